Context: an optimization exercise on an open-source flow, tuned for small area and a short achievable clock period. The choices shown serve that exercise and are no tape-out recipe.
At most, simulation tests tie the RTL to the original design; equivalence was not proved.
The runs stand in the order in which they began. Some may have run side by side, so a run need not build on the results above it, and the first need not be the original design.
Some runs may be left out. An edit can pass the tests and still lose a function that they never use.
Function not checked in runs 4 to 12 and 18: the RTL went through the layout flow alone.
Power and IR drop assume default switching activity.

==> flow/design.v <==
`timescale 1ns / 1ps
module ColorDetect(
    input reset_n,
    input clk,
    input enable,
    input [23:0] DATA_IN,
    input DATA_IN_VALID,
    input [10:0] X_VALUE,
    input [9:0] Y_VALUE,
    input [1:0] COLOR,
	input [31:0] FRAME_WAIT,
    output [31:0] COORDINATE,
    output READY
    );
    reg ready;
    reg frame_count;
    wire EN;
    integer x_sum, y_sum, counter;
    wire sof = (X_VALUE == 11'b0) && (Y_VALUE == 10'b0);
    wire [31:0] x_base = sof ? 32'd0 : x_sum;
    wire [31:0] y_base = sof ? 32'd0 : y_sum;
    wire [31:0] c_base = sof ? 32'd0 : counter;
    Internal_EN dut (
        .CLK(clk),
        .RESET(reset_n),
        .EN_IN(enable),
        .NEW_FRAME(DATA_IN_VALID && (X_VALUE == 11'b0) && (Y_VALUE == 10'b0)),
        .FRAME_WAIT(FRAME_WAIT),
        .EN_OUT(EN)
    );
    always @(posedge clk)
    begin
        if (!reset_n || !EN)
        begin
            x_sum <= 0;
            y_sum <= 0;
            counter <= 0;
            ready <= 1'b0;
        end        
        else if (EN && DATA_IN_VALID)
        begin
            if (sof)
            begin
                x_sum <= 0;
                y_sum <= 0;
                counter <= 0;
            end
            case (COLOR)
            2'b00 :      
                if ( DATA_IN[23:16] >= 180      
                    && DATA_IN[15:8] <= 80       
                    && DATA_IN[7:0] <= 80 )     
                begin     
                    x_sum <= x_base + X_VALUE;
                    y_sum <= y_base + Y_VALUE;
                    counter <= c_base + 1;
                end
            2'b01 :      
                if ( DATA_IN[23:16] < 80       
                    && DATA_IN[15:8] > 180      
                    && DATA_IN[7:0] < 80 )     
                begin     
                    x_sum <= x_base + X_VALUE;
                    y_sum <= y_base + Y_VALUE;
                    counter <= c_base + 1;
                end
            2'b10 :      
                if ( DATA_IN[23:16] < 80       
                    && DATA_IN[15:8] < 80       
                    && DATA_IN[7:0] > 180 )    
                begin     
                    x_sum <= x_base + X_VALUE;
                    y_sum <= y_base + Y_VALUE;
                    counter <= c_base + 1;
                end
            2'b11 :      
                if ( DATA_IN[23:16] > 200      
                    && DATA_IN[15:8] > 200      
                    && DATA_IN[7:0] < 80 )     
                begin     
                    x_sum <= x_base + X_VALUE;
                    y_sum <= y_base + Y_VALUE;
                    counter <= c_base + 1;
                end                 
            endcase
        end
        if( X_VALUE == 1279 && Y_VALUE == 719 ) begin   
            ready <= 1'b1;            
        end 
		if (ready) begin	
			ready <= 1'b0;
		end
    end  
    assign COORDINATE[31:16] = x_sum / counter;  
    assign COORDINATE[15:0] = y_sum / counter;  
    assign READY = ready;
endmodule
module Internal_EN(
    input CLK,
    input RESET,
    input EN_IN,
    input NEW_FRAME,
    input [31:0] FRAME_WAIT,
    output EN_OUT
    );
    reg en_out;
    integer frames;   
    always @ (posedge CLK) begin
        if (!EN_IN || !RESET) begin
            en_out <= 1'b0;
            frames <= 0;
        end
        else if (EN_IN) begin
            if (frames == FRAME_WAIT) begin
                frames <= 0;
                en_out <= 1'b1;
            end
            else if (NEW_FRAME) begin
                frames <= frames + 1;
                en_out <= 1'b0;
            end
            else begin
                en_out <= 1'b0;
            end
        end
        else begin
            en_out <= 1'b0;
        end
    end
    assign EN_OUT = en_out;    
endmodule
==> flow/run.sh <==
#!/bin/bash
# synth_recipe.tcl (not shown) runs the flow's synth.tcl, then flattens the netlist and writes it again
# the make line also repeats each setting of config.mk as NAME=value (left out here)
make -C /OpenROAD-flow-scripts/flow DESIGN_CONFIG=/design/flow/config.mk WORK_HOME=/design/flow/orfs CLKGATE_MAP_FILE= SYNTH_SCRIPT=/design/flow/synth_recipe.tcl finish
==> flow/config.mk <==
export PLATFORM = sky130hd
export DESIGN_NAME = ColorDetect
export DESIGN_NICKNAME = ColorDetect
export VERILOG_FILES = /design/flow/design.v
export SDC_FILE = /design/flow/constraint.sdc
export NUM_CORES = 4
export LEC_CHECK = 0
export CAP_MARGIN = 20
export CORE_MARGIN = 2
export CORE_UTILIZATION = 40
export SLEW_MARGIN = 20
==> flow/constraint.sdc <==
create_clock -name core_clock -period 100.0 [get_ports {clk}]
set_input_delay 20.0000 -clock core_clock [delete_from_list [all_inputs] [get_ports {clk}]]
set_output_delay 20.0000 -clock core_clock [all_outputs]
set_load 0.01 [all_outputs]
==> flow_summary.json, run 1 <==
{
  "tightest_slew_ns": 1.21,
  "slew_violations": 0,
  "hold_path_class": "flop to flop",
  "rrSetupSlack_ns": 94.96,
  "routabilityCongestion": 1.06,
  "first_pass_iters": 8,
  "grtUsageTotal_pct": 34.8,
  "fin_crit_ns": 96.89,
  "setup_viol": 0,
  "synth_edf_count": 0,
  "finalHoldViolCount": 0,
  "ys_seq_elements": 130,
  "fin_skew_ns": 0.0191,
  "drive_gt1_share_pct": 16.7,
  "cts_buffers": 17,
  "clock_latency_ns": 0.45,
  "die_x_um": 413,
  "synthCells": 9831,
  "fin_cells": 12900,
  "totalWireLength_mm": 313,
  "initial_core_util_pct": 40.1,
  "syn_avg_cell_area_um2": 6.80,
  "nFillCells": 17100,
  "async_flop_share_pct": 0,
  "regArea_mm2": 0.00261,
  "root_buffer": "clkbuf_16",
  "outcome": "timing/DRC/antenna clean",
  "antenna_found_initial": 12,
  "ios": 116,
  "cts_tree": "yes",
  "first_iter_violations": 8007,
  "dp_hpwl_mm": 248,
  "postLayoutCoreUtil_pct": 48.3,
  "syn_area_mm2": 0.0668,
  "port_buffers": 115,
  "finalCritPeriodShare_pct": 96.9,
  "htree_levels": 4,
  "postCtsHoldBufs": 0,
  "vias_per_cell": 6.27,
  "yosys_warnings": 2,
  "path_max_fanout": 29,
  "multi_input_comb_area_mm2": 0.0639,
  "antenna_left": 0,
  "grt_pass1_wl_mm": 461,
  "clock_path_buffers": 2,
  "slew_headroom_pct": 19.1,
  "worstPathArrival_ns": 76.89,
  "crit_top_cell": "buf_4",
  "grt_overflow": 0,
  "cp-start-kind": "flop",
  "cts_sinks": 130,
  "coreArea_mm2": 0.167,
  "crit_path_max_incr_delay_ns": 0.61,
  "vias": 80800,
  "dpl.cell_count": 12800,
  "die_h_um": 413,
  "path_clk_slew_ns": 0.06,
  "worstSetupPathType": "flop to primary output",
  "cap_violations": 0,
  "num_rows": 150,
  "synth_seq_area_share_pct": 3.89,
  "wl_per_cell_um": 24.3,
  "synth_top_area_cell": "ha_1",
  "cp_slowest_cell": "or4_4",
  "grt_pass1_vias": 75000,
  "end_kind": "primary output",
  "synth_area_leaders": "ha_1 20%, xnor2_1 7.1%, a21oi_1 6.3%",
  "syn2layout_area_growth_pct": 20.5,
  "drc": 0,
  "finalNetCount": 11800,
  "synth.distinct_cells": 93,
  "ys.flop_type": "dfxtp_1",
  "fmax_ghz": 0.0103,
  "synth_top_area_share_pct": 20.3,
  "die_area_mm2": 0.170,
  "synthTopCellsByCount": "1110 x nor2_1, 1087 x ha_1, 966 x nand2_1",
  "crit_required_ns": 80.00,
  "yosysMostFrequentCell": "nor2_1",
  "grt_max_degree": 91
}
-- state kept, by name (all words and copies together), names as in the netlist --
signal and flops:
counter 32, x_sum 32, y_sum 32, dut.frames 32
dut.en_out 1, ready 1
-- per-layer routing --
layer	vias to the layer above	wire, um	GRT usage (%)	part of all wire [%]
met5	-	75	0	0.024
met4	10	13900	12.7	4.4
met3	657	27800	5.03	8.9
met2	3720	134000	54.9	43
met1	38300	137000	47.7	44
li1	38100	-	-	-
-- critical path, delay by kind of cell, from the launching register on --
family	cells	cell delay, ns
adder cells (fa/ha/maj)	31	9.41
buffers and inverters	48	8.61
AND/OR/NAND/NOR	98	18.91
multiplexers	8	2.14
flip-flops	1	0.46
XOR/XNOR	1	0.39
AO/OA/AOI/OAI	171	36.30
-- cells in the final DEF (no fill, tap or decap), types with 103 or more instances in the layout --
cell type,netlist,routed
a21o_1,346,342
a21oi_1,839,781
a31oi_1,158,136
and3_1,113,111
buf_4,0,1017
clkdlybuf4s50_1,0,113
dfxtp_1,130,123
ha_1,1087,1080
inv_1,338,332
mux2_2,142,142
nand2_1,966,958
nand2b_1,104,103
nand3_1,287,282
nand4_1,144,144
nor2_1,1110,1078
nor2b_1,123,120
nor3_1,334,320
o21a_1,250,246
o21ai_0,573,509
or3_1,110,110
xnor2_1,541,530
xor2_1,334,323
-- cells by family after synthesis --
group | count (synthesis) | synth area share (%)
xor gates and xnor gates | 875 | 11.5
buffers and inverters | 704 | 4.01
and+or+nand+nor | 3712 | 26.3
adders and majority gates | 1090 | 20.4
AOI/OAI and AO/OA | 3110 | 30.5
DFF | 130 | 3.89
muxes | 210 | 3.43
-- layout make-up --
cell class / count / area share (%)
Multi-Input combinational cell: 9001 / 79.4
Timing Repair Buffer: 1168 / 11.6
Tap cell: 2204 / 3.42
Sequential cell: 130 / 3.24
Inverter: 339 / 1.59
Clock buffer: 19 / 0.562
Clock inverter: 13 / 0.199
Antenna cell: 5 / 0.0155
-- worst paths after layout --
check / start / endpoint / cells past startpoint
min: ready$_SDFF_PP0_ / ready$_SDFF_PP0_ / 1
max: counter[5]$_SDFFE_PP0P_ / COORDINATE[29] / 357
max reg2reg: y_sum[0]$_SDFFE_PP0P_ / y_sum[30]$_SDFFE_PP0P_ / 20
min reg2reg: ready$_SDFF_PP0_ / ready$_SDFF_PP0_ / 1
-- metrics by stage --
stage | cell area (um2) | hold slack (ns) | setup slack [ns] | setup TNS [ns]
after floorplan | 66800 | 0.467 | 0.616 | 0
after global placement | 77400 | 0.425 | -2.68 | -56.53
after detailed placement | 77400 | 0.415 | -3.06 | -78.10
after CTS | 78500 | 0.433 | 0.0236 | 0
after global routing | 80500 | 0.451 | -0.349 | -3.82
final | 80500 | 0.439 | 3.11 | 0
-- timing repair --
item,CTS,global route
resized for setup,94,387
setup buffers,6,54
pin swaps,7,67
cloned,2,2
setup endpoints to repair,32,32
Power of run 1 is not shown: default switching activity piles up to over one toggle a cycle in this logic, so the estimate is an artifact.
==> inputs of run 2 (changes only) <==
==> flow/design.v (replaced) <==
`timescale 1ns / 1ps
module ColorDetect(
    input reset_n,
    input clk,
    input enable,
    input [23:0] DATA_IN,
    input DATA_IN_VALID,
    input [10:0] X_VALUE,
    input [9:0] Y_VALUE,
    input [1:0] COLOR,
    input [31:0] FRAME_WAIT,
    output [31:0] COORDINATE,
    output READY
    );
    localparam KX = 4;   
    localparam KY = 4;   
    reg ready;
    reg en;
    reg [15:0] frames;
    reg [19:0] count;            
    reg [10:0] x_q0;             
    reg x_neg;                   
    reg [19:0] x_part;           
    reg [10:KX] x_qhi;           
    reg [9:0] y_q0;
    reg y_neg;
    reg [19:0] y_part;
    reg [9:KY] y_qhi;
    wire sof = (X_VALUE == 11'd0) && (Y_VALUE == 10'd0);
    wire run = enable && reset_n;
    wire hit = (frames == FRAME_WAIT[15:0]);
    always @(posedge clk) begin
        en <= run && hit;
        if (!run || hit)
            frames <= 16'd0;
        else if (DATA_IN_VALID && sof)
            frames <= frames + 16'd1;
    end
    always @(posedge clk)
        ready <= (X_VALUE == 11'd1279) && (Y_VALUE == 10'd719) && !ready;
    wire [7:0] r = DATA_IN[23:16];
    wire [7:0] g = DATA_IN[15:8];
    wire [7:0] b = DATA_IN[7:0];
    reg match;
    always @(*) begin
        case (COLOR)
            2'b00: match = (r >= 8'd180) && (g <= 8'd80) && (b <= 8'd80);
            2'b01: match = (r < 8'd80) && (g > 8'd180) && (b < 8'd80);
            2'b10: match = (r < 8'd80) && (g < 8'd80) && (b > 8'd180);
            default: match = (r > 8'd200) && (g > 8'd200) && (b < 8'd80);
        endcase
    end
    wire [10:0] qx;
    wire [19:0] rx;
    wire [9:0] qy;
    wire [19:0] ry;
    CentroidFinish #(.W(11), .K0(KX)) fx (.q0(x_q0), .neg(x_neg), .part(x_part), .qhi(x_qhi), .d(count), .q(qx), .r(rx));
    CentroidFinish #(.W(10), .K0(KY)) fy (.q0(y_q0), .neg(y_neg), .part(y_part), .qhi(y_qhi), .d(count), .q(qy), .r(ry));
    wire [19:0] dn = count + 20'd1;
    wire nx_neg, ny_neg;
    wire [19:0] nx_part, ny_part;
    wire [10:KX] nx_qhi;
    wire [9:KY] ny_qhi;
    CentroidStart #(.W(11), .K0(KX)) sx (.q(qx), .r(rx), .v(X_VALUE), .d(dn), .neg(nx_neg), .part(nx_part), .qhi(nx_qhi));
    CentroidStart #(.W(10), .K0(KY)) sy (.q(qy), .r(ry), .v(Y_VALUE), .d(dn), .neg(ny_neg), .part(ny_part), .qhi(ny_qhi));
    wire clr = !reset_n || !en;
    always @(posedge clk) begin
        if (clr || (DATA_IN_VALID && sof)) begin
            count <= {19'd0, !clr && match};
            x_q0 <= 11'd0;
            x_neg <= 1'b0;
            x_part <= 20'd0;
            x_qhi <= 0;
            y_q0 <= 10'd0;
            y_neg <= 1'b0;
            y_part <= 20'd0;
            y_qhi <= 0;
        end else if (DATA_IN_VALID && match) begin
            count <= dn;
            x_q0 <= qx;
            x_neg <= nx_neg;
            x_part <= nx_part;
            x_qhi <= nx_qhi;
            y_q0 <= qy;
            y_neg <= ny_neg;
            y_part <= ny_part;
            y_qhi <= ny_qhi;
        end
    end
    assign COORDINATE = {5'd0, qx, 6'd0, qy};
    assign READY = ready;
endmodule
module RippleAdd #(parameter N = 8) (
    input [N-1:0] a,
    input [N-1:0] b,
    input ci,
    output [N-1:0] s,
    output co
    );
    wire [N:0] c;
    assign c[0] = ci;
    genvar j;
    generate
        for (j = 0; j < N; j = j + 1) begin : bit_
            assign s[j] = a[j] ^ b[j] ^ c[j];
            assign c[j+1] = (a[j] & b[j]) | (c[j] & (a[j] ^ b[j]));
        end
    endgenerate
    assign co = c[N];
endmodule
module DivStage #(parameter W = 11, parameter I = 1) (
    input [W:0] a,
    input [19:0] d,
    output [W:0] an,
    output qb
    );
    localparam K = W + 1 - I;
    wire [K-1:0] t;
    wire ge;
    RippleAdd #(.N(K)) sub (.a(a[W:I]), .b(~d[K-1:0]), .ci(1'b1), .s(t), .co(ge));
    assign qb = ge & ~|d[19:K];
    generate
        if (I > 0) begin : low
            assign an = qb ? {t, a[I-1:0]} : a;
        end
    endgenerate
endmodule
module CentroidStart #(parameter W = 11, parameter K0 = 4) (
    input [W-1:0] q,
    input [19:0] r,
    input [W-1:0] v,
    input [19:0] d,
    output neg,
    output [19:0] part,
    output [W-1:K0] qhi
    );
    wire [20:0] o1 = {1'b0, r};
    wire [20:0] o2 = {{(21-W){1'b0}}, v};
    wire [20:0] o3 = {{(21-W){1'b1}}, ~q};
    wire [20:0] cs = o1 ^ o2 ^ o3;
    wire [20:0] cc = (o1 & o2) | (o1 & o3) | (o2 & o3);
    wire [20:0] n;
    wire co;
    RippleAdd #(.N(21)) add (.a(cs), .b({cc[19:0], 1'b0}), .ci(1'b1), .s(n), .co(co));
    assign neg = n[20];
    wire [19:0] m = n[19:0] ^ {20{neg}};
    wire [W:0] a [K0:W];
    assign a[W] = m[W:0];
    genvar i;
    generate
        for (i = W - 1; i >= K0; i = i - 1) begin : stage
            DivStage #(.W(W), .I(i)) st (.a(a[i+1]), .d(d), .an(a[i]), .qb(qhi[i]));
        end
    endgenerate
    assign part = {m[19:W+1], a[K0]};
endmodule
module CentroidFinish #(parameter W = 11, parameter K0 = 4) (
    input [W-1:0] q0,
    input neg,
    input [19:0] part,
    input [W-1:K0] qhi,
    input [19:0] d,
    output [W-1:0] q,
    output [19:0] r
    );
    wire [W:0] a [0:K0];
    wire [K0-1:0] qlo;
    assign a[K0] = part[W:0];
    genvar i;
    generate
        for (i = K0 - 1; i >= 1; i = i - 1) begin : stage
            DivStage #(.W(W), .I(i)) st (.a(a[i+1]), .d(d), .an(a[i]), .qb(qlo[i]));
        end
    endgenerate
    wire [19:0] p = {part[19:W+1], a[1]};
    wire [19:0] t0;
    wire [19:0] u;
    wire ge0, cu;
    RippleAdd #(.N(20)) sub0 (.a(p), .b(~d), .ci(1'b1), .s(t0), .co(ge0));
    RippleAdd #(.N(20)) add2 (.a({d[18:0], 1'b0}), .b(~p), .ci(1'b0), .s(u), .co(cu));
    assign qlo[0] = ge0;
    assign r = neg ? (ge0 ? u : ~t0) : (ge0 ? t0 : p);
    wire [W-1:0] quo = {qhi, qlo};
    wire cq;
    RippleAdd #(.N(W)) addq (.a(q0), .b(quo ^ {W{neg}}), .ci(1'b0), .s(q), .co(cq));
endmodule
--- a/flow/config.mk
+++ b/flow/config.mk
@@ -6,4 +6,5 @@
 export NUM_CORES = 4
 export LEC_CHECK = 0
+export ABC_AREA = 1
 export CAP_MARGIN = 20
 export CORE_MARGIN = 2
==> run 2 against run 1 <==
Compared with the run above:
- global-route usage decreased by 14 points
- clock skew shrank 0.0088 ns
- first-iteration DRC count fell by 91%
- utilization decreased by 2.0 points
- register-to-register slack got worse by 39 ns
- flip-flop and latch count down 16
- worst hold slack better by 0.025 ns
- sequential share of layout area is 11 points higher
- count of clock-buffer cells in the layout unchanged
- fmax is 110% higher
- routed wire length decreased by 88%
- setup slack better by 50 ns
- critical path type unchanged
- critical endpoint is now COORDINATE[26]
==> flow_summary.json, run 2 <==
{
  "outcome": "timing/DRC/antenna clean",
  "nFillCells": 3565,
  "path_clk_slew_ns": 0.06,
  "ys_seq_elements": 114,
  "end_kind": "primary output",
  "dp_slack_ns": 54.06,
  "synth_top_area_cell": "fa_1",
  "synthCells": 1766,
  "worstPathArrival_ns": 26.41,
  "wl_per_cell_um": 16.5,
  "drc": 0,
  "ys.flop_type": "dfxtp_1",
  "synth_seq_area_share_pct": 15.7,
  "path_max_fanout": 21,
  "async_flop_share_pct": 0,
  "hold_path_class": "flop to flop",
  "cts_post_setup_buffers_inserted": 0,
  "syn_area_mm2": 0.0146,
  "regArea_mm2": 0.00229,
  "power_density_mw_per_mm2": 11.6,
  "synth_edf_count": 1,
  "ios": 116,
  "final_common_cell": "inv_1",
  "coreArea_mm2": 0.0357,
  "htree_levels": 4,
  "fin_crit_ns": 46.41,
  "clock_path_buffers": 2,
  "die_x_um": 195,
  "slew_headroom_pct": 20.0,
  "cp_slowest_cell": "fa_1",
  "totalWireLength_mm": 38.2,
  "grt_pass1_vias": 11900,
  "postCtsHoldBufs": 0,
  "crit_top_cell": "fa_1",
  "multi_input_comb_area_mm2": 0.0107,
  "syn_avg_cell_area_um2": 8.25,
  "fmax_ghz": 0.0215,
  "cap_violations": 0,
  "grt_max_degree": 64,
  "synth.distinct_cells": 60,
  "fin_skew_ns": 0.0103,
  "drive_gt1_share_pct": 8.08,
  "setup_viol": 0,
  "antenna_left": 0,
  "final_cell_mix": "337 x inv_1, 297 x nand2_1, 250 x fa_1, 113 x dfxtp_1, 108 x o21ai_0",
  "crit_required_ns": 80.00,
  "finalPower_mw": 0.192,
  "grt_overflow": 0,
  "vias_per_cell": 5.05,
  "cts_sinks": 114,
  "die_h_um": 195,
  "first_pass_iters": 5,
  "num_rows": 69,
  "dp_hpwl_mm": 30.2,
  "slew_violations": 0,
  "synthTopCellsByCount": "337 x inv_1, 298 x nand2_1, 250 x fa_1",
  "finalCritPeriodShare_pct": 46.4,
  "clock_latency_ns": 0.44,
  "vias": 11700,
  "finalHoldViolCount": 0,
  "peakVddDrop_mv": 0.0122,
  "synth_area_leaders": "fa_1 34%, dfxtp_1 16%, inv_1 8.7%",
  "cts_resized": 0,
  "p_leak_nw": 6.86,
  "cts_buffers": 17,
  "grt_pass1_wl_mm": 63.1,
  "grtUsageTotal_pct": 21.1,
  "routabilityCongestion": 0.874,
  "crit_path_max_incr_delay_ns": 0.68,
  "initial_core_util_pct": 40.8,
  "num_antenna_cells": 0,
  "yosysMostFrequentCell": "inv_1",
  "cp-start-kind": "flop",
  "yosys_warnings": 5,
  "cts_tree": "yes",
  "antenna_found_initial": 0,
  "root_buffer": "clkbuf_16",
  "worst_slack_ns": 53.59,
  "port_buffers": 88,
  "die_area_mm2": 0.0380,
  "worstSetupPathType": "flop to primary output",
  "first_iter_violations": 686,
  "syn2layout_area_growth_pct": 13.5,
  "finalNetCount": 2203,
  "grt_setup_unrepaired": "false",
  "synth_top_area_share_pct": 34.3,
  "tightest_slew_ns": 1.19,
  "finalSetupTns_ns": 0,
  "largest_registers": "count: 20 flops, x_part: 20 flops, y_part: 20 flops"
}
[run 2: cell count changes after synthesis, sizes merged, moves of 466 or more]
| cell | previous run | this run |
|---|---|---|
| o21ai | 583 | 117 |
| xnor2 | 541 | 58 |
| nor2 | 1110 | 83 |
| ha | 1087 | 27 |
| a21oi | 840 | 30 |
| nand2 | 966 | 308 |
[run 2: critical path: cells and delay by family (launching register included)]
kind                     cells  cell delay [ns]
flip-flops                   1             0.31
adder cells (fa/ha/maj)     56            20.61
XOR/XNOR                     2             0.45
buffers and inverters       14             2.14
AO/OA/AOI/OAI                2             0.44
AND/OR/NAND/NOR              8             2.00
[run 2: layout make-up]
class | count | share of cell area, %
Sequential cell | 114 | 13.9
Clock buffer | 19 | 2.81
Multi-Input combinational cell | 1250 | 64.8
Inverter | 351 | 7.96
Clock inverter | 13 | 0.824
Timing Repair Buffer | 109 | 6.28
Tap cell | 461 | 3.49
[run 2: kinds of logic (layout without fill, tap and decap cells)]
logic type / count (synthesis) / in the layout / synth area share (%)
AND/OR/NAND/NOR: 587 / 587 / 19.1
buffers and inverters: 412 / 492 / 11.0
adder cells (fa/ha/maj): 277 / 277 / 36.7
AO/OA/AOI/OAI: 274 / 274 / 11.2
flip-flops: 114 / 114 / 15.7
XOR/XNOR: 80 / 80 / 4.86
multiplexers: 21 / 21 / 1.51
other: 1 / 11 / 0.0257
[run 2: report_power, final]
| group | internal [mW] | switching [mW] | leakage, nW | total (mW) |
|---|---|---|---|---|
| registers | 0.0455 | 0.0000000101 | 0.922 | 0.0455 |
| clock network | 0.0373 | 0.0270 | 0.299 | 0.0642 |
| logic | 0.0362 | 0.0458 | 5.64 | 0.0819 |
[run 2: routing by layer]
metal / part of all wire [%] / up-vias / track usage [%]
met4: 2.6 / 0 / 7.21
met1: 45 / 5713 / 27.7
met2: 49 / 240 / 35.7
met5: 0 / - / 0
li1: - / 5708 / -
met3: 4.3 / 36 / 3.21
[run 2: path summary, 6_finish.rpt]
path	from	end	slack, ns	cells after the start
worst max-delay path	count[1]$_SDFFE_PP0P_	COORDINATE[26]	53.59	82
worst min-delay path	x_qhi[4]$_SDFFE_PP0P_	x_qhi[4]$_SDFFE_PP0P_	0.46	2
worst min register to register	x_qhi[4]$_SDFFE_PP0P_	x_qhi[4]$_SDFFE_PP0P_	0.46	2
worst max register to register	count[1]$_SDFFE_PP0P_	x_part[8]$_SDFFE_PP0P_	55.58	158
[run 2: stage by stage]
step	cells	instance area, um2	hold slack [ns]	utilization [%]
after CTS	2317	16500	0.466	46.3
after floorplan	1776	14600	0.439	-
after global placement	2285	15900	0.453	44.6
after detailed placement	2285	15900	0.457	44.6
after global routing	2317	16500	0.483	46.3
final	2317	16500	0.465	46.3
==> inputs of run 3 (changes only) <==
--- a/flow/design.v
+++ b/flow/design.v
@@ -13,6 +13,6 @@
     output READY
     );
-    localparam KX = 4;   
-    localparam KY = 4;   
+    localparam KX = 5;   
+    localparam KY = 5;   
     reg ready;
     reg en;
@@ -57,11 +57,12 @@
     CentroidFinish #(.W(11), .K0(KX)) fx (.q0(x_q0), .neg(x_neg), .part(x_part), .qhi(x_qhi), .d(count), .q(qx), .r(rx));
     CentroidFinish #(.W(10), .K0(KY)) fy (.q0(y_q0), .neg(y_neg), .part(y_part), .qhi(y_qhi), .d(count), .q(qy), .r(ry));
-    wire [19:0] dn = count + 20'd1;
+    wire take = DATA_IN_VALID && match;
+    wire [19:0] dn = count + {19'd0, take};
     wire nx_neg, ny_neg;
     wire [19:0] nx_part, ny_part;
     wire [10:KX] nx_qhi;
     wire [9:KY] ny_qhi;
-    CentroidStart #(.W(11), .K0(KX)) sx (.q(qx), .r(rx), .v(X_VALUE), .d(dn), .neg(nx_neg), .part(nx_part), .qhi(nx_qhi));
-    CentroidStart #(.W(10), .K0(KY)) sy (.q(qy), .r(ry), .v(Y_VALUE), .d(dn), .neg(ny_neg), .part(ny_part), .qhi(ny_qhi));
+    CentroidStart #(.W(11), .K0(KX)) sx (.q(qx), .r(rx), .v(X_VALUE), .take(take), .d(dn), .neg(nx_neg), .part(nx_part), .qhi(nx_qhi));
+    CentroidStart #(.W(10), .K0(KY)) sy (.q(qy), .r(ry), .v(Y_VALUE), .take(take), .d(dn), .neg(ny_neg), .part(ny_part), .qhi(ny_qhi));
     wire clr = !reset_n || !en;
     always @(posedge clk) begin
@@ -76,5 +77,5 @@
             y_part <= 20'd0;
             y_qhi <= 0;
-        end else if (DATA_IN_VALID && match) begin
+        end else begin
             count <= dn;
             x_q0 <= qx;
@@ -109,4 +110,26 @@
     assign co = c[N];
 endmodule
+module SelectAdd #(parameter N = 8, parameter B = 4) (
+    input [N-1:0] a,
+    input [N-1:0] b,
+    input ci,
+    output [N-1:0] s,
+    output co
+    );
+    generate
+        if (N <= B) begin : one
+            RippleAdd #(.N(N)) r (.a(a), .b(b), .ci(ci), .s(s), .co(co));
+        end else begin : split
+            wire c;
+            RippleAdd #(.N(B)) lo (.a(a[B-1:0]), .b(b[B-1:0]), .ci(ci), .s(s[B-1:0]), .co(c));
+            wire [N-B-1:0] s0, s1;
+            wire c0, c1;
+            RippleAdd #(.N(N-B)) h0 (.a(a[N-1:B]), .b(b[N-1:B]), .ci(1'b0), .s(s0), .co(c0));
+            RippleAdd #(.N(N-B)) h1 (.a(a[N-1:B]), .b(b[N-1:B]), .ci(1'b1), .s(s1), .co(c1));
+            assign s[N-1:B] = c ? s1 : s0;
+            assign co = c0 | (c & c1);
+        end
+    endgenerate
+endmodule
 module DivStage #(parameter W = 11, parameter I = 1) (
     input [W:0] a,
@@ -118,5 +141,5 @@
     wire [K-1:0] t;
     wire ge;
-    RippleAdd #(.N(K)) sub (.a(a[W:I]), .b(~d[K-1:0]), .ci(1'b1), .s(t), .co(ge));
+    SelectAdd #(.N(K), .B((K+1)/2)) sub (.a(a[W:I]), .b(~d[K-1:0]), .ci(1'b1), .s(t), .co(ge));
     assign qb = ge & ~|d[19:K];
     generate
@@ -130,4 +153,5 @@
     input [19:0] r,
     input [W-1:0] v,
+    input take,
     input [19:0] d,
     output neg,
@@ -136,11 +160,11 @@
     );
     wire [20:0] o1 = {1'b0, r};
-    wire [20:0] o2 = {{(21-W){1'b0}}, v};
-    wire [20:0] o3 = {{(21-W){1'b1}}, ~q};
+    wire [20:0] o2 = {{(21-W){1'b0}}, v & {W{take}}};
+    wire [20:0] o3 = {{(21-W){1'b1}}, ~(q & {W{take}})};
     wire [20:0] cs = o1 ^ o2 ^ o3;
     wire [20:0] cc = (o1 & o2) | (o1 & o3) | (o2 & o3);
     wire [20:0] n;
     wire co;
-    RippleAdd #(.N(21)) add (.a(cs), .b({cc[19:0], 1'b0}), .ci(1'b1), .s(n), .co(co));
+    SelectAdd #(.N(21), .B(11)) add (.a(cs), .b({cc[19:0], 1'b0}), .ci(1'b1), .s(n), .co(co));
     assign neg = n[20];
     wire [19:0] m = n[19:0] ^ {20{neg}};
@@ -177,6 +201,6 @@
     wire [19:0] u;
     wire ge0, cu;
-    RippleAdd #(.N(20)) sub0 (.a(p), .b(~d), .ci(1'b1), .s(t0), .co(ge0));
-    RippleAdd #(.N(20)) add2 (.a({d[18:0], 1'b0}), .b(~p), .ci(1'b0), .s(u), .co(cu));
+    SelectAdd #(.N(20), .B(10)) sub0 (.a(p), .b(~d), .ci(1'b1), .s(t0), .co(ge0));
+    SelectAdd #(.N(20), .B(10)) add2 (.a({d[18:0], 1'b0}), .b(~p), .ci(1'b0), .s(u), .co(cu));
     assign qlo[0] = ge0;
     assign r = neg ? (ge0 ? u : ~t0) : (ge0 ? t0 : p);
==> run 3 against run 2 <==
Compared with the run above:
- still clean
- clock skew grew 0.0036 ns
- routed wire length increased by 8.8%
- fmax grew 10%
- critical path depth grew 3
- clock power down 34%
- global-route usage about the same
- area after synthesis increased by 8.2%
- utilization is 1.2 points lower
==> flow_summary.json, run 3 <==
{
  "outcome": "timing/DRC/antenna clean",
  "synthAdderAreaFrac_pct": 32.1,
  "fmax_ghz": 0.0237,
  "synthTopCellsByCount": "418 x inv_1, 376 x nand2_1, 197 x nor2_1",
  "end_kind": "primary output",
  "path_clk_slew_ns": 0.09,
  "synth-simple-area-share_pct": 20.6,
  "routabilityCongestion": 0.872,
  "synthCells": 2176,
  "synth_top_area_cell": "fa_1",
  "slew_headroom_pct": 38.4,
  "tightest_slew_ns": 0.923,
  "ys.flop_type": "dfxtp_1",
  "num_antenna_cells": 0,
  "power.share.sequential_pct": 21.7,
  "synthXorXnorAreaFrac_pct": 7.66,
  "cts_buffers": 9,
  "coreArea_mm2": 0.0388,
  "first_pass_iters": 5,
  "syn_area_mm2": 0.0158,
  "fin_skew_ns": 0.0139,
  "dp_hpwl_mm": 33.7,
  "htree_levels": 3,
  "grt_setup_unrepaired": "false",
  "grt_pass1_vias": 13800,
  "synth.distinct_cells": 54,
  "synth_top_family_by_area": "adder cells",
  "synth_compound_area_share_pct": 13.0,
  "drc": 0,
  "grt_pass1_wl_mm": 68.7,
  "synthMuxAreaShare_pct": 0.603,
  "finalCritPeriodShare_pct": 42.1,
  "largest_registers": "count: 20 flops, x_part: 20 flops, y_part: 20 flops",
  "die_h_um": 203,
  "ios": 116,
  "fin_crit_ns": 42.12,
  "final_common_cell": "inv_1",
  "synth_top_area_share_pct": 22.2,
  "syn_avg_cell_area_um2": 7.25,
  "yosys_warnings": 5,
  "setup_viol": 0,
  "crit_path_max_incr_delay_ns": 0.60,
  "power_density_mw_per_mm2": 11.7,
  "power.share.combinational_pct": 57.5,
  "cts_tree": "yes",
  "peakVddDrop_mv": 0.0145,
  "async_flop_share_pct": 0,
  "grtUsageTotal_pct": 21.1,
  "path_max_fanout": 16,
  "intPower_mw": 0.113,
  "cts_sinks": 112,
  "drive_gt1_share_pct": 3.53,
  "die_area_mm2": 0.0410,
  "final_area_mm2": 0.0175,
  "antenna_found_initial": 1,
  "initial_core_util_pct": 40.6,
  "yosysMostFrequentCell": "inv_1",
  "synth_area_leaders": "fa_1 22%, dfxtp_1 14%, inv_1 9.9%",
  "vias_per_cell": 4.98,
  "num_rows": 72,
  "slew_violations": 0,
  "synth_edf_count": 0,
  "postCtsHoldBufs": 0,
  "ys_seq_elements": 112,
  "finalNetCount": 2618,
  "root_buffer": "clkbuf_16",
  "clock_path_buffers": 2,
  "crit_top_cell": "fa_1",
  "antenna_left": 0,
  "worstPathArrival_ns": 22.12,
  "grt_overflow": 0,
  "p_leak_nw": 8.07,
  "top_layer": "met5",
  "die_x_um": 203,
  "synth_seq_area_share_pct": 14.2,
  "finalPower_mw": 0.205,
  "cap_violations": 0,
  "vias": 13700,
  "final_cell_mix": "418 x inv_1, 376 x nand2_1, 195 x nor2_1, 175 x fa_1, 174 x o21ai_0",
  "sw_frac_of_total_pct": 45.1,
  "met3_length_mm": 1.93,
  "wl_per_cell_um": 15.1,
  "crit_required_ns": 80.00,
  "finalSetupTns_ns": 0,
  "cp-start-kind": "flop",
  "p_sw_mw": 0.0925,
  "hold_path_class": "flop to flop",
  "port_buffers": 88,
  "drt-met1-wl_mm": 19.1,
  "clock_latency_ns": 0.40,
  "placed_area_mm2": 0.0172,
  "wl_met2_mm": 19.4,
  "cp_slowest_cell": "clkdlybuf4s50_1",
  "p_clk_share_pct": 20.8,
  "syn2layout_area_growth_pct": 11.1,
  "first_iter_violations": 844,
  "finalHoldViolCount": 0,
  "grt_max_degree": 46,
  "totalWireLength_mm": 41.5,
  "cts_post_setup_buffers_inserted": 0,
  "cts_resized": 0,
  "worstSetupPathType": "flop to primary output"
}
run 3: critical path: cells and delay by family (launching register included):
kind            cells  cell delay (ns)
buf+inv            16             2.93
xor+xnor            3             0.70
fa+ha+maj          36            13.78
compound gates     10             1.40
simple gates       20             2.57
flops               1             0.32
run 3: cell type report:
type	instances	area (um2)
clock buffer	9	225
clock inverter	7	110
fill	3925	21300
inverter	421	1580
multi-input combinational	1587	11700
sequential	112	2240
tap	518	648
timing repair buffer	105	1010
run 3: through the flow:
step                      worst slack [ns]  hold WS [ns]  cells  util, %
after floorplan                      61.61         0.459   2186        -
after CTS                            57.95         0.510   2759     45.1
after detailed placement             58.65         0.494   2743     44.3
after global routing                 56.46         0.522   2759     45.1
final                                57.88         0.502   2759     45.1
after global placement               58.67         0.481   2743     44.3
run 3: power groups by stage:
stage | Sequential, mW | Combinational (mW) | Clock (mW)
after global placement | 0.0456 | 0.113 | 0
after floorplan | 0.0456 | 0.0898 | 0
final | 0.0446 | 0.118 | 0.0426
after CTS | 0.0446 | 0.119 | 0.0436
after detailed placement | 0.0456 | 0.118 | 0
after global routing | 0.0446 | 0.136 | 0.0449
run 3: final timing paths:
check | start | end | slack (ns) | cells after the start
min reg2reg | frames[11]$_SDFFE_PP0P_ | frames[11]$_SDFFE_PP0P_ | 0.50 | 2
max reg2reg | count[0]$_DFF_P_ | x_part[6]$_SDFF_PN0_ | 63.92 | 150
min | frames[11]$_SDFFE_PP0P_ | frames[11]$_SDFFE_PP0P_ | 0.50 | 2
max | count[0]$_DFF_P_ | COORDINATE[26] | 57.88 | 85
run 3: kinds of logic (layout without fill, tap and decap cells):
kind of cell,after synthesis,after routing
simple gates,762,762
mux,9,9
xor+xnor,138,138
compound gates,368,368
other cells,1,11
buf+inv,487,542
fa+ha+maj,299,299
flops,112,112
run 3: layer usage:
metal | track usage (%) | up-vias
met5 | 0 | -
met3 | 3.23 | 54
met2 | 36.0 | 274
met4 | 7.19 | 4
li1 | - | 6932
met1 | 27.3 | 6473
==> inputs of run 4 (changes only) <==
--- a/flow/design.v
+++ b/flow/design.v
@@ -205,6 +205,9 @@
     assign qlo[0] = ge0;
     assign r = neg ? (ge0 ? u : ~t0) : (ge0 ? t0 : p);
-    wire [W-1:0] quo = {qhi, qlo};
-    wire cq;
-    RippleAdd #(.N(W)) addq (.a(q0), .b(quo ^ {W{neg}}), .ci(1'b0), .s(q), .co(cq));
-endmodule
+    wire [W-1:0] e = {qhi, qlo[K0-1:1], 1'b0} ^ {{(W-1){neg}}, 1'b0};
+    wire [W-1:0] q_0, q_1;
+    wire cq0, cq1;
+    RippleAdd #(.N(W)) addq0 (.a(q0), .b(e), .ci(1'b0), .s(q_0), .co(cq0));
+    RippleAdd #(.N(W)) addq1 (.a(q0), .b(e | 1'b1), .ci(1'b0), .s(q_1), .co(cq1));
+    assign q = (ge0 ^ neg) ? q_1 : q_0;
+endmodule
==> flow/flow/run.sh (new file) <==
#!/bin/bash
# Standard layout, with the port buffers made from buf_2 cells instead of
# the resizer's default choice.
set -euo pipefail
export BUFFER_PORTS_ARGS="-buffer_cell sky130_fd_sc_hd__buf_2"
bash standard.sh "BUFFER_PORTS_ARGS=-buffer_cell sky130_fd_sc_hd__buf_2" finish > standard.log 2>&1
==> flow/standard.sh (new file) <==
#!/bin/bash
# synth_recipe.tcl (not shown) runs the flow's synth.tcl, then flattens the netlist and writes it again
# the make line also repeats each setting of config.mk as NAME=value (left out here)
make -C /OpenROAD-flow-scripts/flow DESIGN_CONFIG=/design/flow/config.mk WORK_HOME=/design/flow/orfs CLKGATE_MAP_FILE= SYNTH_SCRIPT=/design/flow/synth_recipe.tcl "${@:-finish}"
removed: flow/run.sh
==> run 4 against run 3 <==
Compared with the run above:
- via count decreased by 0.41%
- fmax about the same
- worst hold slack improved by 0.030 ns
- utilization decreased by 1.0 points
- cell count about the same
- synthesized cell count decreased by 0.23%
- first-iteration DRC count increased by 1.1%
- routed wire length decreased by 1.4%
- still clean on timing, DRC and antenna
- sequential power about the same
- total power decreased by 2.7%
- largest cell class unchanged
==> flow_summary.json, run 4 <==
{
  "p_leak_nw": 8.07,
  "grt_setup_unrepaired": "false",
  "grt_overflow": 0,
  "synthCells": 2171,
  "vias_per_cell": 4.96,
  "coreArea_mm2": 0.0388,
  "grt_pass1_vias": 13300,
  "first_pass_iters": 7,
  "setup_viol": 0,
  "antenna_left": 0,
  "synth_top_area_cell": "fa_1",
  "finalCritPeriodShare_pct": 42.2,
  "synth_edf_count": 0,
  "crit_required_ns": 80.00,
  "fin_crit_ns": 42.16,
  "synth_top_area_share_pct": 22.1,
  "nFillCells": 3975,
  "ys.flop_type": "dfxtp_1",
  "fmax_ghz": 0.0237,
  "final_cell_mix": "416 x inv_1, 382 x nand2_1, 184 x nor2_1, 175 x fa_1, 171 x o21ai_0",
  "grt_max_degree": 47,
  "worstHoldEndpoint": "frames[15]$_SDFFE_PP0P_",
  "largest_registers": "count: 20 flops, x_part: 20 flops, y_part: 20 flops",
  "yosysMostFrequentCell": "inv_1",
  "die_x_um": 203,
  "hold_path_class": "flop to flop",
  "cts_tree": "yes",
  "wl_per_cell_um": 14.8,
  "tightest_slew_ns": 1.17,
  "async_flop_share_pct": 0,
  "hp-start": "frames[15]$_SDFFE_PP0P_",
  "synth_area_leaders": "fa_1 22%, dfxtp_1 14%, inv_1 9.9%",
  "regArea_mm2": 0.00224,
  "vias": 13700,
  "r2r-start": "count[1]$_SDFF_PN0_",
  "cts_post_setup_buffers_inserted": 0,
  "synthTopCellsByCount": "416 x inv_1, 383 x nand2_1, 185 x nor2_1",
  "finalSetupTns_ns": 0,
  "die_area_mm2": 0.0412,
  "end_kind": "primary output",
  "slew_violations": 0,
  "die_h_um": 203,
  "port_buffers": 88,
  "timing.reg2reg.worst_path_depth": 153,
  "first_iter_violations": 853,
  "fin_cells": 2758,
  "synth_seq_area_share_pct": 14.2,
  "grtUsageTotal_pct": 20.5,
  "yosys_warnings": 5,
  "routabilityCongestion": 0.873,
  "r2r_end": "x_part[7]$_SDFF_PN0_",
  "ys_seq_elements": 112,
  "syn_avg_cell_area_um2": 7.29,
  "dpl.cell_count": 2741,
  "clock_path_buffers": 2,
  "ios": 116,
  "path_max_fanout": 43,
  "postCtsHoldBufs": 0,
  "drc": 0,
  "drive_gt1_share_pct": 7.95,
  "totalWireLength_mm": 40.9,
  "cp_slowest_cell": "fa_1",
  "grt_pass1_wl_mm": 67.0,
  "hold_depth": 2,
  "finalNetCount": 2616,
  "dp_hpwl_mm": 33.3,
  "fin_skew_ns": 0.0139,
  "cp-start-kind": "flop",
  "power_density_mw_per_mm2": 11.7,
  "outcome": "timing/DRC/antenna clean",
  "synth.distinct_cells": 58,
  "cts_buffers": 9,
  "htree_levels": 3,
  "initial_core_util_pct": 40.8,
  "syn_area_mm2": 0.0158,
  "rrSetupSlack_ns": 63.75,
  "multi_input_comb_area_mm2": 0.0118,
  "finalHoldViolCount": 0,
  "crit_top_cell": "fa_1",
  "final_common_cell": "inv_1",
  "startpoint": "count[1]$_SDFF_PN0_",
  "cap_violations": 0,
  "slew_headroom_pct": 21.0,
  "num_rows": 72,
  "cts_sinks": 112,
  "root_buffer": "clkbuf_16",
  "worstSetupPathType": "flop to primary output",
  "peakVddDrop_mv": 0.0157,
  "path_clk_slew_ns": 0.07,
  "cts_resized": 0,
  "syn2layout_area_growth_pct": 8.14,
  "crit_path_max_incr_delay_ns": 0.57,
  "worstPathArrival_ns": 22.16,
  "antenna_found_initial": 1,
  "clock_latency_ns": 0.39
}
-- run 4: routing by layer --
metal	global-route usage (%)	vias up	share of wire [%]
li1	-	6883	-
met1	27.8	6448	48
met2	34.2	312	45
met3	2.97	38	5.3
met4	5.16	0	1.9
met5	0	-	0
-- run 4: logic make-up (layout without fill, tap and decap cells) --
| group | Yosys count | in the layout | share of synthesized area, % |
|---|---|---|---|
| AO/OA/AOI/OAI | 363 | 363 | 12.7 |
| XOR/XNOR | 148 | 148 | 8.19 |
| adder cells (fa/ha/maj) | 299 | 299 | 31.9 |
| buffers and inverters | 483 | 541 | 11.8 |
| flip-flops | 112 | 112 | 14.2 |
| multiplexers | 9 | 9 | 0.593 |
| other | 1 | 12 | 0.0237 |
| AND/OR/NAND/NOR | 756 | 756 | 20.6 |
-- run 4: metrics by stage --
| step | hold WS (ns) | instance area (um2) | power [mW] | util (%) | worst slack (ns) |
|---|---|---|---|---|---|
| after global routing | 0.550 | 17100 | 0.221 | 44.1 | 56.30 |
| after floorplan | 0.478 | 15900 | 0.137 | - | 62.09 |
| final | 0.533 | 17100 | 0.200 | 44.1 | 57.84 |
| after global placement | 0.514 | 16800 | 0.157 | 43.3 | 58.69 |
| after CTS | 0.531 | 17100 | 0.201 | 44.1 | 57.86 |
| after detailed placement | 0.517 | 16800 | 0.160 | 43.3 | 58.44 |
-- run 4: worst max path at each step --
stage / to / cells past startpoint
2_1_floorplan: COORDINATE[26] / 82
3_5_place_dp: COORDINATE[26] / 82
5_1_grt: COORDINATE[26] / 82
4_1_cts: COORDINATE[26] / 82
6_report: COORDINATE[26] / 82
3_3_place_gp: COORDINATE[26] / 82
-- run 4: power by group --
group,internal [mW],switching [mW],total [mW]
registers,0.0445,0.0000000801,0.0445
clock network,0.0203,0.0195,0.0398
logic,0.0463,0.0690,0.115
-- run 4: layout make-up --
cell class / instances / area share [%]
Clock buffer: 10 / 1.40
Inverter: 420 / 9.21
Timing Repair Buffer: 105 / 3.32
Antenna cell: 1 / 0.0146
Multi-Input combinational cell: 1586 / 68.8
Clock inverter: 6 / 0.380
Sequential cell: 112 / 13.1
Tap cell: 518 / 3.79
-- run 4: critical path, delay by kind of cell (launching register included) --
kind,cells,cell delay [ns]
buffers and inverters,15,2.75
multiplexers,1,0.14
AO/OA/AOI/OAI,10,1.37
adder cells (fa/ha/maj),33,13.23
flip-flops,1,0.31
XOR/XNOR,2,0.47
AND/OR/NAND/NOR,21,3.48
==> inputs of run 5 (changes only) <==
==> flow/flow/run.sh (replaced) <==
#!/bin/bash
# Standard layout, with the port buffers made from buf_2 cells instead of
# the resizer's default choice, and timing repair aiming at a shorter period
# than the clock's (a larger setup slack margin).
set -euo pipefail
export BUFFER_PORTS_ARGS="-buffer_cell sky130_fd_sc_hd__buf_2"
bash standard.sh "BUFFER_PORTS_ARGS=-buffer_cell sky130_fd_sc_hd__buf_2" "SETUP_SLACK_MARGIN=62" finish > standard.log 2>&1
==> run 5 against run 4 <==
Compared with the run above:
- still clean
- critical path depth increased by 1
- utilization increased by 2.1 points
- global-route usage increased by 0.61 points
- first-iteration DRC count decreased by 10%
- worst hold slack got worse by 0.0043 ns
- non-clock buffer count increased by 45
- flip-flop and latch count unchanged
- sequential power about the same
- critical path type unchanged
- largest cell class unchanged
- largest power group unchanged
- highest routed layer is now met5
==> flow_summary.json, run 5 <==
{
  "outcome": "timing/DRC/antenna clean",
  "worst_slack_ns": 62.73,
  "routabilityCongestion": 0.873,
  "nFillCells": 3945,
  "hold_path_class": "flop to flop",
  "clock_latency_ns": 0.39,
  "end_kind": "primary output",
  "fin_skew_ns": 0.0153,
  "synthXorXnorAreaFrac_pct": 8.19,
  "cts_sinks": 112,
  "crit_path_max_incr_delay_ns": 0.43,
  "cp_slowest_cell": "fa_2",
  "power_density_mw_per_mm2": 11.8,
  "die_h_um": 203,
  "synth-simple-area-share_pct": 20.6,
  "dp_slack_ns": 58.44,
  "cap_violations": 0,
  "syn_avg_cell_area_um2": 7.29,
  "grt_max_degree": 47,
  "synth.distinct_cells": 58,
  "vias_per_cell": 4.98,
  "num_rows": 72,
  "synth_seq_area_share_pct": 14.2,
  "peakVddDrop_mv": 0.0195,
  "final_cell_mix": "409 x inv_1, 368 x nand2_1, 180 x nor2_1, 158 x o21ai_0, 136 x fa_1",
  "cts_tree": "yes",
  "clock_path_buffers": 2,
  "synthCells": 2171,
  "worstPathArrival_ns": 17.27,
  "grt_pass1_wl_mm": 68.8,
  "wl_per_cell_um": 15.3,
  "synthTopCellsByCount": "416 x inv_1, 383 x nand2_1, 185 x nor2_1",
  "totalWireLength_mm": 42.9,
  "slew_headroom_pct": 22.1,
  "root_buffer": "clkbuf_16",
  "crit_required_ns": 80.00,
  "postLayoutCoreUtil_pct": 46.2,
  "crit_top_cell": "fa_2",
  "ys_seq_elements": 112,
  "async_flop_share_pct": 0,
  "fmax_ghz": 0.0268,
  "finalNetCount": 2663,
  "yosys_warnings": 5,
  "dp_hpwl_mm": 33.3,
  "antenna_found_initial": 1,
  "first_pass_iters": 5,
  "synth_compound_area_share_pct": 12.7,
  "die_x_um": 203,
  "port_buffers": 88,
  "yosysMostFrequentCell": "inv_1",
  "finalCritPeriodShare_pct": 37.3,
  "grtUsageTotal_pct": 21.1,
  "antenna_left": 0,
  "htree_levels": 3,
  "ys.flop_type": "dfxtp_1",
  "final_common_cell": "inv_1",
  "first_iter_violations": 765,
  "ios": 116,
  "critical-path-top-delay-family": "adder cells",
  "cp-start-kind": "flop",
  "drc": 0,
  "largest_registers": "count: 20 flops, x_part: 20 flops, y_part: 20 flops",
  "drive_gt1_share_pct": 13.6,
  "synth_top_family_by_area": "adder cells",
  "fin_crit_ns": 37.27,
  "postCtsHoldBufs": 0,
  "synth_edf_count": 0,
  "synthMuxAreaShare_pct": 0.593,
  "synthAdderAreaFrac_pct": 31.9,
  "path_buf_inv": 16,
  "grt_setup_unrepaired": "false",
  "slew_violations": 0,
  "p_leak_nw": 8.32,
  "initial_core_util_pct": 40.8,
  "worstSetupPathType": "flop to primary output",
  "grt_pass1_vias": 13600,
  "synth_area_leaders": "fa_1 22%, dfxtp_1 14%, inv_1 9.9%",
  "grt_overflow": 0,
  "path_max_fanout": 11,
  "synth_top_area_share_pct": 22.1,
  "finalHoldViolCount": 0,
  "syn_area_mm2": 0.0158,
  "syn2layout_area_growth_pct": 13.2,
  "setup_viol": 0,
  "synth_top_area_cell": "fa_1",
  "coreArea_mm2": 0.0388,
  "tightest_slew_ns": 1.16,
  "path_clk_slew_ns": 0.08,
  "cts_buffers": 9,
  "vias": 14000,
  "die_area_mm2": 0.0412,
  "finalSetupTns_ns": 0
}
-- run 5: cell count changes in the layout (fill, tap and decap cells not counted), moves of 4 or more --
cell        before  now
fa_2             0   39
nor2_1         184  180
clkinvlp_4       1    6
nand2_1        382  368
inv_1          416  409
nand2_4          2   13
fa_1           175  136
o21ai_0        171  158
o21ai_1          8   14
nand3_1         83   78
o21ai_2          1    6
buf_4           17   57
-- run 5: where the power goes --
part	switching, mW	internal, mW	leakage [nW]
Combinational	0.0741	0.0527	7.27
Clock	0.0196	0.0203	0.149
Sequential	0.0000000825	0.0445	0.903
Total	0.0937	0.118	8.32
-- run 5: cells by family (layout without fill, tap and decap cells) --
logic type | Yosys count | count (layout)
AO/OA/AOI/OAI | 363 | 363
XOR/XNOR | 148 | 148
adder cells (fa/ha/maj) | 299 | 299
buffers and inverters | 483 | 586
flip-flops | 112 | 112
multiplexers | 9 | 9
other | 1 | 12
AND/OR/NAND/NOR | 756 | 758
-- run 5: final timing paths --
path                                from                endpoint  slack, ns  depth (start not counted)
setup / recovery     count[1]$_SDFF_PN0_          COORDINATE[26]      62.73                         83
hold / removal    frames[1]$_SDFFE_PP0P_  frames[1]$_SDFFE_PP0P_       0.53                          2
setup reg to reg     count[1]$_SDFF_PN0_    x_part[7]$_SDFF_PN0_      70.19                        150
hold reg to reg   frames[1]$_SDFFE_PP0P_  frames[1]$_SDFFE_PP0P_       0.53                          2
-- run 5: metal layers --
metal  part of all wire [%]  global-route usage, %  vias up
li1                       -                      -     6981
met4                    2.2                   5.66        2
met1                     46                   28.2     6612
met5                   0.14                      0        -
met3                    6.0                   3.58       54
met2                     45                   35.1      313
-- run 5: per-stage QoR --
step | area, um2 | power, mW | hold slack [ns] | instances
detailed placement | 16800 | 0.160 | 0.517 | 2741
finish | 17900 | 0.211 | 0.528 | 2805
global route | 17900 | 0.233 | 0.550 | 2804
CTS | 17500 | 0.204 | 0.531 | 2780
floorplan | 15900 | 0.137 | 0.478 | 2181
global placement | 16800 | 0.157 | 0.514 | 2741
-- run 5: final cells by class --
type,instances,area [um2],area share [%]
Multi-Input combinational cell,1588,12200,67.8
Sequential cell,112,2250,12.5
Inverter,420,1600,8.94
Timing Repair Buffer,150,965,5.38
Tap cell,518,648,3.62
Clock buffer,10,239,1.33
Clock inverter,6,65.1,0.363
Antenna cell,1,2.50,0.0140
-- run 5: worst reg2reg max path: cells and delay by family, from the launching register on --
kind                     cells  cell delay [ns]
AO/OA/AOI/OAI               20             2.08
adder cells (fa/ha/maj)     56            20.28
buffers and inverters       26             2.16
flip-flops                   1             0.34
multiplexers                 2             0.22
AND/OR/NAND/NOR             46             4.62
-- run 5: what timing repair did --
| action | in CTS | in global routing |
|---|---|---|
| cloned | 2 | 1 |
| pin swaps | 9 | 22 |
| setup endpoints to repair | 20 | 16 |
| setup buffers | 21 | 23 |
| gates resized for setup | 61 | 73 |
==> inputs of run 6 (changes only) <==
==> flow/flow/run.sh (replaced) <==
#!/bin/bash
# Standard layout, with the port buffers made from buf_2 cells instead of
# the resizer's default choice.
set -euo pipefail
export BUFFER_PORTS_ARGS="-buffer_cell sky130_fd_sc_hd__buf_2"
bash standard.sh "BUFFER_PORTS_ARGS=-buffer_cell sky130_fd_sc_hd__buf_2" finish > standard.log 2>&1
--- a/flow/config.mk
+++ b/flow/config.mk
@@ -9,4 +9,4 @@
 export CAP_MARGIN = 20
 export CORE_MARGIN = 2
-export CORE_UTILIZATION = 40
+export CORE_UTILIZATION = 65
 export SLEW_MARGIN = 20
==> run 6 against run 5 <==
Compared with the run above:
- still clean
- register-to-register slack lost 6.1 ns
- area after synthesis is the same
- flip-flop and latch count is the same
- utilization grew 24 points
- clock skew shrank 0.0015 ns
- sequential power is essentially flat
- count of clock-buffer cells in the layout shrank 1
==> flow_summary.json, run 6 <==
{
  "nFillCells": 2126,
  "multi_input_comb_area_mm2": 0.0118,
  "yosys_warnings": 5,
  "cp-start-kind": "flop",
  "synth.distinct_cells": 58,
  "cts_post_setup_buffers_inserted": 0,
  "final_common_cell": "inv_1",
  "syn_area_mm2": 0.0158,
  "yosysMostFrequentCell": "inv_1",
  "path_max_fanout": 43,
  "cp_slowest_cell": "fa_1",
  "first_iter_violations": 787,
  "crit_required_ns": 80.00,
  "cts_tree": "yes",
  "met3_length_mm": 2.52,
  "hold_depth": 2,
  "tightest_slew_ns": 0.959,
  "finalHoldWorstSlack_ns": 0.527,
  "startpoint": "count[1]$_SDFF_PN0_",
  "grt_max_degree": 44,
  "synth_top_area_share_pct": 22.1,
  "regArea_mm2": 0.00224,
  "postCtsHoldBufs": 0,
  "critical-path-top-delay-family": "adder cells",
  "async_flop_share_pct": 0,
  "fmax_ghz": 0.0238,
  "fin_crit_ns": 41.94,
  "postLayoutCoreUtil_pct": 70.1,
  "crit_top_cell": "fa_1",
  "die_area_mm2": 0.0256,
  "syn2layout_area_growth_pct": 6.74,
  "timing.reg2reg.worst_path_depth": 150,
  "grt_overflow": 0,
  "r2r_end": "x_part[7]$_SDFF_PN0_",
  "wl_per_cell_um": 15.5,
  "outcome": "timing/DRC/antenna clean",
  "grt_pass1_vias": 13800,
  "drive_gt1_share_pct": 7.99,
  "grt_pass1_wl_mm": 66.7,
  "synth_area_leaders": "fa_1 22%, dfxtp_1 14%, inv_1 9.9%",
  "crit_path_max_incr_delay_ns": 0.56,
  "path_clk_slew_ns": 0.09,
  "antenna_left": 0,
  "num_antenna_cells": 0,
  "first_pass_iters": 5,
  "finalNetCount": 2618,
  "clock_path_buffers": 2,
  "largest_registers": "count: 20 flops, x_part: 20 flops, y_part: 20 flops",
  "worstSetupPathType": "flop to primary output",
  "path_buf_inv": 15,
  "antenna_found_initial": 0,
  "finalSetupTns_ns": 0,
  "hold_path_class": "flop to flop",
  "port_buffers": 88,
  "synth_top_area_cell": "fa_1",
  "vias": 13900,
  "p_leak_nw": 8.09,
  "drc": 0,
  "vias_per_cell": 5.43,
  "power_density_mw_per_mm2": 11.7,
  "grtUsageTotal_pct": 32.5,
  "root_buffer": "clkbuf_16",
  "cp.depth": 82,
  "initial_core_util_pct": 65.7,
  "num_rows": 57,
  "final_cell_mix": "416 x inv_1, 382 x nand2_1, 185 x nor2_1, 175 x fa_1, 171 x o21ai_0",
  "synthCells": 2171,
  "fin_skew_ns": 0.0138,
  "cts_sinks": 112,
  "top_layer": "met4",
  "cts_buffers": 9,
  "peakVddDrop_mv": 0.0140,
  "ys_seq_elements": 112,
  "synthTopCellsByCount": "416 x inv_1, 383 x nand2_1, 185 x nor2_1",
  "coreArea_mm2": 0.0241,
  "finalPower_mw": 0.198,
  "wl_met2_mm": 18.7,
  "finalCritPeriodShare_pct": 41.9,
  "setup_viol": 0,
  "cts_resized": 0,
  "synth_edf_count": 0,
  "dp_slack_ns": 58.74,
  "worst_slack_ns": 58.06,
  "slew_headroom_pct": 35.8,
  "end_kind": "primary output",
  "finalHoldViolCount": 0,
  "r2r-start": "count[1]$_SDFF_PN0_",
  "slew_violations": 0,
  "ios": 116,
  "clock_latency_ns": 0.38,
  "syn_avg_cell_area_um2": 7.29,
  "die_x_um": 160,
  "routabilityCongestion": 0.942,
  "grt_setup_unrepaired": "false",
  "cap_violations": 0,
  "worstPathArrival_ns": 21.94,
  "totalWireLength_mm": 39.8,
  "die_h_um": 160,
  "rrSetupSlack_ns": 64.06,
  "crit_path_end": "COORDINATE[26]",
  "ys.flop_type": "dfxtp_1",
  "drt-met1-wl_mm": 17.2,
  "htree_levels": 3,
  "synth_seq_area_share_pct": 14.2,
  "dp_hpwl_mm": 32.0
}
## run 6: logic make-up after synthesis
family                   count (synthesis)  share of synthesized area, %
AO/OA/AOI/OAI                          363                          12.7
XOR/XNOR                               148                          8.19
adder cells (fa/ha/maj)                299                          31.9
buffers and inverters                  483                          11.8
flip-flops                             112                          14.2
multiplexers                             9                         0.593
other                                    1                        0.0237
AND/OR/NAND/NOR                        756                          20.6
## run 6: metrics by stage
step	instance area [um2]	instances
3_3_place_gp	16600	2549
6_report	16900	2565
3_5_place_dp	16600	2549
4_1_cts	16900	2565
2_1_floorplan	15900	2181
5_1_grt	16900	2565
## run 6: worst min-delay path by stage
| stage | slack (ns) | startpoint | to |
|---|---|---|---|
| after CTS | 0.53 | frames[1]$_SDFFE_PP0P_ | frames[1]$_SDFFE_PP0P_ |
| after detailed placement | 0.52 | frames[1]$_SDFFE_PP0P_ | frames[1]$_SDFFE_PP0P_ |
| after global placement | 0.51 | frames[1]$_SDFFE_PP0P_ | frames[1]$_SDFFE_PP0P_ |
| final | 0.53 | frames[1]$_SDFFE_PP0P_ | frames[1]$_SDFFE_PP0P_ |
| after global routing | 0.56 | frames[1]$_SDFFE_PP0P_ | frames[1]$_SDFFE_PP0P_ |
| after floorplan | 0.48 | frames[1]$_SDFFE_PP0P_ | frames[1]$_SDFFE_PP0P_ |
## run 6: worst min-delay path: cells and delay by family, from the launching register on
family                 cells  cell delay, ns
DFF                        1            0.37
buffers and inverters      1            0.07
AOI/OAI and AO/OA          1            0.05
## run 6: layout make-up
type                    count  share of cell area (%)
clock buffers               9                    1.33
clock inverters             7                   0.526
inverters                 420                    9.33
multi-input cells        1586                    69.7
flip-flops and latches    112                    13.3
well taps                 324                    2.40
repair buffers            107                    3.45
## run 6: where the power goes
group / switching, mW / internal, mW
combinational: 0.0673 / 0.0463
clock: 0.0214 / 0.0183
sequential: 0.0000000871 / 0.0446
total: 0.0886 / 0.109
## run 6: metal layers
metal | vias to the layer above | GRT usage [%]
li1 | 6885 | -
met3 | 73 | 3.92
met2 | 390 | 55.3
met4 | 0 | 11.5
met1 | 6580 | 42.9
met5 | - | 0
==> inputs of run 7 (changes only) <==
--- a/flow/design.v
+++ b/flow/design.v
@@ -141,5 +141,5 @@
     wire [K-1:0] t;
     wire ge;
-    SelectAdd #(.N(K), .B((K+1)/2)) sub (.a(a[W:I]), .b(~d[K-1:0]), .ci(1'b1), .s(t), .co(ge));
+    RippleAdd #(.N(K)) sub (.a(a[W:I]), .b(~d[K-1:0]), .ci(1'b1), .s(t), .co(ge));
     assign qb = ge & ~|d[19:K];
     generate
@@ -166,5 +166,5 @@
     wire [20:0] n;
     wire co;
-    SelectAdd #(.N(21), .B(11)) add (.a(cs), .b({cc[19:0], 1'b0}), .ci(1'b1), .s(n), .co(co));
+    RippleAdd #(.N(21)) add (.a(cs), .b({cc[19:0], 1'b0}), .ci(1'b1), .s(n), .co(co));
     assign neg = n[20];
     wire [19:0] m = n[19:0] ^ {20{neg}};
@@ -201,13 +201,10 @@
     wire [19:0] u;
     wire ge0, cu;
-    SelectAdd #(.N(20), .B(10)) sub0 (.a(p), .b(~d), .ci(1'b1), .s(t0), .co(ge0));
-    SelectAdd #(.N(20), .B(10)) add2 (.a({d[18:0], 1'b0}), .b(~p), .ci(1'b0), .s(u), .co(cu));
+    RippleAdd #(.N(20)) sub0 (.a(p), .b(~d), .ci(1'b1), .s(t0), .co(ge0));
+    RippleAdd #(.N(20)) add2 (.a({d[18:0], 1'b0}), .b(~p), .ci(1'b0), .s(u), .co(cu));
     assign qlo[0] = ge0;
     assign r = neg ? (ge0 ? u : ~t0) : (ge0 ? t0 : p);
-    wire [W-1:0] e = {qhi, qlo[K0-1:1], 1'b0} ^ {{(W-1){neg}}, 1'b0};
-    wire [W-1:0] q_0, q_1;
-    wire cq0, cq1;
-    RippleAdd #(.N(W)) addq0 (.a(q0), .b(e), .ci(1'b0), .s(q_0), .co(cq0));
-    RippleAdd #(.N(W)) addq1 (.a(q0), .b(e | 1'b1), .ci(1'b0), .s(q_1), .co(cq1));
-    assign q = (ge0 ^ neg) ? q_1 : q_0;
-endmodule
+    wire [W-1:0] quo = {qhi, qlo};
+    wire cq;
+    RippleAdd #(.N(W)) addq (.a(q0), .b(quo ^ {W{neg}}), .ci(1'b0), .s(q), .co(cq));
+endmodule
==> flow/flow/run.sh (replaced) <==
#!/bin/bash
# Standard layout, except: synthesis leaves adders to ABC (no full-adder
# cells), ABC's buffers are removed at floorplan, and the port buffers are
# buf_2 cells.
set -euo pipefail
export BUFFER_PORTS_ARGS="-buffer_cell sky130_fd_sc_hd__buf_2"
bash standard.sh "ADDER_MAP_FILE=" "REMOVE_ABC_BUFFERS=1" "BUFFER_PORTS_ARGS=-buffer_cell sky130_fd_sc_hd__buf_2" finish > standard.log 2>&1
--- a/flow/config.mk
+++ b/flow/config.mk
@@ -9,4 +9,4 @@
 export CAP_MARGIN = 20
 export CORE_MARGIN = 2
-export CORE_UTILIZATION = 65
+export CORE_UTILIZATION = 40
 export SLEW_MARGIN = 20
==> run 7 against run 6 <==
Compared with the run above:
- first-iteration DRC count grew 54%
- count of clock-buffer cells in the layout is the same
- final area grew 13%
- synthesized cell count grew 48%
- sequential share of layout area shrank 1.5 points
- via count grew 36%
- area after synthesis grew 17%
- worst hold slack gained 0.0027 ns
- routed wire length grew 36%
- utilization shrank 28 points
- critical endpoint is now COORDINATE[9]
==> flow_summary.json, run 7 <==
{
  "outcome": "timing/DRC/antenna clean",
  "synth_top_area_share_pct": 20.6,
  "first_pass_iters": 5,
  "rrSetupSlack_ns": 78.35,
  "antenna_found_initial": 3,
  "setup_viol": 0,
  "syn_area_mm2": 0.0185,
  "clock_path_buffers": 2,
  "final_cell_mix": "1015 x nand2_1, 418 x inv_1, 318 x nand3_1, 241 x nand2_2, 178 x nor2_1",
  "crit_top_cell": "nand2_2",
  "path_max_fanout": 43,
  "crit_path_end": "COORDINATE[9]",
  "largest_registers": "count: 20 flops, x_part: 20 flops, y_part: 20 flops",
  "async_flop_share_pct": 0,
  "finalHoldViolCount": 0,
  "routabilityCongestion": 0.858,
  "cp_slowest_cell": "a21oi_2",
  "antenna_left": 0,
  "num_rows": 78,
  "crit_path_max_incr_delay_ns": 0.58,
  "fin_crit_ns": 34.76,
  "slew_headroom_pct": 36.7,
  "grt_setup_unrepaired": "false",
  "timing.reg2reg.worst_path_depth": 198,
  "synth_seq_area_share_pct": 12.2,
  "crit_required_ns": 80.00,
  "finalCritPeriodShare_pct": 34.8,
  "clock_latency_ns": 0.40,
  "synth.distinct_cells": 72,
  "cts_tree": "yes",
  "postCtsHoldBufs": 0,
  "htree_levels": 3,
  "grt_pass1_wl_mm": 86.3,
  "worstSetupPathType": "flop to primary output",
  "finalSetupTns_ns": 0,
  "syn2layout_area_growth_pct": 3.24,
  "final_common_cell": "nand2_1",
  "wl_per_cell_um": 14.1,
  "end_kind": "primary output",
  "cp-start-kind": "flop",
  "totalWireLength_mm": 54.3,
  "dp_hpwl_mm": 43.1,
  "ys_seq_elements": 112,
  "grt_pass1_vias": 16500,
  "die_area_mm2": 0.0479,
  "synth_top_area_cell": "nand2_1",
  "synth_area_leaders": "nand2_1 21%, dfxtp_1 12%, nand3_1 8.6%",
  "cap_violations": 0,
  "cts_post_setup_buffers_inserted": 0,
  "vias": 18900,
  "fmax_ghz": 0.0288,
  "syn_avg_cell_area_um2": 5.74,
  "worstPathArrival_ns": 14.76,
  "startpoint": "count[1]$_SDFF_PN0_",
  "hold_path_class": "flop to flop",
  "drc": 0,
  "grt_max_degree": 47,
  "die_h_um": 219,
  "ys.flop_type": "dfxtp_1",
  "port_buffers": 88,
  "grtUsageTotal_pct": 22.7,
  "r2r-start": "count[1]$_SDFF_PN0_",
  "coreArea_mm2": 0.0455,
  "cts_buffers": 9,
  "tightest_slew_ns": 0.948,
  "synth_edf_count": 0,
  "drive_gt1_share_pct": 18.8,
  "ios": 116,
  "cts_resized": 0,
  "fin_skew_ns": 0.0140,
  "initial_core_util_pct": 40.6,
  "yosysMostFrequentCell": "nand2_1",
  "grt_overflow": 0,
  "root_buffer": "clkbuf_16",
  "slew_violations": 0,
  "first_iter_violations": 1212,
  "r2r_end": "y_part[5]$_SDFF_PN0_",
  "finalNetCount": 3320,
  "path_clk_slew_ns": 0.09,
  "vias_per_cell": 4.93,
  "die_x_um": 219,
  "synthTopCellsByCount": "1015 x nand2_1, 419 x inv_1, 318 x nand3_1",
  "synthCells": 3213,
  "cts_sinks": 112,
  "yosys_warnings": 5
}
-- run 7: cell count changes after synthesis, moves of 30 or more --
| cell | change |
|---|---|
| a21oi_1 | -32 |
| clkbuf_8 | +45 |
| fa_1 | -175 |
| ha_1 | -124 |
| inv_2 | +38 |
| nand2_1 | +632 |
| nand2_2 | +236 |
| nand2_4 | +30 |
| nand3_1 | +235 |
| nand3_2 | +56 |
| nand4_1 | +44 |
| o21ai_0 | -48 |
| xnor2_1 | +35 |
-- run 7: layout make-up --
class	count	area [um2]
Tap cell	600	751
Timing Repair Buffer	106	576
Antenna cell	1	2.50
Inverter	476	1820
Sequential cell	112	2240
Fill cell	5194	26400
Clock buffer	9	225
Clock inverter	7	96.3
Multi-Input combinational cell	2532	13300
-- run 7: kinds of logic (layout without fill, tap and decap cells) --
| kind of cell | after synthesis | after routing | share of synthesized area, % |
|---|---|---|---|
| fa+ha+maj | 1 | 1 | 0.0543 |
| simple gates | 2061 | 2061 | 54.9 |
| compound gates | 296 | 296 | 9.30 |
| flops | 112 | 112 | 12.2 |
| xor+xnor | 163 | 163 | 7.78 |
| buf+inv | 579 | 598 | 15.8 |
| other cells | 1 | 12 | 0.0203 |
-- run 7: critical path: cells and delay by family (launching register included) --
kind            cells  cell delay, ns
flops               1            0.31
simple gates      112            9.47
buf+inv             8            1.30
compound gates     16            3.23
-- run 7: metrics by stage --
step / worst slack, ns / instance area, um2 / std cells / utilization [%] / hold slack [ns]
finish: 65.24 / 19000 / 3843 / 41.9 / 0.530
detailed placement: 65.71 / 18700 / 3826 / 41.2 / 0.509
CTS: 65.21 / 19000 / 3842 / 41.9 / 0.524
global route: 63.42 / 19000 / 3842 / 41.9 / 0.542
global placement: 65.83 / 18700 / 3826 / 41.2 / 0.505
floorplan: 68.63 / 17400 / 3120 / - / 0.470
-- run 7: per-layer routing --
metal | wire, um | global-route usage (%) | up-vias | part of all wire, %
met3 | 2240 | 2.36 | 64 | 4.1
met4 | 1370 | 6.76 | 0 | 2.5
met2 | 24100 | 37.6 | 371 | 44
met1 | 26600 | 31.1 | 8344 | 49
met5 | 0 | 0 | - | 0
li1 | - | - | 10200 | -
-- run 7: worst min path at each step --
stage | startpoint | endpoint | slack, ns | depth (start not counted)
2_1_floorplan | en$_DFF_P_ | count[0]$_DFF_P_ | 0.47 | 2
3_3_place_gp | frames[10]$_SDFFE_PP0P_ | frames[10]$_SDFFE_PP0P_ | 0.51 | 2
3_5_place_dp | frames[10]$_SDFFE_PP0P_ | frames[10]$_SDFFE_PP0P_ | 0.51 | 2
4_1_cts | frames[10]$_SDFFE_PP0P_ | frames[10]$_SDFFE_PP0P_ | 0.52 | 2
5_1_grt | frames[10]$_SDFFE_PP0P_ | frames[10]$_SDFFE_PP0P_ | 0.54 | 2
6_report | frames[7]$_SDFFE_PP0P_ | frames[7]$_SDFFE_PP0P_ | 0.53 | 2
Power of run 7 is left out: the tool's default activity adds up to more than one toggle a clock period on the data nets, which glitch-free logic cannot reach.
==> inputs of run 8 (changes only) <==
==> flow/flow/run.sh (replaced) <==
#!/bin/bash
# Standard layout, except: synthesis leaves adders to ABC (no full-adder
# cells), and the port buffers are buf_2 cells.
set -euo pipefail
export BUFFER_PORTS_ARGS="-buffer_cell sky130_fd_sc_hd__buf_2"
bash standard.sh "ADDER_MAP_FILE=" "BUFFER_PORTS_ARGS=-buffer_cell sky130_fd_sc_hd__buf_2" finish > standard.log 2>&1
==> run 8 against run 7 <==
Compared with the run above:
- clock skew up 0.0067 ns
- worst hold slack about the same
- sequential share of layout area about the same
- global-route usage down 0.68 points
- utilization about the same
- synthesized cell count unchanged
- flip-flop and latch count unchanged
- via count about the same
==> flow_summary.json, run 8 <==
{
  "r2r_end": "y_part[7]$_SDFF_PN0_",
  "die_area_mm2": 0.0479,
  "setup_viol": 0,
  "port_buffers": 88,
  "r2r-start": "count[1]$_SDFF_PN0_",
  "startpoint": "count[1]$_SDFF_PN0_",
  "synthXorXnorAreaFrac_pct": 7.78,
  "synthAdderAreaFrac_pct": 0.0542,
  "postLayoutCoreUtil_pct": 41.8,
  "hold_depth": 2,
  "tightest_slew_ns": 1.26,
  "wl_per_cell_um": 13.6,
  "async_flop_share_pct": 0,
  "crit_top_cell": "nand2_2",
  "die_x_um": 219,
  "timing.reg2reg.worst_path_depth": 200,
  "grt_pass1_wl_mm": 84.3,
  "synth.distinct_cells": 72,
  "finalCritPeriodShare_pct": 34.4,
  "path_buf_inv": 8,
  "slew_violations": 0,
  "final_common_cell": "nand2_1",
  "finalHoldViolCount": 0,
  "largest_registers": "count: 20 flops, x_part: 20 flops, y_part: 20 flops",
  "yosysMostFrequentCell": "nand2_1",
  "num_antenna_cells": 0,
  "ys_seq_elements": 112,
  "drc": 0,
  "finalSetupTns_ns": 0,
  "vias": 18900,
  "slew_headroom_pct": 15.2,
  "grt_setup_unrepaired": "false",
  "crit_required_ns": 80.00,
  "postCtsHoldBufs": 0,
  "crit_path_end": "COORDINATE[9]",
  "synth_top_area_cell": "nand2_1",
  "die_h_um": 219,
  "antenna_left": 0,
  "grt_overflow": 0,
  "initial_core_util_pct": 40.6,
  "cp_slowest_cell": "a21oi_2",
  "first_iter_violations": 1159,
  "grt_pass1_vias": 16800,
  "clock_path_buffers": 2,
  "synth_top_family_by_area": "simple AND/OR/NAND/NOR gates",
  "synthTopCellsByCount": "1015 x nand2_1, 419 x inv_1, 318 x nand3_1",
  "rrSetupSlack_ns": 78.96,
  "synth-simple-area-share_pct": 54.9,
  "routabilityCongestion": 0.873,
  "fin_skew_ns": 0.0207,
  "syn_area_mm2": 0.0185,
  "yosys_warnings": 5,
  "outcome": "timing/DRC/antenna clean",
  "path_clk_slew_ns": 0.09,
  "worstPathArrival_ns": 14.38,
  "cp.depth": 136,
  "synthMuxAreaShare_pct": 0,
  "hold_path_class": "flop to flop",
  "first_pass_iters": 5,
  "synth_edf_count": 0,
  "cts_tree": "yes",
  "antenna_found_initial": 0,
  "num_rows": 78,
  "synth_area_leaders": "nand2_1 21%, dfxtp_1 12%, nand3_1 8.6%",
  "cap_violations": 0,
  "coreArea_mm2": 0.0455,
  "ios": 116,
  "fin_crit_ns": 34.38,
  "syn_avg_cell_area_um2": 5.74,
  "dp_hpwl_mm": 41.3,
  "clock_latency_ns": 0.42,
  "final_cell_mix": "1015 x nand2_1, 418 x inv_1, 318 x nand3_1, 241 x nand2_2, 178 x nor2_1",
  "synth_top_area_share_pct": 20.6,
  "synth_compound_area_share_pct": 9.30,
  "path_max_fanout": 43,
  "drive_gt1_share_pct": 18.7,
  "grtUsageTotal_pct": 22.0,
  "cp-start-kind": "flop",
  "synth_seq_area_share_pct": 12.2,
  "ys.flop_type": "dfxtp_1",
  "fmax_ghz": 0.0291,
  "cts_sinks": 112,
  "cts_post_setup_buffers_inserted": 0,
  "cts_resized": 0,
  "critical-path-top-delay-family": "simple AND/OR/NAND/NOR gates",
  "grt_max_degree": 64,
  "totalWireLength_mm": 52.4,
  "crit_path_max_incr_delay_ns": 0.53,
  "root_buffer": "clkbuf_16",
  "cts_buffers": 9,
  "finalNetCount": 3318,
  "end_kind": "primary output",
  "syn2layout_area_growth_pct": 3.13,
  "worstSetupPathType": "flop to primary output",
  "synthCells": 3213,
  "vias_per_cell": 4.93,
  "htree_levels": 3
}
## run 8: cell counts after synthesis
No cell type changed its count.
## run 8: cell families after synthesis
| family | after synthesis |
|---|---|
| fa+ha+maj | 1 |
| xor+xnor | 163 |
| other cells | 1 |
| flops | 112 |
| compound gates | 296 |
| buf+inv | 579 |
| simple gates | 2061 |
## run 8: worst reg2reg max path: cells and delay by family (launching register included)
kind,cells,cell delay (ns)
compound gates,19,3.75
buf+inv,11,1.90
flops,1,0.31
simple gates,170,15.01
## run 8: how the worst min path moves through the flow
stage / endpoint / slack [ns] / startpoint
global route: frames[13]$_SDFFE_PP0P_ / 0.55 / frames[13]$_SDFFE_PP0P_
floorplan: count[0]$_DFF_P_ / 0.47 / en$_DFF_P_
global placement: frames[10]$_SDFFE_PP0P_ / 0.51 / frames[10]$_SDFFE_PP0P_
finish: frames[10]$_SDFFE_PP0P_ / 0.53 / frames[10]$_SDFFE_PP0P_
detailed placement: frames[10]$_SDFFE_PP0P_ / 0.51 / frames[10]$_SDFFE_PP0P_
CTS: frames[10]$_SDFFE_PP0P_ / 0.52 / frames[10]$_SDFFE_PP0P_
## run 8: per-stage QoR
step / cells / area [um2] / setup slack [ns] / hold slack (ns)
after floorplan: 3223 / 18500 / 69.39 / 0.470
after global placement: 3824 / 18700 / 66.28 / 0.506
after detailed placement: 3824 / 18700 / 66.11 / 0.505
after CTS: 3840 / 19000 / 65.62 / 0.524
after global routing: 3840 / 19000 / 63.80 / 0.550
final: 3840 / 19000 / 65.62 / 0.530
## run 8: layout make-up
class | count | area (um2)
Clock buffer | 9 | 225
Tap cell | 600 | 751
Multi-Input combinational cell | 2532 | 13300
Timing Repair Buffer | 104 | 561
Sequential cell | 112 | 2240
Inverter | 476 | 1820
Clock inverter | 7 | 93.8
Fill cell | 5109 | 26400
## run 8: metal layers
metal	share of wire, %	track usage (%)	vias up	wire [um]
li1	-	-	10200	-
met2	46	38.1	375	24300
met3	5.1	3.31	47	2680
met4	1.9	5.56	0	1010
met5	0	0	-	0
met1	47	28.6	8346	24400
Power of run 8 is left out for the same reason.
==> inputs of run 9 (changes only) <==
==> flow/flow/run.sh (replaced) <==
#!/bin/bash
# Standard layout, except: synthesis leaves adders to ABC (no full-adder
# cells), timing repair aims at a shorter period than the clock's (a larger
# setup slack margin), and the port buffers are buf_2 cells.
set -euo pipefail
export BUFFER_PORTS_ARGS="-buffer_cell sky130_fd_sc_hd__buf_2"
bash standard.sh "ADDER_MAP_FILE=" "SETUP_SLACK_MARGIN=68" "BUFFER_PORTS_ARGS=-buffer_cell sky130_fd_sc_hd__buf_2" finish > standard.log 2>&1
==> run 9 against run 8 <==
Compared with the run above:
- routed wire length increased by 8.0%
- non-clock buffer count increased by 168
- synthesized cell count is the same
- count of clock-buffer cells in the layout did not move
- die area did not move
- worst hold slack better by 0.0015 ns
- fmax up 7.8%
- sequential share of layout area is 1.1 points lower
- largest cell class unchanged
==> flow_summary.json, run 9 <==
{
  "antenna_found_initial": 0,
  "vias": 20100,
  "finalHoldWorstSlack_ns": 0.531,
  "grt_pass1_vias": 17300,
  "synth-simple-area-share_pct": 54.9,
  "port_buffers": 88,
  "worstPathArrival_ns": 11.90,
  "tightest_slew_ns": 1.31,
  "ys.flop_type": "dfxtp_1",
  "htree_levels": 3,
  "ys_seq_elements": 112,
  "grtUsageTotal_pct": 22.8,
  "cts_buffers": 9,
  "syn_area_mm2": 0.0185,
  "initial_core_util_pct": 40.6,
  "finalNetCount": 3491,
  "die_x_um": 219,
  "end_kind": "primary output",
  "path_clk_slew_ns": 0.10,
  "first_pass_iters": 5,
  "grt_pass1_wl_mm": 87.2,
  "synth_compound_area_share_pct": 9.30,
  "dp_slack_ns": 66.11,
  "coreArea_mm2": 0.0455,
  "vias_per_cell": 5.00,
  "die_h_um": 219,
  "routabilityCongestion": 0.873,
  "synthAdderAreaFrac_pct": 0.0542,
  "grt_setup_unrepaired": "true",
  "totalWireLength_mm": 56.5,
  "synth_top_area_cell": "nand2_1",
  "cap_violations": 0,
  "synthTopCellsByCount": "1015 x nand2_1, 419 x inv_1, 318 x nand3_1",
  "final_cell_mix": "937 x nand2_1, 415 x inv_1, 300 x nand3_1, 290 x nand2_2, 174 x nor2_1",
  "grt_max_degree": 64,
  "postCtsHoldBufs": 0,
  "path_max_fanout": 10,
  "synthCells": 3213,
  "finalSetupTns_ns": 0,
  "cp.depth": 139,
  "synthXorXnorAreaFrac_pct": 7.78,
  "first_iter_violations": 1190,
  "synth_seq_area_share_pct": 12.2,
  "crit_path_max_incr_delay_ns": 0.35,
  "final_common_cell": "nand2_1",
  "yosys_warnings": 5,
  "ios": 116,
  "path_buf_inv": 8,
  "cts_tree": "yes",
  "cp_slowest_cell": "dfxtp_2",
  "setup_viol": 0,
  "grt_overflow": 0,
  "wl_per_cell_um": 14.1,
  "async_flop_share_pct": 0,
  "synth.distinct_cells": 72,
  "antenna_left": 0,
  "hold_depth": 2,
  "fin_crit_ns": 31.90,
  "cts_sinks": 112,
  "slew_violations": 0,
  "die_area_mm2": 0.0479,
  "fin_skew_ns": 0.0187,
  "root_buffer": "clkbuf_16",
  "num_antenna_cells": 0,
  "worstSetupPathType": "flop to primary output",
  "drc": 0,
  "fmax_ghz": 0.0313,
  "hold_path_class": "flop to flop",
  "largest_registers": "count: 20 flops, x_part: 20 flops, y_part: 20 flops",
  "cp-start-kind": "flop",
  "outcome": "timing/DRC/antenna clean",
  "worst_slack_ns": 68.10,
  "yosysMostFrequentCell": "nand2_1",
  "dp_hpwl_mm": 41.3,
  "synth_top_family_by_area": "simple AND/OR/NAND/NOR gates",
  "num_rows": 78,
  "critical-path-top-delay-family": "simple AND/OR/NAND/NOR gates",
  "timing.reg2reg.worst_path_depth": 204,
  "finalCritPeriodShare_pct": 31.9,
  "crit_top_cell": "nand2_2",
  "drive_gt1_share_pct": 26.7,
  "synth_area_leaders": "nand2_1 21%, dfxtp_1 12%, nand3_1 8.6%",
  "syn_avg_cell_area_um2": 5.74,
  "clock_path_buffers": 2,
  "synth_top_area_share_pct": 20.6,
  "crit_required_ns": 80.00,
  "finalHoldViolCount": 0,
  "synth_edf_count": 0,
  "slew_headroom_pct": 11.9,
  "syn2layout_area_growth_pct": 15.6,
  "clock_latency_ns": 0.42,
  "synthMuxAreaShare_pct": 0
}
==> run 9: changes by cell type in the layout (fill, tap and decap cells not counted), moves of 12 or more <==
cell,previous run,this run
dfxtp_1,112,100
nand3_1,318,300
nand2_2,241,290
buf_4,16,172
nand2_4,32,59
nand3_4,5,22
nand2_1,1015,937
==> run 9: layout make-up <==
class                      count  area (um2)
fill                        4863       24200
multi-input combinational   2537       14100
sequential                   112        2270
timing repair buffer         272        1950
inverter                     476        1890
tap                          600         751
clock buffer                   9         225
clock inverter                 7        93.8
==> run 9: what timing repair did <==
action,CTS,global route
hold endpoints to repair,0,0
cloned,6,0
gates resized for setup,90,161
endpoints found under the setup margin,18,34
pin swaps,38,141
buffers inserted,50,117
==> run 9: tightest hold or removal path, cell delays in order (launching register included) <==
cell and delay [ns]:
dfxtp_1 0.34, nor2_1 0.11, nor3_1 0.05
==> run 9: path summary, 6_finish.rpt <==
check | startpoint | slack (ns) | end
worst min-delay path | frames[7]$_SDFFE_PP0P_ | 0.53 | frames[7]$_SDFFE_PP0P_
worst max register to register | count[1]$_SDFF_PN0_ | 80.74 | y_part[6]$_SDFF_PN0_
worst max-delay path | count[1]$_SDFF_PN0_ | 68.10 | COORDINATE[9]
worst min register to register | frames[7]$_SDFFE_PP0P_ | 0.53 | frames[7]$_SDFFE_PP0P_
==> run 9: routing by layer <==
| layer | GRT usage [%] | vias to the layer above | wire, um |
|---|---|---|---|
| li1 | - | 10500 | - |
| met1 | 29.5 | 8990 | 25800 |
| met2 | 39.1 | 464 | 26500 |
| met3 | 3.42 | 76 | 2850 |
| met4 | 6.69 | 0 | 1470 |
| met5 | 0 | - | 0 |
==> run 9: cells by family (layout without fill, tap and decap cells) <==
family,count (synthesis),after routing
buffers and inverters,579,764
DFF,112,112
xor gates and xnor gates,163,163
adders and majority gates,1,1
other,1,11
AOI/OAI and AO/OA,296,297
and+or+nand+nor,2061,2065
==> run 9: stage by stage <==
step                cells  cell area [um2]  util [%]
global route         4013            21300      46.9
global placement     3824            18700      41.1
detailed placement   3824            18700      41.1
floorplan            3223            18500         -
finish               4013            21300      46.9
CTS                  3896            19800      43.6
Power of run 9 is left out for the same reason.
==> inputs of run 10 (changes only) <==
--- a/flow/design.v
+++ b/flow/design.v
@@ -13,6 +13,6 @@
     output READY
     );
-    localparam KX = 5;   
-    localparam KY = 5;   
+    localparam KX = 4;   
+    localparam KY = 4;   
     reg ready;
     reg en;
==> run 10 against run 9 <==
Compared with the run above:
- setup slack better by 0.72 ns
- register-to-register slack better by 0.39 ns
- sequential share of layout area is 0.47 points higher
- flip-flop and latch count is 2 higher
- cell count is 2.3% lower
- first-iteration DRC count is 7.1% higher
- worst hold slack worse by 0.053 ns
- clock skew is 0.0041 ns lower
- die area is 0.87% lower
- fmax is 2.3% higher
- critical endpoint is now x_part[4]$_SDFF_PN0_
- largest cell class unchanged
- critical path depth is 25 lower
- final area is 3.2% lower
==> flow_summary.json, run 10 <==
{
  "outcome": "timing/DRC/antenna clean",
  "coreArea_mm2": 0.0453,
  "regArea_mm2": 0.00229,
  "final_common_cell": "nand2_1",
  "syn_avg_cell_area_um2": 5.72,
  "postCtsHoldBufs": 0,
  "finalSetupTns_ns": 0,
  "tightest_slew_ns": 1.09,
  "die_area_mm2": 0.0474,
  "initial_core_util_pct": 40.4,
  "synth_edf_count": 0,
  "fmax_ghz": 0.0321,
  "path_clk_slew_ns": 0.06,
  "synth_top_area_share_pct": 20.3,
  "syn2layout_area_growth_pct": 12.8,
  "num_rows": 78,
  "root_buffer": "clkbuf_16",
  "first_pass_iters": 5,
  "grt_setup_unrepaired": "true",
  "yosysMostFrequentCell": "nand2_1",
  "synth_seq_area_share_pct": 12.5,
  "synthCells": 3199,
  "cp-start-kind": "primary input",
  "dp_hpwl_mm": 42.1,
  "ys.flop_type": "dfxtp_1",
  "crit_path_max_incr_delay_ns": 0.31,
  "first_iter_violations": 1274,
  "port_buffers": 88,
  "slew_headroom_pct": 26.8,
  "ys_seq_elements": 114,
  "antenna_found_initial": 1,
  "multi_input_comb_area_mm2": 0.0139,
  "worstPathArrival_ns": 31.57,
  "synth.distinct_cells": 66,
  "clock_latency_ns": 0.46,
  "fin_crit_ns": 31.18,
  "grt_pass1_wl_mm": 86.0,
  "synth_top_area_cell": "nand2_1",
  "path_max_fanout": 24,
  "end_kind": "flop",
  "grt_pass1_vias": 16800,
  "hold_path_class": "flop to flop",
  "finalCritPeriodShare_pct": 31.2,
  "async_flop_share_pct": 0,
  "clock_path_buffers": 2,
  "crit_required_ns": 100.39,
  "largest_registers": "count: 20 flops, x_part: 20 flops, y_part: 20 flops",
  "vias": 19500,
  "routabilityCongestion": 0.905,
  "slew_violations": 0,
  "nFillCells": 4913,
  "vias_per_cell": 4.98,
  "crit_top_cell": "nand2_2",
  "worstSetupPathType": "primary input to flop",
  "drc": 0,
  "final_cell_mix": "967 x nand2_1, 405 x inv_1, 304 x nand3_1, 276 x nand2_2, 179 x nor2_1",
  "cts_buffers": 17,
  "htree_levels": 4,
  "fin_skew_ns": 0.0146,
  "cap_violations": 0,
  "ios": 116,
  "die_x_um": 218,
  "grt_overflow": 0,
  "totalWireLength_mm": 55.6,
  "antenna_left": 0,
  "syn_area_mm2": 0.0183,
  "die_h_um": 218,
  "finalNetCount": 3390,
  "yosys_warnings": 5,
  "finalHoldViolCount": 0,
  "grt_max_degree": 62,
  "cp_slowest_cell": "a22o_4",
  "cts_sinks": 114,
  "wl_per_cell_um": 14.2,
  "drive_gt1_share_pct": 24.0,
  "cts_tree": "yes",
  "synthTopCellsByCount": "991 x nand2_1, 414 x inv_1, 331 x nand3_1",
  "grtUsageTotal_pct": 22.8,
  "synth_area_leaders": "nand2_1 20%, dfxtp_1 12%, nand3_1 9.1%",
  "setup_viol": 0
}
## run 10: cell type report
type / instances / share of cell area, %
repair buffers: 171 / 5.85
clock buffers: 21 / 2.28
multi-input cells: 2529 / 67.3
repair inverters: 1 / 0.0424
clock inverters: 11 / 0.849
inverters: 473 / 8.86
well taps: 600 / 3.64
diodes: 1 / 0.0121
flip-flops and latches: 114 / 11.1
## run 10: worst max-delay path: cells and delay by family
kind | cells | cell delay [ns]
buf+inv | 21 | 1.96
compound gates | 5 | 1.03
simple gates | 88 | 8.43
## run 10: final timing paths
check / startpoint / to / slack [ns] / cells past startpoint
worst max-delay path: DATA_IN[21] / x_part[4]$_SDFF_PN0_ / 68.82 / 114
worst min register to register: frames[12]$_SDFFE_PP0P_ / frames[12]$_SDFFE_PP0P_ / 0.48 / 2
worst max register to register: count[11]$_SDFF_PN0_ / y_part[8]$_SDFF_PN0_ / 81.13 / 185
worst min-delay path: frames[12]$_SDFFE_PP0P_ / frames[12]$_SDFFE_PP0P_ / 0.48 / 2
## run 10: cells by family (layout without fill, tap and decap cells)
kind of cell,count (synthesis),after routing,share of synthesized area [%]
simple gates,2053,2058,54.6
buf+inv,571,677,15.3
compound gates,289,289,9.32
xor+xnor,168,168,8.05
flops,114,114,12.5
fa+ha+maj,3,3,0.171
other cells,1,12,0.0205
## run 10: per-layer routing
metal	routed length, um	global-route usage (%)
met1	25900	30.3
met3	2810	2.71
met2	25900	38.9
met5	12	0
met4	903	6.12
## run 10: through the flow
stage	util (%)	std cells	setup slack (ns)	area [um2]	hold slack, ns
after floorplan	-	3209	68.55	18300	0.452
after global placement	41.2	3817	64.98	18600	0.472
after detailed placement	41.2	3817	65.03	18600	0.468
after CTS	43.2	3861	68.04	19600	0.478
after global routing	45.6	3920	67.91	20600	0.510
final	45.6	3921	68.82	20600	0.478
## run 10: what timing repair did
action | in CTS | in global routing
cloned | 2 | 7
resized for setup | 27 | 146
setup endpoints to repair | 22 | 31
buffers inserted | 10 | 52
pin swaps | 9 | 41
Power of run 10 is left out for the same reason.
==> inputs of run 11 (changes only) <==
--- a/flow/design.v
+++ b/flow/design.v
@@ -30,10 +30,12 @@
     wire run = enable && reset_n;
     wire hit = (frames == FRAME_WAIT[15:0]);
+    wire [15:0] frames_inc;
+    Increment #(.N(16)) fi (.a(frames), .ci(DATA_IN_VALID && sof), .s(frames_inc));
     always @(posedge clk) begin
         en <= run && hit;
         if (!run || hit)
             frames <= 16'd0;
-        else if (DATA_IN_VALID && sof)
-            frames <= frames + 16'd1;
+        else
+            frames <= frames_inc;
     end
     always @(posedge clk)
@@ -58,5 +60,6 @@
     CentroidFinish #(.W(10), .K0(KY)) fy (.q0(y_q0), .neg(y_neg), .part(y_part), .qhi(y_qhi), .d(count), .q(qy), .r(ry));
     wire take = DATA_IN_VALID && match;
-    wire [19:0] dn = count + {19'd0, take};
+    wire [19:0] dn;
+    Increment #(.N(20)) ci (.a(count), .ci(take), .s(dn));
     wire nx_neg, ny_neg;
     wire [19:0] nx_part, ny_part;
@@ -92,4 +95,19 @@
     assign READY = ready;
 endmodule
+module Increment #(parameter N = 8) (
+    input [N-1:0] a,
+    input ci,
+    output [N-1:0] s
+    );
+    wire [N:0] c;
+    assign c[0] = ci;
+    genvar j;
+    generate
+        for (j = 0; j < N; j = j + 1) begin : bit_
+            assign s[j] = a[j] ^ c[j];
+            assign c[j+1] = a[j] & c[j];
+        end
+    endgenerate
+endmodule
 module RippleAdd #(parameter N = 8) (
     input [N-1:0] a,
@@ -105,30 +123,25 @@
         for (j = 0; j < N; j = j + 1) begin : bit_
             assign s[j] = a[j] ^ b[j] ^ c[j];
-            assign c[j+1] = (a[j] & b[j]) | (c[j] & (a[j] ^ b[j]));
+            assign c[j+1] = (a[j] & b[j]) | (a[j] & c[j]) | (b[j] & c[j]);
         end
     endgenerate
     assign co = c[N];
 endmodule
-module SelectAdd #(parameter N = 8, parameter B = 4) (
+module RippleSub #(parameter N = 8) (
     input [N-1:0] a,
     input [N-1:0] b,
-    input ci,
-    output [N-1:0] s,
-    output co
-    );
-    generate
-        if (N <= B) begin : one
-            RippleAdd #(.N(N)) r (.a(a), .b(b), .ci(ci), .s(s), .co(co));
-        end else begin : split
-            wire c;
-            RippleAdd #(.N(B)) lo (.a(a[B-1:0]), .b(b[B-1:0]), .ci(ci), .s(s[B-1:0]), .co(c));
-            wire [N-B-1:0] s0, s1;
-            wire c0, c1;
-            RippleAdd #(.N(N-B)) h0 (.a(a[N-1:B]), .b(b[N-1:B]), .ci(1'b0), .s(s0), .co(c0));
-            RippleAdd #(.N(N-B)) h1 (.a(a[N-1:B]), .b(b[N-1:B]), .ci(1'b1), .s(s1), .co(c1));
-            assign s[N-1:B] = c ? s1 : s0;
-            assign co = c0 | (c & c1);
-        end
-    endgenerate
+    output [N-1:0] f,
+    output ge
+    );
+    wire [N:0] bw;
+    assign bw[0] = 1'b0;
+    genvar j;
+    generate
+        for (j = 0; j < N; j = j + 1) begin : bit_
+            assign bw[j+1] = (~a[j] & (b[j] | bw[j])) | (b[j] & bw[j]);
+        end
+    endgenerate
+    assign f = b ^ bw[N-1:0];
+    assign ge = ~bw[N];
 endmodule
 module DivStage #(parameter W = 11, parameter I = 1) (
@@ -139,13 +152,9 @@
     );
     localparam K = W + 1 - I;
-    wire [K-1:0] t;
+    wire [K-1:0] f;
     wire ge;
-    RippleAdd #(.N(K)) sub (.a(a[W:I]), .b(~d[K-1:0]), .ci(1'b1), .s(t), .co(ge));
+    RippleSub #(.N(K)) sub (.a(a[W:I]), .b(d[K-1:0]), .f(f), .ge(ge));
     assign qb = ge & ~|d[19:K];
-    generate
-        if (I > 0) begin : low
-            assign an = qb ? {t, a[I-1:0]} : a;
-        end
-    endgenerate
+    assign an = {a[W:I] ^ (f & {K{qb}}), a[I-1:0]};
 endmodule
 module CentroidStart #(parameter W = 11, parameter K0 = 4) (
@@ -198,11 +207,13 @@
     endgenerate
     wire [19:0] p = {part[19:W+1], a[1]};
-    wire [19:0] t0;
+    wire [19:0] f0;
+    wire ge0;
+    RippleSub #(.N(20)) sub0 (.a(p), .b(d), .f(f0), .ge(ge0));
+    wire [19:0] t0 = p ^ f0;
     wire [19:0] u;
-    wire ge0, cu;
-    RippleAdd #(.N(20)) sub0 (.a(p), .b(~d), .ci(1'b1), .s(t0), .co(ge0));
+    wire cu;
     RippleAdd #(.N(20)) add2 (.a({d[18:0], 1'b0}), .b(~p), .ci(1'b0), .s(u), .co(cu));
     assign qlo[0] = ge0;
-    assign r = neg ? (ge0 ? u : ~t0) : (ge0 ? t0 : p);
+    assign r = neg ? (ge0 ? u : ~t0) : (p ^ (f0 & {20{ge0}}));
     wire [W-1:0] quo = {qhi, qlo};
     wire cq;
--- a/flow/flow/run.sh
+++ b/flow/flow/run.sh
@@ -5,3 +5,3 @@
 set -euo pipefail
 export BUFFER_PORTS_ARGS="-buffer_cell sky130_fd_sc_hd__buf_2"
-bash standard.sh "ADDER_MAP_FILE=" "SETUP_SLACK_MARGIN=68" "BUFFER_PORTS_ARGS=-buffer_cell sky130_fd_sc_hd__buf_2" finish > standard.log 2>&1
+bash standard.sh "ADDER_MAP_FILE=" "SETUP_SLACK_MARGIN=66" "BUFFER_PORTS_ARGS=-buffer_cell sky130_fd_sc_hd__buf_2" finish > standard.log 2>&1
==> run 11 against run 10 <==
Compared with the run above:
- worst hold slack gained 0.020 ns
- count of clock-buffer cells in the layout shrank 4
- setup slack lost 2.1 ns
- first-iteration DRC count shrank 24%
- die area shrank 8.3%
- critical path depth is the same
- area after synthesis shrank 8.4%
- via count shrank 7.5%
- fmax shrank 6.2%
- global-route usage shrank 0.20 points
==> flow_summary.json, run 11 <==
{
  "outcome": "timing/DRC/antenna clean",
  "finalSetupTns_ns": 0,
  "ys.flop_type": "dfxtp_1",
  "routabilityCongestion": 0.938,
  "ios": 116,
  "placed_area_mm2": 0.0172,
  "tightest_slew_ns": 0.869,
  "power_density_mw_per_mm2": 8.56,
  "first_pass_iters": 6,
  "peakVddDrop_mv": 0.0120,
  "grtUsageTotal_pct": 22.6,
  "grt_max_degree": 57,
  "largest_registers": "count: 20 flops, x_part: 20 flops, y_part: 20 flops",
  "initial_core_util_pct": 40.7,
  "hold_depth": 2,
  "fin_crit_ns": 33.25,
  "syn_avg_cell_area_um2": 5.78,
  "synth_top_area_share_pct": 20.8,
  "finalNetCount": 3104,
  "path_max_fanout": 7,
  "cts_sinks": 114,
  "slew_violations": 0,
  "path_buf_inv": 12,
  "syn2layout_area_growth_pct": 14.7,
  "synthTopCellsByCount": "930 x nand2_1, 377 x inv_1, 271 x nand3_1",
  "p_leak_nw": 10.3,
  "final_area_mm2": 0.0192,
  "coreArea_mm2": 0.0411,
  "root_buffer": "clkbuf_16",
  "timing.reg2reg.worst_path_depth": 198,
  "die_area_mm2": 0.0435,
  "final_cell_mix": "866 x nand2_1, 369 x inv_1, 243 x nand3_1, 218 x nor2_1, 180 x nand2_2",
  "rrSetupSlack_ns": 78.82,
  "grt_pass1_vias": 16100,
  "drc": 0,
  "die_x_um": 209,
  "finalHoldWorstSlack_ns": 0.498,
  "grt_pass1_wl_mm": 79.3,
  "clock_path_buffers": 2,
  "critical-path-top-delay-family": "simple AND/OR/NAND/NOR gates",
  "vias_per_cell": 5.06,
  "worstHoldEndpoint": "frames[9]$_SDFF_PP0_",
  "synth_edf_count": 0,
  "wl_per_cell_um": 14.5,
  "htree_levels": 4,
  "fin_skew_ns": 0.0139,
  "port_buffers": 88,
  "synth_top_area_cell": "nand2_1",
  "fmax_ghz": 0.0301,
  "hold_path_class": "flop to flop",
  "final_common_cell": "nand2_1",
  "num_antenna_cells": 0,
  "cap_violations": 0,
  "yosysMostFrequentCell": "nand2_1",
  "cts_buffers": 17,
  "cp-start-kind": "flop",
  "first_iter_violations": 963,
  "cp_slowest_cell": "dfxtp_1",
  "synth_seq_area_share_pct": 13.6,
  "finalHoldViolCount": 0,
  "setup_viol": 0,
  "crit_path_max_incr_delay_ns": 0.39,
  "worstPathArrival_ns": 13.25,
  "fin_cells": 3566,
  "die_h_um": 209,
  "crit_required_ns": 80.00,
  "antenna_left": 0,
  "dp_hpwl_mm": 38.7,
  "yosys_warnings": 5,
  "grt_setup_unrepaired": "true",
  "vias": 18100,
  "num_rows": 74,
  "startpoint": "count[19]$_SDFF_PN0_",
  "synthCells": 2898,
  "path_clk_slew_ns": 0.06,
  "slew_headroom_pct": 42.0,
  "syn_area_mm2": 0.0167,
  "drive_gt1_share_pct": 21.7,
  "grt_overflow": 0,
  "finalCritPeriodShare_pct": 33.2,
  "worstSetupPathType": "flop to primary output",
  "async_flop_share_pct": 0,
  "postLayoutCoreUtil_pct": 46.7,
  "antenna_found_initial": 0,
  "synth_area_leaders": "nand2_1 21%, dfxtp_1 14%, inv_1 8.4%",
  "hp-start": "frames[9]$_SDFF_PP0_",
  "ys_seq_elements": 114,
  "synth.distinct_cells": 70,
  "r2r-start": "count[1]$_SDFF_PN0_",
  "cts_tree": "yes",
  "r2r_end": "x_part[10]$_SDFF_PN0_",
  "end_kind": "primary output",
  "clock_latency_ns": 0.47,
  "crit_top_cell": "nand2_2",
  "dpl.cell_count": 3462,
  "totalWireLength_mm": 51.6,
  "nFillCells": 4300
}
[run 11: cell count changes after synthesis, moves of 21 or more]
cell / before / now
xor2_1: 92 / 159
nand3_1: 331 / 271
o21ai_0: 116 / 70
clkbuf_8: 42 / 21
nor2_1: 196 / 233
nand2_2: 261 / 132
inv_1: 414 / 377
nand2_1: 991 / 930
[run 11: worst max-delay path by stage]
stage,to,cells past startpoint
after floorplan,x_part[10]$_SDFF_PN0_,115
after global placement,x_part[4]$_SDFF_PN0_,118
after detailed placement,x_part[4]$_SDFF_PN0_,119
after CTS,COORDINATE[9],129
after global routing,COORDINATE[9],127
final,COORDINATE[9],114
[run 11: cell families after synthesis]
family,synth area share (%)
and+or+nand+nor,50.0
buffers and inverters,14.0
xor gates and xnor gates,13.2
AOI/OAI and AO/OA,9.06
DFF,13.6
other,0.0224
[run 11: metrics by stage]
stage | power, mW | worst slack, ns
final | 0.164 | 66.75
after global routing | 0.174 | 65.59
after CTS | 0.165 | 66.04
after detailed placement | 0.0948 | 65.57
after global placement | 0.0940 | 65.99
after floorplan | 0.0865 | 68.73
[run 11: cell type report]
| type | instances | area (um2) | share of cell area (%) |
|---|---|---|---|
| clock buffers | 17 | 425 | 2.21 |
| clock inverters | 15 | 205 | 1.07 |
| inverters | 414 | 1590 | 8.27 |
| multi-input cells | 2296 | 12800 | 66.6 |
| flip-flops and latches | 114 | 2290 | 11.9 |
| well taps | 532 | 666 | 3.47 |
| repair buffers | 178 | 1240 | 6.48 |
[run 11: worst min-delay path, delay by kind of cell (launching register included)]
| family | cells | cell delay [ns] |
|---|---|---|
| flip-flops | 1 | 0.33 |
| buffers and inverters | 1 | 0.07 |
| AO/OA/AOI/OAI | 1 | 0.06 |
[run 11: routing by layer]
layer	global-route usage (%)	wire (um)	vias to the layer above
met4	7.96	1410	0
li1	-	-	9359
met3	5.15	3140	71
met1	28.8	23400	8201
met5	0	0	-
met2	37.5	23700	429
[run 11: report_power, final]
| group | total (mW) | leakage, nW | switching, mW | internal, mW |
|---|---|---|---|---|
| logic | 0.0497 | 9.11 | 0.0324 | 0.0173 |
| registers | 0.0454 | 0.920 | 0.0000000697 | 0.0454 |
| clock network | 0.0693 | 0.301 | 0.0274 | 0.0419 |
| total | 0.164 | 10.3 | 0.0598 | 0.105 |
[run 11: timing repair]
action                                  4_1_cts  5_1_grt
gates cloned                                  0        3
hold buffers                                  0        0
hold endpoints to repair                      0        0
buffers inserted                              0       69
resized for setup                             5      191
endpoints found under the setup margin        2       30
pin swaps                                     0      114
==> inputs of run 12 (changes only) <==
--- a/flow/design.v
+++ b/flow/design.v
@@ -13,6 +13,6 @@
     output READY
     );
-    localparam KX = 4;   
-    localparam KY = 4;   
+    localparam KX = 5;   
+    localparam KY = 5;   
     reg ready;
     reg en;
==> flow/flow/run.sh (replaced) <==
#!/bin/bash
# Standard layout, except: synthesis leaves adders to ABC (no full-adder
# cells), and the port buffers are buf_2 cells.
set -euo pipefail
export BUFFER_PORTS_ARGS="-buffer_cell sky130_fd_sc_hd__buf_2"
bash standard.sh "ADDER_MAP_FILE=" "BUFFER_PORTS_ARGS=-buffer_cell sky130_fd_sc_hd__buf_2" finish > standard.log 2>&1
==> run 12 against run 11 <==
Compared with the run above:
- total power fell by 23%
- still clean
- critical path depth rose by 27
- synthesized cell count fell by 1.5%
- worst hold slack barely moved
- non-clock buffer count fell by 81
- final area fell by 11%
- area after synthesis fell by 2.0%
- clock skew rose by 0.0062 ns
- global-route usage fell by 0.43 points
==> flow_summary.json, run 12 <==
{
  "synthCells": 2854,
  "final_cell_mix": "988 x nand2_1, 340 x inv_1, 301 x nand3_1, 187 x nor2_1, 149 x xor2_1",
  "p_leak_nw": 9.33,
  "crit_path_max_incr_delay_ns": 0.94,
  "path_max_fanout": 52,
  "hold_depth": 2,
  "ys_seq_elements": 112,
  "cp_slowest_cell": "dfxtp_1",
  "wl_per_cell_um": 13.6,
  "grt_overflow": 0,
  "syn_avg_cell_area_um2": 5.75,
  "clock_path_buffers": 2,
  "critical-path-top-delay-family": "simple AND/OR/NAND/NOR gates",
  "htree_levels": 3,
  "ys.flop_type": "dfxtp_1",
  "routabilityCongestion": 0.927,
  "final_common_cell": "nand2_1",
  "die_x_um": 207,
  "totalWireLength_mm": 46.6,
  "clock_latency_ns": 0.40,
  "power.share.sequential_pct": 35.3,
  "root_buffer": "clkbuf_16",
  "nFillCells": 4367,
  "antenna_left": 0,
  "die_area_mm2": 0.0427,
  "slew_violations": 0,
  "cts_tree": "yes",
  "crit_top_cell": "nand2_1",
  "num_antenna_cells": 0,
  "hold_path_class": "flop to flop",
  "port_buffers": 88,
  "grt_use_met3_pct": 2.23,
  "cp-start-kind": "flop",
  "worstSetupPathType": "flop to primary output",
  "cts_post_setup_buffers_inserted": 0,
  "syn2layout_area_growth_pct": 4.33,
  "finalCritPeriodShare_pct": 37.3,
  "cts_buffers": 9,
  "path_buf_inv": 5,
  "outcome": "timing/DRC/antenna clean",
  "grt_setup_unrepaired": "false",
  "finalSetupTns_ns": 0,
  "finalPower_mw": 0.126,
  "tightest_slew_ns": 1.02,
  "met1_usage_pct": 28.5,
  "path_clk_slew_ns": 0.09,
  "dp_hpwl_mm": 36.8,
  "yosys_warnings": 5,
  "synth_top_area_cell": "nand2_1",
  "worstPathArrival_ns": 17.35,
  "num_rows": 74,
  "synth.distinct_cells": 66,
  "synth_edf_count": 0,
  "ios": 116,
  "slew_headroom_pct": 31.6,
  "coreArea_mm2": 0.0406,
  "die_h_um": 207,
  "largest_registers": "count: 20 flops, x_part: 20 flops, y_part: 20 flops",
  "fmax_ghz": 0.0268,
  "synth_top_area_share_pct": 22.6,
  "postLayoutCoreUtil_pct": 42.1,
  "synth_seq_area_share_pct": 13.7,
  "drc": 0,
  "rrSetupSlack_ns": 77.20,
  "synthTopCellsByCount": "988 x nand2_1, 340 x inv_1, 302 x nand3_1",
  "vias": 17400,
  "vias_per_cell": 5.07,
  "first_pass_iters": 5,
  "finalHoldViolCount": 0,
  "antenna_found_initial": 0,
  "grt_max_degree": 61,
  "synth_area_leaders": "nand2_1 23%, dfxtp_1 14%, nand3_1 9.2%",
  "syn_area_mm2": 0.0164,
  "p_clk_share_pct": 31.2,
  "grt_pass1_wl_mm": 76.4,
  "first_iter_violations": 1264,
  "peakVddDrop_mv": 0.00817,
  "sw_frac_of_total_pct": 39.4,
  "postCtsHoldBufs": 0,
  "setup_viol": 0,
  "end_kind": "primary output",
  "cts_resized": 0,
  "initial_core_util_pct": 40.4,
  "cp.depth": 141,
  "grtUsageTotal_pct": 22.2,
  "multi_input_comb_area_mm2": 0.0119,
  "fin_skew_ns": 0.0201,
  "busiest_layer": "met2",
  "async_flop_share_pct": 0,
  "drive_gt1_share_pct": 13.4,
  "cts_sinks": 112,
  "crit_required_ns": 80.00,
  "yosysMostFrequentCell": "nand2_1",
  "regArea_mm2": 0.00224,
  "power.share.combinational_pct": 33.5,
  "power_density_mw_per_mm2": 7.38,
  "met2_usage_pct": 38.8,
  "fin_crit_ns": 37.35,
  "grt_pass1_vias": 15700,
  "cap_violations": 0,
  "finalNetCount": 2972,
  "timing.reg2reg.worst_path_depth": 192,
  "intPower_mw": 0.0765,
  "p_sw_mw": 0.0498
}
## run 12: worst paths after layout
path | startpoint | endpoint
worst min register to register | frames[11]$_SDFF_PP0_ | frames[11]$_SDFF_PP0_
worst max register to register | count[1]$_SDFF_PN0_ | y_part[5]$_SDFF_PN0_
worst max-delay path | count[1]$_SDFF_PN0_ | COORDINATE[9]
worst min-delay path | frames[11]$_SDFF_PP0_ | frames[11]$_SDFF_PP0_
## run 12: power by group through the flow
stage / Combinational, mW / Clock, mW / Sequential (mW)
2_1_floorplan: 0.0332 / 0 / 0.0456
3_3_place_gp: 0.0414 / 0 / 0.0456
3_5_place_dp: 0.0420 / 0 / 0.0456
4_1_cts: 0.0423 / 0.0407 / 0.0446
5_1_grt: 0.0481 / 0.0422 / 0.0446
6_report: 0.0424 / 0.0394 / 0.0446
## run 12: through the flow
step	worst slack [ns]	hold WS, ns	std cells	cell area (um2)
after CTS	62.78	0.501	3426	17100
after global routing	60.56	0.517	3426	17100
final	62.65	0.498	3426	17100
after floorplan	67.68	0.468	2864	16400
after detailed placement	63.24	0.484	3410	16800
after global placement	63.63	0.478	3410	16800
## run 12: kinds of logic after synthesis
| group | Yosys count | share of synthesized area, % |
|---|---|---|
| buf+inv | 466 | 14.3 |
| other cells | 1 | 0.0228 |
| compound gates | 228 | 8.84 |
| flops | 112 | 13.7 |
| simple gates | 1816 | 50.5 |
| xor+xnor | 231 | 12.7 |
## run 12: tightest hold or removal path: stages (launching register included)
cell and delay [ns]:
dfxtp_1 0.32, nor2_1 0.10, nor3_1 0.04
## run 12: layout make-up
class / count / share of cell area, %
Clock buffer: 9 / 1.32
Clock inverter: 7 / 0.453
Inverter: 383 / 8.93
Multi-Input combinational cell: 2286 / 69.4
Sequential cell: 112 / 13.1
Tap cell: 532 / 3.89
Timing Repair Buffer: 97 / 2.97
## run 12: routing by layer
metal / share of wire (%) / up-vias
li1: - / 9075
met1: 46 / 7896
met2: 47 / 337
met3: 4.0 / 65
met4: 2.8 / 0
met5: 0 / -
==> inputs of run 13 (changes only) <==
--- a/flow/design.v
+++ b/flow/design.v
@@ -13,6 +13,6 @@
     output READY
     );
-    localparam KX = 5;   
-    localparam KY = 5;   
+    localparam KX = 4;   
+    localparam KY = 4;   
     reg ready;
     reg en;
@@ -177,5 +177,5 @@
     RippleAdd #(.N(21)) add (.a(cs), .b({cc[19:0], 1'b0}), .ci(1'b1), .s(n), .co(co));
     assign neg = n[20];
-    wire [19:0] m = n[19:0] ^ {20{neg}};
+    wire [19:0] m = {n[19:W] & {(20-W){~neg}}, n[W-1:0] ^ {W{neg}}};
     wire [W:0] a [K0:W];
     assign a[W] = m[W:0];
@@ -211,9 +211,9 @@
     RippleSub #(.N(20)) sub0 (.a(p), .b(d), .f(f0), .ge(ge0));
     wire [19:0] t0 = p ^ f0;
-    wire [19:0] u;
+    wire [W:0] u;
     wire cu;
-    RippleAdd #(.N(20)) add2 (.a({d[18:0], 1'b0}), .b(~p), .ci(1'b0), .s(u), .co(cu));
+    RippleAdd #(.N(W+1)) add2 (.a({d[W-1:0], 1'b0}), .b(~p[W:0]), .ci(1'b0), .s(u), .co(cu));
     assign qlo[0] = ge0;
-    assign r = neg ? (ge0 ? u : ~t0) : (p ^ (f0 & {20{ge0}}));
+    assign r = neg ? (ge0 ? {{(19-W){1'b0}}, u} : ~t0) : (p ^ (f0 & {20{ge0}}));
     wire [W-1:0] quo = {qhi, qlo};
     wire cq;
==> flow/flow/run.sh (replaced) <==
#!/bin/bash
# Standard layout, except: synthesis leaves adders to ABC (no full-adder
# cells), timing repair aims at a shorter period than the clock's (a larger
# setup slack margin), and the port buffers are buf_2 cells.
set -euo pipefail
export BUFFER_PORTS_ARGS="-buffer_cell sky130_fd_sc_hd__buf_2"
bash standard.sh "ADDER_MAP_FILE=" "SETUP_SLACK_MARGIN=66" "BUFFER_PORTS_ARGS=-buffer_cell sky130_fd_sc_hd__buf_2" finish > standard.log 2>&1
==> run 13 against run 12 <==
Compared with the run above:
- still clean on timing, DRC and antenna
- final area is 5.1% higher
- clock skew decreased by 0.0058 ns
- setup slack better by 3.9 ns
- cell count is 2.7% lower
- sequential share of layout area down 0.37 points
==> flow_summary.json, run 13 <==
{
  "vias": 16600,
  "startpoint": "count[1]$_SDFF_PN0_",
  "synth_top_area_cell": "nand2_1",
  "synth_area_leaders": "nand2_1 20%, dfxtp_1 15%, nand3_1 9.1%",
  "drc": 0,
  "yosys_warnings": 5,
  "clock_latency_ns": 0.46,
  "cts_tree": "yes",
  "die_area_mm2": 0.0406,
  "totalWireLength_mm": 45.9,
  "drive_gt1_share_pct": 21.5,
  "postCtsHoldBufs": 0,
  "synthTopCellsByCount": "828 x nand2_1, 346 x inv_1, 285 x nand3_1",
  "finalCritPeriodShare_pct": 33.5,
  "postLayoutCoreUtil_pct": 46.7,
  "outcome": "timing/DRC/antenna clean",
  "wl_per_cell_um": 13.8,
  "grt_overflow": 0,
  "cts_buffers": 17,
  "finalNetCount": 2885,
  "synth_top_area_share_pct": 19.9,
  "grt_setup_unrepaired": "true",
  "r2r-start": "count[2]$_SDFF_PN0_",
  "syn_avg_cell_area_um2": 5.83,
  "crit_required_ns": 80.00,
  "finalSetupTns_ns": 0,
  "num_rows": 72,
  "power_density_mw_per_mm2": 9.21,
  "finalPower_mw": 0.166,
  "synth_seq_area_share_pct": 14.6,
  "crit_top_cell": "nand2_2",
  "crit_path_end": "COORDINATE[9]",
  "hold_path_class": "flop to flop",
  "antenna_found_initial": 0,
  "fin_crit_ns": 33.46,
  "first_pass_iters": 6,
  "tightest_slew_ns": 1.13,
  "coreArea_mm2": 0.0386,
  "fmax_ghz": 0.0299,
  "worstPathArrival_ns": 13.46,
  "first_iter_violations": 951,
  "syn_area_mm2": 0.0156,
  "setup_viol": 0,
  "antenna_left": 0,
  "final_cell_mix": "767 x nand2_1, 342 x inv_1, 270 x nand3_1, 205 x nor2_1, 172 x nand2_2",
  "p_leak_nw": 9.28,
  "dp_slack_ns": 65.22,
  "timing.reg2reg.worst_path_depth": 202,
  "grt_max_degree": 58,
  "slew_headroom_pct": 24.2,
  "grtUsageTotal_pct": 21.8,
  "worst_slack_ns": 66.54,
  "final_common_cell": "nand2_1",
  "grt_pass1_wl_mm": 71.7,
  "slew_violations": 0,
  "cts_sinks": 114,
  "htree_levels": 4,
  "worstSetupPathType": "flop to primary output",
  "ys_seq_elements": 114,
  "die_x_um": 202,
  "ios": 116,
  "r2r_end": "x_part[10]$_SDFF_PN0_",
  "largest_registers": "count: 20 flops, x_part: 20 flops, y_part: 20 flops",
  "ys.flop_type": "dfxtp_1",
  "path_max_fanout": 8,
  "grt_pass1_vias": 14900,
  "synthCells": 2679,
  "crit_path_max_incr_delay_ns": 0.35,
  "async_flop_share_pct": 0,
  "yosysMostFrequentCell": "nand2_1",
  "fin_skew_ns": 0.0143,
  "routabilityCongestion": 0.926,
  "cap_violations": 0,
  "root_buffer": "clkbuf_16",
  "dp_hpwl_mm": 34.3,
  "vias_per_cell": 4.97,
  "cp_slowest_cell": "dfxtp_4",
  "cp-start-kind": "flop",
  "path_clk_slew_ns": 0.06,
  "end_kind": "primary output",
  "rrSetupSlack_ns": 78.96,
  "port_buffers": 88,
  "syn2layout_area_growth_pct": 15.2,
  "clock_path_buffers": 2,
  "synth.distinct_cells": 67,
  "finalHoldViolCount": 0,
  "initial_core_util_pct": 40.5,
  "peakVddDrop_mv": 0.0122,
  "synth_edf_count": 0,
  "num_antenna_cells": 0,
  "die_h_um": 202
}
-- run 13: cell types whose count changed after synthesis, sizes merged, moves of 12 or more --
| cell | delta |
|---|---|
| xnor2 | +24 |
| o21a | +12 |
| nand2 | -132 |
| xor2 | -36 |
| clkbuf | -14 |
| a21oi | -18 |
-- run 13: stage by stage --
| step | instance area (um2) | hold WS [ns] | std cells |
|---|---|---|---|
| 3_5_place_dp | 16200 | 0.475 | 3236 |
| 5_1_grt | 18000 | 0.523 | 3333 |
| 4_1_cts | 16900 | 0.484 | 3273 |
| 2_1_floorplan | 15700 | 0.451 | 2689 |
| 3_3_place_gp | 16200 | 0.468 | 3236 |
| 6_report | 18000 | 0.480 | 3333 |
-- run 13: routing by layer --
metal / wire length (um) / GRT usage (%) / up-vias / share of wire [%]
li1: - / - / 8693 / -
met1: 20500 / 27.2 / 7428 / 45
met2: 21700 / 38.2 / 381 / 47
met3: 2050 / 2.82 / 77 / 4.5
met4: 1700 / 8.48 / 0 / 3.7
met5: 0 / 0 / - / 0
-- run 13: timing repair --
item                                    CTS  global route
endpoints found under the setup margin   12            32
setup buffers                             4            54
pin swaps                                 1            79
cloned                                    1             6
gates resized for setup                   8           166
-- run 13: area by class of cell --
cell class | count | area [um2]
repair inverters | 1 | 6.26
fillers | 4124 | 20600
inverters | 386 | 1520
well taps | 518 | 648
multi-input cells | 2119 | 11800
flip-flops and latches | 114 | 2290
clock buffers | 17 | 425
repair buffers | 163 | 1120
clock inverters | 15 | 199
-- run 13: critical path: cells and delay by family (launching register included) --
kind	cells	cell delay, ns
compound gates	20	3.03
flops	1	0.35
buf+inv	13	1.18
xor+xnor	3	0.56
simple gates	91	7.91
-- run 13: kinds of logic after synthesis --
| family | synth area share [%] |
|---|---|
| and+or+nand+nor | 49.7 |
| AOI/OAI and AO/OA | 8.80 |
| buffers and inverters | 13.8 |
| DFF | 14.6 |
| xor gates and xnor gates | 13.0 |
| other | 0.0240 |
-- run 13: where the power goes --
part / internal (mW) / switching (mW) / total, mW
combinational: 0.0188 / 0.0343 / 0.0531
clock: 0.0400 / 0.0273 / 0.0672
sequential: 0.0454 / 0.0000000442 / 0.0454
total: 0.104 / 0.0616 / 0.166
-- run 13: how the worst min path moves through the flow --
stage,from,end,cells after the start
CTS,frames[15]$_SDFF_PP0_,frames[15]$_SDFF_PP0_,2
detailed placement,frames[15]$_SDFF_PP0_,frames[15]$_SDFF_PP0_,2
global placement,frames[15]$_SDFF_PP0_,frames[15]$_SDFF_PP0_,2
global route,frames[14]$_SDFF_PP0_,frames[14]$_SDFF_PP0_,1
finish,frames[15]$_SDFF_PP0_,frames[15]$_SDFF_PP0_,2
floorplan,frames[15]$_SDFF_PP0_,frames[15]$_SDFF_PP0_,2
==> inputs of run 14 (changes only) <==
--- a/flow/design.v
+++ b/flow/design.v
@@ -13,6 +13,6 @@
     output READY
     );
-    localparam KX = 4;   
-    localparam KY = 4;   
+    localparam KX = 5;   
+    localparam KY = 5;   
     reg ready;
     reg en;
==> flow/flow/run.sh (replaced) <==
#!/bin/bash
# Standard layout, except: synthesis leaves adders to ABC (no full-adder
# cells), and the port buffers are buf_2 cells.
set -euo pipefail
export BUFFER_PORTS_ARGS="-buffer_cell sky130_fd_sc_hd__buf_2"
bash standard.sh "ADDER_MAP_FILE=" "BUFFER_PORTS_ARGS=-buffer_cell sky130_fd_sc_hd__buf_2" finish > standard.log 2>&1
==> run 14 against run 13 <==
Compared with the run above:
- still clean on timing, DRC and antenna
- cell count is 2.7% lower
- first-iteration DRC count is 9.4% higher
- sequential share of layout area is 1.2 points higher
- sequential power is 2% lower
- flip-flop and latch count is 2 lower
- critical path depth is 18 higher
- total power is 22% lower
- final area is 10% lower
- largest cell class unchanged
- largest power group is now registers
==> flow_summary.json, run 14 <==
{
  "synth_seq_area_share_pct": 14.8,
  "finalHoldWorstSlack_ns": 0.516,
  "fin_crit_ns": 35.86,
  "htree_levels": 3,
  "ys.flop_type": "dfxtp_1",
  "hold_path_class": "flop to flop",
  "ys_seq_elements": 112,
  "path_max_fanout": 20,
  "initial_core_util_pct": 40.4,
  "outcome": "timing/DRC/antenna clean",
  "crit_top_cell": "nand2_1",
  "busiest_layer": "met2",
  "timing.reg2reg.worst_path_depth": 199,
  "grt_overflow": 0,
  "hold_depth": 3,
  "wl_per_cell_um": 13.9,
  "peakVddDrop_mv": 0.00868,
  "synth_area_leaders": "nand2_1 22%, dfxtp_1 15%, nand3_1 9.6%",
  "synthXorXnorAreaFrac_pct": 12.0,
  "rrSetupSlack_ns": 78.13,
  "root_buffer": "clkbuf_16",
  "finalNetCount": 2810,
  "worstSetupPathType": "flop to primary output",
  "crit_required_ns": 80.00,
  "nFillCells": 4117,
  "p_leak_nw": 8.49,
  "cp_slowest_cell": "xor2_1",
  "crit_path_max_incr_delay_ns": 0.34,
  "drive_gt1_share_pct": 13.1,
  "die_x_um": 199,
  "synth_compound_area_share_pct": 8.59,
  "synthAdderAreaFrac_pct": 0,
  "path_clk_slew_ns": 0.10,
  "drc": 0,
  "synthTopCellsByCount": "902 x nand2_1, 317 x inv_1, 291 x nand3_1",
  "yosys_warnings": 5,
  "die_area_mm2": 0.0396,
  "grt_use_met3_pct": 2.58,
  "setup_viol": 0,
  "final_cell_mix": "901 x nand2_1, 317 x inv_1, 291 x nand3_1, 210 x nor2_1, 112 x dfxtp_1",
  "postCtsHoldBufs": 0,
  "totalWireLength_mm": 45.1,
  "cap_violations": 0,
  "cts_sinks": 112,
  "dp_hpwl_mm": 36.0,
  "vias_per_cell": 5.04,
  "synth_edf_count": 0,
  "cp-start-kind": "flop",
  "synth_top_family_by_area": "simple AND/OR/NAND/NOR gates",
  "grt_setup_unrepaired": "false",
  "synth.distinct_cells": 62,
  "slew_headroom_pct": 31.5,
  "syn_area_mm2": 0.0152,
  "grtUsageTotal_pct": 23.0,
  "async_flop_share_pct": 0,
  "synthCells": 2681,
  "grt_max_degree": 59,
  "first_pass_iters": 8,
  "cts_post_setup_buffers_inserted": 0,
  "port_buffers": 88,
  "largest_registers": "count: 20 flops, x_part: 20 flops, y_part: 20 flops",
  "grt_pass1_wl_mm": 72.1,
  "num_rows": 71,
  "die_h_um": 199,
  "power_density_mw_per_mm2": 7.99,
  "antenna_left": 0,
  "met1_usage_pct": 29.4,
  "slew_violations": 0,
  "ios": 116,
  "tightest_slew_ns": 1.02,
  "synthMuxAreaShare_pct": 0,
  "syn_avg_cell_area_um2": 5.67,
  "synth_top_area_cell": "nand2_1",
  "final_common_cell": "nand2_1",
  "routabilityCongestion": 0.926,
  "finalSetupTns_ns": 0,
  "coreArea_mm2": 0.0376,
  "finalHoldViolCount": 0,
  "clock_path_buffers": 2,
  "synth_top_area_share_pct": 22.3,
  "end_kind": "primary output",
  "grt_pass1_vias": 14700,
  "fmax_ghz": 0.0279,
  "fin_skew_ns": 0.0149,
  "vias": 16400,
  "met2_usage_pct": 40.0,
  "worstPathArrival_ns": 15.86,
  "yosysMostFrequentCell": "nand2_1",
  "cts_buffers": 9,
  "syn2layout_area_growth_pct": 5.94,
  "synth-simple-area-share_pct": 51.3,
  "cts_resized": 0,
  "cts_tree": "yes",
  "finalCritPeriodShare_pct": 35.9,
  "antenna_found_initial": 0,
  "clock_latency_ns": 0.40,
  "first_iter_violations": 1040
}
[run 14: cell count changes after synthesis, moves of 13 or more]
cell and delta:
nand2_1 +74, inv_1 -29, nand2_2 -29, nor3b_1 +16, nand3_2 -15, nand2_4 -14
clkbuf_8 -13
[run 14: worst max-delay path: cells and delay by family, from the launching register on]
family,cells,cell delay [ns]
buffers and inverters,18,1.90
AND/OR/NAND/NOR,103,9.38
XOR/XNOR,4,0.92
AO/OA/AOI/OAI,20,2.90
flip-flops,1,0.32
[run 14: report_power, final]
| group | internal (mW) | switching (mW) |
|---|---|---|
| Clock | 0.0185 | 0.0230 |
| Sequential | 0.0446 | 0.0000000359 |
| Combinational | 0.0149 | 0.0277 |
| Total | 0.0779 | 0.0507 |
[run 14: area by class of cell]
type                    count  area, um2  area share, %
diodes                      1       2.50         0.0155
clock buffers               9        225           1.40
clock inverters             7       98.8          0.614
inverters                 367       1390           8.65
multi-input cells        2137      11000           68.1
flip-flops and latches    112       2240           13.9
well taps                 511        639           3.97
repair buffers            100        531           3.30
[run 14: logic make-up (layout without fill, tap and decap cells)]
group                  after synthesis  in the layout
AND/OR/NAND/NOR                   1718           1718
buffers and inverters              442            483
AO/OA/AOI/OAI                      204            204
XOR/XNOR                           204            204
flip-flops                         112            112
other                                1             12
[run 14: path summary, 6_finish.rpt]
check                            from                   end
setup / recovery     count[0]$_DFF_P_         COORDINATE[9]
hold reg to reg         ready$_DFF_P_         ready$_DFF_P_
setup reg to reg  count[4]$_SDFF_PN0_  x_part[5]$_SDFF_PN0_
hold / removal          ready$_DFF_P_         ready$_DFF_P_
[run 14: stage by stage]
step           util (%)  area, um2  power [mW]  instances  setup WS, ns
3_5_place_dp       42.0      15800      0.0876       3227         64.60
3_3_place_gp       42.0      15800      0.0868       3227         65.01
2_1_floorplan         -      15200      0.0794       2691         67.98
6_report           42.8      16100       0.129       3244         64.14
4_1_cts            42.8      16100       0.130       3243         64.13
5_1_grt            42.8      16100       0.137       3243         62.11
[run 14: layer usage]
metal / part of all wire [%] / wire length [um]
met1: 46 / 20600
met2: 47 / 21300
met3: 4.9 / 2220
met4: 2.4 / 1070
met5: 0 / 0
==> inputs of run 15 (changes only) <==
--- a/flow/design.v
+++ b/flow/design.v
@@ -13,6 +13,6 @@
     output READY
     );
-    localparam KX = 5;   
-    localparam KY = 5;   
+    localparam KX = 4;   
+    localparam KY = 4;   
     reg ready;
     reg en;
==> flow/flow/run.sh (replaced) <==
#!/bin/bash
# Standard layout, except: synthesis leaves adders to ABC (no full-adder
# cells), and the port buffers are buf_1 cells.
set -euo pipefail
export BUFFER_PORTS_ARGS="-buffer_cell sky130_fd_sc_hd__buf_1"
bash standard.sh "ADDER_MAP_FILE=" "BUFFER_PORTS_ARGS=-buffer_cell sky130_fd_sc_hd__buf_1" finish > standard.log 2>&1
==> run 15 against run 14 <==
Compared with the run above:
- still clean
- total power is 27% higher
- via count is 0.88% lower
- fmax is 2.9% higher
- highest routed layer unchanged
==> flow_summary.json, run 15 <==
{
  "p_sw_mw": 0.0600,
  "syn2layout_area_growth_pct": 6.72,
  "slew_violations": 0,
  "cts_buffers": 17,
  "vias": 16200,
  "path_max_fanout": 30,
  "initial_core_util_pct": 40.5,
  "synth_top_area_cell": "nand2_1",
  "critical-path-top-delay-family": "simple AND/OR/NAND/NOR gates",
  "ys.flop_type": "dfxtp_1",
  "async_flop_share_pct": 0,
  "rrSetupSlack_ns": 78.03,
  "grtUsageTotal_pct": 21.7,
  "cp-start-kind": "flop",
  "dpl.cell_count": 3234,
  "dp_slack_ns": 65.69,
  "htree_levels": 4,
  "vias_per_cell": 4.96,
  "synth_seq_area_share_pct": 14.6,
  "final_common_cell": "nand2_1",
  "nFillCells": 4271,
  "coreArea_mm2": 0.0386,
  "grt_pass1_wl_mm": 71.8,
  "power.share.combinational_pct": 31.4,
  "synthTopCellsByCount": "828 x nand2_1, 346 x inv_1, 285 x nand3_1",
  "grt_pass1_vias": 15100,
  "ios": 116,
  "yosys_warnings": 5,
  "cts_post_setup_buffers_inserted": 0,
  "grt_setup_unrepaired": "false",
  "slew_headroom_pct": 18.4,
  "synth-simple-area-share_pct": 49.7,
  "drc": 0,
  "synthMuxAreaShare_pct": 0,
  "sw_frac_of_total_pct": 36.8,
  "synth_edf_count": 0,
  "power.share.sequential_pct": 27.8,
  "synth.distinct_cells": 67,
  "die_area_mm2": 0.0406,
  "intPower_mw": 0.103,
  "tightest_slew_ns": 1.21,
  "first_iter_violations": 843,
  "synthAdderAreaFrac_pct": 0,
  "antenna_left": 0,
  "cts_resized": 0,
  "synth_area_leaders": "nand2_1 20%, dfxtp_1 15%, nand3_1 9.1%",
  "finalSetupTns_ns": 0,
  "synthCells": 2679,
  "antenna_found_initial": 0,
  "root_buffer": "clkbuf_16",
  "largest_registers": "count: 20 flops, x_part: 20 flops, y_part: 20 flops",
  "synth_top_area_share_pct": 19.9,
  "die_x_um": 202,
  "cap_violations": 0,
  "hold_path_class": "flop to flop",
  "outcome": "timing/DRC/antenna clean",
  "num_antenna_cells": 0,
  "dp_hpwl_mm": 34.4,
  "p_clk_share_pct": 40.8,
  "postCtsHoldBufs": 0,
  "ys_seq_elements": 114,
  "finalHoldViolCount": 0,
  "setup_viol": 0,
  "crit_top_cell": "nand2_1",
  "power_density_mw_per_mm2": 9.78,
  "path_clk_slew_ns": 0.06,
  "port_buffers": 88,
  "p_leak_nw": 8.53,
  "syn_avg_cell_area_um2": 5.83,
  "die_h_um": 202,
  "crit_path_max_incr_delay_ns": 0.53,
  "worst_slack_ns": 65.16,
  "clock_path_buffers": 2,
  "clock_latency_ns": 0.44,
  "yosysMostFrequentCell": "nand2_1",
  "num_rows": 72,
  "drive_gt1_share_pct": 12.2,
  "finalNetCount": 2818,
  "finalCritPeriodShare_pct": 34.8,
  "first_pass_iters": 5,
  "grt_max_degree": 58,
  "crit_required_ns": 80.00,
  "grt_overflow": 0,
  "cts_tree": "yes",
  "routabilityCongestion": 0.976,
  "worstPathArrival_ns": 14.84,
  "finalHoldWorstSlack_ns": 0.476,
  "cts_sinks": 114,
  "synth_top_family_by_area": "simple AND/OR/NAND/NOR gates",
  "fmax_ghz": 0.0287,
  "fin_cells": 3266,
  "synthXorXnorAreaFrac_pct": 13.0,
  "cp_slowest_cell": "dfxtp_1",
  "syn_area_mm2": 0.0156,
  "fin_crit_ns": 34.84,
  "end_kind": "primary output",
  "worstSetupPathType": "flop to primary output",
  "peakVddDrop_mv": 0.0114,
  "synth_compound_area_share_pct": 8.80,
  "wl_per_cell_um": 13.4,
  "fin_skew_ns": 0.0130,
  "final_cell_mix": "827 x nand2_1, 346 x inv_1, 285 x nand3_1, 215 x nor2_1, 121 x nand2_2",
  "path_buf_inv": 12,
  "totalWireLength_mm": 43.6
}
run 15: cell count changes in the layout (fill, tap and decap cells not counted), moves of 14 or more:
cell,before,now
buf_1,0,88
nand2_2,92,121
inv_1,317,346
nand3_2,21,36
nand2_4,7,21
nand2_1,901,827
buf_2,88,0
nor3b_1,16,0
run 15: through the flow:
stage                     instance area [um2]  total power [mW]  util [%]
after floorplan                         15700            0.0877         -
after global placement                  16000            0.0964      41.6
after detailed placement                16000            0.0970      41.6
after CTS                               16700             0.164      43.2
after global routing                    16700             0.173      43.2
final                                   16700             0.163      43.2
run 15: tightest hold or removal path, cell delays in order (launching register included):
cell and delay, ns:
dfxtp_1 0.32, inv_1 0.06, a21oi_1 0.05
run 15: power by group through the flow:
stage                     clock network (mW)  logic, mW  registers, mW
final                                 0.0666     0.0511         0.0454
after global placement                     0     0.0500         0.0464
after global routing                  0.0695     0.0582         0.0454
after detailed placement                   0     0.0506         0.0464
after CTS                             0.0680     0.0510         0.0454
after floorplan                            0     0.0413         0.0464
run 15: logic make-up (layout without fill, tap and decap cells):
group	count (synthesis)	in the layout
simple gates	1666	1666
buf+inv	459	518
compound gates	220	220
xor+xnor	219	219
flops	114	114
other cells	1	11
run 15: worst paths after layout:
kind | cells after the start | to | startpoint
hold / removal | 2 | frames[15]$_SDFF_PP0_ | frames[15]$_SDFF_PP0_
hold reg to reg | 2 | frames[15]$_SDFF_PP0_ | frames[15]$_SDFF_PP0_
setup reg to reg | 195 | y_part[4]$_SDFF_PN0_ | count[1]$_SDFF_PN0_
setup / recovery | 129 | COORDINATE[9] | count[1]$_SDFF_PN0_
run 15: layer usage:
| layer | GRT usage (%) | wire length, um | vias up |
|---|---|---|---|
| li1 | - | - | 8552 |
| met2 | 37.2 | 20100 | 293 |
| met4 | 9.87 | 1810 | 0 |
| met1 | 26.8 | 20100 | 7287 |
| met3 | 2.95 | 1610 | 76 |
| met5 | 0 | 0 | - |
run 15: layout make-up:
class	count	area, um2	area share [%]
Multi-Input combinational cell	2116	11200	67.3
Sequential cell	114	2280	13.7
Inverter	386	1480	8.89
Tap cell	518	648	3.89
Clock buffer	17	425	2.55
Timing Repair Buffer	100	420	2.52
Clock inverter	15	196	1.18
==> inputs of run 16 (changes only) <==
--- a/flow/config.mk
+++ b/flow/config.mk
@@ -9,4 +9,4 @@
 export CAP_MARGIN = 20
 export CORE_MARGIN = 2
-export CORE_UTILIZATION = 40
+export CORE_UTILIZATION = 60
 export SLEW_MARGIN = 20
==> run 16 against run 15 <==
Compared with the run above:
- non-clock buffer count is 1 lower
- combinational power rose by 2%
- worst hold slack improved by 0.0030 ns
- clock skew rose by 0.0063 ns
- critical path type unchanged
- largest power group unchanged
==> flow_summary.json, run 16 <==
{
  "htree_levels": 4,
  "hold_path_class": "flop to flop",
  "intPower_mw": 0.103,
  "final_cell_mix": "827 x nand2_1, 346 x inv_1, 285 x nand3_1, 215 x nor2_1, 121 x nand2_2",
  "worstSetupPathType": "flop to primary output",
  "final_common_cell": "nand2_1",
  "async_flop_share_pct": 0,
  "initial_core_util_pct": 60.5,
  "crit_required_ns": 80.00,
  "power_density_mw_per_mm2": 10.0,
  "path_max_fanout": 30,
  "p_clk_share_pct": 40.8,
  "cts_buffers": 17,
  "syn2layout_area_growth_pct": 5.19,
  "grt_pass1_wl_mm": 67.3,
  "slew_violations": 0,
  "synthTopCellsByCount": "828 x nand2_1, 346 x inv_1, 285 x nand3_1",
  "fin_skew_ns": 0.0193,
  "finalSetupTns_ns": 0,
  "final_area_mm2": 0.0164,
  "fmax_ghz": 0.0288,
  "grt_max_degree": 57,
  "finalHoldWorstSlack_ns": 0.479,
  "cts_sinks": 114,
  "cap_violations": 0,
  "die_x_um": 165,
  "postCtsHoldBufs": 0,
  "p_sw_mw": 0.0612,
  "synth_top_area_share_pct": 19.9,
  "num_antenna_cells": 0,
  "p_leak_nw": 8.52,
  "grt_overflow": 0,
  "power.share.sequential_pct": 27.6,
  "cts_post_setup_buffers_inserted": 0,
  "synthCells": 2679,
  "vias": 16400,
  "cp_slowest_cell": "dfxtp_1",
  "wl_per_cell_um": 13.5,
  "die_area_mm2": 0.0273,
  "dp_hpwl_mm": 32.9,
  "routabilityCongestion": 0.890,
  "outcome": "timing/DRC/antenna clean",
  "root_buffer": "clkbuf_16",
  "finalNetCount": 2817,
  "finalPower_mw": 0.165,
  "synth.distinct_cells": 67,
  "coreArea_mm2": 0.0258,
  "syn_avg_cell_area_um2": 5.83,
  "worst_slack_ns": 65.22,
  "largest_registers": "count: 20 flops, x_part: 20 flops, y_part: 20 flops",
  "antenna_left": 0,
  "finalHoldViolCount": 0,
  "clock_latency_ns": 0.43,
  "synth_edf_count": 0,
  "sw_frac_of_total_pct": 37.2,
  "ys_seq_elements": 114,
  "grtUsageTotal_pct": 30.6,
  "finalCritPeriodShare_pct": 34.8,
  "vias_per_cell": 5.32,
  "fin_crit_ns": 34.78,
  "clock_path_buffers": 2,
  "dp_slack_ns": 65.48,
  "path_clk_slew_ns": 0.07,
  "crit_top_cell": "nand2_1",
  "antenna_found_initial": 0,
  "totalWireLength_mm": 41.5,
  "cts_resized": 0,
  "num_rows": 59,
  "grt_setup_unrepaired": "false",
  "yosysMostFrequentCell": "nand2_1",
  "synth_seq_area_share_pct": 14.6,
  "ys.flop_type": "dfxtp_1",
  "grt_pass1_vias": 14500,
  "synth_top_area_cell": "nand2_1",
  "cts_tree": "yes",
  "slew_headroom_pct": 19.9,
  "tightest_slew_ns": 1.19,
  "drive_gt1_share_pct": 12.2,
  "first_iter_violations": 976,
  "power.share.combinational_pct": 31.6,
  "yosys_warnings": 5,
  "setup_viol": 0,
  "ios": 116,
  "drc": 0,
  "placed_area_mm2": 0.0158,
  "syn_area_mm2": 0.0156,
  "cp-start-kind": "flop",
  "end_kind": "primary output",
  "synth_area_leaders": "nand2_1 20%, dfxtp_1 15%, nand3_1 9.1%",
  "port_buffers": 88,
  "peakVddDrop_mv": 0.00726,
  "first_pass_iters": 5,
  "crit_path_max_incr_delay_ns": 0.90,
  "worstPathArrival_ns": 14.78,
  "die_h_um": 165
}
## run 16: changes by cell type in the layout (fill, tap and decap cells not counted), sizes merged
cell / before / now
clkinv: 13 / 9
clkinvlp: 1 / 2
buf: 100 / 99
inv: 383 / 386
## run 16: cells by family after synthesis
family                 synth area share, %
XOR/XNOR                              13.0
other                               0.0240
AND/OR/NAND/NOR                       49.7
buffers and inverters                 13.8
AO/OA/AOI/OAI                         8.80
flip-flops                            14.6
## run 16: per-stage QoR
step	util, %	std cells
6_report	63.6	3082
5_1_grt	63.6	3082
4_1_cts	63.6	3082
3_5_place_dp	61.2	3050
3_3_place_gp	61.2	3050
2_1_floorplan	-	2689
## run 16: area by class of cell
type | instances | area [um2]
Sequential cell | 114 | 2280
Clock buffer | 17 | 425
Fill cell | 2592 | 9410
Multi-Input combinational cell | 2116 | 11200
Clock inverter | 15 | 194
Timing Repair Buffer | 99 | 413
Inverter | 386 | 1480
Tap cell | 335 | 419
## run 16: worst paths after layout
kind / depth (start not counted) / from / slack [ns] / to
worst max-delay path: 128 / count[0]$_DFF_P_ / 65.22 / COORDINATE[9]
worst min-delay path: 2 / frames[11]$_SDFF_PP0_ / 0.48 / frames[11]$_SDFF_PP0_
worst max register to register: 195 / count[0]$_DFF_P_ / 78.13 / y_part[4]$_SDFF_PN0_
worst min register to register: 2 / frames[11]$_SDFF_PP0_ / 0.48 / frames[11]$_SDFF_PP0_
## run 16: worst max-delay path, delay by kind of cell, from the launching register on
family,cells,cell delay [ns]
AO/OA/AOI/OAI,21,3.29
flip-flops,1,0.90
XOR/XNOR,4,0.82
buffers and inverters,12,1.15
AND/OR/NAND/NOR,91,8.17
## run 16: metal layers
layer | track usage (%) | share of wire (%) | up-vias
met5 | 0 | 0 | -
met4 | 11.5 | 2.9 | 0
met3 | 3.90 | 5.3 | 69
met2 | 52.4 | 46 | 387
met1 | 39.2 | 46 | 7382
li1 | - | - | 8564
## run 16: power by group through the flow
stage,Clock (mW),Combinational (mW),Sequential [mW]
finish,0.0672,0.0520,0.0454
global route,0.0698,0.0584,0.0454
CTS,0.0677,0.0514,0.0454
detailed placement,0,0.0511,0.0464
global placement,0,0.0501,0.0464
floorplan,0,0.0413,0.0464
==> inputs of run 17 (changes only) <==
--- a/flow/config.mk
+++ b/flow/config.mk
@@ -9,4 +9,5 @@
 export CAP_MARGIN = 20
 export CORE_MARGIN = 2
-export CORE_UTILIZATION = 60
+export CORE_UTILIZATION = 40
+export CTS_BUF_LIST = sky130_fd_sc_hd__clkbuf_4 sky130_fd_sc_hd__clkbuf_8
 export SLEW_MARGIN = 20
==> run 17 against run 16 <==
Compared with the run above:
- setup slack got worse by 0.069 ns
- synthesized cell count did not move
- cell count increased by 6.0%
- routed wire length up 4.9%
- utilization down 21 points
- area after synthesis is the same
- sequential power barely moved
- count of clock-buffer cells in the layout stayed put
- still clean on timing, DRC and antenna
- global-route usage decreased by 8.9 points
- critical endpoint unchanged
- sequential share of layout area is essentially flat
==> flow_summary.json, run 17 <==
{
  "largest_registers": "count: 20 flops, x_part: 20 flops, y_part: 20 flops",
  "clock_latency_ns": 0.49,
  "antenna_left": 0,
  "finalHoldViolCount": 0,
  "synth_top_area_cell": "nand2_1",
  "ios": 116,
  "antenna_found_initial": 0,
  "htree_levels": 4,
  "synth_edf_count": 0,
  "synthTopCellsByCount": "828 x nand2_1, 346 x inv_1, 285 x nand3_1",
  "slew_violations": 0,
  "die_h_um": 202,
  "final_common_cell": "nand2_1",
  "worst_slack_ns": 65.15,
  "grtUsageTotal_pct": 21.7,
  "vias": 16200,
  "syn2layout_area_growth_pct": 5.50,
  "totalWireLength_mm": 43.6,
  "postCtsHoldBufs": 0,
  "grt_pass1_vias": 15100,
  "wl_per_cell_um": 13.3,
  "die_area_mm2": 0.0406,
  "cp-start-kind": "flop",
  "root_buffer": "clkbuf_8",
  "syn_avg_cell_area_um2": 5.83,
  "finalSetupTns_ns": 0,
  "drive_gt1_share_pct": 12.2,
  "fmax_ghz": 0.0287,
  "drc": 0,
  "cap_violations": 0,
  "synth.distinct_cells": 67,
  "end_kind": "primary output",
  "power_density_mw_per_mm2": 8.90,
  "cts_resized": 0,
  "setup_viol": 0,
  "yosysMostFrequentCell": "nand2_1",
  "syn_area_mm2": 0.0156,
  "async_flop_share_pct": 0,
  "p_leak_nw": 8.44,
  "port_buffers": 88,
  "vias_per_cell": 4.95,
  "initial_core_util_pct": 40.5,
  "grt_pass1_wl_mm": 71.7,
  "finalCritPeriodShare_pct": 34.8,
  "cts_post_setup_buffers_inserted": 0,
  "path_max_fanout": 30,
  "clock_path_buffers": 2,
  "worstSetupPathType": "flop to primary output",
  "rrSetupSlack_ns": 78.06,
  "crit_path_max_incr_delay_ns": 0.53,
  "dpl.cell_count": 3234,
  "nFillCells": 4300,
  "cp_slowest_cell": "dfxtp_1",
  "dp_hpwl_mm": 34.4,
  "cts_buffers": 17,
  "cts_tree": "yes",
  "fin_crit_ns": 34.85,
  "tightest_slew_ns": 1.23,
  "first_iter_violations": 897,
  "routabilityCongestion": 0.976,
  "grt_overflow": 0,
  "yosys_warnings": 5,
  "ys_seq_elements": 114,
  "cts_sinks": 114,
  "worstPathArrival_ns": 14.85,
  "num_antenna_cells": 0,
  "crit_required_ns": 80.00,
  "grt_setup_unrepaired": "false",
  "fin_skew_ns": 0.0232,
  "synth_top_area_share_pct": 19.9,
  "coreArea_mm2": 0.0386,
  "die_x_um": 202,
  "fin_cells": 3266,
  "outcome": "timing/DRC/antenna clean",
  "ys.flop_type": "dfxtp_1",
  "finalNetCount": 2818,
  "crit_top_cell": "nand2_1",
  "first_pass_iters": 8,
  "num_rows": 72,
  "synth_seq_area_share_pct": 14.6,
  "path_clk_slew_ns": 0.09,
  "postLayoutCoreUtil_pct": 42.7,
  "grt_max_degree": 58,
  "peakVddDrop_mv": 0.00807,
  "synth_area_leaders": "nand2_1 20%, dfxtp_1 15%, nand3_1 9.1%",
  "synthCells": 2679,
  "hold_path_class": "flop to flop",
  "dp_slack_ns": 65.69,
  "slew_headroom_pct": 17.0,
  "final_cell_mix": "827 x nand2_1, 346 x inv_1, 285 x nand3_1, 215 x nor2_1, 121 x nand2_2"
}
==> run 17: cell count changes in the layout (fill, tap and decap cells not counted), sizes merged <==
cell | before | now
buf | 99 | 100
clkinv | 9 | 13
clkinvlp | 2 | 1
inv | 386 | 383
==> run 17: cell families (layout without fill, tap and decap cells) <==
| group | Yosys count | after routing | synth area share, % |
|---|---|---|---|
| AO/OA/AOI/OAI | 220 | 220 | 8.80 |
| XOR/XNOR | 219 | 219 | 13.0 |
| buffers and inverters | 459 | 518 | 13.8 |
| flip-flops | 114 | 114 | 14.6 |
| other | 1 | 11 | 0.0240 |
| AND/OR/NAND/NOR | 1666 | 1666 | 49.7 |
==> run 17: critical path, delay by kind of cell, from the launching register on <==
| kind | cells | cell delay, ns |
|---|---|---|
| simple gates | 97 | 8.75 |
| xor+xnor | 3 | 0.57 |
| flops | 1 | 0.53 |
| compound gates | 17 | 3.02 |
| buf+inv | 12 | 1.44 |
==> run 17: layout make-up <==
type / instances / area (um2) / share of cell area, %
sequential: 114 / 2280 / 13.8
inverter: 386 / 1480 / 8.99
tap: 518 / 648 / 3.93
clock inverter: 15 / 196 / 1.19
clock buffer: 17 / 234 / 1.42
multi-input combinational: 2116 / 11200 / 68.1
timing repair buffer: 100 / 420 / 2.55
==> run 17: per-stage QoR <==
| step | hold slack [ns] | cell area [um2] | power (mW) |
|---|---|---|---|
| after detailed placement | 0.469 | 16000 | 0.0970 |
| after floorplan | 0.451 | 15700 | 0.0877 |
| after global routing | 0.517 | 16500 | 0.156 |
| after CTS | 0.482 | 16500 | 0.148 |
| final | 0.479 | 16500 | 0.147 |
| after global placement | 0.465 | 16000 | 0.0964 |
==> run 17: worst paths after layout <==
check,startpoint,end,cells after the start
worst max-delay path,count[1]$_SDFF_PN0_,COORDINATE[9],129
worst max register to register,count[1]$_SDFF_PN0_,y_part[4]$_SDFF_PN0_,195
worst min-delay path,frames[15]$_SDFF_PP0_,frames[15]$_SDFF_PP0_,2
worst min register to register,frames[15]$_SDFF_PP0_,frames[15]$_SDFF_PP0_,2
==> run 17: power breakdown <==
part,switching [mW],internal [mW]
logic,0.0334,0.0178
clock network,0.0247,0.0253
registers,0.0000000415,0.0453
total,0.0581,0.0885
==> run 17: layer usage <==
layer | part of all wire (%) | vias to the layer above | track usage, %
li1 | - | 8544 | -
met1 | 46 | 7242 | 26.9
met2 | 46 | 294 | 37.1
met3 | 3.9 | 78 | 2.88
met4 | 4.3 | 0 | 10.0
met5 | 0 | - | 0
==> inputs of run 18 (changes only) <==
--- a/flow/design.v
+++ b/flow/design.v
@@ -14,5 +14,5 @@
     );
     localparam KX = 4;   
-    localparam KY = 4;   
+    localparam KY = 3;   
     reg ready;
     reg en;
==> run 18 against run 17 <==
Compared with the run above:
- still clean
- global-route usage rose by 0.099 points
- flip-flop and latch count rose by 1
- worst hold slack improved by 0.0053 ns
- clock power fell by 12%
- count of clock-buffer cells in the layout rose by 2
- final area rose by 2.7%
- non-clock buffer count did not move
- fmax rose by 2.4%
- critical endpoint is now y_part[3]$_SDFF_PN0_
==> flow_summary.json, run 18 <==
{
  "vias_per_cell": 5.00,
  "first_iter_violations": 862,
  "finalHoldWorstSlack_ns": 0.484,
  "p_leak_nw": 8.75,
  "root_buffer": "clkbuf_8",
  "yosys_warnings": 5,
  "htree_levels": 4,
  "regArea_mm2": 0.00230,
  "final_common_cell": "nand2_1",
  "tightest_slew_ns": 0.942,
  "syn_avg_cell_area_um2": 5.92,
  "crit_path_max_incr_delay_ns": 0.48,
  "postCtsHoldBufs": 0,
  "vias": 16500,
  "grt_pass1_wl_mm": 72.5,
  "finalPower_mw": 0.147,
  "nFillCells": 4342,
  "routabilityCongestion": 0.890,
  "largest_registers": "count: 20 flops, x_part: 20 flops, y_part: 20 flops",
  "worstSetupPathType": "primary input to flop",
  "slew_violations": 0,
  "placed_area_mm2": 0.0165,
  "setup_viol": 0,
  "cp-start-kind": "primary input",
  "clock_latency_ns": 0.48,
  "fin_crit_ns": 34.04,
  "die_h_um": 204,
  "path_max_fanout": 15,
  "hold_path_class": "flop to flop",
  "hp-start": "frames[15]$_SDFF_PP0_",
  "grt_setup_unrepaired": "false",
  "ios": 116,
  "synth_edf_count": 0,
  "grt_pass1_vias": 14900,
  "coreArea_mm2": 0.0396,
  "wl_per_cell_um": 13.7,
  "synth_seq_area_share_pct": 14.3,
  "synthTopCellsByCount": "781 x nand2_1, 370 x inv_1, 275 x nand3_1",
  "cts_post_setup_buffers_inserted": 0,
  "power_density_mw_per_mm2": 8.68,
  "finalSetupTns_ns": 0,
  "dpl.cell_count": 3269,
  "rrSetupSlack_ns": 78.70,
  "synth_area_leaders": "nand2_1 18%, dfxtp_1 14%, inv_1 8.7%",
  "end_kind": "flop",
  "outcome": "timing/DRC/antenna clean",
  "r2r-start": "count[0]$_DFF_P_",
  "syn_area_mm2": 0.0160,
  "r2r_end": "y_part[3]$_SDFF_PN0_",
  "finalHoldViolCount": 0,
  "syn2layout_area_growth_pct": 5.49,
  "finalNetCount": 2846,
  "cts_tree": "yes",
  "port_buffers": 88,
  "postLayoutCoreUtil_pct": 42.7,
  "cp_slowest_cell": "nor2_1",
  "cts_resized": 0,
  "grt_overflow": 0,
  "synth.distinct_cells": 71,
  "ys_seq_elements": 115,
  "finalCritPeriodShare_pct": 34.0,
  "drc": 0,
  "die_area_mm2": 0.0417,
  "final_area_mm2": 0.0169,
  "synthCells": 2709,
  "peakVddDrop_mv": 0.00491,
  "timing.reg2reg.worst_path_depth": 188,
  "worst_slack_ns": 65.96,
  "ys.flop_type": "dfxtp_1",
  "multi_input_comb_area_mm2": 0.0116,
  "fmax_ghz": 0.0294,
  "cts_sinks": 115,
  "crit_required_ns": 100.41,
  "totalWireLength_mm": 45.3,
  "synth_top_area_cell": "nand2_1",
  "initial_core_util_pct": 40.5,
  "yosysMostFrequentCell": "nand2_1",
  "hold_depth": 2,
  "fin_cells": 3303,
  "die_x_um": 204,
  "grtUsageTotal_pct": 21.8,
  "num_rows": 73,
  "grt_max_degree": 56,
  "slew_headroom_pct": 37.1,
  "dp_hpwl_mm": 36.2,
  "worstPathArrival_ns": 34.44,
  "antenna_left": 0,
  "synth_top_area_share_pct": 18.3,
  "clock_path_buffers": 2,
  "cts_buffers": 17,
  "cap_violations": 0,
  "dp_slack_ns": 65.53,
  "async_flop_share_pct": 0,
  "antenna_found_initial": 1,
  "worstHoldEndpoint": "frames[15]$_SDFF_PP0_",
  "fin_skew_ns": 0.0219,
  "final_cell_mix": "780 x nand2_1, 370 x inv_1, 275 x nand3_1, 210 x nor2_1, 138 x nand2_2",
  "drive_gt1_share_pct": 13.7,
  "first_pass_iters": 6,
  "path_clk_slew_ns": 0.08
}
## run 18: cell types whose count changed after synthesis, moves of 12 or more
| cell | previous run | this run |
|---|---|---|
| nand2_1 | 828 | 781 |
| inv_1 | 346 | 370 |
| nand2_2 | 120 | 137 |
| o211ai_1 | 23 | 10 |
| nor2_2 | 7 | 19 |
| xnor2_1 | 90 | 102 |
## run 18: layer usage
metal	part of all wire [%]	track usage, %
met1	47	28.7
met3	3.8	2.17
met4	2.7	7.69
met5	0	0
met2	46	36.8
## run 18: area by class of cell
type                       count  area share (%)
antenna                        2          0.0296
clock buffer                  19            1.51
clock inverter                13           0.724
inverter                     402            8.99
multi-input combinational   2127            68.8
sequential                   115            13.6
tap                          525            3.88
timing repair buffer         100            2.48
## run 18: worst max-delay path, delay by kind of cell
family / cells / cell delay (ns)
and+or+nand+nor: 83 / 10.00
xor gates and xnor gates: 3 / 0.71
AOI/OAI and AO/OA: 5 / 1.22
buffers and inverters: 28 / 2.44
## run 18: worst max path at each step
stage	from	endpoint	slack, ns	cells past startpoint
floorplan	DATA_IN[3]	y_part[8]$_SDFF_PN0_	68.78	119
global placement	DATA_IN[3]	y_part[5]$_SDFF_PN0_	65.89	118
detailed placement	DATA_IN[3]	y_part[5]$_SDFF_PN0_	65.53	119
CTS	DATA_IN[3]	y_part[5]$_SDFF_PN0_	66.02	118
global route	DATA_IN[3]	y_part[3]$_SDFF_PN0_	63.82	118
finish	DATA_IN[3]	y_part[3]$_SDFF_PN0_	65.96	119
## run 18: cells by family (layout without fill, tap and decap cells)
kind of cell / count (synthesis) / count (layout) / synth area share, %
DFF: 115 / 115 / 14.3
xor gates and xnor gates: 225 / 225 / 13.3
and+or+nand+nor: 1662 / 1662 / 49.9
AOI/OAI and AO/OA: 229 / 229 / 9.05
buffers and inverters: 477 / 534 / 13.4
other: 1 / 13 / 0.0234
## run 18: where the power goes
group	leakage (nW)	internal (mW)	switching, mW
Sequential	0.926	0.0457	0.0000000457
Combinational	7.64	0.0200	0.0370
Clock	0.183	0.0208	0.0233
Total	8.75	0.0866	0.0603
==> inputs of run 19 (changes only) <==
--- a/flow/design.v
+++ b/flow/design.v
@@ -14,5 +14,5 @@
     );
     localparam KX = 4;   
-    localparam KY = 3;   
+    localparam KY = 4;   
     reg ready;
     reg en;
==> flow/flow/run.sh (replaced) <==
#!/bin/bash
# Standard layout, except: synthesis leaves adders to ABC (no full-adder
# cells), timing repair aims a little past the clock's period (a larger
# setup slack margin), and the port buffers are buf_1 cells.
set -euo pipefail
export BUFFER_PORTS_ARGS="-buffer_cell sky130_fd_sc_hd__buf_1"
bash standard.sh "ADDER_MAP_FILE=" "SETUP_SLACK_MARGIN=65.2" "BUFFER_PORTS_ARGS=-buffer_cell sky130_fd_sc_hd__buf_1" finish > standard.log 2>&1
==> run 19 against run 18 <==
Compared with the run above:
- still clean
- flip-flop and latch count fell by 1
- cell count barely moved
- worst hold slack got worse by 0.0049 ns
- critical endpoint is now COORDINATE[9]
- sequential power fell by 0.9%
- non-clock buffer count rose by 37
==> flow_summary.json, run 19 <==
{
  "crit_path_max_incr_delay_ns": 0.45,
  "fin_cells": 3304,
  "synth_top_area_cell": "nand2_1",
  "regArea_mm2": 0.00229,
  "slew_violations": 0,
  "grt_pass1_vias": 15100,
  "syn2layout_area_growth_pct": 9.52,
  "drive_gt1_share_pct": 16.0,
  "peakVddDrop_mv": 0.00815,
  "fmax_ghz": 0.0298,
  "grt_pass1_wl_mm": 71.7,
  "timing.reg2reg.worst_path_depth": 198,
  "synthCells": 2679,
  "synth.distinct_cells": 67,
  "syn_area_mm2": 0.0156,
  "power.share.combinational_pct": 35.0,
  "routabilityCongestion": 0.976,
  "p_clk_share_pct": 34.1,
  "r2r-start": "count[2]$_SDFF_PN0_",
  "dp_hpwl_mm": 34.4,
  "num_rows": 72,
  "crit_required_ns": 80.00,
  "initial_core_util_pct": 40.5,
  "root_buffer": "clkbuf_8",
  "finalHoldWorstSlack_ns": 0.480,
  "antenna_found_initial": 0,
  "setup_viol": 0,
  "first_pass_iters": 5,
  "antenna_left": 0,
  "cp_slowest_cell": "dfxtp_4",
  "cts_buffers": 17,
  "hp-start": "frames[15]$_SDFF_PP0_",
  "finalCritPeriodShare_pct": 33.5,
  "coreArea_mm2": 0.0386,
  "fin_skew_ns": 0.0215,
  "multi_input_comb_area_mm2": 0.0115,
  "synth_edf_count": 0,
  "postCtsHoldBufs": 0,
  "outcome": "timing/DRC/antenna clean",
  "ios": 116,
  "yosysMostFrequentCell": "nand2_1",
  "fin_crit_ns": 33.52,
  "hold_depth": 2,
  "crit_top_cell": "nand2_1",
  "path_max_fanout": 9,
  "clock_latency_ns": 0.49,
  "final_cell_mix": "793 x nand2_1, 342 x inv_1, 275 x nand3_1, 213 x nor2_1, 152 x nand2_2",
  "wl_per_cell_um": 13.4,
  "rrSetupSlack_ns": 78.83,
  "worstPathArrival_ns": 13.52,
  "synth_area_leaders": "nand2_1 20%, dfxtp_1 15%, nand3_1 9.1%",
  "r2r_end": "x_part[7]$_SDFF_PN0_",
  "clock_path_buffers": 2,
  "async_flop_share_pct": 0,
  "grt_setup_unrepaired": "true",
  "die_h_um": 202,
  "finalNetCount": 2856,
  "cp-start-kind": "flop",
  "hold_path_class": "flop to flop",
  "port_buffers": 88,
  "die_x_um": 202,
  "vias_per_cell": 4.94,
  "intPower_mw": 0.0885,
  "grt_overflow": 0,
  "dpl.cell_count": 3234,
  "worstSetupPathType": "flop to primary output",
  "largest_registers": "count: 20 flops, x_part: 20 flops, y_part: 20 flops",
  "p_sw_mw": 0.0579,
  "drc": 0,
  "ys.flop_type": "dfxtp_1",
  "ys_seq_elements": 114,
  "synth_seq_area_share_pct": 14.6,
  "final_common_cell": "nand2_1",
  "vias": 16300,
  "grt_max_degree": 58,
  "finalHoldViolCount": 0,
  "postLayoutCoreUtil_pct": 44.4,
  "cap_violations": 0,
  "finalPower_mw": 0.146,
  "cts_sinks": 114,
  "yosys_warnings": 5,
  "sw_frac_of_total_pct": 39.5,
  "p_leak_nw": 8.71,
  "end_kind": "primary output",
  "finalSetupTns_ns": 0,
  "worstHoldEndpoint": "frames[15]$_SDFF_PP0_",
  "first_iter_violations": 934,
  "num_antenna_cells": 0,
  "synthTopCellsByCount": "828 x nand2_1, 346 x inv_1, 285 x nand3_1",
  "slew_headroom_pct": 17.3,
  "die_area_mm2": 0.0406,
  "totalWireLength_mm": 44.3,
  "htree_levels": 4,
  "synth_top_area_share_pct": 19.9,
  "syn_avg_cell_area_um2": 5.83,
  "nFillCells": 4259,
  "power_density_mw_per_mm2": 8.56,
  "grtUsageTotal_pct": 21.7,
  "tightest_slew_ns": 1.23,
  "cts_tree": "yes",
  "power.share.sequential_pct": 31.0,
  "path_clk_slew_ns": 0.09
}
-- run 19: cell families (layout without fill, tap and decap cells) --
logic type | Yosys count | count (layout) | synth area share [%]
AO/OA/AOI/OAI | 220 | 220 | 8.80
XOR/XNOR | 219 | 219 | 13.0
buffers and inverters | 459 | 555 | 13.8
flip-flops | 114 | 114 | 14.6
other | 1 | 11 | 0.0240
AND/OR/NAND/NOR | 1666 | 1667 | 49.7
-- run 19: worst max-delay path by stage --
stage,endpoint,slack (ns),from
6_report,COORDINATE[9],66.48,count[1]$_SDFF_PN0_
5_1_grt,COORDINATE[9],64.98,count[1]$_SDFF_PN0_
4_1_cts,COORDINATE[9],65.26,count[1]$_SDFF_PN0_
3_5_place_dp,COORDINATE[9],65.69,count[1]$_SDFF_PN0_
3_3_place_gp,COORDINATE[9],65.97,count[1]$_SDFF_PN0_
2_1_floorplan,COORDINATE[9],69.19,count[1]$_SDFF_PN0_
-- run 19: repair_timing --
item	CTS	global route
pin swaps	0	37
setup endpoints to repair	2	21
gates resized for setup	1	96
buffers inserted	0	37
gates cloned	0	1
-- run 19: worst max-delay path, delay by kind of cell (launching register included) --
| kind | cells | cell delay, ns |
|---|---|---|
| flops | 1 | 0.45 |
| compound gates | 21 | 3.00 |
| simple gates | 93 | 8.13 |
| buf+inv | 10 | 0.88 |
| xor+xnor | 3 | 0.49 |
-- run 19: power by group through the flow --
stage	sequential [mW]	combinational [mW]	clock [mW]
6_report	0.0453	0.0512	0.0498
3_5_place_dp	0.0464	0.0506	0
5_1_grt	0.0453	0.0582	0.0529
3_3_place_gp	0.0464	0.0500	0
4_1_cts	0.0453	0.0510	0.0513
2_1_floorplan	0.0464	0.0413	0
-- run 19: routing by layer --
layer | global-route usage [%] | routed length (um) | up-vias
met3 | 2.88 | 1590 | 77
met4 | 10.0 | 1800 | 0
met5 | 0 | 0 | -
met1 | 26.9 | 20300 | 7350
met2 | 37.1 | 20700 | 277
li1 | - | - | 8611
-- run 19: stage by stage --
| stage | area, um2 | setup slack (ns) |
|---|---|---|
| finish | 17100 | 66.48 |
| global route | 17100 | 64.98 |
| CTS | 16500 | 65.26 |
| detailed placement | 16000 | 65.69 |
| global placement | 16000 | 65.97 |
| floorplan | 15700 | 69.19 |
-- run 19: area by class of cell --
type	count	area share, %
Clock buffer	17	1.37
Clock inverter	15	1.15
Inverter	386	8.80
Multi-Input combinational cell	2117	67.3
Sequential cell	114	13.4
Tap cell	518	3.79
Timing Repair Buffer	137	4.24
==> inputs of run 20 (changes only) <==
--- a/flow/design.v
+++ b/flow/design.v
@@ -19,12 +19,10 @@
     reg [15:0] frames;
     reg [19:0] count;            
-    reg [10:0] x_q0;             
+    reg [10:0] x_qs;             
     reg x_neg;                   
     reg [19:0] x_part;           
-    reg [10:KX] x_qhi;           
-    reg [9:0] y_q0;
+    reg [9:0] y_qs;
     reg y_neg;
     reg [19:0] y_part;
-    reg [9:KY] y_qhi;
     wire sof = (X_VALUE == 11'd0) && (Y_VALUE == 10'd0);
     wire run = enable && reset_n;
@@ -57,6 +55,6 @@
     wire [9:0] qy;
     wire [19:0] ry;
-    CentroidFinish #(.W(11), .K0(KX)) fx (.q0(x_q0), .neg(x_neg), .part(x_part), .qhi(x_qhi), .d(count), .q(qx), .r(rx));
-    CentroidFinish #(.W(10), .K0(KY)) fy (.q0(y_q0), .neg(y_neg), .part(y_part), .qhi(y_qhi), .d(count), .q(qy), .r(ry));
+    CentroidFinish #(.W(11), .K0(KX)) fx (.qs(x_qs), .neg(x_neg), .part(x_part), .d(count), .q(qx), .r(rx));
+    CentroidFinish #(.W(10), .K0(KY)) fy (.qs(y_qs), .neg(y_neg), .part(y_part), .d(count), .q(qy), .r(ry));
     wire take = DATA_IN_VALID && match;
     wire [19:0] dn;
@@ -64,30 +62,26 @@
     wire nx_neg, ny_neg;
     wire [19:0] nx_part, ny_part;
-    wire [10:KX] nx_qhi;
-    wire [9:KY] ny_qhi;
-    CentroidStart #(.W(11), .K0(KX)) sx (.q(qx), .r(rx), .v(X_VALUE), .take(take), .d(dn), .neg(nx_neg), .part(nx_part), .qhi(nx_qhi));
-    CentroidStart #(.W(10), .K0(KY)) sy (.q(qy), .r(ry), .v(Y_VALUE), .take(take), .d(dn), .neg(ny_neg), .part(ny_part), .qhi(ny_qhi));
+    wire [10:0] nx_qs;
+    wire [9:0] ny_qs;
+    CentroidStart #(.W(11), .K0(KX)) sx (.q(qx), .r(rx), .v(X_VALUE), .take(take), .d(dn), .neg(nx_neg), .part(nx_part), .qs(nx_qs));
+    CentroidStart #(.W(10), .K0(KY)) sy (.q(qy), .r(ry), .v(Y_VALUE), .take(take), .d(dn), .neg(ny_neg), .part(ny_part), .qs(ny_qs));
     wire clr = !reset_n || !en;
     always @(posedge clk) begin
         if (clr || (DATA_IN_VALID && sof)) begin
             count <= {19'd0, !clr && match};
-            x_q0 <= 11'd0;
+            x_qs <= 11'd0;
             x_neg <= 1'b0;
             x_part <= 20'd0;
-            x_qhi <= 0;
-            y_q0 <= 10'd0;
+            y_qs <= 10'd0;
             y_neg <= 1'b0;
             y_part <= 20'd0;
-            y_qhi <= 0;
         end else begin
             count <= dn;
-            x_q0 <= qx;
+            x_qs <= nx_qs;
             x_neg <= nx_neg;
             x_part <= nx_part;
-            x_qhi <= nx_qhi;
-            y_q0 <= qy;
+            y_qs <= ny_qs;
             y_neg <= ny_neg;
             y_part <= ny_part;
-            y_qhi <= ny_qhi;
         end
     end
@@ -166,5 +160,5 @@
     output neg,
     output [19:0] part,
-    output [W-1:K0] qhi
+    output [W-1:0] qs
     );
     wire [20:0] o1 = {1'b0, r};
@@ -179,4 +173,5 @@
     wire [19:0] m = {n[19:W] & {(20-W){~neg}}, n[W-1:0] ^ {W{neg}}};
     wire [W:0] a [K0:W];
+    wire [W-1:K0] qhi;
     assign a[W] = m[W:0];
     genvar i;
@@ -187,10 +182,13 @@
     endgenerate
     assign part = {m[19:W+1], a[K0]};
+    wire [W-1:K0] qsh;
+    wire cqs;
+    RippleAdd #(.N(W-K0)) addqs (.a(q[W-1:K0]), .b(qhi ^ {(W-K0){neg}}), .ci(1'b0), .s(qsh), .co(cqs));
+    assign qs = {qsh, q[K0-1:0]};
 endmodule
 module CentroidFinish #(parameter W = 11, parameter K0 = 4) (
-    input [W-1:0] q0,
+    input [W-1:0] qs,
     input neg,
     input [19:0] part,
-    input [W-1:K0] qhi,
     input [19:0] d,
     output [W-1:0] q,
@@ -216,6 +214,9 @@
     assign qlo[0] = ge0;
     assign r = neg ? (ge0 ? {{(19-W){1'b0}}, u} : ~t0) : (p ^ (f0 & {20{ge0}}));
-    wire [W-1:0] quo = {qhi, qlo};
-    wire cq;
-    RippleAdd #(.N(W)) addq (.a(q0), .b(quo ^ {W{neg}}), .ci(1'b0), .s(q), .co(cq));
-endmodule
+    wire [K0-1:0] ql;
+    wire cql;
+    RippleAdd #(.N(K0)) addql (.a(qs[K0-1:0]), .b(qlo ^ {K0{neg}}), .ci(1'b0), .s(ql), .co(cql));
+    wire [W-1:K0] qh;
+    Increment #(.N(W-K0)) incqh (.a(qs[W-1:K0]), .ci(cql), .s(qh));
+    assign q = {qh, ql};
+endmodule
==> flow/flow/run.sh (replaced) <==
#!/bin/bash
# Standard layout, except: synthesis leaves adders to ABC (no full-adder
# cells), and the port buffers are buf_1 cells.
set -euo pipefail
export BUFFER_PORTS_ARGS="-buffer_cell sky130_fd_sc_hd__buf_1"
bash standard.sh "ADDER_MAP_FILE=" "BUFFER_PORTS_ARGS=-buffer_cell sky130_fd_sc_hd__buf_1" finish > standard.log 2>&1
--- a/flow/config.mk
+++ b/flow/config.mk
@@ -10,4 +10,4 @@
 export CORE_MARGIN = 2
 export CORE_UTILIZATION = 40
-export CTS_BUF_LIST = sky130_fd_sc_hd__clkbuf_4 sky130_fd_sc_hd__clkbuf_8
+export CTS_BUF_LIST = sky130_fd_sc_hd__clkbuf_8 sky130_fd_sc_hd__clkbuf_16
 export SLEW_MARGIN = 20
==> run 20 against run 19 <==
Compared with the run above:
- non-clock buffer count shrank 40
- flip-flop and latch count shrank 13
- count of clock-buffer cells in the layout shrank 8
- worst hold slack gained 0.033 ns
- routed wire length shrank 4.5%
- total power shrank 13%
- first-iteration DRC count grew 4.3%
- critical path type is now primary input to flop
- largest cell class unchanged
- largest power group unchanged
==> flow_summary.json, run 20 <==
{
  "outcome": "timing/DRC/antenna clean",
  "synth_area_leaders": "nand2_1 21%, dfxtp_1 14%, nand3_1 9.1%",
  "grt_max_degree": 40,
  "vias": 15700,
  "die_h_um": 197,
  "path_max_fanout": 36,
  "die_x_um": 197,
  "cts_tree": "yes",
  "crit_required_ns": 100.27,
  "finalHoldViolCount": 0,
  "end_kind": "flop",
  "yosysMostFrequentCell": "nand2_1",
  "final_common_cell": "nand2_1",
  "hold_path_class": "flop to flop",
  "postCtsHoldBufs": 0,
  "vias_per_cell": 5.02,
  "finalPower_mw": 0.127,
  "antenna_found_initial": 1,
  "cts_sinks": 101,
  "yosys_warnings": 5,
  "syn2layout_area_growth_pct": 3.80,
  "cts_resized": 0,
  "ios": 116,
  "htree_levels": 3,
  "ys_seq_elements": 101,
  "port_buffers": 88,
  "ys.flop_type": "dfxtp_1",
  "async_flop_share_pct": 0,
  "tightest_slew_ns": 1.07,
  "power_density_mw_per_mm2": 8.18,
  "synth.distinct_cells": 67,
  "peakVddDrop_mv": 0.00796,
  "fin_skew_ns": 0.0211,
  "placed_area_mm2": 0.0152,
  "final_cell_mix": "840 x nand2_1, 314 x inv_1, 273 x nand3_1, 191 x nor2_1, 150 x xor2_1",
  "synth_seq_area_share_pct": 13.5,
  "cp-start-kind": "primary input",
  "finalNetCount": 2737,
  "finalSetupTns_ns": 0,
  "cts_buffers": 9,
  "cts_post_setup_buffers_inserted": 0,
  "synth_top_area_share_pct": 21.1,
  "largest_registers": "count: 20 flops, x_part: 20 flops, y_part: 20 flops",
  "fin_crit_ns": 35.28,
  "grt_pass1_vias": 14500,
  "grt_overflow": 0,
  "coreArea_mm2": 0.0367,
  "crit_top_cell": "nand2_1",
  "syn_area_mm2": 0.0150,
  "worstSetupPathType": "primary input to flop",
  "num_antenna_cells": 0,
  "cap_violations": 0,
  "totalWireLength_mm": 42.3,
  "initial_core_util_pct": 40.7,
  "first_iter_violations": 974,
  "grtUsageTotal_pct": 22.1,
  "synth_edf_count": 0,
  "worstPathArrival_ns": 35.56,
  "crit_path_max_incr_delay_ns": 0.57,
  "wl_per_cell_um": 13.5,
  "slew_violations": 0,
  "die_area_mm2": 0.0389,
  "path_clk_slew_ns": 0.08,
  "finalCritPeriodShare_pct": 35.3,
  "p_leak_nw": 8.05,
  "synth_top_area_cell": "nand2_1",
  "drc": 0,
  "drive_gt1_share_pct": 9.89,
  "final_area_mm2": 0.0155,
  "first_pass_iters": 5,
  "setup_viol": 0,
  "grt_setup_unrepaired": "false",
  "synthCells": 2616,
  "routabilityCongestion": 0.873,
  "root_buffer": "clkbuf_16",
  "syn_avg_cell_area_um2": 5.72,
  "clock_latency_ns": 0.38,
  "antenna_left": 0,
  "slew_headroom_pct": 27.8,
  "clock_path_buffers": 2,
  "cp_slowest_cell": "nor2_1",
  "fmax_ghz": 0.0283,
  "dp_hpwl_mm": 33.5,
  "num_rows": 70,
  "synthTopCellsByCount": "840 x nand2_1, 314 x inv_1, 273 x nand3_1",
  "grt_pass1_wl_mm": 69.8
}
[run 20: critical path: cells and delay by family]
| kind | cells | cell delay, ns |
|---|---|---|
| compound gates | 5 | 1.22 |
| xor+xnor | 2 | 0.48 |
| buf+inv | 28 | 2.77 |
| simple gates | 94 | 11.05 |
[run 20: final cells by class]
type | instances | area [um2]
timing repair buffer | 97 | 398
clock buffer | 9 | 225
fill | 3991 | 21200
inverter | 365 | 1400
tap | 468 | 586
multi-input combinational | 2080 | 10800
sequential | 101 | 2020
clock inverter | 7 | 58.8
[run 20: kinds of logic after synthesis]
| group | count (synthesis) | share of synthesized area [%] |
|---|---|---|
| AND/OR/NAND/NOR | 1596 | 48.5 |
| AO/OA/AOI/OAI | 246 | 9.90 |
| flip-flops | 101 | 13.5 |
| XOR/XNOR | 227 | 13.7 |
| buffers and inverters | 445 | 14.3 |
| other | 1 | 0.0251 |
[run 20: power by group]
group	leakage (nW)	switching [mW]	internal, mW
Clock	0.138	0.0198	0.0174
Sequential	0.813	0.0000000503	0.0402
Combinational	7.10	0.0321	0.0175
Total	8.05	0.0519	0.0751
[run 20: metal layers]
layer  global-route usage, %  up-vias  share of wire [%]
li1                        -     8360                  -
met1                    28.5     7022                 47
met2                    38.3      274                 46
met3                    2.41       55                3.9
met4                    7.38        2                2.9
met5                       0        -              0.028
[run 20: final timing paths]
| path | start | end | slack (ns) | depth (start not counted) |
|---|---|---|---|---|
| setup / recovery | DATA_IN[20] | x_qs[10]$_SDFF_PN0_ | 64.72 | 129 |
| hold / removal | frames[6]$_SDFF_PP0_ | frames[6]$_SDFF_PP0_ | 0.51 | 2 |
| setup reg to reg | count[2]$_SDFF_PN0_ | x_qs[10]$_SDFF_PN0_ | 77.78 | 194 |
| hold reg to reg | frames[6]$_SDFF_PP0_ | frames[6]$_SDFF_PP0_ | 0.51 | 2 |
[run 20: metrics by stage]
stage	utilization (%)	setup WS (ns)	hold WS, ns	std cells
after global routing	42.3	62.32	0.539	3127
after floorplan	-	68.39	0.452	2626
final	42.3	64.72	0.513	3127
after global placement	41.5	64.93	0.469	3111
after CTS	42.3	64.85	0.515	3127
after detailed placement	41.5	64.50	0.502	3111
==> inputs of run 21 (changes only) <==
--- a/flow/config.mk
+++ b/flow/config.mk
@@ -10,4 +10,3 @@
 export CORE_MARGIN = 2
 export CORE_UTILIZATION = 40
-export CTS_BUF_LIST = sky130_fd_sc_hd__clkbuf_8 sky130_fd_sc_hd__clkbuf_16
 export SLEW_MARGIN = 20
==> run 21 against run 20 <==
Compared with the run above:
- still clean on timing, DRC and antenna
- utilization stayed put
- clock skew stayed put
- global-route usage unchanged
- highest routed layer unchanged
==> flow_summary.json, run 21 <==
{
  "root_buffer": "clkbuf_16",
  "cp_slowest_cell": "nor2_1",
  "final_common_cell": "nand2_1",
  "worstSetupPathType": "primary input to flop",
  "finalHoldViolCount": 0,
  "critical-path-top-delay-family": "simple AND/OR/NAND/NOR gates",
  "finalPower_mw": 0.127,
  "largest_registers": "count: 20 flops, x_part: 20 flops, y_part: 20 flops",
  "fin_cells": 3127,
  "grt_pass1_vias": 14500,
  "crit_required_ns": 100.27,
  "synth_seq_area_share_pct": 13.5,
  "antenna_left": 0,
  "cts_sinks": 101,
  "yosysMostFrequentCell": "nand2_1",
  "outcome": "timing/DRC/antenna clean",
  "syn2layout_area_growth_pct": 3.80,
  "ios": 116,
  "fin_crit_ns": 35.28,
  "nFillCells": 3991,
  "die_h_um": 197,
  "timing.reg2reg.worst_path_depth": 194,
  "path_clk_slew_ns": 0.08,
  "cts_resized": 0,
  "worstHoldEndpoint": "frames[6]$_SDFF_PP0_",
  "wl_per_cell_um": 13.5,
  "async_flop_share_pct": 0,
  "regArea_mm2": 0.00202,
  "end_kind": "flop",
  "drc": 0,
  "crit_path_max_incr_delay_ns": 0.57,
  "grt_overflow": 0,
  "grtUsageTotal_pct": 22.1,
  "grt_pass1_wl_mm": 69.8,
  "htree_levels": 3,
  "die_x_um": 197,
  "rrSetupSlack_ns": 77.78,
  "worstPathArrival_ns": 35.56,
  "syn_area_mm2": 0.0150,
  "dp_hpwl_mm": 33.5,
  "synth_edf_count": 0,
  "tightest_slew_ns": 1.07,
  "dpl.cell_count": 3111,
  "peakVddDrop_mv": 0.00796,
  "port_buffers": 88,
  "cp-start-kind": "primary input",
  "cap_violations": 0,
  "path_buf_inv": 28,
  "fin_skew_ns": 0.0211,
  "p_leak_nw": 8.05,
  "num_rows": 70,
  "synthCells": 2616,
  "yosys_warnings": 5,
  "drive_gt1_share_pct": 9.89,
  "vias_per_cell": 5.02,
  "first_pass_iters": 5,
  "finalCritPeriodShare_pct": 35.3,
  "hp-start": "frames[6]$_SDFF_PP0_",
  "setup_viol": 0,
  "clock_latency_ns": 0.38,
  "ys.flop_type": "dfxtp_1",
  "first_iter_violations": 974,
  "cts_buffers": 9,
  "final_cell_mix": "840 x nand2_1, 314 x inv_1, 273 x nand3_1, 191 x nor2_1, 150 x xor2_1",
  "synth.distinct_cells": 67,
  "r2r-start": "count[2]$_SDFF_PN0_",
  "finalNetCount": 2737,
  "synth_top_area_share_pct": 21.1,
  "synthTopCellsByCount": "840 x nand2_1, 314 x inv_1, 273 x nand3_1",
  "dp_slack_ns": 64.50,
  "synth_top_area_cell": "nand2_1",
  "grt_setup_unrepaired": "false",
  "die_area_mm2": 0.0389,
  "multi_input_comb_area_mm2": 0.0108,
  "coreArea_mm2": 0.0367,
  "placed_area_mm2": 0.0152,
  "cts_tree": "yes",
  "antenna_found_initial": 1,
  "synth_area_leaders": "nand2_1 21%, dfxtp_1 14%, nand3_1 9.1%",
  "hold_depth": 2,
  "initial_core_util_pct": 40.7,
  "vias": 15700,
  "fmax_ghz": 0.0283,
  "slew_violations": 0,
  "path_max_fanout": 36,
  "worst_slack_ns": 64.72,
  "slew_headroom_pct": 27.8,
  "postCtsHoldBufs": 0,
  "power_density_mw_per_mm2": 8.18,
  "crit_top_cell": "nand2_1",
  "hold_path_class": "flop to flop",
  "routabilityCongestion": 0.873,
  "num_antenna_cells": 0,
  "ys_seq_elements": 101,
  "clock_path_buffers": 2,
  "r2r_end": "x_qs[10]$_SDFF_PN0_",
  "totalWireLength_mm": 42.3,
  "final_area_mm2": 0.0155,
  "finalSetupTns_ns": 0,
  "grt_max_degree": 40,
  "syn_avg_cell_area_um2": 5.72,
  "cts_post_setup_buffers_inserted": 0
}
==> run 21: cell counts after synthesis <==
No cell type changed its count.
==> run 21: how the worst max path moves through the flow <==
stage                                      to        start  cells after the start
after floorplan           x_qs[10]$_SDFF_PN0_  DATA_IN[20]                    124
after global placement    x_qs[10]$_SDFF_PN0_  DATA_IN[20]                    127
after detailed placement  x_qs[10]$_SDFF_PN0_  DATA_IN[20]                    129
after CTS                 x_qs[10]$_SDFF_PN0_  DATA_IN[20]                    129
after global routing      x_qs[10]$_SDFF_PN0_  DATA_IN[20]                    131
final                     x_qs[10]$_SDFF_PN0_  DATA_IN[20]                    129
==> run 21: worst register-to-register path, delay by kind of cell (launching register included) <==
| family | cells | cell delay, ns |
|---|---|---|
| AO/OA/AOI/OAI | 6 | 1.32 |
| XOR/XNOR | 6 | 1.31 |
| buffers and inverters | 11 | 1.27 |
| flip-flops | 1 | 0.75 |
| AND/OR/NAND/NOR | 171 | 17.52 |
==> run 21: metrics by stage <==
stage | util [%] | hold slack, ns
floorplan | - | 0.452
global placement | 41.5 | 0.469
detailed placement | 41.5 | 0.502
CTS | 42.3 | 0.515
global route | 42.3 | 0.539
finish | 42.3 | 0.513
==> run 21: cell type report <==
type	instances	share of cell area, %
Multi-Input combinational cell	2080	69.8
Sequential cell	101	13.0
Inverter	365	9.03
Tap cell	468	3.77
Timing Repair Buffer	97	2.56
Clock buffer	9	1.45
Clock inverter	7	0.379
==> run 21: metal layers <==
metal	wire length, um	vias to the layer above	GRT usage (%)
li1	-	8360	-
met3	1660	55	2.41
met5	12	-	0
met4	1210	2	7.38
met2	19600	274	38.3
met1	19800	7022	28.5
==> run 21: cell families (layout without fill, tap and decap cells) <==
logic type             after synthesis  count (layout)  share of synthesized area, %
AO/OA/AOI/OAI                      246             246                          9.90
flip-flops                         101             101                          13.5
AND/OR/NAND/NOR                   1596            1596                          48.5
XOR/XNOR                           227             227                          13.7
buffers and inverters              445             478                          14.3
other                                1              11                        0.0251
==> run 21: power breakdown <==
part | total, mW | leakage (nW) | switching [mW] | internal, mW
Sequential | 0.0402 | 0.813 | 0.0000000503 | 0.0402
Clock | 0.0372 | 0.138 | 0.0198 | 0.0174
Combinational | 0.0496 | 7.10 | 0.0321 | 0.0175
==> inputs of run 22 (changes only) <==
--- a/flow/design.v
+++ b/flow/design.v
@@ -13,5 +13,5 @@
     output READY
     );
-    localparam KX = 4;   
+    localparam KX = 5;   
     localparam KY = 4;   
     reg ready;
==> run 22 against run 21 <==
Compared with the run above:
- critical endpoint is now COORDINATE[26]
- sequential share of layout area down 0.21 points
- area after synthesis rose by 1.1%
- critical path type is now flop to primary output
- largest power group unchanged
- critical path depth is 2 lower
==> flow_summary.json, run 22 <==
{
  "outcome": "timing/DRC/antenna clean",
  "finalCritPeriodShare_pct": 34.6,
  "finalNetCount": 2752,
  "synth_edf_count": 0,
  "finalHoldWorstSlack_ns": 0.490,
  "num_rows": 71,
  "cts_sinks": 101,
  "grt_pass1_vias": 14800,
  "cts_post_setup_buffers_inserted": 0,
  "largest_registers": "count: 20 flops, x_part: 20 flops, y_part: 20 flops",
  "synth_top_family_by_area": "simple AND/OR/NAND/NOR gates",
  "synthXorXnorAreaFrac_pct": 13.0,
  "grt_overflow": 0,
  "power_density_mw_per_mm2": 7.73,
  "slew_violations": 0,
  "crit_required_ns": 80.00,
  "dp_hpwl_mm": 35.5,
  "end_kind": "primary output",
  "grt_use_met3_pct": 2.42,
  "synth_top_area_cell": "nand2_1",
  "busiest_layer": "met2",
  "slew_headroom_pct": 35.5,
  "fin_crit_ns": 34.61,
  "timing.reg2reg.worst_path_depth": 193,
  "crit_path_max_incr_delay_ns": 0.94,
  "coreArea_mm2": 0.0374,
  "die_area_mm2": 0.0394,
  "cts_buffers": 9,
  "yosys_warnings": 5,
  "clock_latency_ns": 0.38,
  "worstSetupPathType": "flop to primary output",
  "crit_top_cell": "nand2_1",
  "synthMuxAreaShare_pct": 0,
  "die_x_um": 198,
  "hold_depth": 2,
  "cts_resized": 0,
  "antenna_found_initial": 0,
  "totalWireLength_mm": 44.0,
  "grt_max_degree": 43,
  "synthTopCellsByCount": "846 x nand2_1, 314 x inv_1, 282 x nand3_1",
  "dp_slack_ns": 65.98,
  "synth-simple-area-share_pct": 50.5,
  "fmax_ghz": 0.0289,
  "path_clk_slew_ns": 0.08,
  "final_cell_mix": "845 x nand2_1, 314 x inv_1, 282 x nand3_1, 198 x nor2_1, 138 x xor2_1",
  "yosysMostFrequentCell": "nand2_1",
  "fin_cells": 3185,
  "die_h_um": 198,
  "num_antenna_cells": 0,
  "hold_path_class": "flop to flop",
  "synth.distinct_cells": 73,
  "drive_gt1_share_pct": 10.5,
  "root_buffer": "clkbuf_16",
  "grtUsageTotal_pct": 22.8,
  "rrSetupSlack_ns": 76.90,
  "first_iter_violations": 933,
  "met1_usage_pct": 30.4,
  "finalSetupTns_ns": 0,
  "syn_area_mm2": 0.0151,
  "cts_tree": "yes",
  "async_flop_share_pct": 0,
  "vias": 16100,
  "peakVddDrop_mv": 0.00888,
  "synth_area_leaders": "nand2_1 21%, dfxtp_1 13%, nand3_1 9.3%",
  "ys.flop_type": "dfxtp_1",
  "syn_avg_cell_area_um2": 5.75,
  "cp_slowest_cell": "dfxtp_1",
  "synthAdderAreaFrac_pct": 0,
  "drc": 0,
  "ios": 116,
  "tightest_slew_ns": 0.958,
  "finalHoldViolCount": 0,
  "htree_levels": 3,
  "antenna_left": 0,
  "wl_per_cell_um": 13.8,
  "syn2layout_area_growth_pct": 4.32,
  "cp-start-kind": "flop",
  "met2_usage_pct": 39.2,
  "path_max_fanout": 33,
  "vias_per_cell": 5.04,
  "postCtsHoldBufs": 0,
  "setup_viol": 0,
  "synth_seq_area_share_pct": 13.4,
  "port_buffers": 88,
  "worst_slack_ns": 65.39,
  "worstPathArrival_ns": 14.61,
  "synth_compound_area_share_pct": 9.49,
  "fin_skew_ns": 0.0204,
  "final_common_cell": "nand2_1",
  "dpl.cell_count": 3169,
  "ys_seq_elements": 101,
  "first_pass_iters": 8,
  "clock_path_buffers": 2,
  "routabilityCongestion": 0.870,
  "synthCells": 2627,
  "grt_pass1_wl_mm": 71.9,
  "cap_violations": 0,
  "grt_setup_unrepaired": "false",
  "p_leak_nw": 8.13,
  "synth_top_area_share_pct": 21.0,
  "initial_core_util_pct": 40.4
}
run 22: changes by cell type after synthesis, moves of 9 or more:
cell	before	now
xor2_1	150	138
nand3_2	15	36
nor2_2	16	4
o21ai_0	57	48
nand2_2	78	89
nand3_1	273	282
inv_2	38	27
run 22: where the power goes:
part | leakage, nW | internal [mW] | switching, mW
Combinational | 7.18 | 0.0158 | 0.0306
Sequential | 0.813 | 0.0402 | 0.0000000480
Clock | 0.133 | 0.0172 | 0.0182
run 22: kinds of logic (layout without fill, tap and decap cells):
kind of cell / after synthesis / count (layout)
DFF: 101 / 101
AOI/OAI and AO/OA: 236 / 236
and+or+nand+nor: 1642 / 1642
xor gates and xnor gates: 217 / 217
buffers and inverters: 430 / 467
other: 1 / 11
run 22: critical path, delay by kind of cell (launching register included):
family	cells	cell delay, ns
and+or+nand+nor	117	11.63
DFF	1	0.94
xor gates and xnor gates	3	0.65
buffers and inverters	5	0.52
AOI/OAI and AO/OA	2	0.49
run 22: routing by layer:
layer	vias to the layer above	share of wire [%]
li1	8391	-
met5	-	0
met1	7283	47
met4	0	1.9
met3	36	5.2
met2	352	46
run 22: cell type report:
cell class / count / area (um2)
flip-flops and latches: 101 / 2020
clock buffers: 9 / 225
fillers: 4078 / 21600
inverters: 351 / 1340
multi-input cells: 2106 / 11100
clock inverters: 7 / 55.1
well taps: 511 / 639
repair buffers: 100 / 420
run 22: per-stage QoR:
stage	power [mW]	utilization [%]	cell area, um2
6_report	0.122	42.2	15800
5_1_grt	0.131	42.2	15800
4_1_cts	0.122	42.2	15800
3_5_place_dp	0.0868	41.4	15500
3_3_place_gp	0.0857	41.4	15500
2_1_floorplan	0.0783	-	15200
run 22: path summary, 6_finish.rpt:
path	from	end
min	frames[15]$_SDFF_PP0_	frames[15]$_SDFF_PP0_
max	count[0]$_DFF_P_	COORDINATE[26]
min reg2reg	frames[15]$_SDFF_PP0_	frames[15]$_SDFF_PP0_
max reg2reg	count[0]$_DFF_P_	y_qs[9]$_SDFF_PN0_
==> inputs of run 23 (changes only) <==
--- a/flow/config.mk
+++ b/flow/config.mk
@@ -10,3 +10,4 @@
 export CORE_MARGIN = 2
 export CORE_UTILIZATION = 40
+export CTS_BUF_LIST = sky130_fd_sc_hd__clkbuf_8
 export SLEW_MARGIN = 20
==> run 23 against run 22 <==
Compared with the run above:
- area after synthesis did not move
- sequential power barely moved
- synthesized cell count is the same
- critical path depth is the same
- count of clock-buffer cells in the layout did not move
==> flow_summary.json, run 23 <==
{
  "grt_pass1_vias": 14800,
  "vias_per_cell": 5.04,
  "finalPower_mw": 0.114,
  "coreArea_mm2": 0.0374,
  "nFillCells": 4084,
  "fin_skew_ns": 0.0273,
  "clock_latency_ns": 0.44,
  "worst_slack_ns": 65.36,
  "synth_top_area_share_pct": 21.0,
  "drc": 0,
  "dpl.cell_count": 3169,
  "rrSetupSlack_ns": 76.91,
  "finalHoldViolCount": 0,
  "initial_core_util_pct": 40.4,
  "peakVddDrop_mv": 0.00643,
  "path_max_fanout": 33,
  "end_kind": "primary output",
  "antenna_left": 0,
  "postCtsHoldBufs": 0,
  "die_area_mm2": 0.0394,
  "tightest_slew_ns": 1.01,
  "synthTopCellsByCount": "846 x nand2_1, 314 x inv_1, 282 x nand3_1",
  "crit_path_max_incr_delay_ns": 0.95,
  "timing.reg2reg.worst_path_depth": 190,
  "async_flop_share_pct": 0,
  "dp_hpwl_mm": 35.5,
  "root_buffer": "clkbuf_8",
  "num_antenna_cells": 0,
  "synth-simple-area-share_pct": 50.5,
  "syn2layout_area_growth_pct": 3.65,
  "placed_area_mm2": 0.0155,
  "routabilityCongestion": 0.870,
  "drive_gt1_share_pct": 10.5,
  "setup_viol": 0,
  "finalHoldWorstSlack_ns": 0.495,
  "grt_setup_unrepaired": "false",
  "grt_pass1_wl_mm": 71.7,
  "synth_compound_area_share_pct": 9.49,
  "finalNetCount": 2752,
  "grt_max_degree": 43,
  "crit_path_end": "COORDINATE[26]",
  "syn_avg_cell_area_um2": 5.75,
  "port_buffers": 88,
  "synth_area_leaders": "nand2_1 21%, dfxtp_1 13%, nand3_1 9.3%",
  "startpoint": "count[0]$_DFF_P_",
  "fmax_ghz": 0.0289,
  "hp-start": "frames[15]$_SDFF_PP0_",
  "slew_headroom_pct": 31.9,
  "finalCritPeriodShare_pct": 34.6,
  "synth.distinct_cells": 73,
  "wl_per_cell_um": 13.8,
  "fin_crit_ns": 34.64,
  "cts_buffers": 9,
  "clock_path_buffers": 2,
  "p_leak_nw": 8.08,
  "totalWireLength_mm": 44.1,
  "die_x_um": 198,
  "synthMuxAreaShare_pct": 0,
  "cts_sinks": 101,
  "path_clk_slew_ns": 0.12,
  "largest_registers": "count: 20 flops, x_part: 20 flops, y_part: 20 flops",
  "final_cell_mix": "845 x nand2_1, 314 x inv_1, 282 x nand3_1, 198 x nor2_1, 138 x xor2_1",
  "synthCells": 2627,
  "final_area_mm2": 0.0157,
  "synth_seq_area_share_pct": 13.4,
  "first_iter_violations": 993,
  "final_common_cell": "nand2_1",
  "num_rows": 71,
  "outcome": "timing/DRC/antenna clean",
  "ios": 116,
  "yosysMostFrequentCell": "nand2_1",
  "synthXorXnorAreaFrac_pct": 13.0,
  "synth_edf_count": 0,
  "cp-start-kind": "flop",
  "cts_post_setup_buffers_inserted": 0,
  "vias": 16000,
  "synthAdderAreaFrac_pct": 0,
  "synth_top_area_cell": "nand2_1",
  "worstPathArrival_ns": 14.64,
  "cp_slowest_cell": "dfxtp_1",
  "cap_violations": 0,
  "finalSetupTns_ns": 0,
  "cts_tree": "yes",
  "cts_resized": 0,
  "fin_cells": 3185,
  "ys_seq_elements": 101,
  "crit_top_cell": "nand2_1",
  "syn_area_mm2": 0.0151,
  "die_h_um": 198,
  "crit_required_ns": 80.00,
  "grt_overflow": 0,
  "worstSetupPathType": "flop to primary output",
  "yosys_warnings": 5,
  "power_density_mw_per_mm2": 7.25,
  "antenna_found_initial": 0,
  "htree_levels": 3,
  "postLayoutCoreUtil_pct": 41.9,
  "hold_path_class": "flop to flop",
  "grtUsageTotal_pct": 22.8,
  "r2r_end": "y_qs[9]$_SDFF_PN0_",
  "r2r-start": "count[0]$_DFF_P_",
  "slew_violations": 0,
  "dp_slack_ns": 65.98,
  "first_pass_iters": 5,
  "ys.flop_type": "dfxtp_1",
  "synth_top_family_by_area": "simple AND/OR/NAND/NOR gates"
}
==> run 23: cell counts after synthesis <==
No cell type changed its count.
==> run 23: cell families after synthesis <==
logic type,count (synthesis)
and+or+nand+nor,1642
buffers and inverters,430
AOI/OAI and AO/OA,236
xor gates and xnor gates,217
DFF,101
other,1
==> run 23: worst max-delay path: cells and delay by family (launching register included) <==
family	cells	cell delay [ns]
xor+xnor	3	0.64
simple gates	117	11.62
buf+inv	5	0.52
flops	1	0.95
compound gates	2	0.48
==> run 23: final cells by class <==
cell class                      instances  area (um2)  share of cell area, %
Clock buffer                            9         124                  0.791
Clock inverter                          7        55.1                  0.351
Inverter                              351        1340                   8.52
Multi-Input combinational cell       2106       11100                   70.7
Sequential cell                       101        2020                   12.9
Tap cell                              511         639                   4.08
Timing Repair Buffer                  100         420                   2.68
==> run 23: how the worst min path moves through the flow <==
| stage | to | slack (ns) | cells past startpoint |
|---|---|---|---|
| CTS | frames[15]$_SDFF_PP0_ | 0.50 | 2 |
| detailed placement | frames[15]$_SDFF_PP0_ | 0.48 | 2 |
| global placement | frames[15]$_SDFF_PP0_ | 0.47 | 2 |
| floorplan | frames[15]$_SDFF_PP0_ | 0.45 | 2 |
| global route | frames[15]$_SDFF_PP0_ | 0.54 | 2 |
| finish | frames[15]$_SDFF_PP0_ | 0.50 | 2 |
==> run 23: layer usage <==
metal	part of all wire [%]	GRT usage (%)
met5	0	0
met4	1.8	5.93
met3	5.4	2.93
met2	46	39.2
met1	46	30.1
==> run 23: power breakdown <==
part	internal (mW)	total [mW]	switching (mW)
sequential	0.0402	0.0402	0.0000000484
clock	0.00935	0.0269	0.0175
combinational	0.0158	0.0465	0.0307
total	0.0653	0.114	0.0482
==> inputs of run 24 (changes only) <==
==> flow/flow/run.sh (replaced) <==
#!/bin/bash
# Standard layout, except: synthesis leaves adders to ABC (no full-adder
# cells), timing repair aims a little past the clock's period (a larger
# setup slack margin), and the port buffers are buf_1 cells.
set -euo pipefail
export BUFFER_PORTS_ARGS="-buffer_cell sky130_fd_sc_hd__buf_1"
bash standard.sh "ADDER_MAP_FILE=" "SETUP_SLACK_MARGIN=65.5" "BUFFER_PORTS_ARGS=-buffer_cell sky130_fd_sc_hd__buf_1" finish > standard.log 2>&1
==> run 24 against run 23 <==
Compared with the run above:
- still clean on timing, DRC and antenna
- global-route usage did not move
- final area rose by 7.7%
- non-clock buffer count rose by 66
- area after synthesis did not move
- die area did not move
- combinational power barely moved
==> flow_summary.json, run 24 <==
{
  "power_density_mw_per_mm2": 6.72,
  "die_x_um": 198,
  "synthCells": 2627,
  "htree_levels": 3,
  "yosys_warnings": 5,
  "fin_crit_ns": 33.47,
  "cap_violations": 0,
  "root_buffer": "clkbuf_8",
  "grtUsageTotal_pct": 22.8,
  "grt_max_degree": 43,
  "clock_path_buffers": 2,
  "final_area_mm2": 0.0169,
  "grt_overflow": 0,
  "syn2layout_area_growth_pct": 11.6,
  "grt_pass1_vias": 14800,
  "crit_path_max_incr_delay_ns": 0.42,
  "tightest_slew_ns": 1.00,
  "die_area_mm2": 0.0394,
  "dpl.cell_count": 3169,
  "path_max_fanout": 7,
  "antenna_left": 0,
  "peakVddDrop_mv": 0.00594,
  "dp_hpwl_mm": 35.5,
  "path_clk_slew_ns": 0.12,
  "synth_top_area_share_pct": 21.0,
  "crit_required_ns": 80.00,
  "num_antenna_cells": 0,
  "cts_sinks": 101,
  "port_buffers": 88,
  "synth_seq_area_share_pct": 13.4,
  "fin_cells": 3254,
  "cts_tree": "yes",
  "sw_frac_of_total_pct": 42.5,
  "postLayoutCoreUtil_pct": 45.1,
  "coreArea_mm2": 0.0374,
  "slew_headroom_pct": 32.6,
  "grt_pass1_wl_mm": 71.7,
  "postCtsHoldBufs": 0,
  "end_kind": "primary output",
  "synth.distinct_cells": 73,
  "synth_edf_count": 0,
  "syn_avg_cell_area_um2": 5.75,
  "drc": 0,
  "routabilityCongestion": 0.870,
  "worstPathArrival_ns": 13.47,
  "intPower_mw": 0.0653,
  "cp_slowest_cell": "dfxtp_4",
  "cts_buffers": 9,
  "p_leak_nw": 8.71,
  "outcome": "timing/DRC/antenna clean",
  "first_pass_iters": 5,
  "grt_setup_unrepaired": "false",
  "worstSetupPathType": "flop to primary output",
  "vias_per_cell": 5.05,
  "ys.flop_type": "dfxtp_1",
  "final_cell_mix": "770 x nand2_1, 310 x inv_1, 245 x nand3_1, 195 x nor2_1, 156 x nand2_2",
  "yosysMostFrequentCell": "nand2_1",
  "initial_core_util_pct": 40.4,
  "drive_gt1_share_pct": 17.8,
  "fmax_ghz": 0.0299,
  "totalWireLength_mm": 45.5,
  "synth_area_leaders": "nand2_1 21%, dfxtp_1 13%, nand3_1 9.3%",
  "fin_skew_ns": 0.0298,
  "final_common_cell": "nand2_1",
  "die_h_um": 198,
  "vias": 16400,
  "finalHoldViolCount": 0,
  "clock_latency_ns": 0.44,
  "slew_violations": 0,
  "finalCritPeriodShare_pct": 33.5,
  "cp-start-kind": "flop",
  "power.share.combinational_pct": 41.0,
  "async_flop_share_pct": 0,
  "power.share.sequential_pct": 35.4,
  "antenna_found_initial": 0,
  "synthTopCellsByCount": "846 x nand2_1, 314 x inv_1, 282 x nand3_1",
  "syn_area_mm2": 0.0151,
  "largest_registers": "count: 20 flops, x_part: 20 flops, y_part: 20 flops",
  "p_sw_mw": 0.0482,
  "crit_top_cell": "nand2_2",
  "wl_per_cell_um": 14.0,
  "setup_viol": 0,
  "ys_seq_elements": 101,
  "hold_path_class": "flop to flop",
  "finalSetupTns_ns": 0,
  "synth_top_area_cell": "nand2_1",
  "placed_area_mm2": 0.0155,
  "nFillCells": 3985,
  "ios": 116,
  "finalNetCount": 2821,
  "p_clk_share_pct": 23.6,
  "num_rows": 71,
  "first_iter_violations": 1052
}
run 24: cell counts after synthesis:
Identical to the previous run, type by type.
run 24: power by group through the flow:
stage | clock network, mW | registers (mW) | logic (mW)
6_report | 0.0268 | 0.0401 | 0.0465
5_1_grt | 0.0290 | 0.0402 | 0.0525
4_1_cts | 0.0276 | 0.0402 | 0.0459
3_5_place_dp | 0 | 0.0411 | 0.0456
3_3_place_gp | 0 | 0.0411 | 0.0446
2_1_floorplan | 0 | 0.0411 | 0.0372
run 24: cells by family (layout without fill, tap and decap cells):
group,after synthesis,in the layout,share of synthesized area [%]
xor gates and xnor gates,217,217,13.0
and+or+nand+nor,1642,1645,50.5
AOI/OAI and AO/OA,236,236,9.49
DFF,101,101,13.4
other,1,11,0.0248
buffers and inverters,430,533,13.6
run 24: repair_timing:
action / CTS / global route
gates cloned: 0 / 3
setup endpoints to repair: 1 / 21
setup buffers: 0 / 66
gates resized for setup: 1 / 177
pin swaps: 0 / 86
run 24: critical path: cells and delay by family (launching register included):
kind | cells | cell delay, ns
xor+xnor | 3 | 0.54
compound gates | 2 | 0.50
simple gates | 118 | 11.03
flops | 1 | 0.42
buf+inv | 5 | 0.51
run 24: stage by stage:
stage	hold slack, ns	total power [mW]	setup slack, ns
2_1_floorplan	0.455	0.0783	69.20
3_3_place_gp	0.471	0.0857	66.28
3_5_place_dp	0.482	0.0868	65.98
4_1_cts	0.498	0.114	65.76
5_1_grt	0.541	0.122	65.22
6_report	0.495	0.113	66.53
run 24: path summary, 6_finish.rpt:
kind	from	endpoint	slack (ns)	cells past startpoint
worst min register to register	frames[15]$_SDFF_PP0_	frames[15]$_SDFF_PP0_	0.49	2
worst max-delay path	count[1]$_SDFF_PN0_	COORDINATE[26]	66.53	128
worst max register to register	count[1]$_SDFF_PN0_	y_qs[9]$_SDFF_PN0_	78.18	190
worst min-delay path	frames[15]$_SDFF_PP0_	frames[15]$_SDFF_PP0_	0.49	2
run 24: area by class of cell:
| class | instances | area [um2] | share of cell area (%) |
|---|---|---|---|
| repair buffers | 166 | 953 | 5.65 |
| clock inverters | 7 | 55.1 | 0.326 |
| well taps | 511 | 639 | 3.79 |
| flip-flops and latches | 101 | 2030 | 12.0 |
| inverters | 351 | 1360 | 8.08 |
| clock buffers | 9 | 124 | 0.734 |
| multi-input cells | 2109 | 11700 | 69.4 |
run 24: metal layers:
| layer | track usage [%] | routed length, um |
|---|---|---|
| met3 | 2.93 | 2380 |
| met2 | 39.2 | 21200 |
| met1 | 30.1 | 20900 |
| met4 | 5.93 | 1060 |
| met5 | 0 | 0 |
==> inputs of run 25 (changes only) <==
--- a/flow/flow/run.sh
+++ b/flow/flow/run.sh
@@ -5,3 +5,3 @@
 set -euo pipefail
 export BUFFER_PORTS_ARGS="-buffer_cell sky130_fd_sc_hd__buf_1"
-bash standard.sh "ADDER_MAP_FILE=" "SETUP_SLACK_MARGIN=65.5" "BUFFER_PORTS_ARGS=-buffer_cell sky130_fd_sc_hd__buf_1" finish > standard.log 2>&1
+bash standard.sh "ADDER_MAP_FILE=" "SETUP_SLACK_MARGIN=66.0" "BUFFER_PORTS_ARGS=-buffer_cell sky130_fd_sc_hd__buf_1" finish > standard.log 2>&1
==> run 25 against run 24 <==
Compared with the run above:
- still clean
- via count up 0.71%
- critical path depth did not move
- flip-flop and latch count did not move
- worst hold slack hardly changed
- sequential share of layout area shrank 0.42 points
- total power is 0.13% higher
- non-clock buffer count up 38
- largest power group unchanged
==> flow_summary.json, run 25 <==
{
  "outcome": "timing/DRC/antenna clean",
  "synth_area_leaders": "nand2_1 21%, dfxtp_1 13%, nand3_1 9.3%",
  "antenna_left": 0,
  "num_antenna_cells": 0,
  "totalWireLength_mm": 46.4,
  "tightest_slew_ns": 1.01,
  "worstPathArrival_ns": 13.39,
  "grt_max_degree": 43,
  "cp-start-kind": "flop",
  "fmax_ghz": 0.0300,
  "crit_required_ns": 80.00,
  "finalCritPeriodShare_pct": 33.4,
  "synth-simple-area-share_pct": 50.5,
  "path_max_fanout": 5,
  "die_h_um": 198,
  "ios": 116,
  "dp_hpwl_mm": 35.5,
  "peakVddDrop_mv": 0.00622,
  "finalHoldWorstSlack_ns": 0.495,
  "synthMuxAreaShare_pct": 0,
  "slew_violations": 0,
  "ys.flop_type": "dfxtp_1",
  "fin_skew_ns": 0.0272,
  "antenna_found_initial": 0,
  "drive_gt1_share_pct": 21.9,
  "crit_path_max_incr_delay_ns": 0.42,
  "multi_input_comb_area_mm2": 0.0120,
  "first_iter_violations": 1081,
  "num_rows": 71,
  "worstSetupPathType": "flop to primary output",
  "r2r_end": "y_qs[9]$_SDFF_PN0_",
  "grt_pass1_vias": 14800,
  "timing.reg2reg.worst_path_depth": 192,
  "worst_slack_ns": 66.61,
  "die_x_um": 198,
  "vias": 16500,
  "finalNetCount": 2859,
  "vias_per_cell": 5.03,
  "finalPower_mw": 0.114,
  "synthCells": 2627,
  "syn_avg_cell_area_um2": 5.75,
  "worstHoldEndpoint": "frames[15]$_SDFF_PP0_",
  "synth_edf_count": 0,
  "slew_headroom_pct": 31.9,
  "routabilityCongestion": 0.870,
  "synth.distinct_cells": 73,
  "finalSetupTns_ns": 0,
  "grt_overflow": 0,
  "regArea_mm2": 0.00203,
  "synth_seq_area_share_pct": 13.4,
  "port_buffers": 88,
  "synthAdderAreaFrac_pct": 0,
  "fin_crit_ns": 33.39,
  "initial_core_util_pct": 40.4,
  "syn2layout_area_growth_pct": 15.6,
  "nFillCells": 3927,
  "p_leak_nw": 9.03,
  "synth_top_family_by_area": "simple AND/OR/NAND/NOR gates",
  "coreArea_mm2": 0.0374,
  "wl_per_cell_um": 14.1,
  "cts_sinks": 101,
  "first_pass_iters": 6,
  "largest_registers": "count: 20 flops, x_part: 20 flops, y_part: 20 flops",
  "crit_top_cell": "nand2_2",
  "cap_violations": 0,
  "cts_buffers": 9,
  "synth_top_area_cell": "nand2_1",
  "end_kind": "primary output",
  "cp_slowest_cell": "dfxtp_4",
  "grt_pass1_wl_mm": 71.7,
  "synth_compound_area_share_pct": 9.49,
  "synthXorXnorAreaFrac_pct": 13.0,
  "final_common_cell": "nand2_1",
  "die_area_mm2": 0.0394,
  "syn_area_mm2": 0.0151,
  "clock_path_buffers": 2,
  "hold_path_class": "flop to flop",
  "synthTopCellsByCount": "846 x nand2_1, 314 x inv_1, 282 x nand3_1",
  "postLayoutCoreUtil_pct": 46.7,
  "grtUsageTotal_pct": 22.8,
  "final_cell_mix": "723 x nand2_1, 308 x inv_1, 221 x nand3_1, 200 x nand2_2, 192 x nor2_1",
  "path_clk_slew_ns": 0.12,
  "htree_levels": 3,
  "cts_tree": "yes",
  "grt_setup_unrepaired": "true",
  "ys_seq_elements": 101,
  "async_flop_share_pct": 0,
  "dp_slack_ns": 65.98,
  "r2r-start": "count[0]$_DFF_P_",
  "synth_top_area_share_pct": 21.0,
  "finalHoldViolCount": 0,
  "path_buf_inv": 6,
  "clock_latency_ns": 0.43,
  "rrSetupSlack_ns": 78.19,
  "hold_depth": 2,
  "critical-path-top-delay-family": "simple AND/OR/NAND/NOR gates",
  "yosysMostFrequentCell": "nand2_1",
  "setup_viol": 0,
  "hp-start": "frames[15]$_SDFF_PP0_",
  "root_buffer": "clkbuf_8",
  "drc": 0,
  "yosys_warnings": 5,
  "power_density_mw_per_mm2": 6.50
}
## run 25: cell counts after synthesis
No cell type changed its count.
## run 25: area by class of cell
type,instances,area share (%)
Clock buffer,9,0.709
Tap cell,511,3.66
Sequential cell,101,11.6
Timing Repair Buffer,204,7.04
Inverter,351,7.81
Multi-Input combinational cell,2109,68.8
Clock inverter,7,0.315
## run 25: worst max-delay path by stage
stage	start	end	slack [ns]	cells past startpoint
4_1_cts	count[1]$_SDFF_PN0_	COORDINATE[9]	66.02	120
3_5_place_dp	count[0]$_DFF_P_	COORDINATE[26]	65.98	127
5_1_grt	count[1]$_SDFF_PN0_	COORDINATE[26]	65.46	128
2_1_floorplan	count[1]$_SDFF_PN0_	COORDINATE[26]	69.20	127
3_3_place_gp	count[0]$_DFF_P_	COORDINATE[26]	66.28	127
6_report	count[1]$_SDFF_PN0_	COORDINATE[26]	66.61	128
## run 25: stage by stage
step | area [um2] | instances
floorplan | 15200 | 2637
global placement | 15500 | 3169
detailed placement | 15500 | 3169
CTS | 15700 | 3185
global route | 17500 | 3292
finish | 17500 | 3292
## run 25: power breakdown
part,total [mW],internal (mW),switching [mW]
clock network,0.0270,0.00936,0.0176
logic,0.0465,0.0158,0.0307
registers,0.0401,0.0401,0.0000000539
total,0.114,0.0653,0.0483
## run 25: worst min-delay path, stage by stage (launching register included)
cell and delay [ns]:
dfxtp_1 0.33, inv_1 0.07, a21oi_1 0.06
## run 25: cells by family (layout without fill, tap and decap cells)
| group | after synthesis | after routing |
|---|---|---|
| AND/OR/NAND/NOR | 1642 | 1645 |
| buffers and inverters | 430 | 571 |
| AO/OA/AOI/OAI | 236 | 236 |
| XOR/XNOR | 217 | 217 |
| flip-flops | 101 | 101 |
| other | 1 | 11 |
## run 25: what timing repair did
action | in CTS | in global routing
gates resized for setup | 6 | 268
pin swaps | 0 | 120
endpoints found under the setup margin | 9 | 21
buffers inserted | 0 | 104
endpoints found under the hold margin | 0 | 0
gates cloned | 0 | 3
hold buffers | 0 | 0
## run 25: routing by layer
layer  up-vias  routed length [um]  share of wire, %  global-route usage (%)
met1      7530               21400                46                    30.0
met2       359               21600                47                    39.2
met5         -                   0                 0                       0
li1       8599                   -                 -                       -
met3        56                2170               4.7                    2.95
met4         0                1140               2.5                    5.96

[re-timing with driven ports]
No port has a modelled driver above. Below, the same layouts with a new extraction and two added sets of constraints.
Step 1 assumes that a clkbuf_16 drives the clock port and a buf_2 every other input.
Step 2 also shifts input and output timing later by t, the mid clock arrival at the registers, as if the neighbouring blocks saw the same clock.
Slacks: ideal / step 1 / step 2; pairs: ideal / step 1.
run | t (ns) | setup slack, ns | latest minus earliest clock arrival (ns) | worst slew at a driven data input, ns
run 1 | 0.491 | 3.107 / 3.059 / 3.551 | 0.019 / 0.019 | 0.04
run 2 | 0.482 | 53.587 / 53.538 / 54.020 | 0.012 / 0.012 | 0.04
run 3 | 0.446 | 57.877 / 57.827 / 58.273 | 0.014 / 0.014 | 0.05
run 4 | 0.432 | 57.840 / 57.787 / 58.219 | 0.013 / 0.014 | 0.06
run 5 | 0.432 | 62.733 / 62.679 / 62.511 | 0.016 / 0.015 | 0.05
run 6 | 0.421 | 58.061 / 58.010 / 58.432 | 0.014 / 0.015 | 0.04
run 7 | 0.453 | 65.240 / 65.179 / 65.632 | 0.014 / 0.014 | 0.06
run 8 | 0.464 | 65.622 / 65.565 / 66.029 | 0.021 / 0.020 | 0.05
run 9 | 0.465 | 68.099 / 68.042 / 68.390 | 0.018 / 0.019 | 0.06
run 10 | 0.512 | 68.818 / 68.848 / 68.336 | 0.015 / 0.015 | 0.05
run 11 | 0.515 | 66.753 / 66.698 / 66.955 | 0.014 / 0.014 | 0.04
run 12 | 0.448 | 62.652 / 62.593 / 63.041 | 0.020 / 0.020 | 0.04
run 13 | 0.502 | 66.537 / 66.485 / 66.921 | 0.017 / 0.017 | 0.04
run 14 | 0.445 | 64.141 / 64.090 / 64.534 | 0.015 / 0.015 | 0.04
run 15 | 0.488 | 65.157 / 65.107 / 65.595 | 0.013 / 0.013 | 0.05
run 16 | 0.475 | 65.219 / 65.170 / 65.293 | 0.020 / 0.020 | 0.03
run 17 | 0.532 | 65.150 / 65.098 / 65.630 | 0.023 / 0.023 | 0.05
run 18 | 0.520 | 65.964 / 65.991 / 65.471 | 0.023 / 0.022 | 0.08
run 19 | 0.534 | 66.484 / 66.432 / 66.777 | 0.022 / 0.022 | 0.05
run 20 | 0.423 | 64.716 / 64.745 / 64.322 | 0.021 / 0.022 | 0.06
run 21 | 0.423 | 64.716 / 64.745 / 64.322 | 0.021 / 0.022 | 0.06
run 22 | 0.424 | 65.387 / 65.332 / 65.756 | 0.020 / 0.021 | 0.06
run 23 | 0.470 | 65.355 / 65.307 / 65.777 | 0.028 / 0.028 | 0.06
run 24 | 0.468 | 66.532 / 66.484 / 66.952 | 0.030 / 0.030 | 0.07
run 25 | 0.469 | 66.612 / 66.563 / 67.032 | 0.027 / 0.027 | 0.07
After both steps setup and hold are still met in every run listed. The setup slack of run 18, which loses most, moves by +0.027 ns with the drivers and by -0.493 ns with both steps.
